Context: an optimization exercise on an open-source flow, tuned for small area. The choices shown serve that exercise and are no tape-out recipe. At most, simulation tests tie the RTL to the original design; equivalence was not proved. Runs are listed by start time; runs that overlapped did not see each other's results, and the first one shown may already differ from the original design. Some runs may be left out. An edit can pass the tests and still lose a function that they never use. Only the layout flow was run in runs 5 to 7, 9 and 15; the RTL was not checked for function there. The clock cells of runs 11 to 22 come from the design's own scripts or RTL, not from TritonCTS. The flow treats the clock pin as an ideal source. Dropping or thinning the clock tree relies on that and would not hold on a real chip.

<file path="flow/design.v">
`timescale 1ns / 1ps
module dragonbridge_top(
		input wire clk,
		input wire rst_n,
		output wire[2:0] led,
		input wire rxd,
		output wire txd,
		output wire cs_n,
		output wire sck,
		output wire mosi,
		input wire miso,
		input wire i2c_sda_i,
		output wire i2c_sda_o,
		output wire i2c_scl_o
	);
	reg rst_s;
	reg rst;
	assign led = {cs_n, txd, rxd};
	always @(posedge clk)
	begin
		rst_s <= ~rst_n;
		rst <= rst_s;
	end
	wire[7:0] spi_clk_div;
	wire spi_cpol;
	wire spi_cpha;
	wire spi_transfer_req;
	wire spi_transfer_ready;
	wire spi_transfer_done;
	wire[7:0] spi_to_agent;
	wire[7:0] spi_from_agent;
	wire[15:0] i2c_clk_div;
	wire i2c_start_req;
	wire i2c_stop_req;
	wire i2c_write_req;
	wire i2c_read_req;
	wire i2c_ready;
	wire i2c_host_ack;
	wire i2c_agent_ack;
	wire[7:0] i2c_to_agent;
	wire[7:0] i2c_from_agent;
	wire[15:0] uart_clk_div;
	wire uart_tx_req;
	wire[7:0] uart_tx_data;
	wire[7:0] uart_rx_data;
	wire uart_tx_ready;
	wire uart_rx_ready;
	dragonbridge_fsm dragonbridge_fsm_i(
		.clk(clk),
		.rst(rst),
		.spi_cs_n(cs_n),
		.spi_clk_div(spi_clk_div),
		.spi_cpol(spi_cpol),
		.spi_cpha(spi_cpha),
		.spi_transfer_req(spi_transfer_req),
		.spi_transfer_ready(spi_transfer_ready),
		.spi_transfer_done(spi_transfer_done),
		.spi_to_agent(spi_to_agent),
		.spi_from_agent(spi_from_agent),
		.i2c_clk_div(i2c_clk_div),
		.i2c_start_req(i2c_start_req),
		.i2c_stop_req(i2c_stop_req),
		.i2c_write_req(i2c_write_req),
		.i2c_read_req(i2c_read_req),
		.i2c_ready(i2c_ready),
		.i2c_host_ack(i2c_host_ack),
		.i2c_agent_ack(i2c_agent_ack),
		.i2c_to_agent(i2c_to_agent),
		.i2c_from_agent(i2c_from_agent),
		.uart_clk_div(uart_clk_div),
		.uart_tx_req(uart_tx_req),
		.uart_tx_data(uart_tx_data),
		.uart_rx_data(uart_rx_data),
		.uart_tx_ready(uart_tx_ready),
		.uart_rx_ready(uart_rx_ready),
		.cmd_count(),
		.last_tx(),
		.last_rx()
	);
	uart_gen2 uart_i(
		.clk(clk),
		.reset(rst),
		.clk_div(uart_clk_div),
		.tx_req(uart_tx_req),
		.tx_data(uart_tx_data),
		.rx(rxd),
		.tx(txd),
		.rx_data(uart_rx_data),
		.tx_ready(uart_tx_ready),
		.rx_ready(uart_rx_ready));
	spi_host spi_i(
		.clk(clk),
		.rst(rst),
		.clk_div(spi_clk_div),
		.cpol(spi_cpol),
		.cpha(spi_cpha),
		.sck(sck),
		.mosi(mosi),
		.miso(miso),
		.transfer_req(spi_transfer_req),
		.transfer_ready(spi_transfer_ready),
		.transfer_done(spi_transfer_done),
		.to_agent(spi_to_agent),
		.from_agent(spi_from_agent));
	I2C_phy_gen2 I2C_phy_i(
		.clk(clk),
		.rst(rst),
		.clk_div(i2c_clk_div),
		.start_req(i2c_start_req),
		.stop_req(i2c_stop_req),
		.write_req(i2c_write_req),
		.read_req(i2c_read_req),
		.ready(i2c_ready),
		.master_ack(i2c_host_ack),
		.slave_ack(i2c_agent_ack),
		.data_from_master(i2c_to_agent),
		.data_from_slave(i2c_from_agent),
		.i2c_sda_i(i2c_sda_i),
		.i2c_sda_o(i2c_sda_o),
		.i2c_scl_o(i2c_scl_o));
endmodule
`timescale 1ns / 1ps
module dragonbridge_fsm(
		input wire clk,
		input wire rst,
		output reg spi_cs_n,
		output reg[7:0] spi_clk_div,
		output reg spi_cpol,
		output reg spi_cpha,
		output reg spi_transfer_req,
		input wire spi_transfer_ready,
		input wire spi_transfer_done,
		output reg[7:0] spi_to_agent,
		input wire[7:0] spi_from_agent,
		output reg[15:0] i2c_clk_div,
		output reg i2c_start_req,
		output reg i2c_stop_req,
		output reg i2c_write_req,
		output reg i2c_read_req,
		input wire i2c_ready,
		output reg i2c_host_ack,
		input wire i2c_agent_ack,
		output reg[7:0] i2c_to_agent,
		input wire[7:0] i2c_from_agent,
		output reg[15:0] uart_clk_div,
		output reg uart_tx_req,
		output reg[7:0] uart_tx_data,
		input wire[7:0] uart_rx_data,
		input wire uart_tx_ready,
		input wire uart_rx_ready,
		output reg[7:0] cmd_count,
		output reg[7:0] last_tx,
		output reg[7:0] last_rx
	);
	localparam[7:0] CMD_NOP = 8'h00;		 
	localparam[7:0] CMD_TEST = 8'h01;	 
	localparam[7:0] CMD_BAUD = 8'h02;	 
	localparam[7:0] CMD_SPI_SPEED = 8'h03;	 
	localparam[7:0] CMD_SPI_MODE = 8'h04;	 
	localparam[7:0] CMD_SPI_CHIPSEL = 8'h05;	 
	localparam[7:0] CMD_SPI_TRANSFER = 8'h06;	 
	localparam[7:0] CMD_I2C_SPEED = 8'h07;	 
	localparam[7:0] CMD_I2C_START = 8'h08;	 
	localparam[7:0] CMD_I2C_STOP = 8'h09;	 
	localparam[7:0] CMD_I2C_WRITE = 8'h0A;	 
	localparam[7:0] CMD_I2C_READ = 8'h0B;	 
	localparam[7:0] CMD_I2C_HOST_ACK = 8'h0C;	 
	localparam[7:0] CMD_I2C_AGENT_ACK = 8'h0D;	 
	localparam[7:0] S_IDLE = 8'h00;
	localparam[7:0] S_TEST = 8'h01;
	localparam[7:0] S_TEST_REQ = 8'h02;
	localparam[7:0] S_BAUD_H = 8'h03;
	localparam[7:0] S_BAUD_L = 8'h04;
	localparam[7:0] S_SPI_SPEED = 8'h05;
	localparam[7:0] S_SPI_MODE = 8'h06;
	localparam[7:0] S_SPI_CHIPSEL = 8'h07;
	localparam[7:0] S_SPI_TRANSFER_GET = 8'h08;
	localparam[7:0] S_SPI_TRANSFER_SRQ = 8'h09;
	localparam[7:0] S_SPI_TRANSFER_SGT = 8'h0A;
	localparam[7:0] S_SPI_TRANSFER_URQ = 8'h0B;
	localparam[7:0] S_I2C_SPEED_H = 8'h0C;
	localparam[7:0] S_I2C_SPEED_L = 8'h0D;
	localparam[7:0] S_I2C_START_R = 8'h0E;
	localparam[7:0] S_I2C_START_W = 8'h0F;
	localparam[7:0] S_I2C_STOP_R = 8'h10;
	localparam[7:0] S_I2C_STOP_W = 8'h11;
	localparam[7:0] S_I2C_WRITE_GET = 8'h12;
	localparam[7:0] S_I2C_WRITE_W = 8'h13;
	localparam[7:0] S_I2C_READ_IGT = 8'h14;
	localparam[7:0] S_I2C_READ_URQ = 8'h15;
	localparam[7:0] S_I2C_HOST_ACK = 8'h16;
	localparam[7:0] S_I2C_AGENT_ACK = 8'h17;
	reg[7:0] state;
	reg[7:0] baud_buf;
	always @(posedge clk or posedge rst)
	begin
		if(rst)
		begin
			spi_cs_n <= 1'b0;
			spi_clk_div <= 8'h00;	 
			spi_cpol <= 1'b0;
			spi_cpha <= 1'b0;
			spi_transfer_req <= 1'b0;
			spi_to_agent <= 8'h00;
			i2c_clk_div <= 16'h0000;
			i2c_start_req <= 1'b0;
			i2c_stop_req <= 1'b0;
			i2c_write_req <= 1'b0;
			i2c_read_req <= 1'b0;
			i2c_host_ack <= 1'b0;
			i2c_to_agent <= 8'h00;
			uart_clk_div <= 16'd433;	 
			uart_tx_req <= 1'b0;
			uart_tx_data <= 8'h00;
			cmd_count <= 8'h00;
			last_tx <= 8'h00;
			last_rx <= 8'h00;
			state <= S_IDLE;
			baud_buf <= 8'h00;
		end
		else
		begin
			case(state)
			S_IDLE:
			begin
				if(uart_rx_ready)
				begin
					cmd_count <= cmd_count + 8'h01;
					case(uart_rx_data)
					CMD_NOP: ;
					CMD_TEST: state <= S_TEST;
					CMD_BAUD: state <= S_BAUD_H;
					CMD_SPI_SPEED: state <= S_SPI_SPEED;
					CMD_SPI_MODE: state <= S_SPI_MODE;
					CMD_SPI_CHIPSEL: state <= S_SPI_CHIPSEL;
					CMD_SPI_TRANSFER: state <= S_SPI_TRANSFER_GET;
					CMD_I2C_SPEED: state <= S_I2C_SPEED_H;
					CMD_I2C_START: state <= S_I2C_START_R;
					CMD_I2C_STOP: state <= S_I2C_STOP_R;
					CMD_I2C_WRITE: state <= S_I2C_WRITE_GET;
					CMD_I2C_READ: state <= S_I2C_READ_IGT;
					CMD_I2C_HOST_ACK: state <= S_I2C_HOST_ACK;
					CMD_I2C_AGENT_ACK: state <= S_I2C_AGENT_ACK;
					default: ;
					endcase
				end
			end
			S_TEST:
			begin
				if(uart_rx_ready)
				begin
					uart_tx_data <= uart_rx_data;
					uart_tx_req <= 1'b1;
					state <= S_TEST_REQ;
				end
			end
			S_TEST_REQ:
			begin
				if(uart_tx_ready)
				begin
					uart_tx_req <= 1'b0;
					state <= S_IDLE;
				end
			end
			S_BAUD_H:
			begin
				if(uart_rx_ready)
				begin
					baud_buf <= uart_rx_data;
					state <= S_BAUD_L;
				end
			end
			S_BAUD_L:
			begin
				if(uart_rx_ready)
				begin
					uart_clk_div <= {baud_buf, uart_rx_data};
					state <= S_IDLE;
				end
			end
			S_SPI_SPEED:
			begin
				if(uart_rx_ready)
				begin
					spi_clk_div <= uart_rx_data;
					state <= S_IDLE;
				end
			end
			S_SPI_MODE:
			begin
				if(uart_rx_ready)
				begin
					spi_cpha <= uart_rx_data[0];
					spi_cpol <= uart_rx_data[1];
					state <= S_IDLE;
				end
			end
			S_SPI_CHIPSEL:
			begin
				if(uart_rx_ready)
				begin
					spi_cs_n <= uart_rx_data[0];
					state <= S_IDLE;
				end
			end
			S_SPI_TRANSFER_GET:
			begin
				if(uart_rx_ready)
				begin
					spi_to_agent <= uart_rx_data;
					last_tx <= uart_rx_data;
					spi_transfer_req <= 1'b1;
					state <= S_SPI_TRANSFER_SRQ;
				end
			end
			S_SPI_TRANSFER_SRQ:
			begin
				if(spi_transfer_ready)
				begin
					spi_transfer_req <= 1'b0;
					state <= S_SPI_TRANSFER_SGT;
				end
			end
			S_SPI_TRANSFER_SGT:
			begin
				if(spi_transfer_done)
				begin
					uart_tx_data <= spi_from_agent;
					last_rx <= spi_from_agent;
					uart_tx_req <= 1'b1;
					state <= S_SPI_TRANSFER_URQ;
				end
			end
			S_SPI_TRANSFER_URQ:
			begin
				if(uart_tx_ready)
				begin
					uart_tx_req <= 1'b0;
					state <= S_IDLE;
				end
			end
			S_I2C_SPEED_H:
			begin
				if(uart_rx_ready)
				begin
					i2c_clk_div[15:8] <= uart_rx_data;
					state <= S_I2C_SPEED_L;
				end
			end
			S_I2C_SPEED_L:
			begin
				if(uart_rx_ready)
				begin
					i2c_clk_div[7:0] <= uart_rx_data;
					state <= S_IDLE;
				end
			end
			S_I2C_START_R:
			begin
				i2c_start_req <= 1'b1;
				state <= S_I2C_START_W;
			end
			S_I2C_START_W:
			begin
				if(i2c_ready)
				begin
					i2c_start_req <= 1'b0;
					state <= S_IDLE;
				end
			end
			S_I2C_STOP_R:
			begin
				i2c_stop_req <= 1'b1;
				state <= S_I2C_STOP_W;
			end
			S_I2C_STOP_W:
			begin
				if(i2c_ready)
				begin
					i2c_stop_req <= 1'b0;
					state <= S_IDLE;
				end
			end
			S_I2C_WRITE_GET:
			begin
				if(uart_rx_ready)
				begin
					i2c_to_agent <= uart_rx_data;
					last_tx <= uart_rx_data;
					i2c_write_req <= 1'b1;
					state <= S_I2C_WRITE_W;
				end
			end
			S_I2C_WRITE_W:
			begin
				if(i2c_ready)
				begin
					i2c_write_req <= 1'b0;
					state <= S_IDLE;
				end
			end
			S_I2C_READ_IGT:
			begin
				i2c_read_req <= 1'b1;
				if(i2c_ready)
				begin
					i2c_read_req <= 1'b0;
					uart_tx_data <= i2c_from_agent;
					last_rx <= i2c_from_agent;
					uart_tx_req <= 1'b1;
					state <= S_I2C_READ_URQ;
				end
			end
			S_I2C_READ_URQ:
			begin
				if(uart_tx_ready)
				begin
					uart_tx_req <= 1'b0;
					state <= S_IDLE;
				end
			end
			S_I2C_HOST_ACK:
			begin
				if(uart_rx_ready)
				begin
					i2c_host_ack <= uart_rx_data[0];
					state <= S_IDLE;
				end
			end
			S_I2C_AGENT_ACK:
			begin
				uart_tx_data <= {7'h00, i2c_agent_ack};
				uart_tx_req <= 1'b1;
				if(uart_tx_ready)
				begin
					uart_tx_req <= 1'b0;
					state <= S_IDLE;
				end
			end
			default: ;
			endcase
		end
	end
endmodule
module uart_gen2(
		input wire clk,
		input wire reset,
		input wire[15:0] clk_div,
		input wire tx_req,
		input wire[7:0] tx_data,
		input wire rx,
		output wire tx,
		output reg[7:0] rx_data,
		output reg tx_ready,
		output reg rx_ready);
	reg[15:0] rx_timer;
	reg[9:0] rx_frame;
	reg rx_active;
	reg[15:0] tx_timer;
	reg[9:0] tx_frame;
	reg tx_active;
	wire rx_time;
	wire tx_time;
	reg rx_s;
	reg prev_tx_req;
	assign tx_time = (tx_timer == clk_div);
	assign rx_time = (rx_timer == clk_div);
	assign tx = tx_frame[0];
	always @(posedge clk)
	begin
		rx_s <= rx;
		prev_tx_req <= tx_req;
		if(reset)
		begin
			rx_timer <= 0;
			rx_active <= 0;
			tx_active <= 0;
			tx_timer <= 0;
			tx_ready <= 0;
			rx_ready <= 0;
			rx_data <= 0;
			tx_frame <= 10'b1111111111;
			rx_frame <= 10'b1111111111;
		end
		else
		begin
			if(rx_active)
			begin
				if(rx_time)
				begin
					rx_timer <= 0;
					rx_frame <= {rx_s, rx_frame[9:1]};
				end
				else
					rx_timer <= rx_timer + 16'h01;
			end
			else
			begin
				rx_timer <= {1'b0, clk_div[15:1]};	 
				rx_frame <= 10'b1111111111;
			end
			if(~rx_s)	 
				rx_active <= 1'b1;
			if(~rx_frame[0] & rx_active)
			begin
				rx_active <= 1'b0;
				rx_ready <= 1'b1;
				rx_data <= rx_frame[8:1];
			end
			else
				rx_ready <= 1'b0;
			if(tx_active)
			begin
				if(tx_time)
				begin
					tx_timer <= 0;
					tx_frame <= {1'b0, tx_frame[9:1]};
				end
				else
					tx_timer <= tx_timer + 16'h01;
			end
			else
			begin
				tx_timer <= 0;
				tx_frame <= 10'b1111111111;
			end
			if(tx_req & (~prev_tx_req))
			begin
				tx_active <= 1'b1;
				tx_frame <= {1'b1, tx_data, 1'b0};
			end
			if((tx_frame[9:1] == 9'h00) && tx_time)
			begin
				tx_active <= 1'b0;
				tx_frame <= 10'b1111111111;
				tx_ready <= 1'b1;
			end
			else
				tx_ready <= 1'b0;
		end
	end
endmodule
module spi_host(
		input wire clk,
		input wire rst,
		input wire[7:0] clk_div,
		input wire cpol,
		input wire cpha,
		output reg sck,
		output wire mosi,
		input wire miso,
		input wire transfer_req,
		output wire transfer_ready,
		output reg transfer_done,
		input wire[7:0] to_agent,
		output wire[7:0] from_agent);
	wire timer_pulse;
	wire last_cycle;
	wire load_en;
	wire shift_en;
	wire next_load_en;
	wire next_shift_en;
	wire[7:0] load_data;
	reg[3:0] cycle_count;
	reg[7:0] timer;
	reg transfer_active;
	reg load_en_ff;
	reg shift_en_ff;
	reg[7:0] load_data_hold;
	reg[7:0] tx_shift;
	reg[7:0] rx_shift;
	assign timer_pulse = ~|timer;
	assign last_cycle = &cycle_count;
	assign next_load_en = last_cycle & transfer_req;
	assign load_en = cpha ? load_en_ff : next_load_en;
	assign next_shift_en = transfer_active & cycle_count[0];
	assign shift_en = cpha ? shift_en_ff : next_shift_en;
	assign load_data = cpha ? load_data_hold : to_agent;
	assign mosi = tx_shift[7];
	assign transfer_ready = last_cycle & timer_pulse;
	assign from_agent = rx_shift;
	always @(posedge clk or posedge rst)
	begin
		if(rst)
		begin
			sck <= 1'b0;
			transfer_done <= 1'b0;
			cycle_count <= 4'hF;
			timer <= 8'h00;
			transfer_active <= 1'b0;
			load_en_ff <= 1'b0;
			shift_en_ff <= 1'b0;
			load_data_hold <= 8'h00;
			tx_shift <= 8'h00;
			rx_shift <= 8'h00;
		end
		else
		begin
			if(timer_pulse)
			begin
				if(last_cycle & transfer_req)
					cycle_count <= 4'h0;
				else if(~last_cycle)
					cycle_count <= cycle_count + 4'h1;
			end
			if(timer == clk_div || (transfer_ready & ~transfer_req))
				timer <= 8'h0;
			else
				timer <= timer + 8'h01;
			if(transfer_ready)
				transfer_active <= transfer_req;
			if(timer_pulse)
			begin
				load_en_ff <= next_load_en;
				shift_en_ff <= next_shift_en;
				load_data_hold <= to_agent;
			end
			if(shift_en & timer_pulse)
				tx_shift <= {tx_shift[6:0], load_data[0]};
			if((shift_en ^ cpha) & timer_pulse)
				rx_shift <= {rx_shift[6:0], miso};
			if(load_en & timer_pulse)
				tx_shift <= load_data;
			if(timer_pulse)
			begin
				if(last_cycle)
					sck <= cpol;
				else
					sck <= ~sck;
			end
			transfer_done <= transfer_active & last_cycle & timer_pulse;
		end
	end
endmodule
module I2C_phy_gen2(
		input wire clk,
		input wire rst,
		input wire[15:0] clk_div,
		input wire start_req,
		input wire stop_req,
		input wire write_req,
		input wire read_req,
		output reg ready,
		input wire master_ack,
		output wire slave_ack,
		input wire[7:0] data_from_master,
		output wire[7:0] data_from_slave,
		input wire i2c_sda_i,
		output wire i2c_sda_o,
		output wire i2c_scl_o);
	wire clk_p1;	 
	wire clk_p2;	 
	reg clk_i2c;	 
	reg clk_active;
	reg tx_active;
	reg rx_active;
	reg[15:0] clk_cnt;
	reg prev_start_req;
	reg prev_stop_req;
	reg prev_write_req;
	reg prev_read_req;
	reg start_req_flag;
	reg stop_req_flag;
	reg write_req_flag;
	reg read_req_flag;
	reg[10:0] tx_frame;	 
	reg[8:0] rx_frame;	 
	wire tx_done;
	wire rx_done;
	assign clk_p1 = (clk_cnt == 16'h0000);
	assign clk_p2 = (clk_cnt == {1'b0, clk_div[15:1]});
	assign tx_done = &tx_frame[8:0] & tx_active;
	assign rx_done = &tx_frame[8:0] & rx_active;
	assign i2c_scl_o = clk_i2c;
	assign i2c_sda_o = tx_frame[10];
	assign data_from_slave = rx_frame[8:1];
	assign slave_ack = ~rx_frame[0];
	always @(posedge clk)
	begin
		ready <= 1'b0;
		if(rst)
		begin
			clk_cnt <= 16'h0000;
			clk_i2c <= 1'b1;
			tx_frame[10] <= 1'b1;
			clk_active <= 1'b0;
			tx_active <= 1'b0;
			rx_active <= 1'b0;
			prev_start_req <= 1'b0;
			prev_stop_req <= 1'b0;
			prev_write_req <= 1'b0;
			prev_read_req <= 1'b0;
			start_req_flag <= 1'b0;
			stop_req_flag <= 1'b0;
			write_req_flag <= 1'b0;
			read_req_flag <= 1'b0;
		end
		else
		begin
			prev_start_req <= start_req;
			prev_stop_req <= stop_req;
			prev_write_req <= write_req;
			prev_read_req <= read_req;
			if(start_req & ~prev_start_req)
				start_req_flag <= 1'b1;
			if(stop_req & ~prev_stop_req)
				stop_req_flag <= 1'b1;
			if(write_req & ~prev_write_req)
				write_req_flag <= 1'b1;
			if(read_req & ~prev_read_req)
				read_req_flag <= 1'b1;
			if(clk_cnt == clk_div)
				clk_cnt <= 16'h0000;
			else
				clk_cnt <= clk_cnt + 16'h0001;
			if(clk_active & clk_p2)
				clk_i2c <= ~clk_i2c;
			if((tx_active | rx_active) & clk_p1 & ~clk_i2c)
				tx_frame <= {tx_frame[9:0], 1'b1};
			if((tx_active | rx_active) & clk_p1 & clk_i2c)
				rx_frame <= {rx_frame[7:0], i2c_sda_i};
			if(start_req_flag & clk_p1 & clk_i2c)	 
				clk_active <= 1'b1;
			if(start_req_flag & clk_p1 & ~clk_i2c)	 
				tx_frame[10] <= 1'b1;
			if(start_req_flag & clk_p1 & clk_i2c & clk_active)
			begin
				clk_active <= 1'b0;	 
				tx_frame[10] <= 1'b0;	 
				start_req_flag <= 1'b0;
				ready <= 1'b1;
			end
			if(stop_req_flag & clk_p1 & clk_i2c)	 
				clk_active <= 1'b1;
			if(stop_req_flag & clk_p1 & ~clk_i2c)	 
				tx_frame[10] <= 1'b0;
			if(stop_req_flag & clk_p1 & clk_i2c & clk_active)
			begin
				clk_active <= 1'b0;	 
				tx_frame[10] <= 1'b1;	 
				stop_req_flag <= 1'b0;
				ready <= 1'b1;
			end
			if(write_req_flag & clk_p1 & clk_i2c)	 
			begin
				clk_active <= 1'b1;
				tx_active <= 1'b1;
				write_req_flag <= 1'b0;
				tx_frame[9:0] <= {data_from_master, 1'b1, 1'b0};
			end
			if(tx_done & clk_p1 & clk_i2c)
			begin
				clk_active <= 1'b0;
				tx_active <= 1'b0;
				ready <= 1'b1;
			end
			if(read_req_flag & clk_p1 & clk_i2c)
			begin
				clk_active <= 1'b1;
				rx_active <= 1'b1;
				read_req_flag <= 1'b0;
				tx_frame[9:0] <= {8'hff, ~master_ack, 1'b0};
			end
			if(rx_done & clk_p1 & clk_i2c)
			begin
				clk_active <= 1'b0;
				rx_active <= 1'b0;
				ready <= 1'b1;
			end
		end
	end
endmodule
</file>
<file path="flow/run.sh">
#!/bin/bash
# synth_recipe.tcl (not shown) runs the flow's synth.tcl, then flattens the netlist and writes it again
# the make line also repeats each setting of config.mk as NAME=value (left out here)
make -C /OpenROAD-flow-scripts/flow DESIGN_CONFIG=/design/flow/config.mk WORK_HOME=/design/flow/orfs CLKGATE_MAP_FILE= SYNTH_SCRIPT=/design/flow/synth_recipe.tcl finish
</file>
<file path="flow/config.mk">
export PLATFORM = sky130hd
export DESIGN_NAME = dragonbridge_top
export DESIGN_NICKNAME = dragonbridge_top
export VERILOG_FILES = /design/flow/design.v
export SDC_FILE = /design/flow/constraint.sdc
export NUM_CORES = 4
export LEC_CHECK = 0
export CAP_MARGIN = 20
export CORE_MARGIN = 2
export CORE_UTILIZATION = 40
export PLACE_DENSITY = 0.6
export SLEW_MARGIN = 20
</file>
<file path="flow/constraint.sdc">
create_clock -name core_clock -period 10.0 [get_ports {clk}]
set_input_delay 2.0000 -clock core_clock [delete_from_list [all_inputs] [get_ports {clk}]]
set_output_delay 2.0000 -clock core_clock [all_outputs]
set_load 0.01 [all_outputs]
</file>
==> results of run 1 <==
flip-flops by register name, summed over array words and instances, names as in the netlist, 9 cells and up:
register / flops
uart_i.rx_frame: 10
uart_i.tx_timer: 16
I2C_phy_i.rx_frame: 9
uart_i.rx_timer: 16
I2C_phy_i.clk_cnt: 16
uart_i.tx_frame: 10
I2C_phy_i.tx_frame: 11
dragonbridge_fsm_i.i2c_clk_div: 16
dragonbridge_fsm_i.uart_clk_div: 16
per-layer routing:
| layer | up-vias | GRT usage, % | part of all wire, % |
|---|---|---|---|
| met3 | 37 | 2.42 | 3.8 |
| met2 | 123 | 25.6 | 44 |
| met4 | 0 | 3.92 | 1.7 |
| met5 | - | 0 | 0 |
| li1 | 3835 | - | - |
| met1 | 3883 | 24.3 | 51 |
cell families (layout without fill, tap and decap cells):
kind of cell / after synthesis / in the layout / synth area share [%]
xor gates and xnor gates: 118 / 118 / 9.03
buffers and inverters: 89 / 101 / 3.33
adders and majority gates: 7 / 7 / 0.765
muxes: 127 / 127 / 12.2
and+or+nand+nor: 361 / 361 / 16.0
DFF: 245 / 245 / 50.2
AOI/OAI and AO/OA: 151 / 151 / 8.54
cell usage after synthesis, drive strengths merged (3+ instances only):
library cell  instances  area [um^2]
a222oi                8         80.1
dfxtp                98         1960
buf                  28          153
mux2i                36          360
o21ai                41          205
a22oi                 8         60.1
inv                  27          101
edfxtp               19          571
nor3b                 3         27.5
nor2b                 7         43.8
nor4                 12          105
and4                  5         43.8
xnor2                90          788
nor4b                 3         32.5
mux2                 91         1040
ha                    7         87.6
nor3                 27          146
o32ai                 3         26.3
nand2               109          409
a211oi                4         35.0
nand3b                3         22.5
o22ai                11         68.8
xor2                 28          245
nand2b                4         25.0
a21oi                41          209
nor2                 93          374
dfrtp               119         2980
or3                   8         50.1
dfstp                 9          236
nand4                26          178
and3                 16          100
a31oi                 7         43.8
clkbuf               33          124
or4                   3         30.0
nand3                33          170
o22a                  7         61.3
and2                  4         25.0
final cells by class:
| cell class | count | area [um^2] |
|---|---|---|
| clock buffer | 41 | 791 |
| clock inverter | 11 | 51.3 |
| fill | 2650 | 15300 |
| inverter | 28 | 110 |
| multi-input combinational | 764 | 5340 |
| sequential | 245 | 5750 |
| tap | 378 | 473 |
| timing repair buffer | 21 | 190 |
per-stage QoR:
step / worst slack, ps / hold WS, ps / instances
final: 5000 / 345 / 1488
after global routing: 4960 / 355 / 1488
after CTS: 5000 / 345 / 1488
after detailed placement: 5000 / 314 / 1436
after global placement: 4990 / 332 / 1436
after floorplan: 5680 / 310 / 1098
layout by cell type (no fill, tap or decap), types with 10 or more instances in the layout:
cell type        synthesis  layout
dfrtp_1                119     119
nand2_1                109     109
dfxtp_1                 98      98
xnor2_1                 90      90
nor2_1                  89      89
mux2_2                  81      81
a21oi_1                 40      40
o21ai_0                 37      37
mux2i_1                 36      36
nand3_1                 32      32
clkbuf_16                0      29
xor2_1                  28      28
nor3_1                  26      26
nand4_1                 25      25
inv_1                   25      24
edfxtp_1                19      19
and3_1                  16      16
clkdlybuf4s50_1          0      13
o22ai_1                 11      11
clkbuf_1                33      10
final timing paths:
check / endpoint / slack [ps] / depth (start not counted) / startpoint
setup / recovery: led[0] / 5000 / 2 / rxd
hold / removal: rst / 350 / 0 / rst_s
setup reg to reg: I2C_phy_i.tx_frame[3] / 7010 / 8 / I2C_phy_i.clk_cnt[0]
hold reg to reg: rst / 350 / 0 / rst_s
max in group asynchronous: spi_i.load_data_hold[2] / 8060 / 3 / rst
min in group asynchronous: dragonbridge_fsm_i.i2c_to_agent[7] / 620 / 2 / rst
==> results.toml, run 1 <==
[synth]
synth_edf_count = 19
syn_area_um2 = 11500
synth-async-reset-ratio_pct = 52.2
avgSynthCellArea_um2 = 10.4
syn_nets = 1110
yosysUniqueCellTypes = 77
ys_warn_count = 5
synthFlopType = "dfrtp_1"
ys_seq_area_share_pct = 50.2
synth-seq-cells = 245
syn_inst = 1098

[timing]
fmax_mhz = 200
rsz0062_at_grt = "false"
relSlewSlack_pct = 37.2
setup-violations-final = 0
fin_crit_ps = 5000
worstMarginPinSlew_ps = 942
hold_viol = 0
finalSetupTns_ps = 0
drv_slew = 0
skew_ps = 10.4
fin_crit_sh_pct = 50.0

[floorplanning]
die_w_um = 173
coreArea_um2 = 28000
rows = 61
die_y_um = 173
start_util_pct = 40.9
die_area_um2 = 30000
ios = 14

[detailed_routing]
drt-initial-drc-count = 580
totalWireLength_um = 24600
first_pass_iters = 5
route.vias.total = 7878
wire_per_inst_um = 16.6
drc = 0
ant_nets = 0
via_per_inst = 5.29

[critical_path]
start_kind = "input port"
critical_path_buf_inv_count = 2
critPathTopFamily = "buffers and inverters"
cp_data_required_time_ps = 8000
crit_path_end_kind = "primary output"
cpMaxStageDelayCell = "clkdlybuf4s50_1"
crit_top_cell = "clkdlybuf4s50_1"
path_cells = "clkdlybuf4s50_1, clkdlybuf4s50_1"
critPathKind = "input port to primary output"
max_stage_delay_ps = 530
worst-path-max-fanout = 2
arrival_ps = 3000

[final_layout]
area_growth_pct = 10.9
stdcell_area_um2 = 12700
antenna_cells = 0
final_net_count = 1100
post-route-util_pct = 45.3
drive_gt1_share_pct = 14.5

[cts]
clk_pin_slew_ps = 60
cts.sinks = 245
cts_setup_buffers = 0
cts_inserted_buffers = 28
hold_buffers = 0
htree_num_levels = 1
postCtsResizedCells = 0
insertion_delay_ps = 540
clockRootBuffer = "clkbuf_16"
clk_path_buf_depth = 3
cts_tree = "yes"

[min_path]
hold_class = "flop to flop"

[global_route]
antenna_found_initial = 0
grt_usage_pct = 16.5
grt_overflow_total = 0
grt_pass1_wl_um = 41200
grt_pass1_vias = 7734
grt_max_degree = 74

[flow_run]
maxCapViolations = 0

[place]
gp_congestion = 0.844
dp_hpwl_um = 16000
placedInstanceArea_um2 = 11900
port_buffers = 13

[status]
status = "finished clean"
Power of run 1 is not shown: the default activity estimate is doubtful for this run.
==> run 2: changes to the inputs <==
==> flow/design.v (replaced) <==
`timescale 1ns / 1ps
module dragonbridge_top(
		input wire clk,
		input wire rst_n,
		output wire[2:0] led,
		input wire rxd,
		output wire txd,
		output wire cs_n,
		output wire sck,
		output wire mosi,
		input wire miso,
		input wire i2c_sda_i,
		output wire i2c_sda_o,
		output wire i2c_scl_o
	);
	reg rst_s;
	reg rst;
	always @(posedge clk)
	begin
		rst_s <= ~rst_n;
		rst <= rst_s;
	end
	localparam[4:0] S_IDLE    = 5'h00;
	localparam[4:0] A_TEST    = 5'h01;
	localparam[4:0] A_BAUDH   = 5'h02;
	localparam[4:0] A_SPISPD  = 5'h03;
	localparam[4:0] A_SPIMODE = 5'h04;
	localparam[4:0] A_CS      = 5'h05;
	localparam[4:0] A_SPIGET  = 5'h06;
	localparam[4:0] A_I2CH    = 5'h07;
	localparam[4:0] I_DLY2S   = 5'h08;	 
	localparam[4:0] I_DLY2P   = 5'h09;
	localparam[4:0] A_WRGET   = 5'h0A;
	localparam[4:0] I_DLY2R   = 5'h0B;
	localparam[4:0] A_HACK    = 5'h0C;
	localparam[4:0] S_DLY     = 5'h0D;	 
	localparam[4:0] A_BAUDL   = 5'h10;
	localparam[4:0] A_I2CL    = 5'h11;
	localparam[4:0] S_SRQ     = 5'h12;	 
	localparam[4:0] S_SGT     = 5'h13;	 
	localparam[4:0] S_TXST    = 5'h14;	 
	localparam[4:0] S_TXW     = 5'h15;	 
	localparam[4:0] S_RDY     = 5'h16;	 
	localparam[4:0] I_DLY1    = 5'h17;
	localparam[4:0] I_FLAG    = 5'h18;	 
	localparam[4:0] I_CLK     = 5'h19;	 
	localparam[4:0] I_ACT     = 5'h1A;	 
	reg[4:0] st;
	reg[1:0] op;	 
	reg[8:0] udiv;	 
	reg bhi;
	reg[7:0] sdiv;
	reg cpol;
	reg cpha;
	reg cs_r;
	reg[15:0] idiv;
	reg hack;
	reg rx_s;
	reg rx_act;
	reg[8:0] rx_tmr;
	reg[9:0] rx_fr;
	wire rx_time = (rx_tmr == udiv);
	wire rdy = ~rx_fr[0] & ~rx_act;
	wire[7:0] rb = rx_fr[8:1];
	always @(posedge clk)
	begin
		rx_s <= rxd;
		if(rst)
			rx_act <= 1'b0;
		else if(~rx_fr[0] & rx_act)
			rx_act <= 1'b0;
		else if(~rx_s)
			rx_act <= 1'b1;
		if(~rx_act)
			rx_tmr <= {1'b0, udiv[8:1]};
		else if(rx_time)
			rx_tmr <= 9'd0;
		else
			rx_tmr <= rx_tmr + 9'd1;
		if(rst | ~rx_act)
			rx_fr <= 10'h3FF;
		else if(rx_time)
			rx_fr <= {rx_s, rx_fr[9:1]};
	end
	reg[8:0] D;	 
	reg[8:0] T;	 
	reg[3:0] C;	 
	reg txd_r;
	reg ack;
	reg sck_r;
	reg mosi_r;
	reg scl_r;
	reg sda_r;
	reg[15:0] cnt;
	wire p1 = (cnt == 16'd0);
	wire p2 = (cnt == {1'b0, idiv[15:1]});
	wire clk_act = (st == I_CLK) | (st == I_ACT);
	wire t_udiv = (T == udiv);
	wire t_sdiv = (T[7:0] == sdiv);
	wire pulse = (T[7:0] == 8'd0);
	wire c15 = (C == 4'hF);
	wire spi_last = (st == S_SGT) & pulse & c15;
	wire i_p1h = p1 & scl_r;
	wire i_p1l = p1 & ~scl_r;
	assign led = {cs_n, txd, rxd};
	assign txd = txd_r;
	assign cs_n = cs_r;
	assign sck = sck_r;
	assign mosi = mosi_r;
	assign i2c_sda_o = sda_r;
	assign i2c_scl_o = scl_r;
	always @(posedge clk)
	begin
		if(rst)
			cnt <= 16'd0;
		else if(cnt == idiv)
			cnt <= 16'd0;
		else
			cnt <= cnt + 16'd1;
		if(rst)
			scl_r <= 1'b1;
		else if(clk_act & p2)
			scl_r <= ~scl_r;
		if(rst)
			sda_r <= 1'b1;
		else if(((st == I_FLAG) | (st == I_CLK)) & ~op[1] & i_p1l)
			sda_r <= ~op[0];
		else if((st == I_CLK) & i_p1h)
			sda_r <= op[0];
		else if((st == I_ACT) & i_p1l)
			sda_r <= D[8];
		if((st == I_ACT) & i_p1h & c15)
			ack <= i2c_sda_i;
		case(st)
			S_SRQ, S_SGT: T <= (spi_last | t_sdiv) ? 9'd0 : T + 9'd1;
			S_TXW: T <= t_udiv ? 9'd0 : T + 9'd1;
			default: T <= 9'd0;
		endcase
		if(st == S_SRQ)
			C <= 4'd0;
		else if(st == S_SGT)
		begin
			if(pulse & ~c15)
				C <= C + 4'd1;
		end
		else if((st == I_FLAG) & op[1] & i_p1h)
			C <= 4'd6;
		else if((st == I_ACT) & i_p1l)
			C <= C + 4'd1;
		case(st)
			S_IDLE: if(rdy)
			begin
				if(rb == 8'h0B)
					D <= {~hack, 8'hFF};
				else
					D <= {8'h80, ~ack};
			end
			A_TEST, A_SPIGET, A_WRGET: if(rdy) D <= {1'b1, rb};
			S_SGT: if(pulse & C[0]) D <= {D[7:0], miso};
			I_FLAG: if(op[1] & i_p1h) D <= {D[7:0], D[8]};
			I_ACT: if(i_p1h)
			begin
				if(c15)
					D[8] <= 1'b1;
				else if(C != 4'd6)
					D <= {D[7:0], i2c_sda_i};
			end
			S_TXST: D[8] <= 1'b1;
			S_TXW: if(t_udiv) D <= {1'b0, D[8:1]};
			default: ;
		endcase
		if(rst)
			txd_r <= 1'b1;
		else if(st == S_TXST)
			txd_r <= 1'b0;
		else if((st == S_TXW) & t_udiv)
			txd_r <= D[0] | (D == 9'd0);
		if((st == A_BAUDH) & rdy)
			bhi <= rb[0];
		if(rst)
			st <= S_IDLE;
		else case(st)
			S_IDLE: if(rdy)
			begin
				op <= rb[1:0];
				st <= ((rb[7:4] == 4'h0) && (rb[3:1] != 3'b111)) ? {1'b0, rb[3:0]} : S_IDLE;
			end
			A_TEST: if(rdy) st <= S_TXST;
			A_BAUDH: if(rdy) st <= A_BAUDL;
			A_SPISPD, A_SPIMODE, A_CS, A_HACK, A_BAUDL, A_I2CL: if(rdy) st <= S_IDLE;
			A_SPIGET: if(rdy) st <= S_SRQ;
			A_I2CH: if(rdy) st <= A_I2CL;
			A_WRGET: if(rdy) st <= I_DLY1;
			I_DLY2S, I_DLY2P, I_DLY2R: st <= I_DLY1;
			S_DLY: st <= S_TXST;
			S_SRQ: st <= S_SGT;
			S_SGT: if(spi_last) st <= S_DLY;
			S_TXST: st <= S_TXW;
			S_TXW: if(t_udiv & (D == 9'd0)) st <= S_RDY;
			S_RDY: st <= S_IDLE;
			I_DLY1: st <= I_FLAG;
			I_FLAG: if(i_p1h) st <= op[1] ? I_ACT : I_CLK;
			I_CLK: if(i_p1h) st <= S_RDY;
			I_ACT: if(i_p1h & c15) st <= op[0] ? S_DLY : S_RDY;
			default: st <= S_IDLE;
		endcase
	end
	always @(posedge clk or posedge rst)
	begin
		if(rst)
		begin
			sck_r <= 1'b0;
			mosi_r <= 1'b0;
		end
		else
		begin
			if(st != S_SGT)
				sck_r <= cpol;
			else if(pulse)
				sck_r <= c15 ? cpol : ~sck_r;
			if((st == S_SRQ) & ~cpha)
				mosi_r <= D[7];
			else if((st == S_SGT) & pulse & ~c15)
			begin
				if(cpha & ~C[0])
					mosi_r <= D[7];
				else if(~cpha & C[0])
					mosi_r <= D[6];
			end
		end
	end
	always @(posedge clk or posedge rst)
	begin
		if(rst)
		begin
			udiv <= 9'd433;
			sdiv <= 8'h00;
			cpol <= 1'b0;
			cpha <= 1'b0;
			cs_r <= 1'b0;
			idiv <= 16'h0000;
			hack <= 1'b0;
		end
		else if(rdy)
		begin
			case(st)
				A_BAUDL: udiv <= {bhi, rb};
				A_SPISPD: sdiv <= rb;
				A_SPIMODE:
				begin
					cpha <= rb[0];
					cpol <= rb[1];
				end
				A_CS: cs_r <= rb[0];
				A_I2CH: idiv[15:8] <= rb;
				A_I2CL: idiv[7:0] <= rb;
				A_HACK: hack <= rb[0];
				default: ;
			endcase
		end
	end
endmodule
==> run 2 against run 1 <==
Compared with the run above:
- still clean on timing, DRC and antenna
- utilization is 1.4 points lower
- sequential cell count is 133 lower
- final area is 48% lower
- hold slack worse by 16 ps
- via count is 40% lower
- largest cell class is now multi-input combinational cells
- highest routed layer unchanged
==> results.toml, run 2 <==
[status]
status = "finished clean"

[global_route]
grt.busiest_layer = "met2"
antenna_found_initial = 0
grt_pass1_wl_um = 24000
use_met3_pct = 4.31
grt_pass1_vias = 4553
grt_max_degree = 45
grtUsageMet2_pct = 29.1
use_met1_pct = 25.8
grt_overflow_total = 0
grt_usage_pct = 18.7

[timing]
finalSetupTns_ps = 0
fin_crit_sh_pct = 50.0
setup-violations-final = 0
fmax_mhz = 200
hold_viol = 0
worstMarginPinSlew_ps = 984
rsz0062_at_grt = "false"
drv_slew = 0
fin_crit_ps = 5000
skew_ps = 6.38
relSlewSlack_pct = 33.8

[detailed_routing]
wire_per_inst_um = 17.6
drt-initial-drc-count = 456
ant_nets = 0
drc = 0
via_per_inst = 5.70
first_pass_iters = 7
route.vias.total = 4711
totalWireLength_um = 14500

[synth]
syn_inst = 653
synth-async-reset-ratio_pct = 34.8
yosys.area_share.adder_pct = 1.44
syn_nets = 665
ys_seq_area_share_pct = 42.2
synthFlopType = "dfxtp_1"
synth_commonest_cells = "dfxtp_1 (60), nor2_1 (60), nand2_1 (57)"
yosysUniqueCellTypes = 65
synth_xor_area_share_pct = 13.1
synth_edf_count = 13
ys_top_cells_by_area = "dfxtp_1 (20%), dfrtp_1 (14%), xnor2_1 (8.1%), mux2_2 (7.2%), edfxtp_1 (6.4%)"
yosys-mux-area-fraction_pct = 9.18
synth_top_family_by_area = "simple AND/OR/NAND/NOR gates"
synth_compound_area_share_pct = 10.5
syn_area_um2 = 6090
avgSynthCellArea_um2 = 9.33
synth_top_cell_area_share_pct = 19.7
synth-seq-cells = 112
ys_warn_count = 1
synth_simple_gate_area_share_pct = 18.9
synth_top_cell_by_area = "dfxtp_1"

[final_layout]
antenna_cells = 0
num-fill-cells = 1425
multiInputGateArea_um2 = 3250
regArea_um2 = 2570
final_net_count = 645
mostFrequentLayoutCells = "dfxtp_1 (60), nor2_1 (60), nand2_1 (57)"
area_growth_pct = 8.34
largest_registers = "cnt (16), idiv (16), rx_fr (10)"
drive_gt1_share_pct = 11.6

[flow_run]
maxCapViolations = 0

[critical_path]
cp_data_required_time_ps = 8000
worst-path-max-fanout = 2
path_cells = "clkdlybuf4s50_1, clkdlybuf4s50_1"
crit_path_end_kind = "primary output"
critPathKind = "input port to primary output"
crit_top_cell = "clkdlybuf4s50_1"
arrival_ps = 3000
critPathTopFamily = "buffers and inverters"
critical_path_buf_inv_count = 2
cpMaxStageDelayCell = "clkdlybuf4s50_1"
start_kind = "input port"
max_stage_delay_ps = 540

[min_path]
hold_class = "flop to flop"

[cts]
cts_inserted_buffers = 9
cts_setup_buffers = 0
clk_path_buf_depth = 2
clockRootBuffer = "clkbuf_16"
htree_num_levels = 3
postCtsResizedCells = 0
insertion_delay_ps = 360
clk_pin_slew_ps = 70
cts_tree = "yes"
cts.sinks = 112
hold_buffers = 0

[floorplanning]
coreArea_um2 = 15000
die_w_um = 127
die_y_um = 127
rows = 45
start_util_pct = 40.5
ios = 14
die_area_um2 = 16200

[place]
gp_congestion = 0.902
dp_hpwl_um = 10100
port_buffers = 13
==> run 2: cell count changes in the layout (fill, tap and decap cells not counted), sizes merged, moves of 32 or more <==
cell / previous run / this run
xnor2: 90 / 56
dfxtp: 98 / 60
nand2: 109 / 57
dfrtp: 119 / 34
mux2: 91 / 39
nor2: 93 / 61
==> run 2: routing by layer <==
metal / wire length, um / vias up
met2: 6650 / 171
met3: 954 / 29
met1: 6580 / 2268
li1: - / 2243
met4: 348 / 0
met5: 0 / -
==> run 2: area by class of cell <==
type / instances / area share (%)
repair buffers: 17 / 2.43
well taps: 188 / 3.56
clock inverters: 6 / 1.00
multi-input cells: 473 / 49.3
flip-flops and latches: 112 / 39.0
inverters: 20 / 1.14
clock buffers: 10 / 3.62
==> run 2: cell families after synthesis <==
| group | count (synthesis) |
|---|---|
| AOI/OAI and AO/OA | 91 |
| adders and majority gates | 7 |
| and+or+nand+nor | 233 |
| DFF | 112 |
| buffers and inverters | 68 |
| muxes | 51 |
| xor gates and xnor gates | 91 |
==> run 2: final timing paths <==
check	slack (ps)	from	endpoint	cells after the start
hold reg to reg	330	rst_s	rst	0
setup / recovery	5000	rxd	led[0]	2
max in group asynchronous	9040	rst	mosi_r	2
hold / removal	330	rst_s	rst	0
setup reg to reg	6950	st[1]	D[3]	5
min in group asynchronous	570	rst	idiv[13]	2
==> run 2: stage by stage <==
stage	util [%]	cell area (um^2)	setup WS [ps]	instances	hold WS [ps]
after detailed placement	41.9	6290	4990	810	314
after CTS	43.9	6600	4990	826	330
after global placement	41.9	6290	4990	810	312
after floorplan	-	6090	5880	653	310
final	43.9	6600	5000	826	329
after global routing	43.9	6600	4960	826	347
Power of run 2 is not shown: the default activity estimate is doubtful for this run.
==> run 3: changes to the inputs <==
--- a/flow/config.mk
+++ b/flow/config.mk
@@ -6,4 +6,5 @@
 export NUM_CORES = 4
 export LEC_CHECK = 0
+export ABC_AREA = 1
 export CAP_MARGIN = 20
 export CORE_MARGIN = 2
==> run 3 against run 2 <==
Compared with the run above:
- count of clock-buffer cells in the layout increased by 2
- register-to-register slack improved by 400 ps
- maximum frequency increased by 0.16%
- synthesized cell count increased by 29%
- sequential cell count unchanged
- die area increased by 2.5%
- final area increased by 3.1%
- non-clock buffer count decreased by 3
- first-iteration DRC count decreased by 12%
- cell count increased by 29%
- critical path type unchanged
- critical endpoint unchanged
==> results.toml, run 3 <==
[place]
dp.cells = 1049
placedInstanceArea_um2 = 6510
port_buffers = 13
gp_congestion = 0.867
preCtsSetupSlack_ps = 5000
dp_hpwl_um = 11200

[critical_path]
crit_path_end = "led[0]"
cpMaxStageDelayCell = "clkdlybuf4s50_1"
cp_num_cells = 2
critPathTopFamily = "buffers and inverters"
ff2ff_path_depth = 8
r2r_start = "st[4]"
critical_path_buf_inv_count = 2
crit_path_end_kind = "primary output"
reg2reg_to = "D[5]"
worst-path-max-fanout = 2
critPathKind = "input port to primary output"
crit_top_cell = "clkdlybuf4s50_1"
max_stage_delay_ps = 530
r2r_slack_ps = 7350
cp_data_required_time_ps = 8000
path_cells = "clkdlybuf4s50_1, clkdlybuf4s50_1"
start_kind = "input port"
arrival_ps = 3000
crit_start = "rxd"

[synth]
synth_top_cell_area_share_pct = 19.2
synth_top_family_by_area = "simple AND/OR/NAND/NOR gates"
synth_top_cell_by_area = "dfxtp_1"
synth_simple_gate_area_share_pct = 31.4
syn_nets = 857
synthFlopType = "dfxtp_1"
ys_seq_area_share_pct = 41.2
syn_inst = 845
syn_area_um2 = 6250
synth_commonest_cells = "nand2_1 (205), inv_1 (96), nor2_1 (91)"
avgSynthCellArea_um2 = 7.39
synth-async-reset-ratio_pct = 34.8
synth_edf_count = 13
yosysUniqueCellTypes = 41
ys_warn_count = 1
yosysMostFrequentCell = "nand2_1"
ys_top_cells_by_area = "dfxtp_1 (19%), dfrtp_1 (14%), nand2_1 (12%), edfxtp_1 (6.2%), inv_1 (5.8%)"
synth_xor_area_share_pct = 7.71
synth-seq-cells = 112
yosys.area_share.adder_pct = 1.40
yosys-mux-area-fraction_pct = 0
synth_compound_area_share_pct = 9.99

[cts]
cts_tree = "yes"
clk_pin_slew_ps = 70
cts_setup_buffers = 0
hold_buffers = 0
cts.sinks = 112
insertion_delay_ps = 360
postCtsResizedCells = 0
htree_num_levels = 3
cts_inserted_buffers = 9
clk_path_buf_depth = 2
clockRootBuffer = "clkbuf_16"

[timing]
finalSetupTns_ps = 0
hold_viol = 0
fin_crit_ps = 5000
fin_crit_sh_pct = 50.0
relSlewSlack_pct = 52.6
skew_ps = 14.1
setup-violations-final = 0
drv_slew = 0
rsz0062_at_grt = "false"
worstMarginPinSlew_ps = 709
fin_ws_ps = 5000
fmax_mhz = 200

[min_path]
hold_class = "flop to flop"
whs_path_depth = 0
hold_path_startpoint = "rst_s"

[final_layout]
area_growth_pct = 8.91
largest_registers = "cnt (16), idiv (16), rx_fr (10)"
instances_no_fill = 1065
final_net_count = 861
mostFrequentLayoutCells = "nand2_1 (205), inv_1 (95), nor2_1 (91)"
stdcell_area_um2 = 6800
antenna_cells = 0
drive_gt1_share_pct = 7.26
final_common_cell = "nand2_1"

[detailed_routing]
first_pass_iters = 5
totalWireLength_um = 15000
drt-initial-drc-count = 402
drc = 0
route.vias.total = 5357
via_per_inst = 5.03
wire_per_inst_um = 14.0
ant_nets = 0

[global_route]
antenna_found_initial = 0
grt_pass1_vias = 4782
grt_usage_pct = 18.9
grt_max_degree = 49
grt_pass1_wl_um = 24600
grt_overflow_total = 0

[floorplanning]
die_w_um = 129
start_util_pct = 40.9
die_y_um = 129
rows = 45
coreArea_um2 = 15300
die_area_um2 = 16600
ios = 14

[flow_run]
maxCapViolations = 0

[status]
status = "finished clean"
run 3: cell types whose count changed after synthesis, moves of 12 or more:
cell / before / now
mux2i_1: 12 / 0
inv_1: 20 / 96
clkbuf_1: 33 / 4
nor2_1: 60 / 91
xnor2_1: 56 / 30
nand3_1: 31 / 69
nand2_1: 57 / 205
o21ai_0: 12 / 51
mux2_2: 39 / 0
run 3: area by class of cell:
cell class / instances / area [um^2]
clock buffers: 12 / 256
clock inverters: 4 / 36.3
fillers: 1564 / 8450
inverters: 102 / 383
multi-input cells: 610 / 3150
flip-flops and latches: 112 / 2570
well taps: 211 / 264
repair buffers: 14 / 138
run 3: worst min-delay path by stage:
stage	to	slack [ps]
after floorplan	rst	310
after global placement	rst	310
after detailed placement	rst	320
after CTS	rst	330
after global routing	rst	340
final	rst	330
run 3: worst register-to-register path, cell delays in order (launching register included):
cell and delay (ps):
dfxtp_1 710, inv_2 170, nand2_1 140, inv_1 70
nand2_1 130, inv_1 110, o21ai_0 220, o2111ai_1 170
nor2_1 580
run 3: through the flow:
step                hold WS (ps)  util [%]
floorplan                    310         -
global placement             311      42.7
detailed placement           316      42.7
CTS                          334      44.6
global route                 336      44.6
finish                       331      44.6
run 3: routing by layer:
metal	wire [um]	share of wire [%]	global-route usage, %
met2	6630	44	29.9
met1	7240	48	26.6
met3	914	6.1	3.83
met4	179	1.2	4.80
met5	0	0	0
run 3: cells by family after synthesis:
family                   Yosys count
buffers and inverters            123
XOR/XNOR                          55
AND/OR/NAND/NOR                  441
adder cells (fa/ha/maj)            7
AO/OA/AOI/OAI                    107
flip-flops                       112
Power of run 3 is not shown: the default activity estimate is doubtful for this run.
==> run 4: changes to the inputs <==
--- a/flow/config.mk
+++ b/flow/config.mk
@@ -6,8 +6,10 @@
 export NUM_CORES = 4
 export LEC_CHECK = 0
-export ABC_AREA = 1
 export CAP_MARGIN = 20
 export CORE_MARGIN = 2
 export CORE_UTILIZATION = 40
+export CTS_BUF_LIST = sky130_fd_sc_hd__clkbuf_8
+export CTS_CLUSTER_DIAMETER = 100
+export CTS_CLUSTER_SIZE = 30
 export PLACE_DENSITY = 0.6
 export SLEW_MARGIN = 20
==> run 4 against run 3 <==
Compared with the run above:
- die area decreased by 2.4%
- critical path type unchanged
- first-iteration DRC count grew 36%
- highest routed layer unchanged
- routed wire length down 2.6%
==> results.toml, run 4 <==
[status]
status = "finished clean"

[critical_path]
max_stage_delay_ps = 540
critPathKind = "input port to primary output"
path_cells = "clkdlybuf4s50_1, clkdlybuf4s50_1"
critical_path_buf_inv_count = 2
arrival_ps = 3000
crit_path_end_kind = "primary output"
start_kind = "input port"
ff2ff_path_depth = 5
cp_data_required_time_ps = 8000
r2r_slack_ps = 6940
cp_num_cells = 2
critPathTopFamily = "buffers and inverters"
worst-path-max-fanout = 2
crit_top_cell = "clkdlybuf4s50_1"
cpMaxStageDelayCell = "clkdlybuf4s50_1"

[synth]
ys_warn_count = 1
ys_seq_area_share_pct = 42.2
ys_top_cells_by_area = "dfxtp_1 (20%), dfrtp_1 (14%), xnor2_1 (8.1%), mux2_2 (7.2%), edfxtp_1 (6.4%)"
synth_top_cell_by_area = "dfxtp_1"
yosysUniqueCellTypes = 65
synth-async-reset-ratio_pct = 34.8
synth_edf_count = 13
syn_area_um2 = 6090
synth_top_cell_area_share_pct = 19.7
synth-seq-cells = 112
synthFlopType = "dfxtp_1"
syn_nets = 665
avgSynthCellArea_um2 = 9.33
synth_commonest_cells = "dfxtp_1 (60), nor2_1 (60), nand2_1 (57)"
syn_inst = 653

[final_layout]
mostFrequentLayoutCells = "dfxtp_1 (60), nor2_1 (60), nand2_1 (57)"
largest_registers = "cnt (16), idiv (16), rx_fr (10)"
drive_gt1_share_pct = 11.6
instances_no_fill = 826
final_net_count = 645
post-route-util_pct = 43.2
regArea_um2 = 2570
antenna_cells = 0
multiInputGateArea_um2 = 3250
num-fill-cells = 1444
stdcell_area_um2 = 6500
area_growth_pct = 6.67

[place]
gp_congestion = 0.902
dp.cells = 810
placedInstanceArea_um2 = 6290
dp_hpwl_um = 10100
port_buffers = 13

[cts]
cts.sinks = 112
insertion_delay_ps = 400
clk_pin_slew_ps = 100
cts_tree = "yes"
htree_num_levels = 3
hold_buffers = 0
cts_setup_buffers = 0
cts_inserted_buffers = 9
clk_path_buf_depth = 2
postCtsResizedCells = 0
clockRootBuffer = "clkbuf_8"

[global_route]
grt_pass1_vias = 4556
grt_pass1_wl_um = 23900
antenna_found_initial = 0
grt_usage_pct = 18.8
use_met3_pct = 4.65
use_met1_pct = 25.5
grt_max_degree = 45
grt_overflow_total = 0
grt.busiest_layer = "met2"
grtUsageMet2_pct = 29.0

[timing]
skew_ps = 10.1
fin_crit_ps = 5000
fmax_mhz = 200
drv_slew = 0
fin_crit_sh_pct = 50.0
hold_viol = 0
rsz0062_at_grt = "false"
finalSetupTns_ps = 0
relSlewSlack_pct = 34.2
worstMarginPinSlew_ps = 986
setup-violations-final = 0

[flow_run]
maxCapViolations = 0

[floorplanning]
start_util_pct = 40.5
die_area_um2 = 16200
coreArea_um2 = 15000
rows = 45
die_w_um = 127
ios = 14
die_y_um = 127

[detailed_routing]
first_pass_iters = 6
route.vias.total = 4684
totalWireLength_um = 14600
wire_per_inst_um = 17.6
drt-initial-drc-count = 548
drc = 0
via_per_inst = 5.67
ant_nets = 0

[min_path]
hold_class = "flop to flop"
whs_path_depth = 0
==> run 4: cell count changes after synthesis, sizes merged, moves of 39 or more <==
cell,before,now
mux2,0,39
nand2,214,57
inv,102,20
o21ai,56,14
nor2,101,61
nand3,72,31
==> run 4: path summary, 6_finish.rpt <==
path                       startpoint        to
min in group asynchronous         rst  idiv[15]
max in group asynchronous         rst    mosi_r
hold / removal                  rst_s       rst
setup reg to reg                st[1]      D[3]
setup / recovery                  rxd    led[0]
hold reg to reg                 rst_s       rst
==> run 4: metrics by stage <==
stage                     hold WS (ps)  setup WS (ps)
after CTS                          337           4990
after floorplan                    310           5880
final                              336           5000
after global routing               354           4960
after detailed placement           314           4990
after global placement             312           4990
==> run 4: kinds of logic after synthesis <==
kind of cell / Yosys count / share of synthesized area (%)
flops: 112 / 42.2
simple gates: 233 / 18.9
compound gates: 91 / 10.5
fa+ha+maj: 7 / 1.44
mux: 51 / 9.18
buf+inv: 68 / 4.62
xor+xnor: 91 / 13.1
==> run 4: final cells by class <==
cell class / instances / area share, %
Clock buffer: 10 / 2.12
Clock inverter: 6 / 1.02
Inverter: 20 / 1.16
Multi-Input combinational cell: 473 / 50.0
Sequential cell: 112 / 39.6
Tap cell: 188 / 3.62
Timing Repair Buffer: 17 / 2.46
==> run 4: layer usage <==
| metal | up-vias | routed length (um) |
|---|---|---|
| li1 | 2238 | - |
| met3 | 24 | 866 |
| met2 | 156 | 6710 |
| met4 | 0 | 308 |
| met1 | 2266 | 6690 |
| met5 | - | 0 |
==> run 4: worst register-to-register path, stage by stage, from the launching register on <==
cell and delay (ps):
dfxtp_1 960, nor2b_1 500, o21ai_0 220, a21oi_1 680, or4_1 370, nand2_1 90
Power of run 4 is not shown: the default activity estimate is doubtful for this run.
==> run 5: changes to the inputs <==
--- a/flow/design.v
+++ b/flow/design.v
@@ -233,4 +233,11 @@
 	begin
 		if(rst)
+			cs_r <= 1'b0;
+		else if(rdy & (st == A_CS))
+			cs_r <= rb[0];
+	end
+	always @(posedge clk)
+	begin
+		if(rst)
 		begin
 			udiv <= 9'd433;
@@ -238,5 +245,4 @@
 			cpol <= 1'b0;
 			cpha <= 1'b0;
-			cs_r <= 1'b0;
 			idiv <= 16'h0000;
 			hack <= 1'b0;
@@ -252,5 +258,4 @@
 					cpol <= rb[1];
 				end
-				A_CS: cs_r <= rb[0];
 				A_I2CH: idiv[15:8] <= rb;
 				A_I2CL: idiv[7:0] <= rb;
--- a/flow/config.mk
+++ b/flow/config.mk
@@ -8,8 +8,8 @@
 export CAP_MARGIN = 20
 export CORE_MARGIN = 2
-export CORE_UTILIZATION = 40
-export CTS_BUF_LIST = sky130_fd_sc_hd__clkbuf_8
-export CTS_CLUSTER_DIAMETER = 100
-export CTS_CLUSTER_SIZE = 30
-export PLACE_DENSITY = 0.6
+export CORE_UTILIZATION = 60
+export CTS_BUF_LIST = sky130_fd_sc_hd__clkbuf_16
+export CTS_CLUSTER_DIAMETER = 400
+export CTS_CLUSTER_SIZE = 60
+export PLACE_DENSITY = 0.75
 export SLEW_MARGIN = 20
==> run 5 against run 4 <==
Compared with the run above:
- register-to-register slack worse by 140 ps
- routed wire length is 1.1% higher
- sequential cell count unchanged
- critical endpoint unchanged
- still clean on timing, DRC and antenna
- highest routed layer unchanged
- worst setup slack about the same
- count of clock-buffer cells in the layout shrank 1
- cell count rose by 0.48%
==> results.toml, run 5 <==
[status]
status = "finished clean"

[synth]
ys_warn_count = 1
synth_commonest_cells = "dfxtp_1 (96), nand2_1 (65), xnor2_1 (60)"
synthFlopType = "dfxtp_1"
synth-async-reset-ratio_pct = 2.68
ys_seq_area_share_pct = 38.5
avgSynthCellArea_um2 = 8.65
ys_top_cells_by_area = "dfxtp_1 (31%), xnor2_1 (8.5%), edfxtp_1 (6.3%), mux2i_1 (5.5%), nand2_1 (3.9%)"
syn_nets = 728
synth_compound_area_share_pct = 13.1
synth-seq-cells = 112
synth_top_cell_by_area = "dfxtp_1"
synth_edf_count = 13
yosys-mux-area-fraction_pct = 6.22
yosysMostFrequentCell = "dfxtp_1"
synth_xor_area_share_pct = 11.9
yosys.area_share.adder_pct = 1.41
syn_area_um2 = 6190
synth_top_cell_area_share_pct = 31.0
synth_simple_gate_area_share_pct = 22.9
yosysUniqueCellTypes = 73
synth_top_family_by_area = "simple AND/OR/NAND/NOR gates"
syn_inst = 716

[critical_path]
r2r_slack_ps = 6800
critical_path_buf_inv_count = 2
crit_path_end = "led[0]"
r2r_start = "st[1]"
reg2reg_to = "D[8]"
cp_num_cells = 2
crit_path_end_kind = "primary output"
path_cells = "clkdlybuf4s50_1, clkdlybuf4s50_1"
crit_start = "rxd"
critPathTopFamily = "buffers and inverters"
arrival_ps = 3010
critPathKind = "input port to primary output"
start_kind = "input port"
max_stage_delay_ps = 530
cpMaxStageDelayCell = "clkdlybuf4s50_1"
crit_top_cell = "clkdlybuf4s50_1"
cp_data_required_time_ps = 8000
worst-path-max-fanout = 2
ff2ff_path_depth = 5

[timing]
skew_ps = 9.83
rsz0062_at_grt = "false"
hold_viol = 0
finalSetupTns_ps = 0
drv_slew = 0
fin_crit_ps = 5010
setup-violations-final = 0
relSlewSlack_pct = 34.3
fin_crit_sh_pct = 50.1
worstMarginPinSlew_ps = 978
fmax_mhz = 200

[cts]
clockRootBuffer = "clkbuf_16"
postCtsResizedCells = 0
hold_buffers = 0
cts.sinks = 112
cts_tree = "yes"
cts_setup_buffers = 0
clk_path_buf_depth = 2
cts_inserted_buffers = 9
insertion_delay_ps = 360
htree_num_levels = 3
clk_pin_slew_ps = 80

[floorplanning]
start_util_pct = 60.8
die_area_um2 = 11200
ios = 14
coreArea_um2 = 10200
die_w_um = 106
die_y_um = 106
rows = 37

[place]
dp_hpwl_um = 10200
gp_congestion = 0.889
port_buffers = 13

[detailed_routing]
via_per_inst = 6.22
first_pass_iters = 8
route.vias.total = 5166
drt-initial-drc-count = 591
totalWireLength_um = 14700
ant_nets = 0
drc = 0
wire_per_inst_um = 17.8

[global_route]
grt_overflow_total = 0
grt_pass1_wl_um = 24100
grt_max_degree = 42
grt_usage_pct = 27.4
antenna_found_initial = 0
grt_pass1_vias = 4752

[final_layout]
final_net_count = 701
area_growth_pct = 6.36
num-fill-cells = 851
antenna_cells = 0
drive_gt1_share_pct = 6.77
final_common_cell = "dfxtp_1"
largest_registers = "cnt (16), idiv (16), rx_fr (10)"
mostFrequentLayoutCells = "dfxtp_1 (96), nand2_1 (65), xnor2_1 (60)"

[flow_run]
maxCapViolations = 0

[min_path]
hold_class = "flop to flop"
## run 5: cell count changes in the layout (fill, tap and decap cells not counted), moves of 11 or more
cell,before,now
mux2_2,39,4
xor2_1,35,24
dfxtp_1,60,96
dfrtp_1,34,3
mux2i_1,12,34
a21oi_1,15,29
## run 5: through the flow
stage	hold slack (ps)	setup slack, ps	std cells	cell area (um^2)	utilization (%)
6_report	334	4990	830	6590	64.7
5_1_grt	345	4970	830	6590	64.7
4_1_cts	337	4990	830	6590	64.7
3_5_place_dp	319	5000	814	6290	61.7
3_3_place_gp	310	5000	813	6280	61.7
2_1_floorplan	127	5880	716	6190	-
## run 5: worst min-delay path by stage
stage	start	end	slack, ps	cells after the start
finish	rst_s	rst	330	0
global route	rst_s	rst	340	0
CTS	rst_s	rst	340	0
detailed placement	rst_s	rst	320	0
global placement	rst_s	rst	310	0
floorplan	rst	cs_r	130	1
## run 5: final cells by class
type	instances	area, um^2	area share, %
multi-input cells	518	3440	52.3
clock inverters	7	76.3	1.16
inverters	28	105	1.60
clock buffers	9	225	3.42
flip-flops and latches	112	2390	36.2
well taps	136	170	2.58
repair buffers	20	180	2.73
## run 5: kinds of logic after synthesis
kind of cell               Yosys count
muxes                               38
DFF                                112
buffers and inverters               86
adders and majority gates            7
AOI/OAI and AO/OA                  118
xor gates and xnor gates            84
and+or+nand+nor                    271
## run 5: metal layers
layer | part of all wire, % | global-route usage, %
met1 | 43 | 36.2
met3 | 7.3 | 6.25
met5 | 0 | 0
met2 | 47 | 44.1
met4 | 2.3 | 9.77
Power of run 5 is not shown: the default activity estimate is doubtful for this run.
==> run 6: changes to the inputs <==
--- a/flow/config.mk
+++ b/flow/config.mk
@@ -9,7 +9,7 @@
 export CORE_MARGIN = 2
 export CORE_UTILIZATION = 60
-export CTS_BUF_LIST = sky130_fd_sc_hd__clkbuf_16
+export CTS_BUF_LIST = sky130_fd_sc_hd__clkbuf_8
 export CTS_CLUSTER_DIAMETER = 400
-export CTS_CLUSTER_SIZE = 60
+export CTS_CLUSTER_SIZE = 40
 export PLACE_DENSITY = 0.75
 export SLEW_MARGIN = 20
==> run 6 against run 5 <==
Compared with the run above:
- still clean on timing, DRC and antenna
- die area unchanged
- count of clock-buffer cells in the layout unchanged
- synthesized cell count unchanged
- synthesized area unchanged
- global-route usage down 0.14 points
- utilization down 1.0 points
- first-iteration DRC count up 8.6%
- highest routed layer unchanged
==> results.toml, run 6 <==
[synth]
syn_inst = 716
synthFlopType = "dfxtp_1"
ys_top_cells_by_area = "dfxtp_1 (31%), xnor2_1 (8.5%), edfxtp_1 (6.3%), mux2i_1 (5.5%), nand2_1 (3.9%)"
synth_compound_area_share_pct = 13.1
synth_top_cell_area_share_pct = 31.0
avgSynthCellArea_um2 = 8.65
synth_xor_area_share_pct = 11.9
yosysMostFrequentCell = "dfxtp_1"
yosys-mux-area-fraction_pct = 6.22
ys_seq_area_share_pct = 38.5
synth_top_cell_by_area = "dfxtp_1"
synth-async-reset-ratio_pct = 2.68
synth-seq-cells = 112
synth_simple_gate_area_share_pct = 22.9
yosysUniqueCellTypes = 73
yosys.area_share.adder_pct = 1.41
synth_edf_count = 13
synth_commonest_cells = "dfxtp_1 (96), nand2_1 (65), xnor2_1 (60)"
syn_area_um2 = 6190
ys_warn_count = 1
syn_nets = 728
synth_top_family_by_area = "simple AND/OR/NAND/NOR gates"

[floorplanning]
die_area_um2 = 11200
coreArea_um2 = 10200
rows = 37
start_util_pct = 60.8
die_y_um = 106
ios = 14
die_w_um = 106

[critical_path]
r2r_slack_ps = 6830
critical_path_buf_inv_count = 2
path_cells = "clkdlybuf4s50_1, clkdlybuf4s50_1"
start_kind = "input port"
crit_path_end_kind = "primary output"
r2r_start = "st[1]"
cp_data_required_time_ps = 8000
crit_start = "rxd"
worst-path-max-fanout = 2
arrival_ps = 3010
max_stage_delay_ps = 530
cpMaxStageDelayCell = "clkdlybuf4s50_1"
ff2ff_path_depth = 5
reg2reg_to = "D[8]"
critPathTopFamily = "buffers and inverters"
critPathKind = "input port to primary output"
crit_top_cell = "clkdlybuf4s50_1"

[detailed_routing]
drt-initial-drc-count = 642
wire_per_inst_um = 17.8
via_per_inst = 6.21
route.vias.total = 5156
ant_nets = 0
drc = 0
totalWireLength_um = 14800
first_pass_iters = 6

[place]
gp_congestion = 0.889
port_buffers = 13
dp_hpwl_um = 10200

[final_layout]
mostFrequentLayoutCells = "dfxtp_1 (96), nand2_1 (65), xnor2_1 (60)"
largest_registers = "cnt (16), idiv (16), rx_fr (10)"
num-fill-cells = 863
area_growth_pct = 4.73
drive_gt1_share_pct = 6.77
final_net_count = 701
final_common_cell = "dfxtp_1"
antenna_cells = 0

[min_path]
hold-path-endpoint = "rst"
hold_class = "flop to flop"
whs_path_depth = 0
hold_path_startpoint = "rst_s"

[cts]
clockRootBuffer = "clkbuf_8"
cts_setup_buffers = 0
cts.sinks = 112
postCtsResizedCells = 0
clk_path_buf_depth = 2
clk_pin_slew_ps = 110
htree_num_levels = 3
insertion_delay_ps = 380
hold_buffers = 0
cts_inserted_buffers = 9
cts_tree = "yes"

[global_route]
grt_overflow_total = 0
grt_max_degree = 42
grt_pass1_wl_um = 24100
grt_pass1_vias = 4768
grt_usage_pct = 27.3
antenna_found_initial = 0

[timing]
fmax_mhz = 200
skew_ps = 16.5
fin_crit_sh_pct = 50.1
relSlewSlack_pct = 38.9
worstMarginPinSlew_ps = 910
hold_viol = 0
fin_crit_ps = 5010
finalSetupTns_ps = 0
setup-violations-final = 0
rsz0062_at_grt = "false"
drv_slew = 0

[flow_run]
maxCapViolations = 0

[status]
status = "finished clean"
run 6: cell counts after synthesis:
No cell type changed its count.
run 6: how the worst max path moves through the flow:
| stage | endpoint | cells after the start |
|---|---|---|
| after CTS | led[0] | 2 |
| after global placement | led[0] | 2 |
| after global routing | led[0] | 2 |
| after floorplan | led[0] | 1 |
| after detailed placement | led[0] | 2 |
| final | led[0] | 2 |
run 6: area by class of cell:
type / instances / area [um^2] / share of cell area, %
sequential: 112 / 2390 / 36.8
clock buffer: 9 / 124 / 1.91
inverter: 28 / 105 / 1.62
clock inverter: 7 / 76.3 / 1.18
tap: 136 / 170 / 2.62
timing repair buffer: 20 / 180 / 2.78
multi-input combinational: 518 / 3440 / 53.1
run 6: per-stage QoR:
step / instance area, um^2 / hold WS (ps) / std cells / setup slack (ps) / util [%]
global route: 6490 / 352 / 830 / 4970 / 63.7
detailed placement: 6290 / 319 / 814 / 5000 / 61.7
global placement: 6280 / 310 / 813 / 5000 / 61.7
finish: 6490 / 342 / 830 / 4990 / 63.7
floorplan: 6190 / 127 / 716 / 5880 / -
CTS: 6490 / 345 / 830 / 4990 / 63.7
run 6: per-layer routing:
layer | vias to the layer above | share of wire [%] | global-route usage [%]
met5 | - | 0 | 0
met3 | 33 | 6.7 | 6.18
met1 | 2464 | 44 | 36.3
li1 | 2466 | - | -
met2 | 193 | 46 | 43.4
met4 | 0 | 2.8 | 10.2
run 6: cells by family (layout without fill, tap and decap cells):
family,after synthesis,count (layout)
mux,38,38
xor+xnor,84,84
flops,112,112
buf+inv,86,64
compound gates,118,118
fa+ha+maj,7,7
simple gates,271,271
Power of run 6 is not shown: the default activity estimate is doubtful for this run.
==> run 7: changes to the inputs <==
==> flow/flow/run.sh (new file) <==
#!/bin/bash
set -o pipefail
CTS="-sink_clustering_enable -repair_clock_nets -dont_use_dummy_load -buf_list sky130_fd_sc_hd__clkbuf_8 -sink_clustering_size 40 -sink_clustering_max_diameter 400"
bash standard.sh "BUFFER_PORTS_ARGS=-buffer_cell sky130_fd_sc_hd__buf_1" "CTS_ARGS=$CTS" finish > flow_make.log 2>&1
==> flow/standard.sh (new file) <==
#!/bin/bash
# synth_recipe.tcl (not shown) runs the flow's synth.tcl, then flattens the netlist and writes it again
# the make line also repeats each setting of config.mk as NAME=value (left out here)
make -C /OpenROAD-flow-scripts/flow DESIGN_CONFIG=/design/flow/config.mk WORK_HOME=/design/flow/orfs CLKGATE_MAP_FILE= SYNTH_SCRIPT=/design/flow/synth_recipe.tcl "${@:-finish}"
--- a/flow/config.mk
+++ b/flow/config.mk
@@ -9,7 +9,4 @@
 export CORE_MARGIN = 2
 export CORE_UTILIZATION = 60
-export CTS_BUF_LIST = sky130_fd_sc_hd__clkbuf_8
-export CTS_CLUSTER_DIAMETER = 400
-export CTS_CLUSTER_SIZE = 40
 export PLACE_DENSITY = 0.75
 export SLEW_MARGIN = 20
removed: flow/run.sh
==> run 7 against run 6 <==
Compared with the run above:
- count of clock-buffer cells in the layout is the same
- register-to-register slack gained 20 ps
- sequential share of layout area grew 0.93 points
- non-clock buffer count shrank 1
- clock skew grew 18 ps
- global-route usage grew 0.091 points
==> results.toml, run 7 <==
[status]
status = "finished clean"

[cts]
insertion_delay_ps = 380
htree_num_levels = 3
postCtsResizedCells = 0
clockRootBuffer = "clkbuf_8"
cts_setup_buffers = 0
clk_path_buf_depth = 2
hold_buffers = 0
clk_pin_slew_ps = 110
cts_inserted_buffers = 9
cts.sinks = 112
cts_tree = "yes"

[synth]
yosysMostFrequentCell = "dfxtp_1"
syn_area_um2 = 6190
synth_top_cell_by_area = "dfxtp_1"
synth_edf_count = 13
syn_nets = 728
synth_top_cell_area_share_pct = 31.0
avgSynthCellArea_um2 = 8.65
synth_commonest_cells = "dfxtp_1 (96), nand2_1 (65), xnor2_1 (60)"
synth-async-reset-ratio_pct = 2.68
ys_seq_area_share_pct = 38.5
synth-seq-cells = 112
ys_warn_count = 1
yosysUniqueCellTypes = 73
ys_top_cells_by_area = "dfxtp_1 (31%), xnor2_1 (8.5%), edfxtp_1 (6.3%), mux2i_1 (5.5%), nand2_1 (3.9%)"
synthFlopType = "dfxtp_1"
syn_inst = 716

[critical_path]
arrival_ps = 2230
reg2reg_to = "D[8]"
ff2ff_path_depth = 5
r2r_start = "st[1]"
crit_path_end_kind = "primary output"
cp_data_required_time_ps = 8000
crit_top_cell = "buf_1"
max_stage_delay_ps = 150
critPathTopFamily = "buffers and inverters"
cpMaxStageDelayCell = "buf_1"
critical_path_buf_inv_count = 2
critPathKind = "input port to primary output"
start_kind = "input port"
path_cells = "buf_1, buf_1"
worst-path-max-fanout = 2
r2r_slack_ps = 6850

[min_path]
hold_class = "flop to flop"
hold-path-endpoint = "rst"
whs_path_depth = 0
hold_path_startpoint = "rst_s"

[final_layout]
final_net_count = 700
regArea_um2 = 2390
multiInputGateArea_um2 = 3450
final_common_cell = "dfxtp_1"
mostFrequentLayoutCells = "dfxtp_1 (96), nand2_1 (65), xnor2_1 (60)"
area_growth_pct = 2.14
antenna_cells = 0
largest_registers = "cnt (16), idiv (16), rx_fr (10)"
drive_gt1_share_pct = 5.83
num-fill-cells = 881

[floorplanning]
coreArea_um2 = 10200
die_w_um = 106
die_y_um = 106
rows = 37
start_util_pct = 60.8
ios = 14
die_area_um2 = 11200

[global_route]
grt_pass1_vias = 5041
grt_pass1_wl_um = 24500
grt_max_degree = 42
grt_overflow_total = 0
grt_usage_pct = 27.3
antenna_found_initial = 0

[timing]
relSlewSlack_pct = 41.0
skew_ps = 34.1
worstMarginPinSlew_ps = 884
hold_viol = 0
drv_slew = 0
rsz0062_at_grt = "false"
fin_crit_ps = 4230
fin_crit_sh_pct = 42.3
setup-violations-final = 0
finalSetupTns_ps = 0
fmax_mhz = 237

[detailed_routing]
wire_per_inst_um = 17.9
via_per_inst = 6.28
ant_nets = 0
drt-initial-drc-count = 549
route.vias.total = 5162
totalWireLength_um = 14700
drc = 0
first_pass_iters = 6

[place]
gp_congestion = 0.946
port_buffers = 13
dp_hpwl_um = 10400

[flow_run]
maxCapViolations = 0
[run 7: cell counts after synthesis]
Identical to the previous run, type by type.
[run 7: worst max path at each step]
| stage | from | to | depth (start not counted) |
|---|---|---|---|
| after floorplan | rxd | led[0] | 1 |
| after global placement | rxd | led[0] | 2 |
| after detailed placement | rxd | led[0] | 2 |
| after CTS | rxd | led[0] | 2 |
| after global routing | rxd | led[0] | 2 |
| final | rxd | led[0] | 2 |
[run 7: stage by stage]
step | util, % | worst slack (ps) | instance area [um^2] | hold WS (ps) | std cells
finish | 62.1 | 5770 | 6330 | 339 | 822
global route | 62.1 | 5750 | 6330 | 356 | 822
CTS | 62.1 | 5770 | 6320 | 341 | 822
detailed placement | 60.9 | 5770 | 6200 | 314 | 813
global placement | 60.8 | 5770 | 6190 | 312 | 812
floorplan | - | 5880 | 6190 | 127 | 716
[run 7: layout make-up]
class / instances / area share [%]
flip-flops and latches: 112 / 37.7
well taps: 136 / 2.69
multi-input cells: 518 / 54.5
repair buffers: 19 / 1.44
clock buffers: 9 / 1.96
inverters: 28 / 1.66
[run 7: cell families after synthesis]
| logic type | Yosys count | synth area share, % |
|---|---|---|
| simple gates | 271 | 22.9 |
| compound gates | 118 | 13.1 |
| flops | 112 | 38.5 |
| buf+inv | 86 | 5.96 |
| xor+xnor | 84 | 11.9 |
| mux | 38 | 6.22 |
| fa+ha+maj | 7 | 1.41 |
[run 7: per-layer routing]
layer	global-route usage (%)	vias up	share of wire, %
li1	-	2469	-
met1	35.0	2446	43
met2	44.7	208	47
met3	6.18	39	7.2
met4	11.2	0	3.3
met5	0	-	0
Power of run 7 is not shown: the default activity estimate is doubtful for this run.
==> run 8: changes to the inputs <==
--- a/flow/design.v
+++ b/flow/design.v
@@ -141,5 +141,5 @@
 		else if(st == S_SGT)
 		begin
-			if(pulse & ~c15)
+			if(pulse)
 				C <= C + 4'd1;
 		end
@@ -151,5 +151,5 @@
 			S_IDLE: if(rdy)
 			begin
-				if(rb == 8'h0B)
+				if(rb[1])	 
 					D <= {~hack, 8'hFF};
 				else
==> flow/flow/run.sh (replaced) <==
#!/bin/bash
# Own layout flow. It runs the standard flow (standard.sh) with three changes:
#  - synthesis: synth_recipe.tcl unchanged, except that Yosys's final ABC technology
#    mapping uses the area-oriented script flow/area.abc instead of ORFS's speed script
#    (registers are mapped before ABC, so they are the standard synthesis's registers);
#  - port buffers: every input and output port still gets a buffer, but a buf_1;
#  - clock tree: TritonCTS without dummy loads, clkbuf_8 buffers.
# Each tool's full log stays in orfs/logs/...; make's own output goes to flow_make.log.
set -o pipefail
HERE=$(pwd)
export MY_ABC_SCRIPT=$HERE/flow/area.abc
cat > $HERE/my_synth.tcl <<EOT
proc abc {args} {
  set i [lsearch \$args -script]
  if {\$i >= 0} { lset args [expr {\$i+1}] \$::env(MY_ABC_SCRIPT) }
  yosys abc {*}\$args
}
EOT
cat $HERE/synth_recipe.tcl >> $HERE/my_synth.tcl
CTS="-sink_clustering_enable -repair_clock_nets -dont_use_dummy_load -buf_list sky130_fd_sc_hd__clkbuf_8 -sink_clustering_size 40 -sink_clustering_max_diameter 400"
bash standard.sh "SYNTH_SCRIPT=$HERE/my_synth.tcl" "BUFFER_PORTS_ARGS=-buffer_cell sky130_fd_sc_hd__buf_1" "CTS_ARGS=$CTS" finish > $HERE/flow_make.log 2>&1
==> flow/flow/area.abc (new file) <==
strash
&get -n
&deepsyn -T 120
&put
dch -f
map -a
mfs2
strash
dch -f
map -a
topo
==> run 8 against run 7 <==
Compared with the run above:
- sequential cell count unchanged
- hold slack worse by 0.63 ps
- final area down 12%
- critical path type unchanged
- register-to-register slack better by 20 ps
==> results.toml, run 8 <==
[status]
status = "finished clean"

[synth]
synth_top_cell_area_share_pct = 36.3
synthFlopType = "dfxtp_1"
synth_edf_count = 13
syn_nets = 691
synth-async-reset-ratio_pct = 2.68
synth_commonest_cells = "clkinv_1 (126), dfxtp_1 (96), nor2_1 (88)"
yosysUniqueCellTypes = 35
synth_top_cell_by_area = "dfxtp_1"
ys_warn_count = 1
yosysMostFrequentCell = "clkinv_1"
ys_top_cells_by_area = "dfxtp_1 (36%), clkinv_1 (8.9%), edfxtp_1 (7.4%), nor2_1 (6.2%), o22ai_1 (5.7%)"
syn_inst = 679
synth-seq-cells = 112
syn_area_um2 = 5290
ys_seq_area_share_pct = 45.1
avgSynthCellArea_um2 = 7.79

[place]
dp_hpwl_um = 10800
port_buffers = 13
dp.cells = 799
gp_congestion = 0.977

[timing]
finalSetupTns_ps = 0
hold_viol = 0
skew_ps = 28.8
fin_crit_ps = 4230
fin_crit_sh_pct = 42.3
drv_slew = 0
worstMarginPinSlew_ps = 870
setup-violations-final = 0
relSlewSlack_pct = 41.3
fmax_mhz = 237
rsz0062_at_grt = "false"

[final_layout]
final_common_cell = "clkinv_1"
final_net_count = 714
area_growth_pct = 5.77
mostFrequentLayoutCells = "clkinv_1 (126), dfxtp_1 (96), nor2_1 (88)"
antenna_cells = 0
largest_registers = "cnt (16), idiv (16), rx_fr (10)"
drive_gt1_share_pct = 1.86
instances_no_fill = 808

[critical_path]
cpMaxStageDelayCell = "buf_1"
critPathTopFamily = "buffers and inverters"
arrival_ps = 2230
crit_path_end_kind = "primary output"
worst-path-max-fanout = 2
critPathKind = "input port to primary output"
cp_data_required_time_ps = 8000
max_stage_delay_ps = 150
start_kind = "input port"
critical_path_buf_inv_count = 2
crit_top_cell = "buf_1"
path_cells = "buf_1, buf_1"

[global_route]
grt_usage_pct = 30.7
grt_pass1_wl_um = 23800
grt_max_degree = 19
grt_overflow_total = 0
antenna_found_initial = 0
grt_pass1_vias = 4653

[detailed_routing]
drt-initial-drc-count = 434
via_per_inst = 6.25
first_pass_iters = 5
wire_per_inst_um = 17.7
totalWireLength_um = 14300
ant_nets = 0
drc = 0
route.vias.total = 5052

[cts]
clockRootBuffer = "clkbuf_8"
clk_pin_slew_ps = 90
cts.sinks = 112
cts_setup_buffers = 0
insertion_delay_ps = 370
htree_num_levels = 3
clk_path_buf_depth = 2
cts_inserted_buffers = 9
hold_buffers = 0
postCtsResizedCells = 0
cts_tree = "yes"

[floorplanning]
ios = 14
die_y_um = 97.9
start_util_pct = 61.3
die_w_um = 97.9
rows = 34
die_area_um2 = 9590
coreArea_um2 = 8640

[flow_run]
maxCapViolations = 0

[min_path]
hold_class = "flop to flop"
[run 8: path summary, 6_finish.rpt]
check / startpoint / endpoint / slack [ps] / depth (start not counted)
setup / recovery: rxd / led[0] / 5770 / 2
hold / removal: rst_s / rst / 340 / 0
setup reg to reg: st[4] / D[5] / 6870 / 11
hold reg to reg: rst_s / rst / 340 / 0
max in group asynchronous: rst / cs_r / 9300 / 1
min in group asynchronous: rst / sck_r / 410 / 1
[run 8: stage by stage]
stage	utilization (%)	setup WS [ps]	hold WS, ps	instance area [um^2]
5_1_grt	64.8	5710	352	5600
2_1_floorplan	-	5880	195	5290
3_5_place_dp	63.3	5760	320	5470
4_1_cts	64.8	5760	342	5590
6_report	64.8	5770	338	5600
3_3_place_gp	63.3	5760	311	5470
[run 8: layer usage]
metal  part of all wire (%)  track usage [%]
met1                     45             43.4
met2                     46             47.9
met3                    6.6             6.23
met4                    2.3             9.19
met5                      0                0
[run 8: layout make-up]
cell class	instances	area [um^2]
inverters	126	473
flip-flops and latches	112	2390
multi-input cells	438	2410
repair buffers	15	63.8
fillers	767	3040
clock buffers	9	124
well taps	108	135
[run 8: kinds of logic after synthesis]
| kind of cell | after synthesis | share of synthesized area (%) |
|---|---|---|
| and+or+nand+nor | 224 | 18.6 |
| AOI/OAI and AO/OA | 196 | 23.5 |
| buffers and inverters | 129 | 9.36 |
| DFF | 112 | 45.1 |
| xor gates and xnor gates | 11 | 1.82 |
| adders and majority gates | 7 | 1.65 |
Power of run 8 is not shown: the default activity estimate is doubtful for this run.
==> run 9: changes to the inputs <==
--- a/flow/design.v
+++ b/flow/design.v
@@ -49,5 +49,4 @@
 	reg[1:0] op;	 
 	reg[8:0] udiv;	 
-	reg bhi;
 	reg[7:0] sdiv;
 	reg cpol;
@@ -156,5 +155,5 @@
 					D <= {8'h80, ~ack};
 			end
-			A_TEST, A_SPIGET, A_WRGET: if(rdy) D <= {1'b1, rb};
+			A_TEST, A_SPIGET, A_WRGET, A_BAUDH: if(rdy) D <= {1'b1, rb};
 			S_SGT: if(pulse & C[0]) D <= {D[7:0], miso};
 			I_FLAG: if(op[1] & i_p1h) D <= {D[7:0], D[8]};
@@ -176,6 +175,4 @@
 		else if((st == S_TXW) & t_udiv)
 			txd_r <= D[0] | (D == 9'd0);
-		if((st == A_BAUDH) & rdy)
-			bhi <= rb[0];
 		if(rst)
 			st <= S_IDLE;
@@ -251,5 +248,5 @@
 		begin
 			case(st)
-				A_BAUDL: udiv <= {bhi, rb};
+				A_BAUDL: udiv <= {D[0], rb};
 				A_SPISPD: sdiv <= rb;
 				A_SPIMODE:
--- a/flow/flow/run.sh
+++ b/flow/flow/run.sh
@@ -18,4 +18,4 @@
 EOT
 cat $HERE/synth_recipe.tcl >> $HERE/my_synth.tcl
-CTS="-sink_clustering_enable -repair_clock_nets -dont_use_dummy_load -buf_list sky130_fd_sc_hd__clkbuf_8 -sink_clustering_size 40 -sink_clustering_max_diameter 400"
+CTS="-sink_clustering_enable -repair_clock_nets -dont_use_dummy_load -buf_list {sky130_fd_sc_hd__clkbuf_4 sky130_fd_sc_hd__clkbuf_8} -sink_clustering_size 40 -sink_clustering_max_diameter 400"
 bash standard.sh "SYNTH_SCRIPT=$HERE/my_synth.tcl" "BUFFER_PORTS_ARGS=-buffer_cell sky130_fd_sc_hd__buf_1" "CTS_ARGS=$CTS" finish > $HERE/flow_make.log 2>&1
==> flow/flow/area.abc (replaced) <==
strash
ifraig
dc2
strash
dch -f
map -a
mfs2
strash
dc2
dch -f
map -a
mfs2
strash
dch -f
&get -n
&nf -R 1000 -p -a -F 8 -A 4
&put
topo
==> run 9 against run 8 <==
Compared with the run above:
- critical endpoint unchanged
- via count barely moved
- largest cell class unchanged
- first-iteration DRC count fell by 18%
- sequential cell count fell by 1
- final area rose by 0.98%
- highest routed layer unchanged
- clock skew fell by 8.5 ps
- critical path type unchanged
- hold slack got worse by 2.3 ps
==> results.toml, run 9 <==
[status]
status = "finished clean"

[critical_path]
start_kind = "input port"
critPathKind = "input port to primary output"
cp_num_cells = 2
ff2ff_path_depth = 7
critical_path_buf_inv_count = 2
worst-path-max-fanout = 2
cp_data_required_time_ps = 8000
path_cells = "buf_1, buf_1"
max_stage_delay_ps = 150
crit_path_end = "led[0]"
arrival_ps = 2230
crit_path_end_kind = "primary output"
crit_start = "rxd"
reg2reg_to = "D[0]"
r2r_slack_ps = 6600
r2r_start = "st[4]"
cpMaxStageDelayCell = "buf_1"
critPathTopFamily = "buffers and inverters"
crit_top_cell = "buf_1"

[cts]
hold_buffers = 0
clk_pin_slew_ps = 100
cts_tree = "yes"
cts_inserted_buffers = 9
clockRootBuffer = "clkbuf_8"
htree_num_levels = 3
cts.sinks = 111
insertion_delay_ps = 380
clk_path_buf_depth = 2
postCtsResizedCells = 0
cts_setup_buffers = 0

[global_route]
grt_max_degree = 41
antenna_found_initial = 0
grt_overflow_total = 0
grt_pass1_wl_um = 22500
grt_pass1_vias = 4590
grt_usage_pct = 28.7

[final_layout]
area_growth_pct = 5.76
mostFrequentLayoutCells = "nand2_1 (113), dfxtp_1 (96), a21oi_1 (56)"
drive_gt1_share_pct = 1.80
final_net_count = 679
largest_registers = "cnt (16), idiv (16), rx_fr (10)"
final_common_cell = "nand2_1"
antenna_cells = 0

[synth]
syn_inst = 643
synth_commonest_cells = "nand2_1 (113), dfxtp_1 (96), a21oi_1 (56)"
yosysUniqueCellTypes = 45
synth_top_cell_by_area = "dfxtp_1"
synth-async-reset-ratio_pct = 2.70
synthFlopType = "dfxtp_1"
synth_top_cell_area_share_pct = 36.0
yosysMostFrequentCell = "nand2_1"
syn_area_um2 = 5350
ys_seq_area_share_pct = 44.1
avgSynthCellArea_um2 = 8.31
synth-seq-cells = 111
ys_top_cells_by_area = "dfxtp_1 (36%), nand2_1 (7.9%), edfxtp_1 (6.7%), a21oi_1 (5.2%), clkinv_1 (3.7%)"
syn_nets = 655
synth_edf_count = 12
ys_warn_count = 1

[min_path]
hold_class = "flop to flop"
whs_path_depth = 0
hold_path_startpoint = "rst_s"

[detailed_routing]
totalWireLength_um = 13700
ant_nets = 0
drt-initial-drc-count = 358
first_pass_iters = 5
via_per_inst = 6.54
wire_per_inst_um = 17.7
drc = 0
route.vias.total = 5056

[timing]
skew_ps = 20.3
fin_crit_ps = 4230
rsz0062_at_grt = "false"
fin_crit_sh_pct = 42.3
fmax_mhz = 236
relSlewSlack_pct = 29.0
worstMarginPinSlew_ps = 1060
drv_slew = 0
setup-violations-final = 0
finalSetupTns_ps = 0
hold_viol = 0

[place]
gp_congestion = 1.05
port_buffers = 13
dp_hpwl_um = 9820

[floorplanning]
die_y_um = 98.4
ios = 14
rows = 34
coreArea_um2 = 8680
die_w_um = 98.4
start_util_pct = 61.6
die_area_um2 = 9680

[flow_run]
maxCapViolations = 0
[run 9: worst min path at each step]
| stage | endpoint | slack (ps) |
|---|---|---|
| global route | rst | 350 |
| detailed placement | rst | 310 |
| finish | rst | 340 |
| global placement | rst | 320 |
| floorplan | rst | 310 |
| CTS | rst | 340 |
[run 9: layout make-up]
type | count | area, um^2
clock buffers | 9 | 124
repair buffers | 16 | 71.3
well taps | 108 | 135
inverters | 52 | 195
fillers | 784 | 3030
flip-flops and latches | 111 | 2360
multi-input cells | 477 | 2770
[run 9: cells by family after synthesis]
group / after synthesis / synth area share (%)
mux: 13 / 2.46
xor+xnor: 22 / 3.60
fa+ha+maj: 7 / 1.64
simple gates: 271 / 23.7
flops: 111 / 44.1
compound gates: 164 / 20.4
buf+inv: 55 / 4.07
[run 9: routing by layer]
metal / GRT usage, % / up-vias / wire [um]
li1: - / 2430 / -
met1: 40.5 / 2373 / 6200
met2: 43.9 / 227 / 6090
met3: 7.66 / 26 / 1200
met4: 8.11 / 0 / 203
met5: 0 / - / 0
[run 9: through the flow]
step | area [um^2] | util [%] | setup slack [ps] | hold slack, ps | instances
finish | 5650 | 65.1 | 5770 | 336 | 773
global route | 5650 | 65.1 | 5730 | 345 | 773
CTS | 5650 | 65.1 | 5770 | 340 | 773
detailed placement | 5530 | 63.7 | 5770 | 314 | 764
global placement | 5530 | 63.7 | 5770 | 315 | 764
floorplan | 5350 | - | 5880 | 310 | 643
Power of run 9 is not shown: the default activity estimate is doubtful for this run.
==> run 10: changes to the inputs <==
--- a/flow/design.v
+++ b/flow/design.v
@@ -45,7 +45,7 @@
 	localparam[4:0] I_FLAG    = 5'h18;	 
 	localparam[4:0] I_CLK     = 5'h19;	 
-	localparam[4:0] I_ACT     = 5'h1A;	 
+	localparam[4:0] I_ACTW    = 5'h1A;	 
+	localparam[4:0] I_ACTR    = 5'h1B;	 
 	reg[4:0] st;
-	reg[1:0] op;	 
 	reg[8:0] udiv;	 
 	reg[7:0] sdiv;
@@ -85,4 +85,6 @@
 	reg[8:0] T;	 
 	reg[3:0] C;	 
+	wire[1:0] op = C[1:0];
+	wire i_act = (st == I_ACTW) | (st == I_ACTR);
 	reg txd_r;
 	reg ack;
@@ -94,5 +96,5 @@
 	wire p1 = (cnt == 16'd0);
 	wire p2 = (cnt == {1'b0, idiv[15:1]});
-	wire clk_act = (st == I_CLK) | (st == I_ACT);
+	wire clk_act = (st == I_CLK) | i_act;
 	wire t_udiv = (T == udiv);
 	wire t_sdiv = (T[7:0] == sdiv);
@@ -127,7 +129,7 @@
 		else if((st == I_CLK) & i_p1h)
 			sda_r <= op[0];
-		else if((st == I_ACT) & i_p1l)
+		else if(i_act & i_p1l)
 			sda_r <= D[8];
-		if((st == I_ACT) & i_p1h & c15)
+		if(i_act & i_p1h & c15)
 			ack <= i2c_sda_i;
 		case(st)
@@ -136,5 +138,7 @@
 			default: T <= 9'd0;
 		endcase
-		if(st == S_SRQ)
+		if(st == S_IDLE)
+			C <= {2'b00, rb[1:0]};
+		else if(st == S_SRQ)
 			C <= 4'd0;
 		else if(st == S_SGT)
@@ -145,5 +149,5 @@
 		else if((st == I_FLAG) & op[1] & i_p1h)
 			C <= 4'd6;
-		else if((st == I_ACT) & i_p1l)
+		else if(i_act & i_p1l)
 			C <= C + 4'd1;
 		case(st)
@@ -158,5 +162,5 @@
 			S_SGT: if(pulse & C[0]) D <= {D[7:0], miso};
 			I_FLAG: if(op[1] & i_p1h) D <= {D[7:0], D[8]};
-			I_ACT: if(i_p1h)
+			I_ACTW, I_ACTR: if(i_p1h)
 			begin
 				if(c15)
@@ -180,5 +184,4 @@
 			S_IDLE: if(rdy)
 			begin
-				op <= rb[1:0];
 				st <= ((rb[7:4] == 4'h0) && (rb[3:1] != 3'b111)) ? {1'b0, rb[3:0]} : S_IDLE;
 			end
@@ -197,7 +200,8 @@
 			S_RDY: st <= S_IDLE;
 			I_DLY1: st <= I_FLAG;
-			I_FLAG: if(i_p1h) st <= op[1] ? I_ACT : I_CLK;
+			I_FLAG: if(i_p1h) st <= op[1] ? (op[0] ? I_ACTR : I_ACTW) : I_CLK;
 			I_CLK: if(i_p1h) st <= S_RDY;
-			I_ACT: if(i_p1h & c15) st <= op[0] ? S_DLY : S_RDY;
+			I_ACTW: if(i_p1h & c15) st <= S_RDY;
+			I_ACTR: if(i_p1h & c15) st <= S_DLY;
 			default: st <= S_IDLE;
 		endcase
==> flow/flow/run.sh (replaced) <==
#!/bin/bash
# Own layout flow. It runs the standard flow (standard.sh) with three changes:
#  - synthesis: synth_recipe.tcl unchanged, except that Yosys's final ABC technology
#    mapping (after the registers are mapped, so the registers are the standard
#    synthesis's) is run with each of the area-oriented scripts flow/abc_*.script,
#    and the smallest result is kept;
#  - port buffers: every input and output port still gets a buffer, but a buf_1;
#  - clock tree: TritonCTS without dummy loads, clkbuf_8 buffers.
# Each tool's full log stays in orfs/logs/...; make's own output goes to flow_make.log.
set -o pipefail
HERE=$(pwd)
export MY_ABC_SCRIPTS="$(ls $HERE/flow/abc_*.script | tr '\n' ' ')"
cat > $HERE/my_synth.tcl <<'EOT'
proc abc {args} {
  set i [lsearch $args -script]
  if {$i < 0} { yosys abc {*}$args; return }
  set libargs ""
  foreach lib $::env(LIB_FILES) { append libargs "-liberty $lib " }
  yosys design -save pre_abc
  set besta 1e18
  set bestsc ""
  foreach sc $::env(MY_ABC_SCRIPTS) {
    yosys design -load pre_abc
    set a $args
    lset a [expr {$i+1}] $sc
    yosys abc {*}$a
    set txt [yosys tee -q -s result.string stat {*}$libargs]
    if {[regexp {Chip area for module[^:]*:\s*([0-9.]+)} $txt -> area]} {
      puts "MYABC $sc area $area"
      if {$area < $besta} { set besta $area; set bestsc $sc; yosys design -save best_abc }
    }
  }
  puts "MYABC best $bestsc $besta"
  yosys design -load best_abc
}
EOT
cat $HERE/synth_recipe.tcl >> $HERE/my_synth.tcl
CTS="-sink_clustering_enable -repair_clock_nets -dont_use_dummy_load -buf_list sky130_fd_sc_hd__clkbuf_8 -sink_clustering_size 40 -sink_clustering_max_diameter 400"
bash standard.sh "SYNTH_SCRIPT=$HERE/my_synth.tcl" "BUFFER_PORTS_ARGS=-buffer_cell sky130_fd_sc_hd__buf_1" "CTS_ARGS=$CTS" finish > $HERE/flow_make.log 2>&1
==> flow/flow/abc_0.script (new file) <==
strash
ifraig
dc2
strash
dch -f
map -a
mfs2
strash
dc2
dch -f
map -a
mfs2
strash
dch -f
&get -n
&nf -R 1000 -p -a -F 8 -A 4
&put
topo
==> flow/flow/abc_1.script (new file) <==
strash
&get -n
&deepsyn -T 40 -S 1
&put
dch -f
map -a
mfs2
strash
dc2
dch -f
map -a
mfs2
strash
dch -f
&get -n
&nf -R 1000 -p -a -F 8 -A 4
&put
topo
==> flow/flow/abc_2.script (new file) <==
strash
&get -n
&deepsyn -T 40 -S 2
&put
dch -f
map -a
mfs2
strash
dc2
dch -f
map -a
mfs2
strash
dch -f
&get -n
&nf -R 1000 -p -a -F 8 -A 4
&put
topo
==> flow/flow/abc_3.script (new file) <==
strash
&get -n
&deepsyn -T 40 -S 3
&put
dch -f
map -a
mfs2
strash
dc2
dch -f
map -a
mfs2
strash
dch -f
&get -n
&nf -R 1000 -p -a -F 8 -A 4
&put
topo
==> flow/flow/abc_4.script (new file) <==
strash
&get -n
&deepsyn -T 40 -S 4
&put
dch -f
map -a
mfs2
strash
dc2
dch -f
map -a
mfs2
strash
dch -f
&get -n
&nf -R 1000 -p -a -F 8 -A 4
&put
topo
==> flow/flow/abc_5.script (new file) <==
strash
&get -n
&deepsyn -T 40 -S 5
&put
dch -f
map -a
mfs2
strash
dc2
dch -f
map -a
mfs2
strash
dch -f
&get -n
&nf -R 1000 -p -a -F 8 -A 4
&put
topo
removed: flow/flow/area.abc
==> run 10 against run 9 <==
Compared with the run above:
- cell count down 11%
- non-clock buffer count decreased by 1
- highest routed layer unchanged
- still clean
- maximum frequency about the same
==> results.toml, run 10 <==
[timing]
hold_viol = 0
finalSetupTns_ps = 0
fin_crit_sh_pct = 42.3
fin_ws_ps = 5770
setup-violations-final = 0
skew_ps = 33.5
rsz0062_at_grt = "false"
drv_slew = 0
fin_crit_ps = 4230
worstMarginPinSlew_ps = 1050
relSlewSlack_pct = 29.7
fmax_mhz = 236

[critical_path]
max_stage_delay_ps = 150
crit_path_end = "led[0]"
crit_path_end_kind = "primary output"
reg2reg_to = "D[1]"
crit_start = "rxd"
critPathTopFamily = "buffers and inverters"
cp_num_cells = 2
arrival_ps = 2230
start_kind = "input port"
r2r_slack_ps = 6620
critPathKind = "input port to primary output"
crit_top_cell = "buf_1"
cpMaxStageDelayCell = "buf_1"
cp_data_required_time_ps = 8000
worst-path-max-fanout = 2
r2r_start = "st[3]"
critical_path_buf_inv_count = 2
path_cells = "buf_1, buf_1"
ff2ff_path_depth = 9

[synth]
ys_seq_area_share_pct = 45.2
synth_top_cell_area_share_pct = 36.7
syn_area_um2 = 5120
yosysMostFrequentCell = "dfxtp_1"
yosysUniqueCellTypes = 47
synth_top_cell_by_area = "dfxtp_1"
synth-seq-cells = 109
avgSynthCellArea_um2 = 9.07
synth-async-reset-ratio_pct = 2.75
synth_edf_count = 12
synth_commonest_cells = "dfxtp_1 (94), clkinv_1 (42), nor2_1 (41)"
ys_warn_count = 1
synthFlopType = "dfxtp_1"
ys_top_cells_by_area = "dfxtp_1 (37%), edfxtp_1 (7.0%), a22o_1 (5.0%), a21oi_1 (3.6%), clkinv_1 (3.1%)"
syn_nets = 577
syn_inst = 565

[final_layout]
mostFrequentLayoutCells = "dfxtp_1 (94), clkinv_1 (42), nor2_1 (41)"
largest_registers = "cnt (16), idiv (16), rx_fr (10)"
instances_no_fill = 691
final_net_count = 600
drive_gt1_share_pct = 2.22
antenna_cells = 0
post-route-util_pct = 65.8
area_growth_pct = 6.03
final_common_cell = "dfxtp_1"

[place]
dp.cells = 682
port_buffers = 13
preCtsSetupSlack_ps = 5760
dp_hpwl_um = 9580
gp_congestion = 1.04

[detailed_routing]
route.vias.total = 4683
drt-initial-drc-count = 367
first_pass_iters = 7
wire_per_inst_um = 19.3
ant_nets = 0
via_per_inst = 6.78
drc = 0
totalWireLength_um = 13400

[cts]
clk_path_buf_depth = 2
htree_num_levels = 3
cts_tree = "yes"
clk_pin_slew_ps = 80
cts.sinks = 109
postCtsResizedCells = 0
clockRootBuffer = "clkbuf_8"
cts_setup_buffers = 0
hold_buffers = 0
insertion_delay_ps = 370
cts_inserted_buffers = 9

[floorplanning]
coreArea_um2 = 8260
die_area_um2 = 9290
rows = 33
die_w_um = 96.4
start_util_pct = 62.0
ios = 14
die_y_um = 96.4

[global_route]
antenna_found_initial = 0
grt_overflow_total = 0
grt_pass1_wl_um = 21600
grt_max_degree = 19
grt_usage_pct = 30.5
grt_pass1_vias = 4266

[status]
status = "finished clean"

[flow_run]
maxCapViolations = 0

[min_path]
hold_class = "flop to flop"
## run 10: changes by cell type after synthesis, sizes merged, moves of 10 or more
cell | previous run | this run
mux2i | 12 | 1
a21oi | 56 | 37
nand2 | 113 | 38
nor3 | 35 | 24
a22o | 0 | 29
clkinv | 52 | 42
o22a | 0 | 10
## run 10: logic make-up (layout without fill, tap and decap cells)
family          after synthesis  count (layout)  share of synthesized area (%)
xor+xnor                     27              27                           4.62
buf+inv                      45              66                           3.52
flops                       109             109                           45.2
mux                           3               3                          0.635
compound gates              187             187                           25.9
simple gates                187             187                           18.4
fa+ha+maj                     7               7                           1.71
## run 10: layout make-up
class                           count  area [um^2]
Multi-Input combinational cell    411         2640
Tap cell                          105          131
Sequential cell                   109         2320
Fill cell                         709         2830
Clock buffer                        9          124
Inverter                           42          158
Timing Repair Buffer               15         63.8
## run 10: how the worst min path moves through the flow
stage / to / slack (ps) / start / cells after the start
after floorplan: cs_r / 220 / rst / 1
after detailed placement: rst / 320 / rst_s / 0
after CTS: rst / 340 / rst_s / 0
after global routing: rst / 340 / rst_s / 0
after global placement: rst / 320 / rst_s / 0
final: rst / 340 / rst_s / 0
## run 10: metrics by stage
stage | cell area (um^2) | hold WS [ps]
after floorplan | 5120 | 216
after global placement | 5300 | 316
after detailed placement | 5300 | 318
after CTS | 5430 | 339
after global routing | 5430 | 342
final | 5430 | 335
## run 10: per-layer routing
| layer | routed length [um] | vias up | global-route usage, % |
|---|---|---|---|
| li1 | - | 2207 | - |
| met1 | 5870 | 2239 | 41.4 |
| met2 | 6230 | 194 | 49.2 |
| met3 | 925 | 43 | 6.05 |
| met4 | 326 | 0 | 9.62 |
| met5 | 0 | - | 0 |
Power of run 10 is not shown: the default activity estimate is doubtful for this run.
==> run 11: changes to the inputs <==
--- a/flow/flow/run.sh
+++ b/flow/flow/run.sh
@@ -6,5 +6,6 @@
 #    and the smallest result is kept;
 #  - port buffers: every input and output port still gets a buffer, but a buf_1;
-#  - clock tree: TritonCTS without dummy loads, clkbuf_8 buffers.
+#  - clock tree: built by flow/my_cts.tcl (the PRE_CTS_TCL hook) instead of TritonCTS:
+#    the clock port drives four clkbuf cells, each driving a quarter of the flip-flops.
 # Each tool's full log stays in orfs/logs/...; make's own output goes to flow_make.log.
 set -o pipefail
@@ -37,3 +38,4 @@
 cat $HERE/synth_recipe.tcl >> $HERE/my_synth.tcl
 CTS="-sink_clustering_enable -repair_clock_nets -dont_use_dummy_load -buf_list sky130_fd_sc_hd__clkbuf_8 -sink_clustering_size 40 -sink_clustering_max_diameter 400"
-bash standard.sh "SYNTH_SCRIPT=$HERE/my_synth.tcl" "BUFFER_PORTS_ARGS=-buffer_cell sky130_fd_sc_hd__buf_1" "CTS_ARGS=$CTS" finish > $HERE/flow_make.log 2>&1
+export MY_CLK_BUF=sky130_fd_sc_hd__clkbuf_16 MY_CLK_NX=2 MY_CLK_NY=2
+bash standard.sh "SYNTH_SCRIPT=$HERE/my_synth.tcl" "PRE_CTS_TCL=$HERE/flow/my_cts.tcl" "BUFFER_PORTS_ARGS=-buffer_cell sky130_fd_sc_hd__buf_1" "CTS_ARGS=$CTS" finish > $HERE/flow_make.log 2>&1
==> flow/flow/my_cts.tcl (new file) <==
# PRE_CTS_TCL hook: a hand-built clock tree replaces TritonCTS. The clock port
# drives MY_CLK_NBUF buffers (MY_CLK_BUF cells); each drives the flip-flops of one
# region of the placement (the regions split the flip-flops evenly).
rename clock_tree_synthesis orig_clock_tree_synthesis
proc my_split {items axis n} {
  # split a list of {iterm x y} into n groups of nearly equal size along axis (1=x, 2=y)
  set s [lsort -integer -index $axis $items]
  set len [llength $s]
  set out {}
  for {set i 0} {$i < $n} {incr i} {
    set a [expr {($len * $i) / $n}]
    set b [expr {($len * ($i + 1)) / $n - 1}]
    lappend out [lrange $s $a $b]
  }
  return $out
}
proc clock_tree_synthesis {args} {
  puts "my_cts: hand-built clock tree instead of clock_tree_synthesis $args"
  set db [ord::get_db]
  set block [ord::get_db_block]
  set clknet [[lindex [$block getBTerms] [lsearch -exact [lmap b [$block getBTerms] {$b getName}] clk]] getNet]
  set sinks {}
  foreach it [$clknet getITerms] {
    set loc [[$it getInst] getLocation]
    lappend sinks [list $it [lindex $loc 0] [lindex $loc 1]]
  }
  puts "my_cts: [llength $sinks] sinks"
  set nx $::env(MY_CLK_NX)
  set ny $::env(MY_CLK_NY)
  set clusters {}
  foreach col [my_split $sinks 1 $nx] {
    foreach cl [my_split $col 2 $ny] { lappend clusters $cl }
  }
  set master [$db findMaster $::env(MY_CLK_BUF)]
  set k 0
  foreach cl $clusters {
    set sx 0; set sy 0
    foreach s $cl { incr sx [lindex $s 1]; incr sy [lindex $s 2] }
    set cx [expr {$sx / [llength $cl]}]
    set cy [expr {$sy / [llength $cl]}]
    set inst [odb::dbInst_create $block $master "clkbuf_hand_$k"]
    set net [odb::dbNet_create $block "clknet_hand_$k"]
    $net setSigType CLOCK
    [$inst findITerm A] connect $clknet
    [$inst findITerm X] connect $net
    foreach s $cl { set it [lindex $s 0]; $it disconnect; $it connect $net }
    $inst setLocation $cx $cy
    $inst setPlacementStatus PLACED
    puts "my_cts: buffer $k at $cx $cy drives [llength $cl] sinks"
    incr k
  }
  $clknet setSigType CLOCK
  set_propagated_clock [all_clocks]
}
removed: flow/flow/abc_2.script
removed: flow/flow/abc_3.script
removed: flow/flow/abc_4.script
removed: flow/flow/abc_5.script
==> run 11 against run 10 <==
Compared with the run above:
- still clean
- routed wire length decreased by 2.1%
- die area increased by 0.68%
- global-route usage fell by 3.4 points
- hold slack better by 10 ps
- sequential cell count unchanged
- synthesized cell count is 3.9% higher
- critical path depth unchanged
- largest cell class unchanged
==> results.toml, run 11 <==
[status]
status = "finished clean"

[critical_path]
worst-path-max-fanout = 2
arrival_ps = 2240
max_stage_delay_ps = 150
critical_path_buf_inv_count = 2
path_cells = "buf_1, buf_1"
cp_data_required_time_ps = 8000
start_kind = "input port"
crit_path_end_kind = "primary output"
critPathTopFamily = "buffers and inverters"
critPathKind = "input port to primary output"
crit_top_cell = "buf_1"
cpMaxStageDelayCell = "buf_1"

[synth]
synth-seq-cells = 109
ys_warn_count = 1
yosysUniqueCellTypes = 50
synth_commonest_cells = "dfxtp_1 (94), nand2_1 (57), clkinv_1 (47)"
synth-async-reset-ratio_pct = 2.75
ys_top_cells_by_area = "dfxtp_1 (36%), edfxtp_1 (7.0%), nand2_1 (4.1%), a21oi_1 (4.1%), clkinv_1 (3.4%)"
synthFlopType = "dfxtp_1"
ys_seq_area_share_pct = 44.9
yosysMostFrequentCell = "dfxtp_1"
syn_area_um2 = 5160
synth_top_cell_area_share_pct = 36.5
avgSynthCellArea_um2 = 8.79
synth_edf_count = 12
syn_nets = 599
synth_top_cell_by_area = "dfxtp_1"
syn_inst = 587

[cts]
hold_buffers = 0
postCtsResizedCells = 0
insertion_delay_ps = 170
cts_setup_buffers = 0
clk_pin_slew_ps = 90

[timing]
relSlewSlack_pct = 34.8
drv_slew = 0
skew_ps = 16.6
finalSetupTns_ps = 0
hold_viol = 0
rsz0062_at_grt = "false"
setup-violations-final = 0
worstMarginPinSlew_ps = 970
fin_crit_sh_pct = 42.4
fmax_mhz = 236
fin_crit_ps = 4240

[place]
dp.cells = 703
dp_hpwl_um = 9400
gp_congestion = 0.991
port_buffers = 13

[final_layout]
num-fill-cells = 721
final_net_count = 616
final_common_cell = "dfxtp_1"
instances_no_fill = 707
area_growth_pct = 5.24
mostFrequentLayoutCells = "dfxtp_1 (94), nand2_1 (57), clkinv_1 (47)"
regArea_um2 = 2320
drive_gt1_share_pct = 0.997
multiInputGateArea_um2 = 2650
antenna_cells = 0
post-route-util_pct = 65.8
largest_registers = "cnt (16), idiv (16), rx_fr (10)"

[global_route]
grt_overflow_total = 0
grt_pass1_vias = 4291
grt_usage_pct = 27.1
grt_pass1_wl_um = 21700
grt_max_degree = 29
antenna_found_initial = 0

[detailed_routing]
first_pass_iters = 5
route.met3.wl_um = 884
wl_met2_um = 6120
route.vias.total = 4681
drc = 0
ant_nets = 0
via_per_inst = 6.62
detail_route.wirelength.met1_um = 5740
totalWireLength_um = 13100
wire_per_inst_um = 18.5
drt-initial-drc-count = 366
routed.top_layer = "met4"

[floorplanning]
start_util_pct = 62.5
die_w_um = 96.7
rows = 33
die_y_um = 96.7
ios = 14
coreArea_um2 = 8260
die_area_um2 = 9360

[min_path]
hold_class = "flop to flop"

[flow_run]
maxCapViolations = 0
-- run 11: cell count changes after synthesis, sizes merged, moves of 5 or more --
cell / change
a211oi: -8
a21oi: +5
a22o: -9
clkinv: +5
nand2: +19
nand4: +5
o21ai: -6
o22a: +6
o22ai: +6
-- run 11: area by class of cell --
| type | count | area share [%] |
|---|---|---|
| well taps | 105 | 2.42 |
| inverters | 47 | 3.25 |
| flip-flops and latches | 109 | 42.7 |
| repair buffers | 14 | 1.04 |
| multi-input cells | 428 | 48.8 |
| plain buffers | 4 | 1.84 |
-- run 11: per-stage QoR --
| step | instance area [um^2] | hold WS, ps | worst slack, ps |
|---|---|---|---|
| global placement | 5330 | 314 | 5770 |
| detailed placement | 5330 | 331 | 5760 |
| finish | 5430 | 345 | 5760 |
| global route | 5430 | 357 | 5730 |
| floorplan | 5160 | 252 | 5880 |
| CTS | 5430 | 353 | 5760 |
-- run 11: path summary, 6_finish.rpt --
check                      endpoint  slack (ps)  cells after the start  startpoint
setup / recovery             led[0]        5760                      2         rxd
hold / removal                  rst         350                      0       rst_s
setup reg to reg               D[4]        6890                      5       st[1]
hold reg to reg                 rst         350                      0       rst_s
max in group asynchronous    mosi_r        9200                      1         rst
min in group asynchronous     sck_r         510                      1         rst
-- run 11: cells by family after synthesis --
group,share of synthesized area [%]
compound gates,23.9
simple gates,21.3
fa+ha+maj,1.70
flops,44.9
buf+inv,3.86
xor+xnor,3.56
mux,0.800
-- run 11: layer usage --
metal	global-route usage, %	vias to the layer above
met3	2.24	27
met2	44.2	195
met4	7.80	0
met5	0	-
li1	-	2267
met1	38.7	2192
Power of run 11 is not shown: the default activity estimate is doubtful for this run.
==> run 12: changes to the inputs <==
--- a/flow/flow/run.sh
+++ b/flow/flow/run.sh
@@ -37,5 +37,4 @@
 EOT
 cat $HERE/synth_recipe.tcl >> $HERE/my_synth.tcl
-CTS="-sink_clustering_enable -repair_clock_nets -dont_use_dummy_load -buf_list sky130_fd_sc_hd__clkbuf_8 -sink_clustering_size 40 -sink_clustering_max_diameter 400"
 export MY_CLK_BUF=sky130_fd_sc_hd__clkbuf_16 MY_CLK_NX=2 MY_CLK_NY=2
-bash standard.sh "SYNTH_SCRIPT=$HERE/my_synth.tcl" "PRE_CTS_TCL=$HERE/flow/my_cts.tcl" "BUFFER_PORTS_ARGS=-buffer_cell sky130_fd_sc_hd__buf_1" "CTS_ARGS=$CTS" finish > $HERE/flow_make.log 2>&1
+bash standard.sh "SYNTH_SCRIPT=$HERE/my_synth.tcl" "PRE_CTS_TCL=$HERE/flow/my_cts.tcl" "BUFFER_PORTS_ARGS=-buffer_cell sky130_fd_sc_hd__buf_1" finish > $HERE/flow_make.log 2>&1
==> flow/flow/abc_2.script (new file) <==
strash
&get -n
&deepsyn -T 40 -S 2
&put
dch -f
map -a
mfs2
strash
dc2
dch -f
map -a
mfs2
strash
dch -f
&get -n
&nf -R 1000 -p -a -F 8 -A 4
&put
topo
==> flow/flow/abc_3.script (new file) <==
strash
&get -n
&deepsyn -T 40 -S 3
&put
dch -f
map -a
mfs2
strash
dc2
dch -f
map -a
mfs2
strash
dch -f
&get -n
&nf -R 1000 -p -a -F 8 -A 4
&put
topo
==> flow/flow/abc_4.script (new file) <==
strash
&get -n
&deepsyn -T 40 -S 4
&put
dch -f
map -a
mfs2
strash
dc2
dch -f
map -a
mfs2
strash
dch -f
&get -n
&nf -R 1000 -p -a -F 8 -A 4
&put
topo
==> flow/flow/abc_5.script (new file) <==
strash
&get -n
&deepsyn -T 40 -S 5
&put
dch -f
map -a
mfs2
strash
dc2
dch -f
map -a
mfs2
strash
dch -f
&get -n
&nf -R 1000 -p -a -F 8 -A 4
&put
topo
==> flow/flow/abc_6.script (new file) <==
strash
&get -n
&deepsyn -T 40 -S 6
&put
dch -f
map -a
mfs2
strash
dc2
dch -f
map -a
mfs2
strash
dch -f
&get -n
&nf -R 1000 -p -a -F 8 -A 4
&put
topo
==> flow/flow/abc_7.script (new file) <==
strash
&get -n
&deepsyn -T 40 -S 7
&put
dch -f
map -a
mfs2
strash
dc2
dch -f
map -a
mfs2
strash
dch -f
&get -n
&nf -R 1000 -p -a -F 8 -A 4
&put
topo
==> flow/flow/abc_8.script (new file) <==
strash
&get -n
&deepsyn -T 40 -S 8
&put
dch -f
map -a
mfs2
strash
dc2
dch -f
map -a
mfs2
strash
dch -f
&get -n
&nf -R 1000 -p -a -F 8 -A 4
&put
topo
==> run 12 against run 11 <==
Compared with the run above:
- routed wire length grew 2.5%
- register-to-register slack lost 290 ps
- synthesized area shrank 0.70%
- sequential cell count is the same
- global-route usage grew 2.0 points
- critical path depth is the same
- first-iteration DRC count grew 5.2%
- worst setup slack gained 5.0 ps
- maximum frequency grew 0.12%
- hold slack lost 3.2 ps
==> results.toml, run 12 <==
[status]
status = "finished clean"

[cts]
hold_buffers = 0
clk_pin_slew_ps = 110
cts_setup_buffers = 0
insertion_delay_ps = 170
postCtsResizedCells = 0

[critical_path]
start_kind = "input port"
r2r_start = "st[3]"
worst-path-max-fanout = 2
critPathKind = "input port to primary output"
critical_path_buf_inv_count = 2
reg2reg_to = "D[6]"
crit_top_cell = "buf_1"
path_cells = "buf_1, buf_1"
crit_path_end_kind = "primary output"
ff2ff_path_depth = 9
cpMaxStageDelayCell = "buf_1"
r2r_slack_ps = 6600
cp_data_required_time_ps = 8000
arrival_ps = 2230
max_stage_delay_ps = 150
critPathTopFamily = "buffers and inverters"

[detailed_routing]
totalWireLength_um = 13400
first_pass_iters = 7
drt-initial-drc-count = 385
route.vias.total = 4656
drc = 0
ant_nets = 0
via_per_inst = 6.79
wire_per_inst_um = 19.5

[synth]
ys_warn_count = 1
ys_top_cells_by_area = "dfxtp_1 (37%), edfxtp_1 (7.0%), a22o_1 (5.0%), a21oi_1 (3.6%), clkinv_1 (3.1%)"
syn_area_um2 = 5120
ys_seq_area_share_pct = 45.2
synth_edf_count = 12
syn_inst = 565
synth-seq-cells = 109
syn_nets = 577
synth_commonest_cells = "dfxtp_1 (94), clkinv_1 (42), nor2_1 (41)"
synth_top_cell_area_share_pct = 36.7
avgSynthCellArea_um2 = 9.07
yosysMostFrequentCell = "dfxtp_1"
synth_top_cell_by_area = "dfxtp_1"
yosysUniqueCellTypes = 47
synth-async-reset-ratio_pct = 2.75
synthFlopType = "dfxtp_1"

[floorplanning]
start_util_pct = 62.0
die_area_um2 = 9290
coreArea_um2 = 8260
ios = 14
die_y_um = 96.4
die_w_um = 96.4
rows = 33

[timing]
finalSetupTns_ps = 0
drv_slew = 0
relSlewSlack_pct = 29.2
hold_viol = 0
fmax_mhz = 236
setup-violations-final = 0
rsz0062_at_grt = "false"
skew_ps = 14.3
fin_crit_sh_pct = 42.3
fin_crit_ps = 4230
worstMarginPinSlew_ps = 1050
fin_ws_ps = 5770

[global_route]
grt_overflow_total = 0
use_met1_pct = 40.7
grt.busiest_layer = "met2"
grt_usage_pct = 29.1
grt_pass1_vias = 4247
grt_pass1_wl_um = 21500
grtUsageMet2_pct = 49.3
antenna_found_initial = 0
grt_max_degree = 29
use_met3_pct = 2.79

[final_layout]
final_common_cell = "dfxtp_1"
mostFrequentLayoutCells = "dfxtp_1 (94), clkinv_1 (42), nor2_1 (41)"
post-route-util_pct = 65.5
final_net_count = 595
largest_registers = "cnt (16), idiv (16), rx_fr (10)"
stdcell_area_um2 = 5410
area_growth_pct = 5.57
drive_gt1_share_pct = 1.38
antenna_cells = 0

[place]
dp_hpwl_um = 9580
preCtsSetupSlack_ps = 5760
gp_congestion = 1.04
placedInstanceArea_um2 = 5300
port_buffers = 13

[flow_run]
maxCapViolations = 0

[min_path]
whs_path_depth = 0
hold_path_startpoint = "rst_s"
hold-path-endpoint = "rst"
hold_class = "flop to flop"
run 12: cell count changes after synthesis, sizes merged, moves of 4 or more:
cell	previous run	this run
a22o	20	29
and2	4	0
a211oi	3	11
o22ai	28	22
nand2	57	38
clkinv	47	42
a221oi	9	13
o21ai	13	19
nor3	28	24
o22a	16	10
nand4	12	7
a21oi	42	37
run 12: worst max path at each step:
| stage | start | to | cells past startpoint |
|---|---|---|---|
| 6_report | rxd | led[0] | 2 |
| 5_1_grt | rxd | led[0] | 2 |
| 4_1_cts | rxd | led[0] | 2 |
| 3_5_place_dp | rxd | led[0] | 2 |
| 3_3_place_gp | rxd | led[0] | 2 |
| 2_1_floorplan | rxd | led[0] | 1 |
run 12: stage by stage:
stage                     hold slack, ps  std cells
after floorplan                      216        565
after global placement               316        682
after detailed placement             318        682
after CTS                            344        686
after global routing                 347        686
final                                342        686
run 12: cells by family (layout without fill, tap and decap cells):
family,after synthesis,in the layout,synth area share (%)
compound gates,187,187,25.9
simple gates,187,187,18.4
flops,109,109,45.2
buf+inv,45,61,3.52
xor+xnor,27,27,4.62
fa+ha+maj,7,7,1.71
mux,3,3,0.635
run 12: worst reg2reg max path, stage by stage, from the launching register on:
cell,delay (ps)
dfxtp_1,500
clkinv_1,170
nor2_1,330
nand2_1,260
nor2_1,360
or2_0,430
nor2_1,140
nand2b_1,170
o21ai_0,130
nor3_2,550
run 12: layer usage:
metal	up-vias	share of wire, %
li1	2191	-
met3	20	7.6
met4	0	1.7
met5	-	0
met2	208	47
met1	2237	44
run 12: final cells by class:
type	instances	area, um^2
Fill cell	706	2850
Multi-Input combinational cell	411	2640
Buffer	4	100
Inverter	42	158
Tap cell	105	131
Sequential cell	109	2320
Timing Repair Buffer	15	63.8
Power of run 12 is not shown: the default activity estimate is doubtful for this run.
==> run 13: changes to the inputs <==
--- a/flow/design.v
+++ b/flow/design.v
@@ -97,7 +97,7 @@
 	wire p2 = (cnt == {1'b0, idiv[15:1]});
 	wire clk_act = (st == I_CLK) | i_act;
-	wire t_udiv = (T == udiv);
-	wire t_sdiv = (T[7:0] == sdiv);
-	wire pulse = (T[7:0] == 8'd0);
+	wire tz = (T == 9'd0);
+	wire pulse = tz;
+	wire t_udiv = tz;
 	wire c15 = (C == 4'hF);
 	wire spi_last = (st == S_SGT) & pulse & c15;
@@ -134,6 +134,7 @@
 			ack <= i2c_sda_i;
 		case(st)
-			S_SRQ, S_SGT: T <= (spi_last | t_sdiv) ? 9'd0 : T + 9'd1;
-			S_TXW: T <= t_udiv ? 9'd0 : T + 9'd1;
+			S_SRQ, S_SGT: T <= spi_last ? 9'd0 : (tz ? {1'b0, sdiv} : T - 9'd1);
+			S_TXST: T <= udiv;
+			S_TXW: T <= tz ? udiv : T - 9'd1;
 			default: T <= 9'd0;
 		endcase
@@ -160,5 +161,5 @@
 			end
 			A_TEST, A_SPIGET, A_WRGET, A_BAUDH: if(rdy) D <= {1'b1, rb};
-			S_SGT: if(pulse & C[0]) D <= {D[7:0], miso};
+			S_SGT: if(pulse & C[0]) D[7:0] <= {D[6:0], miso};
 			I_FLAG: if(op[1] & i_p1h) D <= {D[7:0], D[8]};
 			I_ACTW, I_ACTR: if(i_p1h)
@@ -169,5 +170,4 @@
 					D <= {D[7:0], i2c_sda_i};
 			end
-			S_TXST: D[8] <= 1'b1;
 			S_TXW: if(t_udiv) D <= {1'b0, D[8:1]};
 			default: ;
==> run 13 against run 12 <==
Compared with the run above:
- still clean on timing, DRC and antenna
- worst setup slack about the same
- hold slack about the same
- first-iteration DRC count decreased by 9.9%
- final area decreased by 1.7%
==> results.toml, run 13 <==
[status]
status = "finished clean"

[global_route]
grt_pass1_vias = 3987
grt_pass1_wl_um = 20900
grt_usage_pct = 28.5
antenna_found_initial = 0
grt_max_degree = 29
grt_overflow_total = 0

[critical_path]
cpMaxStageDelayCell = "buf_1"
r2r_slack_ps = 6240
crit_top_cell = "buf_1"
worst-path-max-fanout = 2
start_kind = "input port"
max_stage_delay_ps = 150
cp_data_required_time_ps = 8000
arrival_ps = 2230
critical_path_buf_inv_count = 2
critPathKind = "input port to primary output"
reg2reg_to = "D[4]"
r2r_start = "st[2]"
cp_num_cells = 2
path_cells = "buf_1, buf_1"
critPathTopFamily = "buffers and inverters"
crit_path_end_kind = "primary output"
ff2ff_path_depth = 12

[detailed_routing]
drt-initial-drc-count = 347
ant_nets = 0
drc = 0
first_pass_iters = 5
route.met3.wl_um = 862
totalWireLength_um = 12900
detail_route.wirelength.met1_um = 5860
routed.top_layer = "met4"
via_per_inst = 6.59
wire_per_inst_um = 19.2
route.vias.total = 4428
wl_met2_um = 5890

[final_layout]
mostFrequentLayoutCells = "dfxtp_1 (94), clkinv_1 (46), nor2_1 (44)"
largest_registers = "cnt (16), idiv (16), rx_fr (10)"
antenna_cells = 0
area_growth_pct = 5.80
drive_gt1_share_pct = 1.59
final_common_cell = "dfxtp_1"
post-route-util_pct = 65.0
final_net_count = 582

[floorplanning]
die_w_um = 95.5
rows = 33
coreArea_um2 = 8180
die_y_um = 95.5
ios = 14
die_area_um2 = 9120
start_util_pct = 61.5

[timing]
setup-violations-final = 0
fin_crit_sh_pct = 42.3
fin_crit_ps = 4230
skew_ps = 11.8
rsz0062_at_grt = "false"
fmax_mhz = 236
worstMarginPinSlew_ps = 981
drv_slew = 0
relSlewSlack_pct = 34.1
finalSetupTns_ps = 0
hold_viol = 0
finalHoldWorstSlack_ps = 342

[synth]
ys_warn_count = 1
syn_inst = 550
synth_edf_count = 12
syn_nets = 563
synth-async-reset-ratio_pct = 2.75
synthFlopType = "dfxtp_1"
avgSynthCellArea_um2 = 9.14
yosysUniqueCellTypes = 55
synth_top_cell_by_area = "dfxtp_1"
synth_top_cell_area_share_pct = 37.5
ys_seq_area_share_pct = 46.1
yosysMostFrequentCell = "dfxtp_1"
synth_commonest_cells = "dfxtp_1 (94), clkinv_1 (46), nor2_1 (44)"
synth-seq-cells = 109
ys_top_cells_by_area = "dfxtp_1 (37%), edfxtp_1 (7.2%), a22o_1 (4.9%), clkinv_1 (3.4%), nor2_1 (3.3%)"
syn_area_um2 = 5020

[cts]
hold_buffers = 0
clk_pin_slew_ps = 110
cts_setup_buffers = 0
insertion_delay_ps = 170
postCtsResizedCells = 0

[min_path]
hold-path-endpoint = "rst"
hold_path_startpoint = "rst_s"
hold_class = "flop to flop"
whs_path_depth = 0

[place]
dp_hpwl_um = 9450
port_buffers = 13
gp_congestion = 0.947

[flow_run]
maxCapViolations = 0
## run 13: cells by family (layout without fill, tap and decap cells)
kind of cell	after synthesis	after routing	share of synthesized area (%)
buf+inv	49	66	3.88
simple gates	187	187	18.7
flops	109	109	46.1
mux	5	5	1.02
compound gates	170	170	24.5
xor+xnor	22	22	3.83
fa+ha+maj	8	8	1.99
## run 13: cell type report
type	count	area, um^2
multi-input combinational	392	2520
inverter	46	173
timing repair buffer	16	71.3
buffer	4	100
sequential	109	2320
tap	105	131
fill	692	2860
## run 13: through the flow
step	area, um^2	setup slack (ps)	instances
floorplan	5020	5880	550
global placement	5200	5770	668
detailed placement	5210	5770	668
CTS	5310	5770	672
global route	5320	5670	672
finish	5320	5770	672
## run 13: layer usage
metal  up-vias  global-route usage [%]
met2       207                    46.7
met1      2064                    41.6
met3        25                    2.21
li1       2132                       -
met4         0                    5.83
met5         -                       0
## run 13: worst max path at each step
stage,start,end
3_5_place_dp,rxd,led[0]
2_1_floorplan,rxd,led[0]
4_1_cts,rxd,led[0]
6_report,rxd,led[0]
5_1_grt,st[2],D[4]
3_3_place_gp,rxd,led[0]
Power of run 13 is not shown: the default activity estimate is doubtful for this run.
==> run 14: changes to the inputs <==
--- a/flow/design.v
+++ b/flow/design.v
@@ -133,10 +133,8 @@
 		if(i_act & i_p1h & c15)
 			ack <= i2c_sda_i;
-		case(st)
-			S_SRQ, S_SGT: T <= spi_last ? 9'd0 : (tz ? {1'b0, sdiv} : T - 9'd1);
-			S_TXST: T <= udiv;
-			S_TXW: T <= tz ? udiv : T - 9'd1;
-			default: T <= 9'd0;
-		endcase
+		if((st == S_SRQ) | (st == S_TXST) | tz)
+			T <= ((st == S_SRQ) | (st == S_SGT)) ? {1'b0, sdiv} : udiv;
+		else
+			T <= T - 9'd1;
 		if(st == S_IDLE)
 			C <= {2'b00, rb[1:0]};
==> run 14 against run 13 <==
Compared with the run above:
- still clean
- global-route usage down 0.23 points
- via count increased by 1.2%
- synthesized area shrank 0.75%
- die area fell by 0.72%
- clock skew about the same
- synthesized cell count fell by 0.18%
- utilization down 0.45 points
- register-to-register slack better by 230 ps
- critical endpoint unchanged
- highest routed layer unchanged
==> results.toml, run 14 <==
[detailed_routing]
totalWireLength_um = 12800
drt-initial-drc-count = 425
drc = 0
route.vias.total = 4483
first_pass_iters = 8
via_per_inst = 6.70
wire_per_inst_um = 19.1
ant_nets = 0

[timing]
finalSetupTns_ps = 0
drv_slew = 0
fin_crit_ps = 4240
fmax_mhz = 236
skew_ps = 11.9
fin_ws_ps = 5760
setup-violations-final = 0
worstMarginPinSlew_ps = 1060
relSlewSlack_pct = 28.7
fin_crit_sh_pct = 42.4
rsz0062_at_grt = "false"
hold_viol = 0

[final_layout]
largest_registers = "cnt (16), idiv (16), rx_fr (10)"
drive_gt1_share_pct = 0.887
mostFrequentLayoutCells = "dfxtp_1 (94), clkinv_1 (47), nand2_1 (42)"
post-route-util_pct = 64.6
final_common_cell = "dfxtp_1"
num-fill-cells = 685
final_net_count = 577
antenna_cells = 0
area_growth_pct = 5.32

[global_route]
antenna_found_initial = 0
grt_max_degree = 29
grt_pass1_wl_um = 20800
grt_overflow_total = 0
grt_pass1_vias = 4061
grt_usage_pct = 28.3

[place]
gp_congestion = 0.946
port_buffers = 13
dp_hpwl_um = 9250
preCtsSetupSlack_ps = 5750

[critical_path]
critical_path_buf_inv_count = 2
cpMaxStageDelayCell = "buf_1"
critPathTopFamily = "buffers and inverters"
start_kind = "input port"
critPathKind = "input port to primary output"
crit_top_cell = "buf_1"
arrival_ps = 2240
cp_data_required_time_ps = 8000
max_stage_delay_ps = 150
path_cells = "buf_1, buf_1"
cp_num_cells = 2
ff2ff_path_depth = 11
crit_path_end_kind = "primary output"
worst-path-max-fanout = 2

[floorplanning]
die_w_um = 95.2
coreArea_um2 = 8130
start_util_pct = 61.3
die_area_um2 = 9060
die_y_um = 95.2
ios = 14
rows = 33

[synth]
synth_commonest_cells = "dfxtp_1 (94), clkinv_1 (47), nand2_1 (42)"
avgSynthCellArea_um2 = 9.08
yosysMostFrequentCell = "dfxtp_1"
synth_edf_count = 12
synth_top_cell_area_share_pct = 37.7
synth-async-reset-ratio_pct = 2.75
ys_warn_count = 1
syn_nets = 560
synth-seq-cells = 109
ys_top_cells_by_area = "dfxtp_1 (38%), edfxtp_1 (7.2%), a22o_1 (5.6%), a21oi_1 (4.1%), clkinv_1 (3.5%)"
synthFlopType = "dfxtp_1"
yosysUniqueCellTypes = 51
ys_seq_area_share_pct = 46.5
syn_inst = 549
syn_area_um2 = 4990
synth_top_cell_by_area = "dfxtp_1"

[cts]
cts_setup_buffers = 0
hold_buffers = 0
clk_pin_slew_ps = 100
insertion_delay_ps = 170
postCtsResizedCells = 0

[min_path]
hold_class = "flop to flop"
whs_path_depth = 0

[status]
status = "finished clean"

[flow_run]
maxCapViolations = 0
## run 14: worst reg2reg max path, stage by stage, from the launching register on
cell	delay, ps
dfxtp_1	350
clkinv_1	50
ha_1	170
nand2b_1	80
or4_1	430
or3_1	350
or2_0	390
nand3_1	140
o221ai_1	190
a31oi_1	270
a31oi_1	70
a21oi_1	680
## run 14: final cells by class
| type | instances | area (um^2) | share of cell area (%) |
|---|---|---|---|
| multi-input combinational | 390 | 2470 | 47.0 |
| sequential | 109 | 2320 | 44.1 |
| inverter | 47 | 176 | 3.36 |
| tap | 105 | 131 | 2.50 |
| buffer | 4 | 100 | 1.91 |
| timing repair buffer | 14 | 56.3 | 1.07 |
## run 14: path summary, 6_finish.rpt
path | start | end | slack, ps
worst max-delay path | rxd | led[0] | 5760
worst min-delay path | rst_s | rst | 340
worst max register to register | T[0] | D[3] | 6470
worst min register to register | rst_s | rst | 340
max in group asynchronous | rst | cs_r | 9390
min in group asynchronous | rst | mosi_r | 420
## run 14: logic make-up (layout without fill, tap and decap cells)
kind of cell               Yosys count  in the layout  synth area share, %
and+or+nand+nor                    182            182                 17.9
AOI/OAI and AO/OA                  179            179                 25.8
DFF                                109            109                 46.5
buffers and inverters               50             65                 3.99
xor gates and xnor gates            16             16                 2.81
muxes                                7              7                 1.51
adders and majority gates            6              6                 1.51
## run 14: routing by layer
| metal | routed length [um] | up-vias | track usage (%) |
|---|---|---|---|
| li1 | - | 2137 | - |
| met1 | 5790 | 2100 | 41.6 |
| met2 | 5700 | 210 | 45.2 |
| met3 | 939 | 36 | 2.13 |
| met4 | 348 | 0 | 6.88 |
| met5 | 0 | - | 0 |
## run 14: per-stage QoR
stage	instances	area [um^2]	hold slack, ps
floorplan	549	4990	205
finish	669	5250	344
detailed placement	665	5150	323
global route	669	5250	351
global placement	665	5150	316
CTS	669	5250	349
Power of run 14 is not shown: the default activity estimate is doubtful for this run.
==> run 15: changes to the inputs <==
--- a/flow/design.v
+++ b/flow/design.v
@@ -216,6 +216,6 @@
 			if(st != S_SGT)
 				sck_r <= cpol;
-			else if(pulse)
-				sck_r <= c15 ? cpol : ~sck_r;
+			else if(pulse)	 
+				sck_r <= ~sck_r;
 			if((st == S_SRQ) & ~cpha)
 				mosi_r <= D[7];
--- a/flow/flow/run.sh
+++ b/flow/flow/run.sh
@@ -37,4 +37,4 @@
 EOT
 cat $HERE/synth_recipe.tcl >> $HERE/my_synth.tcl
-export MY_CLK_BUF=sky130_fd_sc_hd__clkbuf_16 MY_CLK_NX=2 MY_CLK_NY=2
+export MY_CLK_BUF=sky130_fd_sc_hd__buf_12 MY_CLK_NX=2 MY_CLK_NY=2
 bash standard.sh "SYNTH_SCRIPT=$HERE/my_synth.tcl" "PRE_CTS_TCL=$HERE/flow/my_cts.tcl" "BUFFER_PORTS_ARGS=-buffer_cell sky130_fd_sc_hd__buf_1" finish > $HERE/flow_make.log 2>&1
removed: flow/flow/abc_2.script
removed: flow/flow/abc_3.script
removed: flow/flow/abc_4.script
removed: flow/flow/abc_5.script
removed: flow/flow/abc_6.script
removed: flow/flow/abc_7.script
removed: flow/flow/abc_8.script
==> run 15 against run 14 <==
Compared with the run above:
- clock skew is 4.6 ps lower
- first-iteration DRC count is 8.7% higher
- critical path depth stayed put
- maximum frequency is 0.27% lower
- cell count is 0.60% higher
- hold slack better by 11 ps
- utilization is 0.23 points lower
- via count is 1.4% higher
==> results.toml, run 15 <==
[status]
status = "finished clean"

[critical_path]
path_cells = "buf_1, buf_1"
r2r_start = "st[0]"
worst-path-max-fanout = 2
crit_top_cell = "buf_1"
cpMaxStageDelayCell = "buf_1"
critPathTopFamily = "buffers and inverters"
crit_path_end_kind = "primary output"
arrival_ps = 2250
start_kind = "input port"
critPathKind = "input port to primary output"
cp_data_required_time_ps = 8000
crit_start = "rxd"
max_stage_delay_ps = 160
critical_path_buf_inv_count = 2

[synth]
syn_area_um2 = 4990
ys_top_cells_by_area = "dfxtp_1 (38%), edfxtp_1 (7.2%), a22o_1 (5.4%), o22ai_1 (4.1%), nor2_1 (3.4%)"
synth_edf_count = 12
synth_top_cell_by_area = "dfxtp_1"
ys_seq_area_share_pct = 46.5
syn_nets = 564
yosysUniqueCellTypes = 46
synthFlopType = "dfxtp_1"
synth-seq-cells = 109
synth_top_cell_area_share_pct = 37.7
syn_inst = 553
ys_warn_count = 1
synth-async-reset-ratio_pct = 2.75
avgSynthCellArea_um2 = 9.02
yosysMostFrequentCell = "dfxtp_1"
synth_commonest_cells = "dfxtp_1 (94), nor2_1 (45), clkinv_1 (42)"

[timing]
fin_crit_ps = 4250
rsz0062_at_grt = "false"
fmax_mhz = 235
setup-violations-final = 0
relSlewSlack_pct = 45.3
fin_crit_sh_pct = 42.5
hold_viol = 0
drv_slew = 0
worstMarginPinSlew_ps = 812
finalSetupTns_ps = 0
skew_ps = 7.24
fin_ws_ps = 5750

[cts]
insertion_delay_ps = 140
cts_setup_buffers = 0
hold_buffers = 0
clk_pin_slew_ps = 100
postCtsResizedCells = 0

[global_route]
grt_max_degree = 29
grt_pass1_wl_um = 20800
antenna_found_initial = 0
grt_overflow_total = 0
grt_usage_pct = 29.0
grt_pass1_vias = 4098

[floorplanning]
rows = 33
die_y_um = 95.2
coreArea_um2 = 8130
start_util_pct = 61.3
die_w_um = 95.2
ios = 14
die_area_um2 = 9060

[place]
port_buffers = 13
gp_congestion = 0.972
preCtsSetupSlack_ps = 5740
dp_hpwl_um = 9420

[detailed_routing]
wire_per_inst_um = 19.3
ant_nets = 0
totalWireLength_um = 13000
first_pass_iters = 5
drc = 0
via_per_inst = 6.76
drt-initial-drc-count = 462
route.vias.total = 4547

[final_layout]
post-route-util_pct = 64.3
area_growth_pct = 4.92
final_net_count = 581
antenna_cells = 0
drive_gt1_share_pct = 0.880
mostFrequentLayoutCells = "dfxtp_1 (94), nor2_1 (45), clkinv_1 (42)"
largest_registers = "cnt (16), idiv (16), rx_fr (10)"
final_common_cell = "dfxtp_1"

[flow_run]
maxCapViolations = 0

[min_path]
hold_path_startpoint = "rst_s"
hold_class = "flop to flop"
run 15: cell types whose count changed in the layout (fill, tap and decap cells not counted), moves of 7 or more:
| cell | previous run | this run |
|---|---|---|
| o22ai_1 | 24 | 33 |
| a21oi_1 | 41 | 32 |
| nand2_1 | 42 | 35 |
| o21ai_0 | 12 | 19 |
| nand3_1 | 13 | 22 |
| nand2b_1 | 4 | 12 |
run 15: worst paths after layout:
| check | cells after the start | slack (ps) | end |
|---|---|---|---|
| worst max-delay path | 2 | 5750 | led[0] |
| worst min-delay path | 0 | 350 | rst |
| worst max register to register | 9 | 6630 | D[1] |
| worst min register to register | 0 | 350 | rst |
| max in group asynchronous | 1 | 9210 | sck_r |
| min in group asynchronous | 1 | 510 | cs_r |
run 15: cell families (layout without fill, tap and decap cells):
| kind of cell | count (synthesis) | after routing | share of synthesized area [%] |
|---|---|---|---|
| and+or+nand+nor | 193 | 193 | 19.2 |
| adders and majority gates | 6 | 6 | 1.50 |
| DFF | 109 | 109 | 46.5 |
| xor gates and xnor gates | 18 | 18 | 3.16 |
| AOI/OAI and AO/OA | 177 | 177 | 25.1 |
| buffers and inverters | 45 | 60 | 3.61 |
| muxes | 5 | 5 | 1.00 |
run 15: metal layers:
metal | track usage, % | wire length, um | up-vias
met1 | 41.4 | 5840 | 2184
met2 | 48.3 | 6090 | 168
met5 | 0 | 0 | -
li1 | - | - | 2158
met3 | 1.90 | 737 | 37
met4 | 6.40 | 337 | 0
run 15: area by class of cell:
class                   count  area [um^2]
fillers                   734         2900
repair buffers             14         56.3
inverters                  42          158
flip-flops and latches    109         2320
plain buffers               4         80.1
multi-input cells         399         2490
well taps                 105          131
run 15: through the flow:
step / instances / hold WS [ps] / cell area [um^2]
6_report: 673 / 355 / 5230
2_1_floorplan: 553 / 215 / 4990
3_5_place_dp: 669 / 332 / 5150
3_3_place_gp: 669 / 318 / 5150
4_1_cts: 673 / 360 / 5230
5_1_grt: 673 / 365 / 5230
Power of run 15 is not shown: the default activity estimate is doubtful for this run.
==> run 16: changes to the inputs <==
--- a/flow/design.v
+++ b/flow/design.v
@@ -82,5 +82,5 @@
 			rx_fr <= {rx_s, rx_fr[9:1]};
 	end
-	reg[8:0] D;	 
+	reg[7:0] D;	 
 	reg[8:0] T;	 
 	reg[3:0] C;	 
@@ -129,6 +129,6 @@
 		else if((st == I_CLK) & i_p1h)
 			sda_r <= op[0];
-		else if(i_act & i_p1l)
-			sda_r <= D[8];
+		else if(i_act & i_p1l)	 
+			sda_r <= (C == 4'd14) ? ((st == I_ACTW) | ~hack) : D[7];
 		if(i_act & i_p1h & c15)
 			ack <= i2c_sda_i;
@@ -139,9 +139,9 @@
 		if(st == S_IDLE)
 			C <= {2'b00, rb[1:0]};
-		else if(st == S_SRQ)
+		else if((st == S_SRQ) | (st == S_TXST))
 			C <= 4'd0;
-		else if(st == S_SGT)
-		begin
-			if(pulse)
+		else if((st == S_SGT) | (st == S_TXW))
+		begin
+			if(tz)
 				C <= C + 4'd1;
 		end
@@ -154,19 +154,12 @@
 			begin
 				if(rb[1])	 
-					D <= {~hack, 8'hFF};
+					D <= 8'hFF;
 				else
-					D <= {8'h80, ~ack};
+					D <= {7'h00, ~ack};
 			end
-			A_TEST, A_SPIGET, A_WRGET, A_BAUDH: if(rdy) D <= {1'b1, rb};
-			S_SGT: if(pulse & C[0]) D[7:0] <= {D[6:0], miso};
-			I_FLAG: if(op[1] & i_p1h) D <= {D[7:0], D[8]};
-			I_ACTW, I_ACTR: if(i_p1h)
-			begin
-				if(c15)
-					D[8] <= 1'b1;
-				else if(C != 4'd6)
-					D <= {D[7:0], i2c_sda_i};
-			end
-			S_TXW: if(t_udiv) D <= {1'b0, D[8:1]};
+			A_TEST, A_SPIGET, A_WRGET, A_BAUDH: if(rdy) D <= rb;
+			S_SGT: if(pulse & C[0]) D <= {D[6:0], miso};
+			I_ACTW, I_ACTR: if(i_p1h & ~c15 & (C != 4'd6)) D <= {D[6:0], i2c_sda_i};
+			S_TXW: if(t_udiv) D <= {1'b0, D[7:1]};
 			default: ;
 		endcase
@@ -176,5 +169,5 @@
 			txd_r <= 1'b0;
 		else if((st == S_TXW) & t_udiv)
-			txd_r <= D[0] | (D == 9'd0);
+			txd_r <= D[0] | C[3];	 
 		if(rst)
 			st <= S_IDLE;
@@ -195,5 +188,5 @@
 			S_SGT: if(spi_last) st <= S_DLY;
 			S_TXST: st <= S_TXW;
-			S_TXW: if(t_udiv & (D == 9'd0)) st <= S_RDY;
+			S_TXW: if(t_udiv & C[3] & C[0]) st <= S_RDY;
 			S_RDY: st <= S_IDLE;
 			I_DLY1: st <= I_FLAG;
--- a/flow/flow/run.sh
+++ b/flow/flow/run.sh
@@ -7,5 +7,5 @@
 #  - port buffers: every input and output port still gets a buffer, but a buf_1;
 #  - clock tree: built by flow/my_cts.tcl (the PRE_CTS_TCL hook) instead of TritonCTS:
-#    the clock port drives four clkbuf cells, each driving a quarter of the flip-flops.
+#    the clock port drives four buf_12 cells, each driving a quarter of the flip-flops.
 # Each tool's full log stays in orfs/logs/...; make's own output goes to flow_make.log.
 set -o pipefail
==> flow/flow/abc_2.script (new file) <==
strash
&get -n
&deepsyn -T 40 -S 2
&put
dch -f
map -a
mfs2
strash
dc2
dch -f
map -a
mfs2
strash
dch -f
&get -n
&nf -R 1000 -p -a -F 8 -A 4
&put
topo
==> flow/flow/abc_3.script (new file) <==
strash
&get -n
&deepsyn -T 40 -S 3
&put
dch -f
map -a
mfs2
strash
dc2
dch -f
map -a
mfs2
strash
dch -f
&get -n
&nf -R 1000 -p -a -F 8 -A 4
&put
topo
==> flow/flow/abc_4.script (new file) <==
strash
&get -n
&deepsyn -T 40 -S 4
&put
dch -f
map -a
mfs2
strash
dc2
dch -f
map -a
mfs2
strash
dch -f
&get -n
&nf -R 1000 -p -a -F 8 -A 4
&put
topo
==> flow/flow/abc_5.script (new file) <==
strash
&get -n
&deepsyn -T 40 -S 5
&put
dch -f
map -a
mfs2
strash
dc2
dch -f
map -a
mfs2
strash
dch -f
&get -n
&nf -R 1000 -p -a -F 8 -A 4
&put
topo
==> flow/flow/abc_6.script (new file) <==
strash
&get -n
&deepsyn -T 40 -S 6
&put
dch -f
map -a
mfs2
strash
dc2
dch -f
map -a
mfs2
strash
dch -f
&get -n
&nf -R 1000 -p -a -F 8 -A 4
&put
topo
==> flow/flow/abc_7.script (new file) <==
strash
&get -n
&deepsyn -T 40 -S 7
&put
dch -f
map -a
mfs2
strash
dc2
dch -f
map -a
mfs2
strash
dch -f
&get -n
&nf -R 1000 -p -a -F 8 -A 4
&put
topo
==> flow/flow/abc_8.script (new file) <==
strash
&get -n
&deepsyn -T 40 -S 8
&put
dch -f
map -a
mfs2
strash
dc2
dch -f
map -a
mfs2
strash
dch -f
&get -n
&nf -R 1000 -p -a -F 8 -A 4
&put
topo
==> run 16 against run 15 <==
Compared with the run above:
- still clean
- via count fell by 2.2%
- worst setup slack improved by 13 ps
- critical path depth did not move
- clock skew rose by 4.1 ps
- maximum frequency rose by 0.32%
- synthesized area fell by 1.6%
- global-route usage fell by 0.27 points
- critical path type unchanged
- largest cell class unchanged
==> results.toml, run 16 <==
[timing]
relSlewSlack_pct = 38.6
fin_crit_sh_pct = 42.4
worstMarginPinSlew_ps = 915
rsz0062_at_grt = "false"
setup-violations-final = 0
fin_crit_ps = 4240
hold_viol = 0
fmax_mhz = 236
drv_slew = 0
finalSetupTns_ps = 0
skew_ps = 11.3

[global_route]
use_met3_pct = 1.68
grtUsageMet2_pct = 46.8
grt_pass1_wl_um = 20700
grt_overflow_total = 0
grt_max_degree = 28
grt_pass1_vias = 4099
grt_usage_pct = 28.7
grt.busiest_layer = "met2"
antenna_found_initial = 0
use_met1_pct = 42.6

[synth]
syn_area_um2 = 4910
synth_top_cell_by_area = "dfxtp_1"
synth_edf_count = 11
synth-async-reset-ratio_pct = 2.78
avgSynthCellArea_um2 = 8.99
yosysUniqueCellTypes = 48
synth_top_cell_area_share_pct = 38.3
ys_warn_count = 1
synth_commonest_cells = "dfxtp_1 (94), nor2_1 (42), clkinv_1 (40)"
ys_seq_area_share_pct = 46.6
ys_top_cells_by_area = "dfxtp_1 (38%), edfxtp_1 (6.7%), a22o_1 (5.2%), a21oi_1 (3.6%), nor2_1 (3.2%)"
syn_inst = 546
yosysMostFrequentCell = "dfxtp_1"
syn_nets = 557
synthFlopType = "dfxtp_1"
synth-seq-cells = 108

[status]
status = "finished clean"

[final_layout]
antenna_cells = 0
regArea_um2 = 2290
stdcell_area_um2 = 5150
multiInputGateArea_um2 = 2450
final_net_count = 574
drive_gt1_share_pct = 0.891
final_common_cell = "dfxtp_1"
mostFrequentLayoutCells = "dfxtp_1 (94), nor2_1 (42), clkinv_1 (40)"
largest_registers = "cnt (16), idiv (16), rx_fr (10)"
area_growth_pct = 4.92
num-fill-cells = 637

[place]
placedInstanceArea_um2 = 5070
gp_congestion = 0.984
port_buffers = 13
dp_hpwl_um = 9160

[detailed_routing]
via_per_inst = 6.70
drt-initial-drc-count = 329
wire_per_inst_um = 19.1
drc = 0
route.vias.total = 4445
ant_nets = 0
first_pass_iters = 5
totalWireLength_um = 12700

[critical_path]
critPathKind = "input port to primary output"
cpMaxStageDelayCell = "buf_1"
critPathTopFamily = "buffers and inverters"
critical_path_buf_inv_count = 2
worst-path-max-fanout = 2
arrival_ps = 2240
crit_top_cell = "buf_1"
cp_data_required_time_ps = 8000
max_stage_delay_ps = 150
path_cells = "buf_1, buf_1"
start_kind = "input port"
crit_path_end_kind = "primary output"

[min_path]
hold_class = "flop to flop"

[floorplanning]
start_util_pct = 62.9
ios = 14
rows = 32
die_area_um2 = 8920
coreArea_um2 = 7810
die_y_um = 94.4
die_w_um = 94.4

[flow_run]
maxCapViolations = 0

[cts]
postCtsResizedCells = 0
insertion_delay_ps = 140
hold_buffers = 0
cts_setup_buffers = 0
clk_pin_slew_ps = 100
## run 16: cell types whose count changed in the layout (fill, tap and decap cells not counted), sizes merged, moves of 4 or more
cell    delta
o22ai     -13
xor2       -9
a222oi     -6
nand2b     -6
nand3      +6
a22oi      +5
a221o      +4
nor3       +4
o21ai      +4
o221ai     +4
xnor2      +4
## run 16: stage by stage
step           worst slack [ps]  std cells  utilization (%)  hold slack (ps)
2_1_floorplan              5880        546                -              221
3_3_place_gp               5770        659             64.9              313
3_5_place_dp               5750        659             64.9              323
4_1_cts                    5750        663             66.0              346
5_1_grt                    5750        663             66.0              354
6_report                   5760        663             66.0              342
## run 16: path summary, 6_finish.rpt
path / end / slack, ps / startpoint / cells after the start
worst min-delay path: rst / 340 / rst_s / 0
min in group asynchronous: sck_r / 430 / rst / 1
worst min register to register: rst / 340 / rst_s / 0
max in group asynchronous: cs_r / 9330 / rst / 1
worst max register to register: C[2] / 6600 / T[0] / 13
worst max-delay path: led[0] / 5760 / rxd / 2
## run 16: logic make-up (layout without fill, tap and decap cells)
| group | Yosys count | in the layout | synth area share, % |
|---|---|---|---|
| and+or+nand+nor | 195 | 195 | 19.8 |
| AOI/OAI and AO/OA | 176 | 176 | 25.2 |
| DFF | 108 | 108 | 46.6 |
| buffers and inverters | 43 | 58 | 3.52 |
| xor gates and xnor gates | 13 | 13 | 2.32 |
| adders and majority gates | 6 | 6 | 1.53 |
| muxes | 5 | 5 | 1.05 |
## run 16: final cells by class
cell class	count	share of cell area [%]
Sequential cell	108	44.4
Tap cell	102	2.48
Buffer	4	1.55
Multi-Input combinational cell	395	47.5
Inverter	40	2.92
Timing Repair Buffer	14	1.09
## run 16: metal layers
layer  wire [um]  part of all wire [%]
met5           0                     0
met2        5790                    46
met1        5900                    47
met4         238                   1.9
met3         751                   5.9
Power of run 16 is not shown: the default activity estimate is doubtful for this run.
==> run 17: changes to the inputs <==
--- a/flow/design.v
+++ b/flow/design.v
@@ -47,8 +47,9 @@
 	localparam[4:0] I_ACTW    = 5'h1A;	 
 	localparam[4:0] I_ACTR    = 5'h1B;	 
+	localparam[4:0] S_MODE2   = 5'h1C;	 
 	reg[4:0] st;
 	reg[8:0] udiv;	 
 	reg[7:0] sdiv;
-	reg cpol;
+	reg cpol;	 
 	reg cpha;
 	reg cs_r;
@@ -87,7 +88,5 @@
 	wire[1:0] op = C[1:0];
 	wire i_act = (st == I_ACTW) | (st == I_ACTR);
-	reg txd_r;
 	reg ack;
-	reg sck_r;
 	reg mosi_r;
 	reg scl_r;
@@ -105,7 +104,7 @@
 	wire i_p1l = p1 & ~scl_r;
 	assign led = {cs_n, txd, rxd};
-	assign txd = txd_r;
+	assign txd = (st != S_TXW) | (C[3] & ~C[0]) | (D[0] & ~C[3]);
 	assign cs_n = cs_r;
-	assign sck = sck_r;
+	assign sck = ~rst & (cpol ^ ((st == S_SGT) & C[0]));
 	assign mosi = mosi_r;
 	assign i2c_sda_o = sda_r;
@@ -139,6 +138,8 @@
 		if(st == S_IDLE)
 			C <= {2'b00, rb[1:0]};
-		else if((st == S_SRQ) | (st == S_TXST))
+		else if(st == S_SRQ)
 			C <= 4'd0;
+		else if(st == S_TXST)
+			C <= 4'hF;
 		else if((st == S_SGT) | (st == S_TXW))
 		begin
@@ -158,16 +159,10 @@
 					D <= {7'h00, ~ack};
 			end
-			A_TEST, A_SPIGET, A_WRGET, A_BAUDH: if(rdy) D <= rb;
+			A_TEST, A_SPIGET, A_WRGET, A_BAUDH, A_SPIMODE: if(rdy) D <= rb;
 			S_SGT: if(pulse & C[0]) D <= {D[6:0], miso};
 			I_ACTW, I_ACTR: if(i_p1h & ~c15 & (C != 4'd6)) D <= {D[6:0], i2c_sda_i};
-			S_TXW: if(t_udiv) D <= {1'b0, D[7:1]};
+			S_TXW: if(t_udiv & ~C[3]) D <= {1'b0, D[7:1]};
 			default: ;
 		endcase
-		if(rst)
-			txd_r <= 1'b1;
-		else if(st == S_TXST)
-			txd_r <= 1'b0;
-		else if((st == S_TXW) & t_udiv)
-			txd_r <= D[0] | C[3];	 
 		if(rst)
 			st <= S_IDLE;
@@ -179,5 +174,7 @@
 			A_TEST: if(rdy) st <= S_TXST;
 			A_BAUDH: if(rdy) st <= A_BAUDL;
-			A_SPISPD, A_SPIMODE, A_CS, A_HACK, A_BAUDL, A_I2CL: if(rdy) st <= S_IDLE;
+			A_SPISPD, A_CS, A_HACK, A_BAUDL, A_I2CL: if(rdy) st <= S_IDLE;
+			A_SPIMODE: if(rdy) st <= S_MODE2;
+			S_MODE2: st <= S_IDLE;	 
 			A_SPIGET: if(rdy) st <= S_SRQ;
 			A_I2CH: if(rdy) st <= A_I2CL;
@@ -188,5 +185,5 @@
 			S_SGT: if(spi_last) st <= S_DLY;
 			S_TXST: st <= S_TXW;
-			S_TXW: if(t_udiv & C[3] & C[0]) st <= S_RDY;
+			S_TXW: if(t_udiv & C[3] & ~C[0]) st <= S_RDY;
 			S_RDY: st <= S_IDLE;
 			I_DLY1: st <= I_FLAG;
@@ -202,13 +199,8 @@
 		if(rst)
 		begin
-			sck_r <= 1'b0;
 			mosi_r <= 1'b0;
 		end
 		else
 		begin
-			if(st != S_SGT)
-				sck_r <= cpol;
-			else if(pulse)	 
-				sck_r <= ~sck_r;
 			if((st == S_SRQ) & ~cpha)
 				mosi_r <= D[7];
@@ -232,8 +224,11 @@
 	begin
 		if(rst)
+			cpol <= 1'b0;
+		else if(st == S_MODE2)
+			cpol <= D[1];
+		if(rst)
 		begin
 			udiv <= 9'd433;
 			sdiv <= 8'h00;
-			cpol <= 1'b0;
 			cpha <= 1'b0;
 			idiv <= 16'h0000;
@@ -245,9 +240,5 @@
 				A_BAUDL: udiv <= {D[0], rb};
 				A_SPISPD: sdiv <= rb;
-				A_SPIMODE:
-				begin
-					cpha <= rb[0];
-					cpol <= rb[1];
-				end
+				A_SPIMODE: cpha <= rb[0];
 				A_I2CH: idiv[15:8] <= rb;
 				A_I2CL: idiv[7:0] <= rb;
==> run 17 against run 16 <==
Compared with the run above:
- still clean
- final area shrank 0.15%
- via count is essentially flat
- utilization shrank 0.096 points
- global-route usage is essentially flat
- critical endpoint unchanged
- highest routed layer unchanged
==> results.toml, run 17 <==
[status]
status = "finished clean"

[cts]
hold_buffers = 0
insertion_delay_ps = 140
postCtsResizedCells = 0
cts_setup_buffers = 0
clk_pin_slew_ps = 100

[global_route]
grt_overflow_total = 0
grt_pass1_wl_um = 20600
grt_pass1_vias = 4008
antenna_found_initial = 0
grt_usage_pct = 28.7
grt_max_degree = 28

[critical_path]
crit_path_end_kind = "primary output"
ff2ff_path_depth = 10
r2r_slack_ps = 6810
cpMaxStageDelayCell = "buf_1"
r2r_start = "st[0]"
crit_top_cell = "buf_1"
path_cells = "buf_1, buf_1"
max_stage_delay_ps = 150
start_kind = "input port"
worst-path-max-fanout = 2
critPathTopFamily = "buffers and inverters"
critPathKind = "input port to primary output"
cp_num_cells = 2
arrival_ps = 2240
reg2reg_to = "st[1]"
critical_path_buf_inv_count = 2
cp_data_required_time_ps = 8000

[timing]
fin_crit_ps = 4240
relSlewSlack_pct = 32.5
skew_ps = 11.7
fmax_mhz = 236
fin_crit_sh_pct = 42.4
hold_viol = 0
finalSetupTns_ps = 0
drv_slew = 0
setup-violations-final = 0
rsz0062_at_grt = "false"
worstMarginPinSlew_ps = 1010

[floorplanning]
ios = 14
start_util_pct = 62.4
coreArea_um2 = 7810
die_area_um2 = 8850
die_w_um = 94.1
rows = 32
die_y_um = 94.1

[detailed_routing]
via_per_inst = 6.84
first_pass_iters = 7
drt-initial-drc-count = 397
wire_per_inst_um = 19.3
ant_nets = 0
totalWireLength_um = 12500
drc = 0
route.vias.total = 4449

[min_path]
hold_path_startpoint = "rst_s"
hold-path-endpoint = "rst"
whs_path_depth = 0
hold_class = "flop to flop"

[synth]
synth_top_family_by_area = "compound AO/OA/AOI/OAI gates"
syn_inst = 529
avgSynthCellArea_um2 = 9.21
yosysUniqueCellTypes = 54
syn_nets = 540
synth_top_cell_area_share_pct = 38.2
synth_xor_area_share_pct = 2.70
ys_warn_count = 1
synth_top_cell_by_area = "dfxtp_1"
synth-async-reset-ratio_pct = 1.89
synth-seq-cells = 106
synth_commonest_cells = "dfxtp_1 (93), clkinv_1 (44), nor2_1 (35)"
synth_edf_count = 11
synth_simple_gate_area_share_pct = 18.3
syn_area_um2 = 4870
synth_compound_area_share_pct = 27.1
synthFlopType = "dfxtp_1"
yosys.area_share.adder_pct = 1.54
yosysMostFrequentCell = "dfxtp_1"
ys_top_cells_by_area = "dfxtp_1 (38%), edfxtp_1 (6.8%), a22o_1 (5.6%), clkinv_1 (3.4%), o22ai_1 (3.1%)"
ys_seq_area_share_pct = 46.0
yosys-mux-area-fraction_pct = 0.437

[final_layout]
final_net_count = 561
mostFrequentLayoutCells = "dfxtp_1 (93), clkinv_1 (44), nor2_1 (35)"
final_common_cell = "dfxtp_1"
area_growth_pct = 5.60
antenna_cells = 0
largest_registers = "cnt (16), idiv (16), rx_fr (10)"
drive_gt1_share_pct = 1.64
stdcell_area_um2 = 5140

[place]
placedInstanceArea_um2 = 5060
port_buffers = 13
dp_hpwl_um = 9190
gp_congestion = 0.970

[flow_run]
maxCapViolations = 0
[run 17: final cells by class]
cell class,count,area [um^2]
inverter,44,165
buffer,4,80.1
sequential,106,2240
fill,699,2670
tap,102,128
multi-input combinational,376,2440
timing repair buffer,18,86.3
[run 17: how the worst max path moves through the flow]
stage | startpoint | to
floorplan | rxd | led[0]
global placement | rxd | led[0]
detailed placement | rxd | led[0]
CTS | rxd | led[0]
global route | rxd | led[0]
finish | rxd | led[0]
[run 17: metrics by stage]
stage | instances | util, % | hold WS [ps] | worst slack [ps]
after floorplan | 529 | - | 207 | 5880
after global placement | 646 | 64.8 | 310 | 5770
after detailed placement | 646 | 64.8 | 316 | 5760
after CTS | 650 | 65.9 | 340 | 5750
after global routing | 650 | 65.9 | 343 | 5750
final | 650 | 65.9 | 336 | 5760
[run 17: layer usage]
layer	GRT usage [%]	share of wire (%)
met5	0	0
met4	4.59	1.9
met3	1.85	8.5
met2	47.5	46
met1	42.0	44
[run 17: logic make-up after synthesis]
| logic type | Yosys count |
|---|---|
| multiplexers | 2 |
| buffers and inverters | 47 |
| AO/OA/AOI/OAI | 180 |
| flip-flops | 106 |
| XOR/XNOR | 15 |
| AND/OR/NAND/NOR | 173 |
| adder cells (fa/ha/maj) | 6 |
Power of run 17 is not shown: the default activity estimate is doubtful for this run.
==> run 18: changes to the inputs <==
--- a/flow/config.mk
+++ b/flow/config.mk
@@ -9,4 +9,5 @@
 export CORE_MARGIN = 2
 export CORE_UTILIZATION = 60
+export GPL_TIMING_DRIVEN = 0
 export PLACE_DENSITY = 0.75
 export SLEW_MARGIN = 20
removed: flow/flow/abc_0.script
removed: flow/flow/abc_2.script
removed: flow/flow/abc_3.script
removed: flow/flow/abc_4.script
removed: flow/flow/abc_5.script
removed: flow/flow/abc_6.script
removed: flow/flow/abc_7.script
removed: flow/flow/abc_8.script
==> run 18 against run 17 <==
Compared with the run above:
- first-iteration DRC count grew 0.25%
- critical path depth grew 1
- worst setup slack lost 87 ps
- routed wire length shrank 3.8%
- hold slack gained 1.4 ps
- register-to-register slack lost 450 ps
- still clean on timing, DRC and antenna
- cell count is the same
- sequential cell count is the same
- via count shrank 0.61%
- die area is the same
- sequential share of layout area shrank 0.074 points
- utilization grew 0.11 points
==> results.toml, run 18 <==
[detailed_routing]
first_pass_iters = 5
via_per_inst = 6.80
totalWireLength_um = 12100
wire_per_inst_um = 18.6
drc = 0
drt-initial-drc-count = 398
ant_nets = 0
route.vias.total = 4422

[timing]
setup-violations-final = 0
worstMarginPinSlew_ps = 949
drv_slew = 0
fin_crit_sh_pct = 43.2
hold_viol = 0
skew_ps = 13.2
rsz0062_at_grt = "false"
relSlewSlack_pct = 36.5
fmax_mhz = 231
fin_ws_ps = 5680
finalHoldWorstSlack_ps = 337
finalSetupTns_ps = 0
fin_crit_ps = 4320

[synth]
syn_nets = 540
ys_seq_area_share_pct = 46.0
avgSynthCellArea_um2 = 9.21
synthFlopType = "dfxtp_1"
synth-async-reset-ratio_pct = 1.89
synth-seq-cells = 106
ys_top_cells_by_area = "dfxtp_1 (38%), edfxtp_1 (6.8%), a22o_1 (5.6%), clkinv_1 (3.4%), o22ai_1 (3.1%)"
synth_top_cell_by_area = "dfxtp_1"
synth_edf_count = 11
synth_top_cell_area_share_pct = 38.2
yosysMostFrequentCell = "dfxtp_1"
syn_area_um2 = 4870
yosysUniqueCellTypes = 54
ys_warn_count = 1
synth_commonest_cells = "dfxtp_1 (93), clkinv_1 (44), nor2_1 (35)"
syn_inst = 529

[critical_path]
crit_path_end = "led[0]"
cpMaxStageDelayCell = "buf_1"
critPathKind = "input port to primary output"
max_stage_delay_ps = 140
ff2ff_path_depth = 8
crit_start = "rxd"
critical_path_buf_inv_count = 3
r2r_slack_ps = 6360
critPathTopFamily = "buffers and inverters"
reg2reg_to = "D[4]"
start_kind = "input port"
worst-path-max-fanout = 2
r2r_start = "st[0]"
path_cells = "buf_1, buf_4, buf_1"
crit_top_cell = "buf_1"
cp_num_cells = 3
arrival_ps = 2320
crit_path_end_kind = "primary output"
cp_data_required_time_ps = 8000

[place]
port_buffers = 13
gp_congestion = 0.971
preCtsSetupSlack_ps = 5670
dp_hpwl_um = 8800

[final_layout]
mostFrequentLayoutCells = "dfxtp_1 (93), clkinv_1 (44), nor2_1 (35)"
antenna_cells = 0
final_common_cell = "dfxtp_1"
final_net_count = 561
area_growth_pct = 5.78
post-route-util_pct = 66.0
drive_gt1_share_pct = 2.01
largest_registers = "cnt (16), idiv (16), rx_fr (10)"

[cts]
cts_setup_buffers = 0
insertion_delay_ps = 140
clk_pin_slew_ps = 90
postCtsResizedCells = 0
hold_buffers = 0

[floorplanning]
die_w_um = 94.1
die_area_um2 = 8850
start_util_pct = 62.4
coreArea_um2 = 7810
ios = 14
rows = 32
die_y_um = 94.1

[global_route]
grt_pass1_vias = 4046
grt_overflow_total = 0
grt_pass1_wl_um = 20100
grt_max_degree = 28
antenna_found_initial = 0
grt_usage_pct = 27.6

[flow_run]
maxCapViolations = 0

[status]
status = "finished clean"

[min_path]
hold_class = "flop to flop"
run 18: kinds of logic (layout without fill, tap and decap cells):
| family | count (synthesis) | in the layout | share of synthesized area [%] |
|---|---|---|---|
| muxes | 2 | 2 | 0.437 |
| AOI/OAI and AO/OA | 180 | 180 | 27.1 |
| xor gates and xnor gates | 15 | 15 | 2.70 |
| buffers and inverters | 47 | 66 | 3.85 |
| adders and majority gates | 6 | 6 | 1.54 |
| and+or+nand+nor | 173 | 173 | 18.3 |
| DFF | 106 | 106 | 46.0 |
run 18: cell type report:
cell class,count,area (um^2)
repair buffers,15,61.3
well taps,102,128
fillers,649,2660
plain buffers,7,103
flip-flops and latches,106,2240
multi-input cells,376,2450
inverters,44,165
run 18: metrics by stage:
| stage | cells | cell area [um^2] |
|---|---|---|
| global placement | 644 | 5050 |
| global route | 650 | 5150 |
| CTS | 650 | 5150 |
| floorplan | 529 | 4870 |
| finish | 650 | 5150 |
| detailed placement | 646 | 5070 |
run 18: how the worst min path moves through the flow:
stage / start / endpoint / slack [ps] / cells after the start
floorplan: rst / cs_r / 210 / 1
global placement: rst_s / rst / 310 / 0
detailed placement: rst_s / rst / 310 / 0
CTS: rst_s / rst / 340 / 0
global route: rst_s / rst / 350 / 0
finish: rst_s / rst / 340 / 0
run 18: routing by layer:
metal / global-route usage, % / vias up / wire length [um]
li1: - / 2101 / -
met1: 40.0 / 2038 / 5410
met5: 0 / - / 0
met3: 1.52 / 42 / 985
met2: 46.3 / 241 / 5390
met4: 4.95 / 0 / 279
Power of run 18 is not shown: the default activity estimate is doubtful for this run.
==> run 19: changes to the inputs <==
--- a/flow/config.mk
+++ b/flow/config.mk
@@ -6,8 +6,8 @@
 export NUM_CORES = 4
 export LEC_CHECK = 0
-export CAP_MARGIN = 20
+export CAP_MARGIN = 0
 export CORE_MARGIN = 2
 export CORE_UTILIZATION = 60
 export GPL_TIMING_DRIVEN = 0
 export PLACE_DENSITY = 0.75
-export SLEW_MARGIN = 20
+export SLEW_MARGIN = 0
==> run 19 against run 18 <==
Compared with the run above:
- sequential cell count unchanged
- global-route usage fell by 0.42 points
- worst setup slack better by 1.0 ps
- sequential share of layout area is the same
- synthesized area stayed put
- final area unchanged
- clock skew grew 2.3 ps
- register-to-register slack got worse by 280 ps
==> results.toml, run 19 <==
[status]
status = "finished clean"

[detailed_routing]
ant_nets = 0
via_per_inst = 6.84
drc = 0
totalWireLength_um = 12100
first_pass_iters = 5
wire_per_inst_um = 18.6
drt-initial-drc-count = 409
route.vias.total = 4444

[synth]
ys_warn_count = 1
synth_compound_area_share_pct = 27.1
yosysMostFrequentCell = "dfxtp_1"
ys_top_cells_by_area = "dfxtp_1 (38%), edfxtp_1 (6.8%), a22o_1 (5.6%), clkinv_1 (3.4%), o22ai_1 (3.1%)"
synth_edf_count = 11
syn_inst = 529
yosysUniqueCellTypes = 54
synth_simple_gate_area_share_pct = 18.3
synthFlopType = "dfxtp_1"
synth_top_family_by_area = "compound AO/OA/AOI/OAI gates"
synth-async-reset-ratio_pct = 1.89
synth_commonest_cells = "dfxtp_1 (93), clkinv_1 (44), nor2_1 (35)"
yosys.area_share.adder_pct = 1.54
syn_nets = 540
ys_seq_area_share_pct = 46.0
synth_xor_area_share_pct = 2.70
avgSynthCellArea_um2 = 9.21
synth_top_cell_area_share_pct = 38.2
synth-seq-cells = 106
syn_area_um2 = 4870
yosys-mux-area-fraction_pct = 0.437
synth_top_cell_by_area = "dfxtp_1"

[floorplanning]
start_util_pct = 62.4
die_w_um = 94.1
die_y_um = 94.1
ios = 14
coreArea_um2 = 7810
die_area_um2 = 8850
rows = 32

[min_path]
whs_path_depth = 0
hold_class = "flop to flop"

[timing]
fmax_mhz = 231
setup-violations-final = 0
rsz0062_at_grt = "false"
skew_ps = 15.5
fin_crit_sh_pct = 43.2
hold_viol = 0
finalSetupTns_ps = 0
finalHoldWorstSlack_ps = 337
worstMarginPinSlew_ps = 1200
fin_crit_ps = 4320
drv_slew = 0
relSlewSlack_pct = 19.4

[global_route]
grt_max_degree = 28
antenna_found_initial = 0
grt_pass1_vias = 4086
grt_pass1_wl_um = 19700
grt_usage_pct = 27.2
grt_overflow_total = 0

[final_layout]
regArea_um2 = 2240
final_net_count = 561
multiInputGateArea_um2 = 2450
drive_gt1_share_pct = 2.01
mostFrequentLayoutCells = "dfxtp_1 (93), clkinv_1 (44), nor2_1 (35)"
instances_no_fill = 650
area_growth_pct = 5.78
antenna_cells = 0
final_common_cell = "dfxtp_1"
num-fill-cells = 673
largest_registers = "cnt (16), idiv (16), rx_fr (10)"

[critical_path]
cpMaxStageDelayCell = "buf_1"
start_kind = "input port"
ff2ff_path_depth = 10
path_cells = "buf_1, buf_4, buf_1"
critPathKind = "input port to primary output"
cp_data_required_time_ps = 8000
worst-path-max-fanout = 2
crit_top_cell = "buf_1"
arrival_ps = 2320
crit_path_end_kind = "primary output"
max_stage_delay_ps = 140

[cts]
postCtsResizedCells = 0
cts_setup_buffers = 0
insertion_delay_ps = 140
clk_pin_slew_ps = 90
hold_buffers = 0

[place]
gp_congestion = 0.971
dp_hpwl_um = 8800
port_buffers = 13
dp.cells = 646

[flow_run]
maxCapViolations = 0
[run 19: critical path, delay by kind of cell]
family,cells,cell delay (ps)
buffers and inverters,3,320
[run 19: routing by layer]
metal / up-vias / routed length, um / track usage [%]
li1: 2097 / - / -
met2: 229 / 5340 / 44.4
met1: 2068 / 5450 / 39.0
met3: 50 / 906 / 1.77
met4: 0 / 411 / 7.73
met5: - / 0 / 0
[run 19: cell type report]
cell class,count,share of cell area [%]
Tap cell,102,2.48
Buffer,7,1.99
Timing Repair Buffer,15,1.19
Inverter,44,3.21
Multi-Input combinational cell,376,47.6
Sequential cell,106,43.5
[run 19: final timing paths]
path | slack, ps | from | end
min in group asynchronous | 450 | rst | mosi_r
worst min-delay path | 340 | rst_s | rst
worst min register to register | 340 | rst_s | rst
max in group asynchronous | 9310 | rst | cs_r
worst max register to register | 6080 | T[0] | st[3]
worst max-delay path | 5680 | rxd | led[0]
[run 19: cell families after synthesis]
kind of cell,after synthesis
AOI/OAI and AO/OA,180
xor gates and xnor gates,15
adders and majority gates,6
buffers and inverters,47
DFF,106
muxes,2
and+or+nand+nor,173
[run 19: metrics by stage]
stage | area (um^2) | worst slack [ps] | utilization, %
after floorplan | 4870 | 5880 | -
after global placement | 5050 | 4970 | 64.6
after detailed placement | 5060 | 5670 | 64.9
after CTS | 5140 | 5670 | 65.9
after global routing | 5150 | 5640 | 66.0
final | 5150 | 5680 | 66.0
Power of run 19 is not shown: the default activity estimate is doubtful for this run.
==> run 20: changes to the inputs <==
==> flow/config.mk (replaced) <==
export PLATFORM = sky130hd
export DESIGN_NAME = dragonbridge_top
export DESIGN_NICKNAME = dragonbridge_top
export VERILOG_FILES = /design/flow/design.v
export SDC_FILE = /design/flow/constraint.sdc
export NUM_CORES = 4
export LEC_CHECK = 0
export CAP_MARGIN = 20
export CORE_MARGIN = 2
export CORE_UTILIZATION = 50
export PLACE_DENSITY = 0.65
export SLEW_MARGIN = 20
==> run 20 against run 19 <==
Compared with the run above:
- maximum frequency is 2.2% higher
- via count fell by 1.8%
- clock skew is 1.7 ps lower
- sequential cell count unchanged
- register-to-register slack better by 650 ps
- final area grew 0.58%
==> results.toml, run 20 <==
[status]
status = "finished clean"

[synth]
ys_top_cells_by_area = "dfxtp_1 (38%), edfxtp_1 (6.8%), a22o_1 (5.6%), clkinv_1 (3.4%), o22ai_1 (3.1%)"
synthFlopType = "dfxtp_1"
ys_seq_area_share_pct = 46.0
synth_edf_count = 11
synth-seq-cells = 106
synth_top_cell_by_area = "dfxtp_1"
syn_area_um2 = 4870
synth_top_cell_area_share_pct = 38.2
yosysMostFrequentCell = "dfxtp_1"
syn_inst = 529
yosysUniqueCellTypes = 54
ys_warn_count = 1
synth_commonest_cells = "dfxtp_1 (93), clkinv_1 (44), nor2_1 (35)"
synth-async-reset-ratio_pct = 1.89
avgSynthCellArea_um2 = 9.21
syn_nets = 540

[critical_path]
path_cells = "buf_1, buf_1"
crit_top_cell = "buf_1"
worst-path-max-fanout = 2
critPathTopFamily = "buffers and inverters"
critical_path_buf_inv_count = 2
max_stage_delay_ps = 150
cpMaxStageDelayCell = "buf_1"
arrival_ps = 2230
start_kind = "input port"
critPathKind = "input port to primary output"
r2r_start = "st[0]"
crit_start = "rxd"
crit_path_end_kind = "primary output"
cp_data_required_time_ps = 8000

[timing]
drv_slew = 0
rsz0062_at_grt = "false"
worstMarginPinSlew_ps = 961
relSlewSlack_pct = 35.5
hold_viol = 0
fmax_mhz = 236
setup-violations-final = 0
finalSetupTns_ps = 0
fin_crit_ps = 4230
skew_ps = 13.7
fin_crit_sh_pct = 42.3

[cts]
hold_buffers = 0
postCtsResizedCells = 0
insertion_delay_ps = 140
cts_setup_buffers = 0
clk_pin_slew_ps = 110

[place]
dp_hpwl_um = 9750
gp_congestion = 0.991
port_buffers = 13

[global_route]
grt_pass1_vias = 3858
grt_pass1_wl_um = 20800
grt_overflow_total = 0
antenna_found_initial = 0
grt_max_degree = 28
grt_usage_pct = 24.9

[min_path]
hold_class = "flop to asynchronous set/reset pin"

[final_layout]
final_common_cell = "dfxtp_1"
antenna_cells = 0
largest_registers = "cnt (16), idiv (16), rx_fr (10)"
area_growth_pct = 6.40
final_net_count = 561
mostFrequentLayoutCells = "dfxtp_1 (93), clkinv_1 (44), nor2_1 (35)"
drive_gt1_share_pct = 1.64

[detailed_routing]
totalWireLength_um = 13300
ant_nets = 0
drc = 0
via_per_inst = 6.41
first_pass_iters = 5
wire_per_inst_um = 19.5
route.vias.total = 4366
drt-initial-drc-count = 274

[floorplanning]
die_area_um2 = 10500
die_w_um = 103
die_y_um = 103
start_util_pct = 50.8
coreArea_um2 = 9590
ios = 14
rows = 36

[flow_run]
maxCapViolations = 0
-- run 20: path summary, 6_finish.rpt --
| kind | endpoint | slack, ps | depth (start not counted) |
|---|---|---|---|
| worst max-delay path | led[0] | 5770 | 2 |
| worst min-delay path | cs_r | 340 | 2 |
| worst max register to register | st[3] | 6730 | 10 |
| worst min register to register | cs_r | 340 | 2 |
| max in group asynchronous | mosi_r | 9430 | 2 |
| min in group core_clock | rst | 340 | 0 |
-- run 20: per-stage QoR --
stage	setup WS, ps	hold slack, ps	cells	instance area, um^2	utilization (%)
4_1_cts	5770	339	681	5180	54.0
6_report	5770	337	681	5180	54.0
2_1_floorplan	5880	207	529	4870	-
3_3_place_gp	5760	312	677	5100	53.2
5_1_grt	5760	345	681	5180	54.0
3_5_place_dp	5770	314	677	5100	53.2
-- run 20: cell type report --
type | count | area, um^2
fillers | 921 | 4410
multi-input cells | 376 | 2440
flip-flops and latches | 106 | 2240
well taps | 133 | 166
inverters | 44 | 165
repair buffers | 18 | 86.3
plain buffers | 4 | 80.1
-- run 20: cells by family after synthesis --
family	count (synthesis)	synth area share, %
compound gates	180	27.1
xor+xnor	15	2.70
fa+ha+maj	6	1.54
buf+inv	47	3.85
flops	106	46.0
mux	2	0.437
simple gates	173	18.3
-- run 20: layer usage --
metal,vias to the layer above,part of all wire [%],track usage [%]
met4,0,2.3,5.64
li1,2095,-,-
met2,135,44,39.4
met3,18,5.2,1.56
met1,2118,49,37.3
met5,-,0,0
Power of run 20 is not shown: the default activity estimate is doubtful for this run.
==> run 21: changes to the inputs <==
--- a/flow/config.mk
+++ b/flow/config.mk
@@ -8,5 +8,5 @@
 export CAP_MARGIN = 20
 export CORE_MARGIN = 2
-export CORE_UTILIZATION = 50
-export PLACE_DENSITY = 0.65
+export CORE_UTILIZATION = 70
+export PLACE_DENSITY = 0.85
 export SLEW_MARGIN = 20
==> run 21 against run 20 <==
Compared with the run above:
- still clean on timing, DRC and antenna
- critical path depth did not move
- synthesized area did not move
- first-iteration DRC count rose by 88%
- synthesized cell count did not move
- sequential share of layout area rose by 0.63 points
- register-to-register slack got worse by 320 ps
- utilization rose by 22 points
- final area fell by 1.4%
- worst setup slack got worse by 9.8 ps
==> results.toml, run 21 <==
[global_route]
antenna_found_initial = 0
use_met3_pct = 3.41
grtUsageMet2_pct = 57.5
grt_max_degree = 28
grt_overflow_total = 0
grt_pass1_wl_um = 20900
grt_pass1_vias = 4196
use_met1_pct = 46.0
grt.busiest_layer = "met2"
grt_usage_pct = 33.9

[critical_path]
r2r_slack_ps = 6410
reg2reg_to = "st[1]"
ff2ff_path_depth = 9
max_stage_delay_ps = 160
worst-path-max-fanout = 2
crit_path_end_kind = "primary output"
critPathKind = "input port to primary output"
critPathTopFamily = "buffers and inverters"
crit_top_cell = "buf_1"
arrival_ps = 2240
start_kind = "input port"
r2r_start = "st[0]"
cp_data_required_time_ps = 8000
path_cells = "buf_1, buf_1"
critical_path_buf_inv_count = 2
cpMaxStageDelayCell = "buf_1"

[final_layout]
mostFrequentLayoutCells = "dfxtp_1 (93), clkinv_1 (44), nor2_1 (35)"
largest_registers = "cnt (16), idiv (16), rx_fr (10)"
area_growth_pct = 4.88
drive_gt1_share_pct = 1.46
antenna_cells = 0
final_common_cell = "dfxtp_1"
final_net_count = 560

[detailed_routing]
route.vias.total = 4544
drt-initial-drc-count = 516
drc = 0
wire_per_inst_um = 20.7
via_per_inst = 7.25
totalWireLength_um = 13000
ant_nets = 0
first_pass_iters = 8

[timing]
hold_viol = 0
finalHoldWorstSlack_ps = 337
skew_ps = 13.7
finalSetupTns_ps = 0
worstMarginPinSlew_ps = 930
fin_crit_sh_pct = 42.4
fmax_mhz = 236
relSlewSlack_pct = 37.8
drv_slew = 0
fin_crit_ps = 4240
rsz0062_at_grt = "false"
setup-violations-final = 0

[floorplanning]
die_y_um = 87.4
start_util_pct = 72.1
ios = 14
rows = 30
coreArea_um2 = 6760
die_w_um = 87.4
die_area_um2 = 7640

[synth]
syn_area_um2 = 4870
yosysMostFrequentCell = "dfxtp_1"
yosys-mux-area-fraction_pct = 0.437
synth_commonest_cells = "dfxtp_1 (93), clkinv_1 (44), nor2_1 (35)"
synthFlopType = "dfxtp_1"
synth_top_cell_by_area = "dfxtp_1"
synth_compound_area_share_pct = 27.1
syn_nets = 540
ys_seq_area_share_pct = 46.0
synth_simple_gate_area_share_pct = 18.3
syn_inst = 529
synth_edf_count = 11
avgSynthCellArea_um2 = 9.21
synth-async-reset-ratio_pct = 1.89
yosysUniqueCellTypes = 54
synth_xor_area_share_pct = 2.70
ys_warn_count = 1
yosys.area_share.adder_pct = 1.54
synth-seq-cells = 106
synth_top_cell_area_share_pct = 38.2
ys_top_cells_by_area = "dfxtp_1 (38%), edfxtp_1 (6.8%), a22o_1 (5.6%), clkinv_1 (3.4%), o22ai_1 (3.1%)"
synth_top_family_by_area = "compound AO/OA/AOI/OAI gates"

[place]
dp_hpwl_um = 9300
port_buffers = 13
gp_congestion = 0.962

[min_path]
hold-path-endpoint = "rst"
hold_class = "flop to flop"
hold_path_startpoint = "rst_s"
whs_path_depth = 0

[status]
status = "finished clean"

[cts]
cts_setup_buffers = 0
insertion_delay_ps = 140
clk_pin_slew_ps = 100
postCtsResizedCells = 0
hold_buffers = 0

[flow_run]
maxCapViolations = 0
run 21: cell counts after synthesis:
Identical to the previous run, type by type.
run 21: worst max-delay path by stage:
| stage | start | to | slack, ps | cells after the start |
|---|---|---|---|---|
| after floorplan | rxd | led[0] | 5880 | 1 |
| after global placement | rxd | led[0] | 5770 | 2 |
| after detailed placement | rxd | led[0] | 5760 | 2 |
| after CTS | rxd | led[0] | 5750 | 2 |
| after global routing | rxd | led[0] | 5750 | 2 |
| final | rxd | led[0] | 5760 | 2 |
run 21: area by class of cell:
class | count | area (um^2)
inverters | 44 | 165
well taps | 80 | 100
repair buffers | 17 | 78.8
flip-flops and latches | 106 | 2240
plain buffers | 4 | 80.1
multi-input cells | 376 | 2440
fillers | 497 | 1650
run 21: routing by layer:
layer,vias to the layer above,share of wire [%]
met5,-,0
met4,0,3.2
met3,49,8.8
met2,278,48
met1,2121,40
li1,2096,-
run 21: metrics by stage:
stage | std cells | setup slack (ps) | area (um^2) | utilization (%)
finish | 627 | 5760 | 5110 | 75.6
global route | 627 | 5750 | 5110 | 75.6
CTS | 627 | 5750 | 5110 | 75.6
detailed placement | 623 | 5760 | 5030 | 74.4
global placement | 623 | 5770 | 5030 | 74.4
floorplan | 529 | 5880 | 4870 | -
run 21: cells by family after synthesis:
logic type | after synthesis
flops | 106
fa+ha+maj | 6
mux | 2
compound gates | 180
xor+xnor | 15
buf+inv | 47
simple gates | 173
run 21: worst reg2reg max path: cells and delay by family, from the launching register on:
kind | cells | cell delay [ps]
AO/OA/AOI/OAI | 5 | 1660
flip-flops | 1 | 480
AND/OR/NAND/NOR | 4 | 1340
Power of run 21 is not shown: the default activity estimate is doubtful for this run.
==> run 22: changes to the inputs <==
==> flow/flow/abc_0.script (new file) <==
strash
ifraig
dc2
strash
dch -f
map -a
mfs2
strash
dc2
dch -f
map -a
mfs2
strash
dch -f
&get -n
&nf -R 1000 -p -a -F 8 -A 4
&put
topo
==> flow/flow/abc_2.script (new file) <==
strash
&get -n
&deepsyn -T 40 -S 2
&put
dch -f
map -a
mfs2
strash
dc2
dch -f
map -a
mfs2
strash
dch -f
&get -n
&nf -R 1000 -p -a -F 8 -A 4
&put
topo
==> flow/flow/abc_3.script (new file) <==
strash
&get -n
&deepsyn -T 40 -S 3
&put
dch -f
map -a
mfs2
strash
dc2
dch -f
map -a
mfs2
strash
dch -f
&get -n
&nf -R 1000 -p -a -F 8 -A 4
&put
topo
==> flow/flow/abc_4.script (new file) <==
strash
&get -n
&deepsyn -T 40 -S 4
&put
dch -f
map -a
mfs2
strash
dc2
dch -f
map -a
mfs2
strash
dch -f
&get -n
&nf -R 1000 -p -a -F 8 -A 4
&put
topo
==> flow/flow/abc_5.script (new file) <==
strash
&get -n
&deepsyn -T 40 -S 5
&put
dch -f
map -a
mfs2
strash
dc2
dch -f
map -a
mfs2
strash
dch -f
&get -n
&nf -R 1000 -p -a -F 8 -A 4
&put
topo
==> flow/flow/abc_6.script (new file) <==
strash
&get -n
&deepsyn -T 40 -S 6
&put
dch -f
map -a
mfs2
strash
dc2
dch -f
map -a
mfs2
strash
dch -f
&get -n
&nf -R 1000 -p -a -F 8 -A 4
&put
topo
==> flow/flow/abc_7.script (new file) <==
strash
&get -n
&deepsyn -T 40 -S 7
&put
dch -f
map -a
mfs2
strash
dc2
dch -f
map -a
mfs2
strash
dch -f
&get -n
&nf -R 1000 -p -a -F 8 -A 4
&put
topo
==> flow/flow/abc_8.script (new file) <==
strash
&get -n
&deepsyn -T 40 -S 8
&put
dch -f
map -a
mfs2
strash
dc2
dch -f
map -a
mfs2
strash
dch -f
&get -n
&nf -R 1000 -p -a -F 8 -A 4
&put
topo
==> run 22 against run 21 <==
Compared with the run above:
- highest routed layer unchanged
- hold slack did not move
- worst setup slack unchanged
- cell count unchanged
- first-iteration DRC count is the same
- clock skew is the same
- die area is the same
- critical path depth is the same
- final area unchanged
- sequential share of layout area stayed put
==> results.toml, run 22 <==
[status]
status = "finished clean"

[synth]
syn_inst = 529
synthFlopType = "dfxtp_1"
synth-async-reset-ratio_pct = 1.89
synth_edf_count = 11
synth-seq-cells = 106
ys_warn_count = 1
syn_area_um2 = 4870
ys_seq_area_share_pct = 46.0
synth_top_cell_by_area = "dfxtp_1"
yosysUniqueCellTypes = 54
synth_commonest_cells = "dfxtp_1 (93), clkinv_1 (44), nor2_1 (35)"
synth_top_cell_area_share_pct = 38.2
ys_top_cells_by_area = "dfxtp_1 (38%), edfxtp_1 (6.8%), a22o_1 (5.6%), clkinv_1 (3.4%), o22ai_1 (3.1%)"
avgSynthCellArea_um2 = 9.21
syn_nets = 540
yosysMostFrequentCell = "dfxtp_1"

[floorplanning]
start_util_pct = 72.1
rows = 30
die_area_um2 = 7640
coreArea_um2 = 6760
die_w_um = 87.4
die_y_um = 87.4
ios = 14

[timing]
finalSetupTns_ps = 0
fin_crit_ps = 4240
relSlewSlack_pct = 37.8
worstMarginPinSlew_ps = 930
setup-violations-final = 0
skew_ps = 13.7
hold_viol = 0
rsz0062_at_grt = "false"
fin_crit_sh_pct = 42.4
fmax_mhz = 236
drv_slew = 0
finalHoldWorstSlack_ps = 337

[final_layout]
final_net_count = 560
drive_gt1_share_pct = 1.46
num-fill-cells = 497
instances_no_fill = 627
stdcell_area_um2 = 5110
antenna_cells = 0
largest_registers = "cnt (16), idiv (16), rx_fr (10)"
final_common_cell = "dfxtp_1"
area_growth_pct = 4.88
mostFrequentLayoutCells = "dfxtp_1 (93), clkinv_1 (44), nor2_1 (35)"

[global_route]
grt_max_degree = 28
grt_pass1_vias = 4196
grt_pass1_wl_um = 20900
antenna_found_initial = 0
grt_usage_pct = 33.9
grt_overflow_total = 0

[detailed_routing]
drt-initial-drc-count = 516
route.met3.wl_um = 1140
drc = 0
totalWireLength_um = 13000
via_per_inst = 7.25
wire_per_inst_um = 20.7
routed.top_layer = "met4"
route.vias.total = 4544
detail_route.wirelength.met1_um = 5220
first_pass_iters = 8
ant_nets = 0
wl_met2_um = 6190

[cts]
hold_buffers = 0
postCtsResizedCells = 0
cts_setup_buffers = 0
clk_pin_slew_ps = 100
insertion_delay_ps = 140

[place]
gp_congestion = 0.962
port_buffers = 13
placedInstanceArea_um2 = 5030
dp.cells = 623
dp_hpwl_um = 9300

[min_path]
hold_class = "flop to flop"

[critical_path]
max_stage_delay_ps = 160
critPathTopFamily = "buffers and inverters"
cp_num_cells = 2
crit_path_end_kind = "primary output"
r2r_start = "st[0]"
cp_data_required_time_ps = 8000
reg2reg_to = "st[1]"
critical_path_buf_inv_count = 2
cpMaxStageDelayCell = "buf_1"
crit_top_cell = "buf_1"
path_cells = "buf_1, buf_1"
arrival_ps = 2240
worst-path-max-fanout = 2
start_kind = "input port"
crit_path_end = "led[0]"
r2r_slack_ps = 6410
critPathKind = "input port to primary output"
ff2ff_path_depth = 9
crit_start = "rxd"

[flow_run]
maxCapViolations = 0
==> run 22: cell counts after synthesis <==
Identical to the previous run, type by type.
==> run 22: cell families after synthesis <==
| logic type | count (synthesis) | synth area share [%] |
|---|---|---|
| mux | 2 | 0.437 |
| compound gates | 180 | 27.1 |
| fa+ha+maj | 6 | 1.54 |
| buf+inv | 47 | 3.85 |
| xor+xnor | 15 | 2.70 |
| simple gates | 173 | 18.3 |
| flops | 106 | 46.0 |
==> run 22: cell type report <==
class                           count  area [um^2]  share of cell area (%)
Multi-Input combinational cell    376         2440                    47.8
Buffer                              4         80.1                    1.57
Timing Repair Buffer               17         78.8                    1.54
Sequential cell                   106         2240                    43.9
Inverter                           44          165                    3.23
Tap cell                           80          100                    1.96
==> run 22: how the worst min path moves through the flow <==
stage / cells after the start / to / from / slack [ps]
detailed placement: 0 / rst / rst_s / 310
floorplan: 1 / cs_r / rst / 210
finish: 0 / rst / rst_s / 340
global placement: 0 / rst / rst_s / 310
global route: 0 / rst / rst_s / 350
CTS: 0 / rst / rst_s / 340
==> run 22: metrics by stage <==
stage | setup WS (ps) | utilization [%]
finish | 5760 | 75.6
global route | 5750 | 75.6
CTS | 5750 | 75.6
detailed placement | 5760 | 74.4
global placement | 5770 | 74.4
floorplan | 5880 | -
==> run 22: layer usage <==
metal	GRT usage, %	up-vias
li1	-	2096
met1	46.0	2121
met2	57.5	278
met3	3.41	49
met4	9.79	0
met5	0	-
Power of run 22 is not shown: the default activity estimate is doubtful for this run.

==> port drivers added, routing unchanged <==
The results above use ideal ports. As a check the final layouts listed here were re-extracted and re-timed, cells and wires unchanged. Step 1 sets driving cells, clkbuf_16 on the clock port and buf_2 on the other inputs (assumed; they add their load-dependent delay and slew). Step 2 adds t to the input delays and takes it off the output delays; t is the mean of the earliest and latest rising clock arrival at the registers after step 1. Input paths then give back, and output paths get back, about the clock's delay inside the block. Slacks: ideal / step 1 / step 2; pairs: ideal / step 1.
| run | shift t [ns] | setup slack, ns | latest minus earliest clock arrival (ns) | worst data-port slew with drivers (ns) | cell pins on the clock port's net |
|---|---|---|---|---|---|
| run 1 | 0.583 | 5.004 / 4.976 / 4.976 | 0.011 / 0.011 | 0.03 | 1 |
| run 2 | 0.395 | 4.995 / 4.974 / 4.974 | 0.007 / 0.007 | 0.03 | 1 |
| run 3 | 0.393 | 5.003 / 4.980 / 4.980 | 0.014 / 0.014 | 0.03 | 1 |
| run 4 | 0.432 | 4.995 / 4.974 / 4.974 | 0.011 / 0.011 | 0.03 | 1 |
| run 5 | 0.397 | 4.995 / 4.969 / 4.969 | 0.010 / 0.010 | 0.03 | 1 |
| run 6 | 0.414 | 4.995 / 4.969 / 4.969 | 0.017 / 0.017 | 0.03 | 1 |
| run 7 | 0.400 | 5.773 / 5.748 / 5.748 | 0.034 / 0.034 | 0.03 | 1 |
| run 8 | 0.395 | 5.773 / 5.750 / 5.750 | 0.029 / 0.029 | 0.03 | 1 |
| run 9 | 0.409 | 5.771 / 5.747 / 5.747 | 0.021 / 0.021 | 0.04 | 1 |
| run 10 | 0.393 | 5.770 / 5.747 / 5.747 | 0.035 / 0.035 | 0.03 | 1 |
| run 11 | 0.246 | 5.765 / 5.740 / 5.740 | 0.017 / 0.017 | 0.03 | 4 |
| run 12 | 0.251 | 5.770 / 5.747 / 5.747 | 0.014 / 0.014 | 0.03 | 4 |
| run 13 | 0.239 | 5.770 / 5.748 / 5.748 | 0.012 / 0.011 | 0.03 | 4 |
| run 14 | 0.245 | 5.760 / 5.738 / 5.738 | 0.012 / 0.012 | 0.03 | 4 |
| run 15 | 0.224 | 5.748 / 5.727 / 5.727 | 0.007 / 0.007 | 0.03 | 4 |
| run 16 | 0.224 | 5.762 / 5.740 / 5.740 | 0.012 / 0.011 | 0.03 | 4 |
| run 17 | 0.223 | 5.763 / 5.742 / 5.742 | 0.011 / 0.012 | 0.03 | 4 |
| run 18 | 0.212 | 5.676 / 5.652 / 5.652 | 0.015 / 0.015 | 0.04 | 4 |
| run 19 | 0.222 | 5.677 / 5.653 / 5.653 | 0.017 / 0.017 | 0.03 | 4 |
| run 20 | 0.229 | 5.771 / 5.749 / 5.749 | 0.015 / 0.014 | 0.03 | 4 |
| run 21 | 0.221 | 5.761 / 5.739 / 5.739 | 0.014 / 0.014 | 0.03 | 4 |
| run 22 | 0.221 | 5.761 / 5.739 / 5.739 | 0.014 / 0.014 | 0.03 | 4 |
After both steps every run listed still meets setup and hold. The setup slack of run 1, which loses most, moves by -0.028 ns with the drivers and by -0.028 ns with both steps.
